From an optimization exercise on the open Yosys and OpenROAD flow, aimed at small area; shortcuts taken in it are not production practice. RTL that was checked went through simulation tests only; none was proved equivalent to the original. Order is by start time. A run may have started before the one above it ended, and the first run may already hold edits. The series may have gaps, and a smaller design here may also do less where the tests do not look. Function not checked in runs 8 to 10, 20 to 22, 27 and 30: the RTL went through the layout flow alone.

## design.v

```verilog
module hart #(
    parameter RESET_ADDR = 32'h00000000
) (
    input  wire        i_clk,
    input  wire        i_rst,
    output wire [31:0] o_imem_raddr,
    input  wire [31:0] i_imem_rdata,
    output wire [31:0] o_dmem_addr,
    output wire        o_dmem_ren,
    output wire        o_dmem_wen,
    output wire [31:0] o_dmem_wdata,
    output wire [ 3:0] o_dmem_mask,
    input  wire [31:0] i_dmem_rdata,
    output wire        o_retire_valid,
    output wire [31:0] o_retire_inst,
    output wire        o_retire_trap,
    output wire        o_retire_halt,
    output wire [ 4:0] o_retire_rs1_raddr,
    output wire [ 4:0] o_retire_rs2_raddr,
    output wire [31:0] o_retire_rs1_rdata,
    output wire [31:0] o_retire_rs2_rdata,
    output wire [ 4:0] o_retire_rd_waddr,
    output wire [31:0] o_retire_rd_wdata,
    output wire [31:0] o_retire_pc,
    output wire [31:0] o_retire_next_pc
);
    localparam [2:0] S_CLR  = 3'd0,    
                     S_FST  = 3'd1,    
                     S_MAIN = 3'd2,
                     S_X0   = 3'd3,
                     S_X1   = 3'd4,
                     S_X2   = 3'd5,
                     S_F    = 3'd6;
    localparam [2:0] P_RS2  = 3'd7;    
    reg  [4:0] t;
    reg  [2:0] st;
    wire       t0  = (t == 5'd0);
    wire       t31 = (t == 5'd31);
    wire [31:0] inst = i_imem_rdata;
    wire [6:0]  opc  = inst[6:0];
    wire [2:0]  f3   = inst[14:12];
    wire [6:0]  f7   = inst[31:25];
    wire [4:0]  rd   = inst[11:7];
    wire [4:0]  rs1  = inst[19:15];
    wire [4:0]  rs2  = inst[24:20];
    wire op_lui   = (opc == 7'b0110111);
    wire op_auipc = (opc == 7'b0010111);
    wire op_jal   = (opc == 7'b1101111);
    wire op_jalr  = (opc == 7'b1100111);
    wire op_br    = (opc == 7'b1100011);
    wire op_load  = (opc == 7'b0000011);
    wire op_store = (opc == 7'b0100011);
    wire op_imm   = (opc == 7'b0010011);
    wire op_reg   = (opc == 7'b0110011);
    wire f7_zero  = (f7 == 7'b0000000);
    wire f7_alt   = (f7 == 7'b0100000);
    wire is_lui   = op_lui;
    wire is_auipc = op_auipc;
    wire is_jal   = op_jal;
    wire is_jalr  = op_jalr & (f3 == 3'b000);
    wire is_br    = op_br & (f3[2:1] != 2'b01);
    wire is_load  = op_load & (f3[1:0] != 2'b11) & ~(f3[2] & f3[1]);
    wire is_store = op_store & ~f3[2] & (f3[1:0] != 2'b11);
    wire is_opi   = op_imm & ((f3[1:0] != 2'b01) | (f3 == 3'b001 & f7_zero) |
                              (f3 == 3'b101 & (f7_zero | f7_alt)));
    wire is_opr   = op_reg & (f7_zero | (f7_alt & (f3 == 3'b000 | f3 == 3'b101)));
    wire is_ebrk  = (inst == 32'h00100073);
    wire is_alu   = is_opi | is_opr;
    wire legal    = is_lui | is_auipc | is_jal | is_jalr | is_br | is_load |
                    is_store | is_alu | is_ebrk;
    wire is_shift = is_alu & (f3[1:0] == 2'b01);
    wire is_slt   = is_alu & (f3[2:1] == 2'b01);
    wire sh_right = f3[2];
    wire sh_arith = inst[30];
    wire is_sub   = is_opr & (f3 == 3'b000) & inst[30];
    wire use_rs1  = ~(is_lui | is_auipc | is_jal);
    wire use_rs2  = is_opr | is_store | is_br;
    wire wr_rd    = is_alu | is_load | is_lui | is_auipc | is_jal | is_jalr;
    wire [2:0] ep = (st == S_FST) ? (use_rs2 ? P_RS2 : S_MAIN) : st;
    wire p_clr  = (st == S_CLR);
    wire p_rs2  = (ep == P_RS2);
    wire p_main = (ep == S_MAIN);
    wire p_x0   = (ep == S_X0);
    wire p_x1   = (ep == S_X1);
    wire p_x2   = (ep == S_X2);
    wire p_f    = (ep == S_F);
    wire p_sh   = p_x0 | p_x1 | p_x2;
    wire fin = (p_main & ~(is_slt | is_shift | is_load | is_store | is_br)) |
               (p_x0 & (is_slt | is_load | is_br)) |
               (p_x2 & sh_right) |
               p_f;
    reg  [31:0] op1, op2, res, npc;
    reg  [29:0] pc;
    wire        op1_in, op2_in, res_in, npc_in;
    wire [31:0] rf_lsb;
    wire        rf_bit = rf_lsb[p_rs2 ? rs2 : rs1];
    wire        we_rd;
    wire        wbit = ~p_clr & res_in;
    assign rf_lsb[0] = 1'b0;
    genvar r;
    generate
        for (r = 1; r < 32; r = r + 1) begin : g_rf
            reg  [31:0] q;
            wire we = p_clr | (we_rd & (rd == r));
            always @(posedge i_clk)
                q <= {we ? wbit : q[0], q[31:1]};
            assign rf_lsb[r] = q[0];
        end
    endgenerate
    reg imm_t;
    always @(*) begin
        imm_t = inst[31];
        if (op_lui | op_auipc) begin                  
            imm_t = (t < 5'd12) ? 1'b0 : inst[t];
        end else if (op_jal) begin                    
            if (t == 5'd0)       imm_t = 1'b0;
            else if (t <= 5'd10) imm_t = inst[20 + t];
            else if (t == 5'd11) imm_t = inst[20];
            else if (t <= 5'd19) imm_t = inst[t];
            else                 imm_t = inst[31];
        end else if (op_br) begin                     
            if (t == 5'd0)       imm_t = 1'b0;
            else if (t <= 5'd4)  imm_t = inst[7 + t];
            else if (t <= 5'd10) imm_t = inst[20 + t];
            else if (t == 5'd11) imm_t = inst[7];
            else                 imm_t = inst[31];
        end else if (op_store) begin                  
            if (t <= 5'd4)       imm_t = inst[7 + t];
            else if (t <= 5'd10) imm_t = inst[20 + t];
            else                 imm_t = inst[31];
        end else begin                                
            if (t <= 5'd10)      imm_t = inst[20 + t];
            else                 imm_t = inst[31];
        end
    end
    wire four_t = (t == 5'd2);
    reg  c;           
    reg  tk;          
    reg  aux;         
    reg  off0, off1;  
    reg  [1:0] dg;    
    reg  nc;          
    wire a_alu = is_lui ? 1'b0 : (is_auipc | is_jal | is_jalr) ? npc[0] : rf_bit;
    wire b_alu = (is_jal | is_jalr) ? four_t :
                 is_shift           ? 1'b0 :
                 (is_opr | is_br)   ? op2[0] : imm_t;
    wire binv  = is_sub | is_slt | is_br;
    wire bb    = b_alu ^ binv;
    wire cin   = t0 ? binv : c;
    wire sum   = a_alu ^ bb ^ cin;
    wire cout  = (a_alu & bb) | (a_alu & cin) | (bb & cin);
    reg  alu_out;
    always @(*) begin
        alu_out = sum;
        if (is_alu)
            case (f3)
                3'b100:  alu_out = a_alu ^ b_alu;
                3'b110:  alu_out = a_alu | b_alu;
                3'b111:  alu_out = a_alu & b_alu;
                default: alu_out = sum;
            endcase
    end
    wire cmp_signed = is_br ? ~f3[1] : ~f3[0];
    wire lt     = ~cout ^ (cmp_signed & (a_alu ^ b_alu));
    wire eq_all = tk & ~(a_alu ^ b_alu);
    wire taken  = f3[2] ? (lt ^ f3[0]) : (eq_all ^ f3[0]);
    wire [4:0] shamt = is_opr ? op2[5:1] : rs2;
    wire [1:0] dg_next = p_main ? shamt[1:0] : p_x0 ? shamt[3:2] : {1'b0, shamt[4]};
    reg sh_bit;
    always @(*) begin
        sh_bit = res[0];
        if (sh_right) begin
            if (p_x0)
                case (dg)
                    2'd1: sh_bit = (t <= 5'd30) ? res[1] : (sh_arith & aux);
                    2'd2: sh_bit = (t <= 5'd29) ? res[2] : (sh_arith & aux);
                    2'd3: sh_bit = (t <= 5'd28) ? res[3] : (sh_arith & aux);
                    default: sh_bit = res[0];
                endcase
            else if (p_x1)
                case (dg)
                    2'd1: sh_bit = (t <= 5'd27) ? res[4]  : (sh_arith & aux);
                    2'd2: sh_bit = (t <= 5'd23) ? res[8]  : (sh_arith & aux);
                    2'd3: sh_bit = (t <= 5'd19) ? res[12] : (sh_arith & aux);
                    default: sh_bit = res[0];
                endcase
            else
                sh_bit = dg[0] ? ((t <= 5'd15) ? res[16] : (sh_arith & aux)) : res[0];
        end else begin
            if (p_x0)
                case (dg)
                    2'd1: sh_bit = (t >= 5'd1) & op1[31];
                    2'd2: sh_bit = (t >= 5'd2) & op1[30];
                    2'd3: sh_bit = (t >= 5'd3) & op1[29];
                    default: sh_bit = res[0];
                endcase
            else if (p_x1)
                case (dg)
                    2'd1: sh_bit = (t >= 5'd4)  & op1[28];
                    2'd2: sh_bit = (t >= 5'd8)  & op1[24];
                    2'd3: sh_bit = (t >= 5'd12) & op1[20];
                    default: sh_bit = res[0];
                endcase
            else
                sh_bit = dg[0] ? ((t >= 5'd16) & op1[16]) : res[0];
        end
    end
    wire mis = (f3[1:0] == 2'b01 & off0) | (f3[1:0] == 2'b10 & (off0 | off1));
    wire mem_trap = (is_load | is_store) & mis;
    reg  ld_tap, st_tap;
    always @(*) begin
        case ({off1, off0})
            2'd0: begin ld_tap = res[0];  st_tap = op2[0];  end
            2'd1: begin ld_tap = res[8];  st_tap = op2[24]; end
            2'd2: begin ld_tap = res[16]; st_tap = op2[16]; end
            default: begin ld_tap = res[24]; st_tap = op2[8]; end
        endcase
    end
    wire ld_in  = f3[1] | (f3[0] ? ~t[4] : (t[4:3] == 2'b00));
    wire ld_bit = ld_in ? ld_tap : (~f3[2] & aux);
    wire st_bit = (t[4:3] == 2'b00) ? op2[0] : st_tap;
    assign res_in = p_main ? alu_out :
                    p_x0 ? (is_slt ? (t0 & c) : is_load ? ld_bit : sh_bit) :
                    (p_x1 | p_x2) ? sh_bit :
                    res[0];
    assign op1_in = p_main ? (is_store ? st_bit : (use_rs1 & rf_bit)) :
                    p_f ? rf_bit :
                    (p_sh & is_shift & ~sh_right) ? res[0] :
                    op1[0];
    assign op2_in = p_rs2 ? rf_bit : (use_rs2 & op2[0]);
    wire redir = is_jal | is_jalr | (is_br & tk);
    wire a_n   = is_jalr ? rf_bit : npc[0];
    wire b_n   = redir ? imm_t : four_t;
    wire cin_n = ~t0 & nc;
    wire sum_n = a_n ^ b_n ^ cin_n;
    wire cout_n = (a_n & b_n) | (a_n & cin_n) | (b_n & cin_n);
    wire [31:0] reset_addr = RESET_ADDR;
    assign npc_in = p_clr ? reset_addr[t] :
                    fin ? (sum_n & ~(t0 & is_jalr)) :
                    npc[0];
    assign we_rd = fin & wr_rd & ~mem_trap;
    wire ld_cap = t31 & p_main & is_load;
    always @(posedge i_clk) begin
        op1 <= {op1_in, op1[31:1]};
        op2 <= {op2_in, op2[31:1]};
        npc <= {npc_in, npc[31:1]};
        res <= ld_cap ? i_dmem_rdata : {res_in, res[31:1]};
        c   <= (t31 & p_main) ? lt : cout;
        nc  <= cout_n;
        if (p_main)
            tk <= t31 ? taken : ((t0 | tk) & ~(a_alu ^ b_alu));
        if (p_main)
            aux <= rf_bit;
        else if (p_x0 & is_load & ld_in)
            aux <= ld_tap;
        if (p_main & t0)
            off0 <= alu_out;
        if (p_main & (t == 5'd1))
            off1 <= alu_out;
        if (t31 & (p_main | p_x0 | p_x1))
            dg <= dg_next;
        if (t31 & (fin | p_clr))
            pc <= {npc_in, npc[31:3]};
    end
    always @(posedge i_clk) begin
        if (i_rst) begin
            t  <= 5'd0;
            st <= S_CLR;
        end else begin
            t <= t + 5'd1;
            if (t31) begin
                if (p_clr | fin)
                    st <= S_FST;
                else if (p_rs2)
                    st <= S_MAIN;
                else if (p_main)
                    st <= is_store ? S_F : S_X0;
                else if (p_x0)
                    st <= S_X1;
                else if (p_x1)
                    st <= S_X2;
                else
                    st <= S_F;
            end
        end
    end
    assign o_imem_raddr       = {pc, 2'b00};
    assign o_retire_pc        = {pc, 2'b00};
    assign o_retire_inst      = inst;
    assign o_retire_valid     = t31 & fin & ~p_clr;
    assign o_retire_trap      = ~legal | mem_trap | (redir & npc[2]);
    assign o_retire_halt      = is_ebrk;
    assign o_retire_rs1_raddr = use_rs1 ? rs1 : 5'd0;
    assign o_retire_rs2_raddr = use_rs2 ? rs2 : 5'd0;
    assign o_retire_rd_waddr  = wr_rd ? rd : 5'd0;
    assign o_retire_rs1_rdata = {op1_in, op1[31:1]};
    assign o_retire_rs2_rdata = {op2_in, op2[31:1]};
    assign o_retire_rd_wdata  = {res_in, res[31:1]};
    assign o_retire_next_pc   = {npc_in, npc[31:1]};
    assign o_dmem_addr  = {res_in, res[31:3], 2'b00};
    assign o_dmem_wdata = {op1_in, op1[31:1]};
    assign o_dmem_ren   = t31 & p_main & is_load & ~mis;
    assign o_dmem_wen   = t31 & p_main & is_store & ~mis;
    assign o_dmem_mask  = (f3[1:0] == 2'b00) ? (4'b0001 << {off1, off0}) :
                          (f3[1:0] == 2'b01) ? (off1 ? 4'b1100 : 4'b0011) :
                                               4'b1111;
endmodule
`default_nettype wire
```

## constraint.sdc

```tcl
create_clock -name core_clock -period 13.0 [get_ports {i_clk}]
set_input_delay 2.6000 -clock core_clock [delete_from_list [all_inputs] [get_ports {i_clk}]]
set_output_delay 2.6000 -clock core_clock [all_outputs]
set_load 0.01 [all_outputs]
```

## config.mk

```make
export PLATFORM = sky130hd
export DESIGN_NAME = hart
export DESIGN_NICKNAME = hart
export VERILOG_FILES = /design/flow/design.v
export SDC_FILE = /design/flow/constraint.sdc
export NUM_CORES = 8
export LEC_CHECK = 0
export ABC_AREA = 1
export CAP_MARGIN = 20
export CORE_MARGIN = 2
export CORE_UTILIZATION = 40
export SETUP_SLACK_MARGIN = 0.5
export SLEW_MARGIN = 20
```

## run.sh

```bash
#!/bin/bash
# synth_recipe.tcl (not shown) runs the flow's synth.tcl, then flattens the netlist and writes it again
# the make line also repeats each setting of config.mk as NAME=value (left out here)
make -C /OpenROAD-flow-scripts/flow DESIGN_CONFIG=/design/flow/config.mk WORK_HOME=/design/flow/orfs CLKGATE_MAP_FILE= SYNTH_SCRIPT=/design/flow/synth_recipe.tcl finish
```

==> results of run 1 <==
==> critical path: stages <==
cell and delay, ns:
clkdlybuf4s50_1 0.54, nor2_1 0.29, nand2_1 0.08, nor2_1 0.30, nand3_2 0.19, nand4_4 0.16
nand4_2 0.25, o21ai_4 0.39, inv_2 0.16, nand3_1 0.12, nand3_1 0.07, nand2_1 0.10
nand2_1 0.08, nand3_2 0.10, nand3_2 0.08, nand2_2 0.12, inv_2 0.04, ha_1 0.31
inv_1 0.06, o22ai_1 0.16, a21oi_1 0.07, mux2i_1 0.23, nand2_1 0.13, nand2_1 0.09
buf_4 0.35, clkdlybuf4s50_1 0.62
==> placed cells by master (no fill, tap or decap), drive strengths merged, types with 7 or more instances in the layout <==
cell type,Yosys,routed
ha,8,8
clkbuf,14,139
buf,281,7
nand3b,10,10
mux2,24,24
nand3,90,90
clkdlybuf4s50,0,371
dfxtp,1130,1130
o21ai,72,72
a21oi,37,37
nand4,42,42
nor3,28,28
inv,127,139
edfxtp,36,36
bufinv,0,11
nor2,132,132
clkinv,3,31
o211ai,18,18
nand2,224,224
==> sequential cells by signal (all words and copies together) (netlist names) <==
register / cells
aux: 1
st: 3
dg: 2
nc: 1
g_rf.q: 992
pc: 30
c: 1
t: 5
off1: 1
tk: 1
op1: 32
op2: 32
npc: 32
off0: 1
res: 32
==> path summary, 6_finish.rpt <==
check	end	cells after the start	slack (ns)	start
max	o_dmem_addr[31]	26	2.67	i_imem_rdata[31]
min	g_rf[20].q[24]	0	0.28	g_rf[20].q[25]
max reg2reg	g_rf[29].q[31]	25	8.27	t[0]
min reg2reg	g_rf[20].q[24]	0	0.28	g_rf[20].q[25]
==> routing by layer <==
layer / vias up / track usage / wire, um
met5: - / 0 / 27
met4: 4 / 0.0710 / 2520
met2: 546 / 0.264 / 29300
met1: 7407 / 0.214 / 28800
met3: 124 / 0.0433 / 4330
li1: 7533 / - / -
==> through the flow <==
stage	area, um^2	hold slack [ns]	worst slack [ns]	utilization	cells
3_3_place_gp	33000	0.310	2.68	0.443	3371
4_1_cts	36600	0.288	2.61	0.491	3563
3_5_place_dp	33000	0.312	2.63	0.443	3371
5_1_grt	36600	0.308	2.12	0.491	3563
2_1_floorplan	30200	0.310	4.80	-	2319
6_report	36600	0.279	2.67	0.491	3564
==> cell usage after synthesis, types with 2 or more instances <==
| cell | n | area (um^2) |
|---|---|---|
| edfxtp_1 | 36 | 1080 |
| nor2_1 | 128 | 480 |
| buf_6 | 3 | 33.8 |
| nor4_1 | 2 | 12.5 |
| a21oi_1 | 37 | 185 |
| a22oi_1 | 4 | 30.0 |
| nand2_4 | 5 | 56.3 |
| clkbuf_1 | 14 | 52.6 |
| buf_4 | 263 | 1970 |
| o21ai_1 | 5 | 25.0 |
| nand2_2 | 10 | 62.6 |
| nor3_1 | 27 | 135 |
| dfxtp_1 | 1130 | 22600 |
| inv_2 | 7 | 26.3 |
| fa_1 | 2 | 40.0 |
| inv_1 | 119 | 447 |
| ha_1 | 8 | 100 |
| o21a_1 | 5 | 37.5 |
| nand3_1 | 81 | 405 |
| o21ai_0 | 66 | 330 |
| o211ai_1 | 18 | 135 |
| o2111ai_1 | 2 | 17.5 |
| o22ai_1 | 4 | 25.0 |
| mux2_2 | 24 | 270 |
| nand3b_1 | 10 | 75.1 |
| nand3_2 | 8 | 80.1 |
| nand4_1 | 40 | 250 |
| o31ai_1 | 2 | 15.0 |
| clkinv_1 | 3 | 11.3 |
| buf_2 | 15 | 75.1 |
| nand2_1 | 209 | 785 |
| nor2_2 | 3 | 18.8 |
| a31oi_1 | 6 | 37.5 |
==> cells by family (layout without fill, tap and decap cells) <==
kind of cell,after synthesis,in the layout
AND/OR/NAND/NOR,530,530
adder cells (fa/ha/maj),10,10
multiplexers,25,25
XOR/XNOR,1,1
buffers and inverters,425,700
flip-flops,1166,1166
other,1,7
AO/OA/AOI/OAI,156,156
==> cell type report <==
class / count / area (um^2) / area share
Multi-Input combinational cell: 728 / 3830 / 0.105
Tap cell: 969 / 1210 / 0.0331
Inverter: 130 / 493 / 0.0135
Clock buffer: 139 / 2990 / 0.0815
Clock inverter: 53 / 646 / 0.0176
Sequential cell: 1166 / 23700 / 0.647
Antenna cell: 1 / 2.50 / 0.0000683
Timing Repair Buffer: 378 / 3770 / 0.103
==> flow_summary.yaml, run 1 <==
sta:
  hold_viol: 0
  fin_crit_sh: 0.795
  fin_skew_ns: 0.0486
  setup_viol: 0
  max_slew_margin: 0.260
  tns_ns: 0
  slew_violations: 0
  layout_min_cycle_time_ns: 10.33
  max_freq_mhz: 96.8
  worstMarginPinSlew_ns: 1.11
  grt_setup_unrepaired: "no"
cts:
  cts_tree: "built"
  ctsResizeCount: 0
  htree_levels: 3
  clk_latency_ns: 0.68
  cts.sinks: 1166
  cts_buffer_depth: 3
  cts_buffers: 104
  cts_setup_buffers: 0
  clkTransAtPathRegs_ns: 0.06
  root_buffer: "clkbuf_16"
  holdBufCountCts: 0
synthesis:
  synthesis.area_mm2: 0.0301
  synth_seq_cells: 1166
  synth_top_family_by_area: "buffers and inverters"
  synth.mux.area_fraction: 0.00930
  synth_area_per_cell_um2: 13.0
  synth_top_flop_cell: "dfxtp_1"
  synth_edf_count: 36
  synth_compound_area_frac: 0.0301
  synthAdderAreaFrac: 0.00465
  synthArstFlopShare: 0
  yosys_warnings: 1
  synth_xor_area_frac: 0.000291
  ys_seq_area_frac: 0.786
  synth-simple-area-share: 0.0820
  postSynthCellCount: 2314
  synth_cell_types: 51
placement:
  port_buffers: 371
  hpwl_mm: 46.1
  gp_congestion: 0.860
die:
  start_util: 0.404
  dieHeight_um: 279
  rows: 100
  ioPinCount: 378
  die_area_mm2: 0.0776
  die_w_um: 279
  core_mm2: 0.0746
worst_setup_path:
  crit_required_ns: 10.40
  worstPathMaxFanout: 33
  start_kind: "input port"
  crit_type: "in2out"
  crit_arrival_ns: 7.73
  crit_path_end_kind: "output port"
routing:
  vias: 15600
  dr.pass1.iters: 5
  drt-vias-per-instance: 4.38
  postRouteAntennaNets: 0
  routed_wl_mm: 64.9
  drt_iter0_markers: 1043
  drcViolationCount: 0
  wl_per_cell_um: 18.2
global_route:
  grt_max_degree: 50
  grt_pass1_wl_mm: 96.5
  grt_pass1_vias: 15500
  antenna_found_initial: 3
  track_usage: 0.166
  grt_overflow: 0
job:
  cap_violations: 0
final_layout:
  drive_above_1_share: 0.0979
  nFillCells: 6420
  nets: 2584
  area_growth_pct: 21.6
outcome:
  status: "complete, no violations"
min_path:
  hp-class: "reg2reg"
Power of run 1 is not shown: the default activity estimate is doubtful for this run.
==> run 2: changes to the inputs <==
==> flow/run.sh (new file) <==
#!/bin/bash
# Standard ORFS layout, with the port buffers made of the smallest buffer.
export BUFFER_PORTS_ARGS="-buffer_cell sky130_fd_sc_hd__buf_1"

bash standard.sh > standard.log 2>&1
==> standard.sh (new file) <==
#!/bin/bash
# synth_recipe.tcl (not shown) runs the flow's synth.tcl, then flattens the netlist and writes it again
# the make line also repeats each setting of config.mk as NAME=value (left out here)
make -C /OpenROAD-flow-scripts/flow DESIGN_CONFIG=/design/flow/config.mk WORK_HOME=/design/flow/orfs CLKGATE_MAP_FILE= SYNTH_SCRIPT=/design/flow/synth_recipe.tcl "${@:-finish}"
--- a/config.mk
+++ b/config.mk
@@ -9,5 +9,6 @@
 export CAP_MARGIN = 20
 export CORE_MARGIN = 2
 export CORE_UTILIZATION = 40
+export CTS_BUF_LIST = sky130_fd_sc_hd__clkbuf_2
 export SETUP_SLACK_MARGIN = 0.5
 export SLEW_MARGIN = 20
removed: run.sh
==> run 2 against run 1 <==
  * Still clean on timing, DRC and antenna
  * Setup slack improved by 0.80 ns
  * Count of clock-buffer cells in the layout rose by 275
  * Register-to-register slack got worse by 0.46 ns
  * Non-clock buffer count fell by 2
  * Utilization fell by 4.9 points
  * Hold slack got worse by 0.059 ns
  * Largest cell class unchanged
==> flow_summary.yaml, run 2 <==
worst_setup_path:
  cp-endpoint: "o_dmem_addr[31]"
  reg2reg_slack_ns: 7.81
  start_kind: "input port"
  r2r-start: "t[0]"
  reg2regPathDepth: 25
  crit_path_end_kind: "output port"
  crit-reg2reg-capture: "g_rf[31].q[31]"
  crit_required_ns: 10.40
  crit_type: "in2out"
  crit_start: "i_imem_rdata[11]"
  worstPathMaxFanout: 33
  crit_arrival_ns: 6.93
cts:
  ctsResizeCount: 0
  htree_levels: 5
  cts_buffer_depth: 4
  cts.sinks: 1166
  root_buffer: "clkbuf_2"
  cts_tree: "built"
  clkTransAtPathRegs_ns: 0.10
  cts_setup_buffers: 0
  cts_buffers: 283
  holdBufCountCts: 0
  clk_latency_ns: 1.39
global_route:
  grt_pass1_wl_mm: 98.5
  grt_pass1_vias: 17000
  antenna_found_initial: 6
  grt_max_degree: 42
  track_usage: 0.169
  grt_overflow: 0
sta:
  max_slew_margin: 0.323
  hold_viol: 0
  tns_ns: 0
  layout_min_cycle_time_ns: 9.53
  setup_viol: 0
  max_freq_mhz: 105
  hold_ws_ns: 0.220
  worstMarginPinSlew_ns: 1.01
  setup_slack_ns: 3.47
  fin_skew_ns: 0.142
  grt_setup_unrepaired: "no"
  fin_crit_sh: 0.733
  slew_violations: 0
routing:
  drt-vias-per-instance: 4.34
  routed_wl_mm: 65.5
  wl_per_cell_um: 17.0
  drcViolationCount: 0
  drt_iter0_markers: 900
  dr.pass1.iters: 5
  postRouteAntennaNets: 0
  vias: 16700
synthesis:
  synthesis.area_mm2: 0.0301
  synth_top_flop_cell: "dfxtp_1"
  synth_area_per_cell_um2: 13.0
  yosysTopAreaCellShare: 0.751
  postSynthCellCount: 2314
  synthArstFlopShare: 0
  synth_edf_count: 36
  synthTopCellsByCount: "dfxtp_1 (1130), buf_4 (263), nand2_1 (209)"
  yosys.area.top_type: "dfxtp_1"
  yosys_warnings: 1
  synth_seq_cells: 1166
  ys_seq_area_frac: 0.786
  synth_top_cells_by_area: "dfxtp_1 (75%), buf_4 (6.6%), edfxtp_1 (3.6%), nand2_1 (2.6%), nor2_1 (1.6%)"
  synth.most_common_cell: "dfxtp_1"
  synth_cell_types: 51
job:
  cap_violations: 0
die:
  rows: 100
  core_mm2: 0.0746
  die_area_mm2: 0.0776
  start_util: 0.404
  ioPinCount: 378
  dieHeight_um: 279
  die_w_um: 279
final_layout:
  layout_common_cells: "dfxtp_1 (1130), clkbuf_2 (414), buf_1 (371)"
  area_growth_pct: 9.54
  regMostFlops: "g_rf.q"
  nets: 2761
  largest_reg_flops: 992
  drive_above_1_share: 0.175
  final_common_cell: "dfxtp_1"
  final_cells: 3842
min_path:
  holdPathStages: 0
  hp-class: "reg2reg"
placement:
  port_buffers: 371
  hpwl_mm: 45.1
  gp_congestion: 0.877
  place_inst: 3369
  pre_cts_ws_ns: 3.51
outcome:
  status: "complete, no violations"
-- run 2: cell count changes in the layout (fill, tap and decap cells not counted), sizes merged --
cell / previous run / this run
clkinvlp: 2 / 1
inv: 139 / 134
clkinv: 31 / 45
clkdlybuf4s50: 371 / 0
buf: 7 / 376
clkbuf: 139 / 414
bufinv: 11 / 2
diode: 1 / 7
-- run 2: area by class of cell --
| class | count | area, um^2 |
|---|---|---|
| fillers | 6950 | 41600 |
| flip-flops and latches | 1166 | 23700 |
| multi-input cells | 728 | 3830 |
| clock buffers | 414 | 2070 |
| repair buffers | 376 | 1430 |
| well taps | 969 | 1210 |
| inverters | 130 | 493 |
| clock inverters | 52 | 256 |
| diodes | 7 | 17.5 |
-- run 2: worst min-delay path by stage --
stage	endpoint	from	slack [ns]
2_1_floorplan	g_rf[10].q[0]	g_rf[10].q[1]	0.31
3_3_place_gp	g_rf[19].q[17]	g_rf[19].q[18]	0.31
3_5_place_dp	g_rf[26].q[29]	g_rf[26].q[30]	0.31
4_1_cts	g_rf[24].q[13]	g_rf[24].q[14]	0.19
5_1_grt	g_rf[24].q[22]	g_rf[24].q[23]	0.21
6_report	g_rf[24].q[13]	g_rf[24].q[14]	0.22
-- run 2: layer usage --
metal,up-vias,global-route usage,part of all wire
li1,8068,-,-
met1,7891,0.208,0.44
met2,592,0.275,0.47
met3,128,0.0477,0.058
met4,4,0.0764,0.030
met5,-,0,0.00041
-- run 2: logic make-up (layout without fill, tap and decap cells) --
logic type      Yosys count  after routing  synth area share
fa+ha+maj                10             10           0.00465
simple gates            530            530            0.0820
other cells               1             13          0.000124
mux                      25             25           0.00930
compound gates          156            156            0.0301
flops                  1166           1166             0.786
xor+xnor                  1              1          0.000291
buf+inv                 425            972            0.0872
-- run 2: critical path: stages --
cell and delay (ns):
buf_1 0.07, buf_4 0.30, clkinv_1 0.74, o211ai_1 0.44
nand4_1 0.13, a21oi_1 0.19, nand4_1 0.10, nand3b_1 0.11
nand3_1 0.08, nand2_1 0.07, inv_1 0.04, nand2_1 0.06
nand2_1 0.11, nand2_1 0.09, nand2_1 0.08, nand2_1 0.12
nand2_1 0.06, nand2_1 0.08, fa_1 0.42, mux2i_1 0.22
nand2_1 0.11, nand2_1 0.08, buf_4 0.37, buf_1 0.20
-- run 2: stage by stage --
step,utilization,area (um^2)
floorplan,-,30200
global placement,0.411,30700
detailed placement,0.411,30700
CTS,0.443,33000
global route,0.443,33000
finish,0.443,33000
Power of run 2 is not shown: the default activity estimate is doubtful for this run.
==> run 3: changes to the inputs <==
--- a/config.mk
+++ b/config.mk
@@ -9,6 +9,6 @@
 export CAP_MARGIN = 20
 export CORE_MARGIN = 2
 export CORE_UTILIZATION = 40
-export CTS_BUF_LIST = sky130_fd_sc_hd__clkbuf_2
+export CTS_BUF_LIST = sky130_fd_sc_hd__clkbuf_4
 export SETUP_SLACK_MARGIN = 0.5
 export SLEW_MARGIN = 20
==> run 3 against run 2 <==
  * Still clean on timing, DRC and antenna
  * Die area did not move
  * Fmax fell by 0.23%
  * Largest cell class unchanged
  * Global-route usage barely moved
  * Sequential cell count did not move
  * Highest routed layer unchanged
  * Count of clock-buffer cells in the layout rose by 1
  * Critical endpoint unchanged
  * Register-to-register slack barely moved
  * Cell area rose by 3.3%
  * Synthesized cell count did not move
==> flow_summary.yaml, run 3 <==
worst_setup_path:
  start_kind: "input port"
  worstPathMaxFanout: 33
  reg2regPathDepth: 25
  crit_type: "in2out"
  crit_required_ns: 10.40
  crit_path_end_kind: "output port"
  crit_arrival_ns: 6.95
synthesis:
  synth_area_per_cell_um2: 13.0
  yosys_warnings: 1
  synth_edf_count: 36
  synth_cell_types: 51
  synth_top_cells_by_area: "dfxtp_1 (75%), buf_4 (6.6%), edfxtp_1 (3.6%), nand2_1 (2.6%), nor2_1 (1.6%)"
  yosys.area.top_type: "dfxtp_1"
  synth_seq_cells: 1166
  synth_top_flop_cell: "dfxtp_1"
  synthArstFlopShare: 0
  yosysTopAreaCellShare: 0.751
  synthTopCellsByCount: "dfxtp_1 (1130), buf_4 (263), nand2_1 (209)"
  ys_seq_area_frac: 0.786
  postSynthCellCount: 2314
  synth.most_common_cell: "dfxtp_1"
  synthesis.area_mm2: 0.0301
cts:
  cts_tree: "built"
  cts_buffer_depth: 4
  clk_latency_ns: 1.06
  htree_levels: 5
  cts.sinks: 1166
  cts_setup_buffers: 0
  holdBufCountCts: 0
  cts_buffers: 288
  clkTransAtPathRegs_ns: 0.07
  ctsResizeCount: 0
  root_buffer: "clkbuf_4"
global_route:
  grt_max_degree: 42
  grt_pass1_wl_mm: 98.6
  grt_overflow: 0
  grt_pass1_vias: 17100
  track_usage: 0.169
  antenna_found_initial: 5
min_path:
  hp-class: "reg2reg"
  holdPathStages: 0
final_layout:
  largest_reg_flops: 992
  stdcell_area_mm2: 0.0341
  layout_common_cells: "dfxtp_1 (1130), clkbuf_4 (415), buf_1 (371)"
  nets: 2766
  final_common_cell: "dfxtp_1"
  drive_above_1_share: 0.176
  regMostFlops: "g_rf.q"
  final_cells: 3840
  area_growth_pct: 13.1
  nFillCells: 6783
placement:
  port_buffers: 371
  hpwl_mm: 45.1
  gp_congestion: 0.877
  placed_area_mm2: 0.0307
  place_inst: 3369
die:
  rows: 100
  dieHeight_um: 279
  ioPinCount: 378
  start_util: 0.404
  core_mm2: 0.0746
  die_w_um: 279
  die_area_mm2: 0.0776
sta:
  max_freq_mhz: 105
  grt_setup_unrepaired: "no"
  layout_min_cycle_time_ns: 9.55
  hold_viol: 0
  tns_ns: 0
  slew_violations: 0
  max_slew_margin: 0.269
  fin_crit_sh: 0.735
  worstMarginPinSlew_ns: 1.09
  fin_skew_ns: 0.118
  setup_viol: 0
routing:
  postRouteAntennaNets: 0
  wl_per_cell_um: 17.0
  routed_wl_mm: 65.1
  drt-vias-per-instance: 4.35
  drcViolationCount: 0
  vias: 16700
  dr.pass1.iters: 5
  drt_iter0_markers: 900
outcome:
  status: "complete, no violations"
job:
  cap_violations: 0
==> run 3: cell type report <==
cell class / instances / area, um^2 / share of cell area
repair buffers: 376 / 1430 / 0.0419
inverters: 130 / 493 / 0.0145
diodes: 6 / 15.0 / 0.000440
flip-flops and latches: 1166 / 23700 / 0.695
clock inverters: 50 / 302 / 0.00884
multi-input cells: 728 / 3830 / 0.112
clock buffers: 415 / 3120 / 0.0914
well taps: 969 / 1210 / 0.0356
==> run 3: path summary, 6_finish.rpt <==
path	from	endpoint	slack, ns
worst max-delay path	i_imem_rdata[11]	o_dmem_addr[31]	3.45
worst min-delay path	g_rf[24].q[14]	g_rf[24].q[13]	0.27
worst max register to register	t[0]	g_rf[31].q[31]	7.82
worst min register to register	g_rf[24].q[14]	g_rf[24].q[13]	0.27
==> run 3: kinds of logic after synthesis <==
family                   share of synthesized area
other                                     0.000124
multiplexers                               0.00930
flip-flops                                   0.786
XOR/XNOR                                  0.000291
AND/OR/NAND/NOR                             0.0820
AO/OA/AOI/OAI                               0.0301
adder cells (fa/ha/maj)                    0.00465
buffers and inverters                       0.0872
==> run 3: per-stage QoR <==
step	setup slack [ns]	hold WS, ns	utilization
global route	2.98	0.267	0.457
floorplan	4.80	0.310	-
detailed placement	3.51	0.312	0.411
global placement	3.48	0.310	0.411
finish	3.45	0.270	0.457
CTS	3.50	0.259	0.457
==> run 3: critical path: stages <==
cell and delay [ns]:
buf_1 0.07, buf_4 0.31, clkinv_1 0.75, o211ai_1 0.45, nand4_1 0.13, a21oi_1 0.19
nand4_1 0.10, nand3b_1 0.12, nand3_1 0.09, nand2_1 0.07, inv_1 0.04, nand2_1 0.06
nand2_1 0.10, nand2_1 0.08, nand2_1 0.08, nand2_1 0.11, nand2_1 0.06, nand2_1 0.08
fa_1 0.42, mux2i_1 0.22, nand2_1 0.11, nand2_1 0.08, buf_4 0.36, buf_1 0.20
==> run 3: layer usage <==
metal,share of wire,vias up,global-route usage,wire length [um]
met2,0.47,597,0.271,30600
met1,0.44,7925,0.208,28500
li1,-,8068,-,-
met5,0.00015,-,0,10
met4,0.032,2,0.0812,2090
met3,0.060,121,0.0499,3930
Power of run 3 is not shown: the default activity estimate is doubtful for this run.
==> run 4: changes to the inputs <==
==> flow/run.sh (replaced) <==
#!/bin/bash
# Standard ORFS layout, with the port buffers made of the smallest buffer
# and a clock tree without dummy loads.
export BUFFER_PORTS_ARGS="-buffer_cell sky130_fd_sc_hd__buf_1"
export CTS_ARGS="-sink_clustering_enable -repair_clock_nets -buf_list {sky130_fd_sc_hd__clkbuf_4 sky130_fd_sc_hd__clkbuf_8} -dont_use_dummy_load"
bash standard.sh > standard.log 2>&1
--- a/config.mk
+++ b/config.mk
@@ -9,6 +9,5 @@
 export CAP_MARGIN = 20
 export CORE_MARGIN = 2
 export CORE_UTILIZATION = 40
-export CTS_BUF_LIST = sky130_fd_sc_hd__clkbuf_4
 export SETUP_SLACK_MARGIN = 0.5
 export SLEW_MARGIN = 20
==> run 4 against run 3 <==
  * Synthesized cell count did not move
  * Register-to-register slack improved by 0.03 ns
  * Setup slack improved by 0.022 ns
  * Sequential share of layout area rose by 2.4 points
  * Synthesized area did not move
  * Still clean on timing, DRC and antenna
  * First-iteration DRC count fell by 6.7%
==> flow_summary.yaml, run 4 <==
outcome:
  status: "complete, no violations"
min_path:
  min_to: "g_rf[20].q[23]"
  hp-class: "reg2reg"
  holdPathStages: 0
  hold_start: "g_rf[20].q[24]"
sta:
  max_freq_mhz: 105
  grt_setup_unrepaired: "no"
  fin_crit_sh: 0.733
  slew_violations: 0
  hold_viol: 0
  max_slew_margin: 0.295
  fin_skew_ns: 0.0790
  tns_ns: 0
  setup_viol: 0
  hold_ws_ns: 0.270
  layout_min_cycle_time_ns: 9.53
  worstMarginPinSlew_ns: 1.05
synthesis:
  synth_top_family_by_area: "buffers and inverters"
  yosys.area.top_type: "dfxtp_1"
  synth_top_cells_by_area: "dfxtp_1 (75%), buf_4 (6.6%), edfxtp_1 (3.6%), nand2_1 (2.6%), nor2_1 (1.6%)"
  synthArstFlopShare: 0
  yosysTopAreaCellShare: 0.751
  synth.mux.area_fraction: 0.00930
  synth_top_flop_cell: "dfxtp_1"
  yosys_warnings: 1
  postSynthCellCount: 2314
  synthAdderAreaFrac: 0.00465
  ys_seq_area_frac: 0.786
  synthTopCellsByCount: "dfxtp_1 (1130), buf_4 (263), nand2_1 (209)"
  synthesis.area_mm2: 0.0301
  synth_edf_count: 36
  synth_area_per_cell_um2: 13.0
  synth-simple-area-share: 0.0820
  synth_seq_cells: 1166
  synth.most_common_cell: "dfxtp_1"
  synth_compound_area_frac: 0.0301
  synth_xor_area_frac: 0.000291
  synth_cell_types: 51
worst_setup_path:
  start_kind: "input port"
  crit_required_ns: 10.40
  crit_arrival_ns: 6.93
  crit_start: "i_imem_rdata[14]"
  worstPathMaxFanout: 33
  r2r-start: "t[0]"
  crit_path_end_kind: "output port"
  reg2regPathDepth: 25
  crit_type: "in2out"
  crit-reg2reg-capture: "g_rf[31].q[31]"
  reg2reg_slack_ns: 7.85
final_layout:
  largest_reg_flops: 992
  area_growth_pct: 9.35
  drive_above_1_share: 0.0931
  regMostFlops: "g_rf.q"
  nets: 2644
  multi_input_area_mm2: 0.00383
  seq_area_mm2: 0.0237
  final_common_cell: "dfxtp_1"
  nFillCells: 6755
  layout_common_cells: "dfxtp_1 (1130), buf_1 (371), nand2_1 (208)"
die:
  die_area_mm2: 0.0776
  core_mm2: 0.0746
  die_w_um: 279
  start_util: 0.404
  rows: 100
  ioPinCount: 378
  dieHeight_um: 279
global_route:
  grt_pass1_wl_mm: 95.0
  grt_pass1_vias: 15800
  grt_max_degree: 42
  antenna_found_initial: 4
  track_usage: 0.163
  grt_overflow: 0
routing:
  vias: 15700
  drt-vias-per-instance: 4.45
  postRouteAntennaNets: 0
  wl_per_cell_um: 18.0
  drcViolationCount: 0
  drt_iter0_markers: 840
  routed_wl_mm: 63.6
  dr.pass1.iters: 5
cts:
  ctsResizeCount: 0
  cts_tree: "built"
  cts_setup_buffers: 0
  cts.sinks: 1166
  clk_latency_ns: 0.77
  htree_levels: 4
  cts_buffers: 166
  root_buffer: "clkbuf_8"
  clkTransAtPathRegs_ns: 0.06
  holdBufCountCts: 0
  cts_buffer_depth: 3
job:
  cap_violations: 0
placement:
  port_buffers: 371
  gp_congestion: 0.877
  hpwl_mm: 45.1
==> run 4: cell counts after synthesis <==
Identical to the previous run, type by type.
==> run 4: metal layers <==
metal / track usage / up-vias / wire length (um)
li1: - / 7554 / -
met2: 0.265 / 574 / 29400
met4: 0.0709 / 0 / 2170
met3: 0.0426 / 132 / 3780
met5: 0 / - / 0
met1: 0.206 / 7473 / 28300
==> run 4: area by class of cell <==
cell class | instances | area share
Timing Repair Buffer | 376 | 0.0434
Clock buffer | 166 | 0.0693
Tap cell | 969 | 0.0368
Sequential cell | 1166 | 0.719
Multi-Input combinational cell | 728 | 0.116
Antenna cell | 2 | 0.000152
Inverter | 130 | 0.0150
==> run 4: how the worst max path moves through the flow <==
| stage | cells past startpoint | slack, ns | to |
|---|---|---|---|
| 3_5_place_dp | 24 | 3.51 | o_dmem_addr[31] |
| 5_1_grt | 25 | 2.99 | o_dmem_addr[31] |
| 6_report | 25 | 3.47 | o_dmem_addr[31] |
| 2_1_floorplan | 27 | 4.80 | o_dmem_addr[31] |
| 4_1_cts | 24 | 3.50 | o_dmem_addr[31] |
| 3_3_place_gp | 24 | 3.48 | o_dmem_addr[31] |
==> run 4: cell families after synthesis <==
family	Yosys count
buffers and inverters	425
multiplexers	25
AO/OA/AOI/OAI	156
AND/OR/NAND/NOR	530
other	1
adder cells (fa/ha/maj)	10
flip-flops	1166
XOR/XNOR	1
==> run 4: stage by stage <==
step | area (um^2) | instances | setup slack (ns) | util
5_1_grt | 33000 | 3535 | 2.99 | 0.442
3_5_place_dp | 30700 | 3369 | 3.51 | 0.411
3_3_place_gp | 30700 | 3369 | 3.48 | 0.411
2_1_floorplan | 30200 | 2319 | 4.80 | -
6_report | 33000 | 3537 | 3.47 | 0.442
4_1_cts | 33000 | 3535 | 3.50 | 0.442
==> run 4: worst max-delay path: stages <==
cell	delay [ns]
buf_1	0.54
inv_2	0.21
nand2_1	0.16
nand2_2	0.14
nand4_4	0.18
nand4_2	0.26
o21ai_4	0.39
inv_2	0.15
nand3_1	0.12
nand3_1	0.08
nand2_1	0.08
nand2_1	0.07
nand3_2	0.08
nand3_2	0.10
nand2_2	0.13
inv_2	0.04
ha_1	0.31
inv_1	0.06
o22ai_1	0.16
a21oi_1	0.06
mux2i_1	0.22
nand2_1	0.11
nand2_1	0.08
buf_4	0.36
buf_1	0.20
Power of run 4 is not shown: the default activity estimate is doubtful for this run.
==> run 5: changes to the inputs <==
==> flow/run.sh (replaced) <==
#!/bin/bash
# Standard ORFS layout, with the port buffers made of the smallest buffer
# and a clock tree without dummy loads.
export BUFFER_PORTS_ARGS="-buffer_cell sky130_fd_sc_hd__buf_1"
export CTS_ARGS="-sink_clustering_enable -repair_clock_nets -buf_list sky130_fd_sc_hd__clkbuf_8 -dont_use_dummy_load -sink_clustering_size 20 -sink_clustering_max_diameter 45"
bash standard.sh > standard.log 2>&1
==> run 5 against run 4 <==
  * Still clean on timing, DRC and antenna
  * Synthesized area stayed put
  * Cell count is 2.2% lower
  * Routed wire length is 1.7% lower
  * Register-to-register slack better by 0.07 ns
  * Setup slack worse by 0.0077 ns
  * Fmax hardly changed
  * Utilization is 1.4 points lower
  * Hold slack better by 0.0039 ns
  * Clock skew is 0.033 ns higher
  * Global-route usage is 0.41 points lower
  * Die area stayed put
  * Critical endpoint unchanged
  * Highest routed layer is now met5
==> flow_summary.yaml, run 5 <==
worst_setup_path:
  critPathMaxStageDelay_ns: 0.73
  crit_family: "buffers and inverters"
  r2r-start: "t[0]"
  crit_required_ns: 10.40
  crit_start: "i_imem_rdata[11]"
  crit_arrival_ns: 6.94
  path_cells: "buf_1 -> buf_4 -> clkinv_1 -> o211ai_1 -> nand4_1 -> a21oi_1 -> nand4_1 -> nand3b_1 -> nand3_1 -> nand2_1 -> inv_1 -> nand2_1 -> nand2_1 -> nand2_1 -> nand2_1 -> nand2_1 -> nand2_1 -> nand2_1 -> fa_1 -> mux2i_1 -> nand2_1 -> nand2_1 -> buf_4 -> buf_1"
  start_kind: "input port"
  reg2reg_slack_ns: 7.92
  cpMostUsedCell: "nand2_1"
  crit_path_end_kind: "output port"
  crit_buf_inv: 6
  worstPathMaxFanout: 33
  crit_type: "in2out"
  cpMaxStageDelayCell: "clkinv_1"
die:
  ioPinCount: 378
  start_util: 0.404
  dieHeight_um: 279
  die_area_mm2: 0.0776
  core_mm2: 0.0746
  rows: 100
  die_w_um: 279
cts:
  root_buffer: "clkbuf_8"
  holdBufCountCts: 0
  ctsResizeCount: 0
  clk_latency_ns: 0.72
  clkTransAtPathRegs_ns: 0.10
  cts_setup_buffers: 0
  cts_buffers: 89
  cts.sinks: 1166
  cts_buffer_depth: 3
  htree_levels: 3
  cts_tree: "built"
synthesis:
  yosys_warnings: 1
  ys_seq_area_frac: 0.786
  synth_seq_cells: 1166
  synthesis.area_mm2: 0.0301
  synth_top_cells_by_area: "dfxtp_1 (75%), buf_4 (6.6%), edfxtp_1 (3.6%), nand2_1 (2.6%), nor2_1 (1.6%)"
  synth.most_common_cell: "dfxtp_1"
  yosys.area.top_type: "dfxtp_1"
  synthArstFlopShare: 0
  synth_cell_types: 51
  synth_top_flop_cell: "dfxtp_1"
  yosysTopAreaCellShare: 0.751
  postSynthCellCount: 2314
  synth_edf_count: 36
  synth_area_per_cell_um2: 13.0
  synthTopCellsByCount: "dfxtp_1 (1130), buf_4 (263), nand2_1 (209)"
placement:
  port_buffers: 371
  gp_congestion: 0.877
  hpwl_mm: 45.1
global_route:
  grt_pass1_wl_mm: 93.4
  grt_pass1_vias: 15200
  grt_max_degree: 42
  antenna_found_initial: 5
  grt_overflow: 0
  track_usage: 0.159
min_path:
  hp-class: "reg2reg"
  hold_start: "g_rf[27].q[26]"
routing:
  drt_iter0_markers: 887
  drcViolationCount: 0
  vias: 15300
  drt-vias-per-instance: 4.44
  routed_wl_mm: 62.6
  dr.pass1.iters: 5
  wl_per_cell_um: 18.1
  postRouteAntennaNets: 0
final_layout:
  final_common_cell: "dfxtp_1"
  regMostFlops: "g_rf.q"
  nets: 2567
  nFillCells: 6856
  layout_common_cells: "dfxtp_1 (1130), buf_1 (371), nand2_1 (208)"
  drive_above_1_share: 0.0651
  area_growth_pct: 5.82
  largest_reg_flops: 992
sta:
  max_slew_margin: 0.282
  setup_viol: 0
  layout_min_cycle_time_ns: 9.54
  fin_crit_sh: 0.734
  slew_violations: 0
  tns_ns: 0
  fin_skew_ns: 0.112
  worstMarginPinSlew_ns: 1.07
  hold_viol: 0
  grt_setup_unrepaired: "no"
  max_freq_mhz: 105
job:
  cap_violations: 0
outcome:
  status: "complete, no violations"
-- run 5: changes by cell type in the layout (fill, tap and decap cells not counted), sizes merged --
cell / before / now
clkbuf: 166 / 89
diode: 2 / 1
-- run 5: layout make-up --
| class | instances | area (um^2) | area share |
|---|---|---|---|
| flip-flops and latches | 1166 | 23700 | 0.743 |
| multi-input cells | 728 | 3830 | 0.120 |
| repair buffers | 376 | 1430 | 0.0448 |
| clock buffers | 89 | 1220 | 0.0384 |
| well taps | 969 | 1210 | 0.0380 |
| inverters | 130 | 493 | 0.0155 |
| diodes | 1 | 2.50 | 0.0000785 |
-- run 5: logic make-up (layout without fill, tap and decap cells) --
group	Yosys count	count (layout)	synth area share
fa+ha+maj	10	10	0.00465
xor+xnor	1	1	0.000291
mux	25	25	0.00930
buf+inv	425	595	0.0872
compound gates	156	156	0.0301
other cells	1	7	0.000124
simple gates	530	530	0.0820
flops	1166	1166	0.786
-- run 5: routing by layer --
metal	wire, um	vias to the layer above	GRT usage
met3	3390	120	0.0328
met1	28400	7324	0.208
met5	13	-	0
li1	-	7395	-
met4	2090	2	0.0607
met2	28700	508	0.260
-- run 5: final timing paths --
path | endpoint | cells after the start
worst max-delay path | o_dmem_addr[31] | 24
worst min-delay path | g_rf[27].q[25] | 0
worst max register to register | g_rf[31].q[31] | 25
worst min register to register | g_rf[27].q[25] | 0
-- run 5: through the flow --
stage / cell area, um^2 / hold slack (ns) / setup slack (ns) / utilization / instances
global placement: 30700 / 0.310 / 3.48 / 0.411 / 3369
CTS: 31900 / 0.275 / 3.50 / 0.428 / 3458
floorplan: 30200 / 0.310 / 4.80 / - / 2319
finish: 31900 / 0.274 / 3.46 / 0.428 / 3459
detailed placement: 30700 / 0.312 / 3.51 / 0.411 / 3369
global route: 31900 / 0.250 / 2.99 / 0.428 / 3459
Power of run 5 is not shown: the default activity estimate is doubtful for this run.
==> run 6: changes to the inputs <==
==> flow/run.sh (replaced) <==
#!/bin/bash
# Standard ORFS layout, with the port buffers made of the smallest buffer
# and a clock tree without dummy loads.
export BUFFER_PORTS_ARGS="-buffer_cell sky130_fd_sc_hd__buf_1"
export CTS_ARGS="-sink_clustering_enable -repair_clock_nets -buf_list sky130_fd_sc_hd__clkbuf_16 -dont_use_dummy_load -sink_clustering_size 32 -sink_clustering_max_diameter 60"
bash standard.sh > standard.log 2>&1
==> run 6 against run 5 <==
  * Global-route usage is 0.27 points lower
  * Clock skew is 0.0035 ns higher
  * Non-clock buffer count stayed put
  * Critical path type unchanged
  * Largest cell class unchanged
==> flow_summary.yaml, run 6 <==
outcome:
  status: "complete, no violations"
min_path:
  hp-class: "reg2reg"
placement:
  placed_area_mm2: 0.0307
  hpwl_mm: 45.1
  port_buffers: 371
  gp_congestion: 0.877
  pre_cts_ws_ns: 3.51
cts:
  clkTransAtPathRegs_ns: 0.10
  cts_buffers: 58
  holdBufCountCts: 0
  htree_levels: 2
  cts_tree: "built"
  clk_latency_ns: 0.66
  cts_buffer_depth: 3
  root_buffer: "clkbuf_16"
  cts_setup_buffers: 0
  ctsResizeCount: 0
  cts.sinks: 1166
routing:
  postRouteAntennaNets: 0
  drt-vias-per-instance: 4.44
  routed_wl_mm: 61.8
  wl_per_cell_um: 18.0
  dr.pass1.iters: 7
  drt_iter0_markers: 952
  drcViolationCount: 0
  vias: 15200
global_route:
  track_usage: 0.157
  grt_overflow: 0
  grt_pass1_wl_mm: 92.0
  grt_max_degree: 42
  antenna_found_initial: 4
  grt_pass1_vias: 14900
synthesis:
  synth_edf_count: 36
  synthTopCellsByCount: "dfxtp_1 (1130), buf_4 (263), nand2_1 (209)"
  yosysTopAreaCellShare: 0.751
  yosys.area.top_type: "dfxtp_1"
  ys_seq_area_frac: 0.786
  synth.most_common_cell: "dfxtp_1"
  synthesis.area_mm2: 0.0301
  yosys_warnings: 1
  synth_top_flop_cell: "dfxtp_1"
  synth_top_cells_by_area: "dfxtp_1 (75%), buf_4 (6.6%), edfxtp_1 (3.6%), nand2_1 (2.6%), nor2_1 (1.6%)"
  postSynthCellCount: 2314
  synth_seq_cells: 1166
  synthArstFlopShare: 0
  synth_cell_types: 51
  synth_area_per_cell_um2: 13.0
worst_setup_path:
  worstPathMaxFanout: 33
  cpMostUsedCell: "nand2_1"
  crit_family: "buffers and inverters"
  crit_buf_inv: 6
  crit_type: "in2out"
  reg2reg_slack_ns: 7.86
  path_cells: "buf_1 -> buf_4 -> clkinv_1 -> o211ai_1 -> nand4_1 -> a21oi_1 -> nand4_1 -> nand3b_1 -> nand3_1 -> nand2_1 -> inv_1 -> nand2_1 -> nand2_1 -> nand2_1 -> nand2_1 -> nand2_1 -> nand2_1 -> nand2_1 -> fa_1 -> mux2i_1 -> nand2_1 -> nand2_1 -> buf_4 -> buf_1"
  crit_arrival_ns: 6.95
  critPathMaxStageDelay_ns: 0.74
  start_kind: "input port"
  crit_required_ns: 10.40
  cpMaxStageDelayCell: "clkinv_1"
  crit_path_end_kind: "output port"
die:
  die_w_um: 279
  ioPinCount: 378
  die_area_mm2: 0.0776
  core_mm2: 0.0746
  rows: 100
  dieHeight_um: 279
  start_util: 0.404
sta:
  slew_violations: 0
  fin_skew_ns: 0.115
  hold_viol: 0
  worstMarginPinSlew_ns: 1.06
  tns_ns: 0
  fin_crit_sh: 0.735
  layout_min_cycle_time_ns: 9.55
  grt_setup_unrepaired: "no"
  max_slew_margin: 0.293
  max_freq_mhz: 105
  setup_slack_ns: 3.45
  setup_viol: 0
final_layout:
  largest_reg_flops: 992
  nets: 2536
  area_growth_pct: 6.59
  regMostFlops: "g_rf.q"
  layout_common_cells: "dfxtp_1 (1130), buf_1 (371), nand2_1 (208)"
  drive_above_1_share: 0.0533
  stdcell_area_mm2: 0.0321
  final_common_cell: "dfxtp_1"
job:
  cap_violations: 0
-- run 6: cell counts after synthesis --
No cell type changed its count.
-- run 6: final cells by class --
cell class / instances / area, um^2
fill: 6804 / 42400
sequential: 1166 / 23700
multi-input combinational: 728 / 3830
clock buffer: 58 / 1450
timing repair buffer: 376 / 1430
tap: 969 / 1210
inverter: 130 / 493
antenna: 3 / 7.51
-- run 6: path summary, 6_finish.rpt --
path / cells past startpoint / from / end
min: 0 / g_rf[14].q[20] / g_rf[14].q[19]
min reg2reg: 0 / g_rf[14].q[20] / g_rf[14].q[19]
max: 24 / i_imem_rdata[11] / o_dmem_addr[31]
max reg2reg: 25 / t[0] / g_rf[31].q[31]
-- run 6: cells by family (layout without fill, tap and decap cells) --
group                      Yosys count  count (layout)  synth area share
adders and majority gates           10              10           0.00465
DFF                               1166            1166             0.786
and+or+nand+nor                    530             530            0.0820
muxes                               25              25           0.00930
other                                1               9          0.000124
AOI/OAI and AO/OA                  156             156            0.0301
buffers and inverters              425             564            0.0872
xor gates and xnor gates             1               1          0.000291
-- run 6: per-stage QoR --
stage	hold WS (ns)	instances	utilization
3_5_place_dp	0.312	3369	0.411
2_1_floorplan	0.310	2319	-
3_3_place_gp	0.310	3369	0.411
5_1_grt	0.262	3428	0.431
6_report	0.257	3430	0.431
4_1_cts	0.257	3427	0.431
-- run 6: per-layer routing --
layer | track usage | routed length [um]
met5 | 0 | 13
met4 | 0.0623 | 2190
met3 | 0.0238 | 3090
met2 | 0.258 | 28500
met1 | 0.207 | 28000
-- run 6: worst register-to-register path: cells and delay by family (launching register included) --
family,cells,cell delay (ns)
DFF,1,0.74
buffers and inverters,5,1.41
and+or+nand+nor,17,1.93
muxes,1,0.22
adders and majority gates,2,0.73
Power of run 6 is not shown: the default activity estimate is doubtful for this run.
==> run 7: changes to the inputs <==
==> flow/run.sh (replaced) <==
#!/bin/bash
# Standard ORFS layout, with the port buffers made of the smallest buffer
# and a clock tree without dummy loads.
export BUFFER_PORTS_ARGS="-buffer_cell sky130_fd_sc_hd__buf_1"
export CTS_ARGS="-sink_clustering_enable -repair_clock_nets -buf_list sky130_fd_sc_hd__clkbuf_8 -dont_use_dummy_load -sink_clustering_size 18 -sink_clustering_max_diameter 60"
bash standard.sh > standard.log 2>&1
==> run 7 against run 6 <==
  * Via count increased by 0.24%
  * Setup slack improved by 0.0042 ns
  * First-iteration DRC count decreased by 0.84%
  * Critical path depth unchanged
  * Die area unchanged
  * Sequential cell count unchanged
  * Global-route usage increased by 0.25 points
  * Sequential share of layout area increased by 0.79 points
  * Register-to-register slack improved by 0.05 ns
  * Cell area decreased by 1.1%
  * Hold slack improved by 0.022 ns
  * Utilization decreased by 0.45 points
==> flow_summary.yaml, run 7 <==
synthesis:
  yosys.area.top_type: "dfxtp_1"
  yosysTopAreaCellShare: 0.751
  synthTopCellsByCount: "dfxtp_1 (1130), buf_4 (263), nand2_1 (209)"
  yosys_warnings: 1
  ys_seq_area_frac: 0.786
  synth_cell_types: 51
  synth_area_per_cell_um2: 13.0
  postSynthCellCount: 2314
  synth_seq_cells: 1166
  synth.most_common_cell: "dfxtp_1"
  synth_top_flop_cell: "dfxtp_1"
  synth_edf_count: 36
  synth_top_cells_by_area: "dfxtp_1 (75%), buf_4 (6.6%), edfxtp_1 (3.6%), nand2_1 (2.6%), nor2_1 (1.6%)"
  synthesis.area_mm2: 0.0301
  synthArstFlopShare: 0
routing:
  drt_iter0_markers: 944
  routed_wl_mm: 62.5
  wl_per_cell_um: 18.1
  dr_wl_met2_mm: 28.9
  met1_length_mm: 28.0
  vias: 15300
  drcViolationCount: 0
  drt-vias-per-instance: 4.42
  dr.pass1.iters: 5
  met3WireLength_mm: 3.41
  topRoutingLayerUsed: "met5"
  postRouteAntennaNets: 0
global_route:
  track_usage: 0.159
  grt_pass1_wl_mm: 93.1
  grt_pass1_vias: 15000
  grt_max_degree: 42
  grt_overflow: 0
  antenna_found_initial: 4
die:
  rows: 100
  dieHeight_um: 279
  die_w_um: 279
  die_area_mm2: 0.0776
  ioPinCount: 378
  core_mm2: 0.0746
  start_util: 0.404
cts:
  clk_latency_ns: 0.71
  cts.sinks: 1166
  clkTransAtPathRegs_ns: 0.10
  root_buffer: "clkbuf_8"
  ctsResizeCount: 0
  holdBufCountCts: 0
  cts_buffers: 81
  cts_setup_buffers: 0
  htree_levels: 3
  cts_tree: "built"
  cts_buffer_depth: 3
final_layout:
  regMostFlops: "g_rf.q"
  layout_common_cells: "dfxtp_1 (1130), buf_1 (371), nand2_1 (208)"
  area_growth_pct: 5.47
  final_common_cell: "dfxtp_1"
  stdcell_area_mm2: 0.0318
  largest_reg_flops: 992
  drive_above_1_share: 0.0621
  nets: 2559
  nFillCells: 6868
sta:
  hold_viol: 0
  max_freq_mhz: 105
  grt_setup_unrepaired: "no"
  tns_ns: 0
  layout_min_cycle_time_ns: 9.55
  fin_skew_ns: 0.116
  setup_viol: 0
  worstMarginPinSlew_ns: 1.01
  max_slew_margin: 0.326
  fin_crit_sh: 0.734
  slew_violations: 0
worst_setup_path:
  crit_required_ns: 10.40
  cpMostUsedCell: "nand2_1"
  worstPathMaxFanout: 33
  crit-reg2reg-capture: "g_rf[31].q[31]"
  crit_path_end_kind: "output port"
  critPathMaxStageDelay_ns: 0.75
  crit_arrival_ns: 6.95
  cp-endpoint: "o_dmem_addr[31]"
  r2r-start: "t[0]"
  crit_start: "i_imem_rdata[11]"
  crit_type: "in2out"
  crit_family: "buffers and inverters"
  reg2reg_slack_ns: 7.91
  reg2regPathDepth: 25
  crit_cells: 24
  path_cells: "buf_1 -> buf_4 -> clkinv_1 -> o211ai_1 -> nand4_1 -> a21oi_1 -> nand4_1 -> nand3b_1 -> nand3_1 -> nand2_1 -> inv_1 -> nand2_1 -> nand2_1 -> nand2_1 -> nand2_1 -> nand2_1 -> nand2_1 -> nand2_1 -> fa_1 -> mux2i_1 -> nand2_1 -> nand2_1 -> buf_4 -> buf_1"
  start_kind: "input port"
  cpMaxStageDelayCell: "clkinv_1"
  crit_buf_inv: 6
min_path:
  hp-class: "reg2reg"
  hold_start: "g_rf[27].q[22]"
placement:
  placed_area_mm2: 0.0307
  port_buffers: 371
  gp_congestion: 0.877
  hpwl_mm: 45.1
job:
  cap_violations: 0
outcome:
  status: "complete, no violations"
[run 7: changes by cell type in the layout (fill, tap and decap cells not counted)]
cell	change
clkbuf_16	-58
clkbuf_8	+81
diode_2	-1
[run 7: logic make-up after synthesis]
group | share of synthesized area
AOI/OAI and AO/OA | 0.0301
and+or+nand+nor | 0.0820
other | 0.000124
muxes | 0.00930
xor gates and xnor gates | 0.000291
DFF | 0.786
buffers and inverters | 0.0872
adders and majority gates | 0.00465
[run 7: layer usage]
metal,GRT usage,up-vias
met5,0,-
met4,0.0564,2
met3,0.0306,127
met2,0.263,486
met1,0.209,7275
li1,-,7383
[run 7: cell type report]
type	count	area, um^2	share of cell area
Antenna cell	2	5.00	0.000157
Multi-Input combinational cell	728	3830	0.121
Tap cell	969	1210	0.0381
Sequential cell	1166	23700	0.746
Inverter	130	493	0.0155
Clock buffer	81	1110	0.0351
Timing Repair Buffer	376	1430	0.0450
[run 7: worst min-delay path by stage]
stage | end | slack [ns] | cells past startpoint
after floorplan | g_rf[10].q[0] | 0.31 | 0
after global placement | g_rf[19].q[17] | 0.31 | 0
after detailed placement | g_rf[26].q[29] | 0.31 | 0
after CTS | g_rf[6].q[19] | 0.27 | 0
after global routing | g_rf[3].q[21] | 0.28 | 0
final | g_rf[27].q[21] | 0.28 | 0
[run 7: stage by stage]
step | worst slack [ns] | hold slack [ns] | utilization | std cells
6_report | 3.45 | 0.279 | 0.426 | 3452
5_1_grt | 2.99 | 0.280 | 0.426 | 3451
3_3_place_gp | 3.48 | 0.310 | 0.411 | 3369
2_1_floorplan | 4.80 | 0.310 | - | 2319
4_1_cts | 3.50 | 0.271 | 0.426 | 3450
3_5_place_dp | 3.51 | 0.312 | 0.411 | 3369
[run 7: worst register-to-register path, cell delays in order, from the launching register on]
cell and delay (ns):
dfxtp_1 0.74, buf_4 0.44, inv_1 0.32, ha_1 0.31
nand2_1 0.27, inv_1 0.25, nor2_1 0.15, nand4_1 0.10
nand3_1 0.09, nand3_1 0.09, nand2_1 0.07, inv_1 0.04
nand2_1 0.06, nand2_1 0.10, nand2_1 0.08, nand2_1 0.07
nand2_1 0.11, nand2_1 0.06, nand2_1 0.08, fa_1 0.42
mux2i_1 0.22, nand2_1 0.11, nand2_1 0.08, buf_4 0.38
nor2_1 0.12, nor2_1 0.28
Power of run 7 is not shown: the default activity estimate is doubtful for this run.
==> run 8: changes to the inputs <==
--- a/design.v
+++ b/design.v
@@ -107,32 +107,18 @@
             assign rf_lsb[r] = q[0];
         end
     endgenerate
-    reg imm_t;
-    always @(*) begin
-        imm_t = inst[31];
-        if (op_lui | op_auipc) begin                  
-            imm_t = (t < 5'd12) ? 1'b0 : inst[t];
-        end else if (op_jal) begin                    
-            if (t == 5'd0)       imm_t = 1'b0;
-            else if (t <= 5'd10) imm_t = inst[20 + t];
-            else if (t == 5'd11) imm_t = inst[20];
-            else if (t <= 5'd19) imm_t = inst[t];
-            else                 imm_t = inst[31];
-        end else if (op_br) begin                     
-            if (t == 5'd0)       imm_t = 1'b0;
-            else if (t <= 5'd4)  imm_t = inst[7 + t];
-            else if (t <= 5'd10) imm_t = inst[20 + t];
-            else if (t == 5'd11) imm_t = inst[7];
-            else                 imm_t = inst[31];
-        end else if (op_store) begin                  
-            if (t <= 5'd4)       imm_t = inst[7 + t];
-            else if (t <= 5'd10) imm_t = inst[20 + t];
-            else                 imm_t = inst[31];
-        end else begin                                
-            if (t <= 5'd10)      imm_t = inst[20 + t];
-            else                 imm_t = inst[31];
-        end
-    end
+    wire [31:0] mv = {inst[31:12], inst[31:20]};
+    wire m = mv[t];
+    wire [7:0] lv = {3'b000, inst[11:7]};
+    wire l = lv[t[2:0]];
+    wire ge12 = (t >= 5'd12);
+    wire le4  = (t <= 5'd4);
+    wire t11  = (t == 5'd11);
+    wire tz   = (t == 5'd0);
+    wire imm_t = f_u ? (ge12 & m) :
+                   f_j ? (tz ? 1'b0 : t11 ? inst[20] : t[4] & (t[3] | t[2]) ? inst[31] : m) :
+                   (f_s | f_b) ? ((f_b & tz) ? 1'b0 : le4 ? l : (f_b & t11) ? inst[7] : ge12 ? inst[31] : m) :
+                   (ge12 ? inst[31] : m);
     wire four_t = (t == 5'd2);
     reg  c;           
     reg  tk;          
==> run 8 against run 7 <==
  * Hold slack worse by 0.0077 ns
  * Sequential cell count stayed put
  * Critical path type unchanged
  * Still clean
  * Synthesized cell count is 2.4% lower
  * Global-route usage is 1.0 points lower
  * Register-to-register slack better by 0.57 ns
  * Highest routed layer is now met4
  * Die area is 0.72% lower
  * Sequential share of layout area is 0.57 points higher
  * Via count is 4.8% lower
==> flow_summary.yaml, run 8 <==
global_route:
  grt_overflow: 0
  grt_pass1_vias: 14500
  antenna_found_initial: 1
  grt_max_degree: 36
  track_usage: 0.149
  grt_pass1_wl_mm: 87.7
sta:
  worstMarginPinSlew_ns: 1.02
  tns_ns: 0
  fin_crit_sh: 0.755
  max_freq_mhz: 102
  setup_viol: 0
  fin_skew_ns: 0.0762
  grt_setup_unrepaired: "no"
  slew_violations: 0
  hold_viol: 0
  max_slew_margin: 0.316
  layout_min_cycle_time_ns: 9.81
synthesis:
  yosys.area.top_type: "dfxtp_1"
  synthTopCellsByCount: "dfxtp_1 (1130), buf_4 (259), nand2_1 (172)"
  synth_top_cells_by_area: "dfxtp_1 (76%), buf_4 (6.5%), edfxtp_1 (3.6%), nand2_1 (2.2%), inv_1 (2.0%)"
  synthesis.area_mm2: 0.0299
  synthArstFlopShare: 0
  postSynthCellCount: 2259
  synth_edf_count: 36
  synth_top_flop_cell: "dfxtp_1"
  synth_cell_types: 51
  yosysTopAreaCellShare: 0.756
  yosys_warnings: 9
  synth_seq_cells: 1166
  synth.most_common_cell: "dfxtp_1"
  synth_area_per_cell_um2: 13.2
  ys_seq_area_frac: 0.792
worst_setup_path:
  worstPathMaxFanout: 31
  r2r-start: "st[0]"
  cpMostUsedCell: "nand3_1"
  crit_required_ns: 10.40
  start_kind: "input port"
  crit_arrival_ns: 7.21
  cpMaxStageDelayCell: "o21ai_2"
  crit_start: "i_imem_rdata[14]"
  crit_path_end_kind: "output port"
  critPathMaxStageDelay_ns: 0.50
  crit_type: "in2out"
die:
  dieHeight_um: 278
  die_w_um: 278
  start_util: 0.403
  ioPinCount: 378
  die_area_mm2: 0.0770
  rows: 100
  core_mm2: 0.0742
routing:
  drt_iter0_markers: 902
  vias: 14500
  drcViolationCount: 0
  wl_per_cell_um: 17.0
  dr.pass1.iters: 5
  postRouteAntennaNets: 0
  drt-vias-per-instance: 4.27
  routed_wl_mm: 57.9
cts:
  cts_buffers: 79
  cts_tree: "built"
  ctsResizeCount: 0
  holdBufCountCts: 0
  clk_latency_ns: 0.68
  cts_buffer_depth: 3
  cts.sinks: 1166
  root_buffer: "clkbuf_8"
  cts_setup_buffers: 0
  htree_levels: 3
  clkTransAtPathRegs_ns: 0.10
final_layout:
  largest_reg_flops: 992
  layout_common_cells: "dfxtp_1 (1130), buf_1 (371), nand2_1 (172)"
  drive_above_1_share: 0.0670
  nets: 2511
  regMostFlops: "g_rf.q"
  stdcell_area_mm2: 0.0315
  area_growth_pct: 5.43
  nFillCells: 6875
  final_common_cell: "dfxtp_1"
placement:
  gp_congestion: 0.870
  port_buffers: 371
  hpwl_mm: 41.9
  placed_area_mm2: 0.0305
outcome:
  status: "complete, no violations"
min_path:
  hold_start: "g_rf[27].q[20]"
  hp-class: "reg2reg"
job:
  cap_violations: 0
[run 8: routing by layer]
layer	vias to the layer above	GRT usage	wire length [um]
met4	0	0.0582	1970
met3	107	0.0305	2680
met1	6898	0.202	27500
li1	7104	-	-
met2	435	0.233	25700
met5	-	0	0
[run 8: worst paths after layout]
kind,end,slack (ns),cells after the start
hold reg to reg,g_rf[27].q[19],0.27,0
setup reg to reg,g_rf[16].q[31],8.48,22
hold / removal,g_rf[27].q[19],0.27,0
setup / recovery,o_dmem_addr[31],3.19,25
[run 8: stage by stage]
| step | cells | utilization | hold slack, ns | worst slack, ns |
|---|---|---|---|---|
| final | 3404 | 0.425 | 0.271 | 3.19 |
| after global routing | 3404 | 0.425 | 0.268 | 2.66 |
| after CTS | 3402 | 0.425 | 0.250 | 3.12 |
| after detailed placement | 3323 | 0.410 | 0.312 | 3.13 |
| after global placement | 3323 | 0.410 | 0.310 | 3.29 |
| after floorplan | 2264 | - | 0.310 | 4.91 |
[run 8: critical path: cells and delay by family]
| family | cells | cell delay [ns] |
|---|---|---|
| AND/OR/NAND/NOR | 13 | 1.96 |
| adder cells (fa/ha/maj) | 1 | 0.32 |
| buffers and inverters | 7 | 1.35 |
| AO/OA/AOI/OAI | 4 | 0.95 |
[run 8: logic make-up (layout without fill, tap and decap cells)]
kind of cell	count (synthesis)	count (layout)	synth area share
multiplexers	31	31	0.0117
adder cells (fa/ha/maj)	10	10	0.00468
flip-flops	1166	1166	0.792
AND/OR/NAND/NOR	470	470	0.0746
AO/OA/AOI/OAI	121	121	0.0233
XOR/XNOR	2	2	0.000586
buffers and inverters	458	627	0.0928
other	1	8	0.000125
[run 8: area by class of cell]
class / instances / area, um^2 / area share
clock buffers: 79 / 1090 / 0.0345
flip-flops and latches: 1166 / 23700 / 0.751
repair buffers: 376 / 1430 / 0.0453
well taps: 969 / 1210 / 0.0384
multi-input cells: 640 / 3460 / 0.110
diodes: 2 / 5.00 / 0.000159
inverters: 172 / 646 / 0.0205
Power of run 8 is not shown: the default activity estimate is doubtful for this run.
==> run 9: changes to the inputs <==
--- a/design.v
+++ b/design.v
@@ -97,28 +97,51 @@
     wire        we_rd;
     wire        wbit = ~p_clr & res_in;
     assign rf_lsb[0] = 1'b0;
+    wire [3:0] dhi;
+    wire [7:0] dlo;
     genvar r;
     generate
+        for (r = 0; r < 4; r = r + 1) begin : g_dhi
+            assign dhi[r] = p_clr | (rd[4:3] == r);
+        end
+        for (r = 0; r < 8; r = r + 1) begin : g_dlo
+            assign dlo[r] = p_clr | (we_rd & (rd[2:0] == r));
+        end
         for (r = 1; r < 32; r = r + 1) begin : g_rf
-            reg  [31:0] q;
-            wire we = p_clr | (we_rd & (rd == r));
-            always @(posedge i_clk)
-                q <= {we ? wbit : q[0], q[31:1]};
-            assign rf_lsb[r] = q[0];
+            rf_ring u_ring (
+                .clk  (i_clk),
+                .sel_n(~(dhi[r >> 3] & dlo[r & 7])),
+                .w    (wbit),
+                .q0   (rf_lsb[r])
+            );
         end
     endgenerate
-    wire [31:0] mv = {inst[31:12], inst[31:20]};
-    wire m = mv[t];
-    wire [7:0] lv = {3'b000, inst[11:7]};
-    wire l = lv[t[2:0]];
-    wire ge12 = (t >= 5'd12);
-    wire le4  = (t <= 5'd4);
-    wire t11  = (t == 5'd11);
-    wire tz   = (t == 5'd0);
-    wire imm_t = f_u ? (ge12 & m) :
-                   f_j ? (tz ? 1'b0 : t11 ? inst[20] : t[4] & (t[3] | t[2]) ? inst[31] : m) :
-                   (f_s | f_b) ? ((f_b & tz) ? 1'b0 : le4 ? l : (f_b & t11) ? inst[7] : ge12 ? inst[31] : m) :
-                   (ge12 ? inst[31] : m);
+    reg imm_t;
+    always @(*) begin
+        imm_t = inst[31];
+        if (op_lui | op_auipc) begin                  
+            imm_t = (t < 5'd12) ? 1'b0 : inst[t];
+        end else if (op_jal) begin                    
+            if (t == 5'd0)       imm_t = 1'b0;
+            else if (t <= 5'd10) imm_t = inst[20 + t];
+            else if (t == 5'd11) imm_t = inst[20];
+            else if (t <= 5'd19) imm_t = inst[t];
+            else                 imm_t = inst[31];
+        end else if (op_br) begin                     
+            if (t == 5'd0)       imm_t = 1'b0;
+            else if (t <= 5'd4)  imm_t = inst[7 + t];
+            else if (t <= 5'd10) imm_t = inst[20 + t];
+            else if (t == 5'd11) imm_t = inst[7];
+            else                 imm_t = inst[31];
+        end else if (op_store) begin                  
+            if (t <= 5'd4)       imm_t = inst[7 + t];
+            else if (t <= 5'd10) imm_t = inst[20 + t];
+            else                 imm_t = inst[31];
+        end else begin                                
+            if (t <= 5'd10)      imm_t = inst[20 + t];
+            else                 imm_t = inst[31];
+        end
+    end
     wire four_t = (t == 5'd2);
     reg  c;           
     reg  tk;          
@@ -292,3 +315,14 @@
                                                4'b1111;
 endmodule
 `default_nettype wire
+module rf_ring (
+    input  wire clk,
+    input  wire sel_n,
+    input  wire w,
+    output wire q0
+);
+    reg [31:0] q;
+    always @(posedge clk)
+        q <= {sel_n ? q[0] : w, q[31:1]};
+    assign q0 = q[0];
+endmodule
--- a/config.mk
+++ b/config.mk
@@ -11,3 +11,5 @@
 export CORE_UTILIZATION = 40
 export SETUP_SLACK_MARGIN = 0.5
 export SLEW_MARGIN = 20
+export SYNTH_HIERARCHICAL = 1
+export SYNTH_MINIMUM_KEEP_SIZE = 0
==> run 9 against run 8 <==
  * Sequential share of layout area fell by 0.38 points
  * Critical path depth grew 1
  * Utilization grew 0.15 points
  * Register-to-register slack worse by 0.27 ns
  * Count of clock-buffer cells in the layout grew 2
  * Cell area up 0.51%
  * Largest cell class unchanged
  * Synthesized cell count increased by 1.6%
==> flow_summary.yaml, run 9 <==
cts:
  cts_buffers: 81
  ctsResizeCount: 0
  cts_tree: "built"
  htree_levels: 3
  cts.sinks: 1166
  cts_buffer_depth: 3
  holdBufCountCts: 0
  root_buffer: "clkbuf_8"
  clk_latency_ns: 0.68
  clkTransAtPathRegs_ns: 0.10
  cts_setup_buffers: 0
worst_setup_path:
  worstPathMaxFanout: 14
  cpMaxStageDelayCell: "buf_1"
  cpMostUsedCell: "nand2_1"
  crit_required_ns: 10.40
  crit_family: "simple AND/OR/NAND/NOR gates"
  crit_buf_inv: 6
  crit_path_end_kind: "output port"
  crit_type: "in2out"
  start_kind: "input port"
  crit_arrival_ns: 7.05
  critPathMaxStageDelay_ns: 0.61
die:
  die_area_mm2: 0.0771
  ioPinCount: 378
  rows: 100
  start_util: 0.403
  die_w_um: 278
  core_mm2: 0.0743
  dieHeight_um: 278
placement:
  hpwl_mm: 48.0
  gp_congestion: 0.927
  place_inst: 3364
  port_buffers: 371
synthesis:
  synth_cell_types: 49
  synth.mux.area_fraction: 0.0104
  synth_top_cells_by_area: "dfxtp_1 (75%), buf_4 (6.5%), edfxtp_1 (3.6%), nand2_1 (3.5%), inv_1 (1.6%)"
  synth_edf_count: 36
  synth_xor_area_frac: 0.000292
  postSynthCellCount: 2296
  yosys_warnings: 8
  synthAdderAreaFrac: 0.00468
  synth_compound_area_frac: 0.0327
  synth_area_per_cell_um2: 13.1
  synth_top_family_by_area: "buffers and inverters"
  synth.most_common_cell: "dfxtp_1"
  synth_seq_cells: 1166
  synth_top_flop_cell: "dfxtp_1"
  synthesis.area_mm2: 0.0300
  synthArstFlopShare: 0
  synthTopCellsByCount: "dfxtp_1 (1130), nand2_1 (281), buf_4 (259)"
  yosys.area.top_type: "dfxtp_1"
  synth-simple-area-share: 0.0740
  yosysTopAreaCellShare: 0.755
  ys_seq_area_frac: 0.791
global_route:
  track_usage: 0.165
  grt_pass1_wl_mm: 94.5
  grt_util_met3: 0.0332
  grt_max_degree: 48
  antenna_found_initial: 3
  grt_pass1_vias: 14600
  use_met1: 0.205
  gr-max-usage-layer: "met2"
  grt_util_met2: 0.270
  grt_overflow: 0
sta:
  fin_crit_sh: 0.742
  setup_viol: 0
  slew_violations: 0
  fin_skew_ns: 0.0856
  grt_setup_unrepaired: "no"
  max_slew_margin: 0.358
  layout_min_cycle_time_ns: 9.65
  tns_ns: 0
  hold_ws_ns: 0.270
  max_freq_mhz: 104
  hold_viol: 0
  worstMarginPinSlew_ns: 0.952
routing:
  vias: 15100
  drt-vias-per-instance: 4.37
  postRouteAntennaNets: 0
  drt_iter0_markers: 960
  drcViolationCount: 0
  wl_per_cell_um: 18.8
  routed_wl_mm: 64.9
  dr.pass1.iters: 5
final_layout:
  final_cells: 3448
  final_common_cell: "dfxtp_1"
  layout_common_cells: "dfxtp_1 (1130), buf_1 (371), nand2_1 (281)"
  drive_above_1_share: 0.0687
  nets: 2554
  largest_reg_flops: 992
  nFillCells: 6891
  regMostFlops: "g_rf.u_ring.q"
  area_growth_pct: 5.79
job:
  cap_violations: 0
outcome:
  status: "complete, no violations"
min_path:
  hp-class: "reg2reg"
==> run 9: per-module statistics from Yosys (local to each module, per instance) <==
| module | flip-flops and latches | cell area (um^2) | copies in the design |
|---|---|---|---|
| hart | 174 | 9650 | 1 |
| rf_ring | 32 | 656 | 31 |
==> run 9: cells by family (layout without fill, tap and decap cells) <==
group / count (synthesis) / in the layout
flip-flops: 1166 / 1166
AO/OA/AOI/OAI: 155 / 155
buffers and inverters: 428 / 603
AND/OR/NAND/NOR: 507 / 507
adder cells (fa/ha/maj): 10 / 10
XOR/XNOR: 1 / 1
multiplexers: 28 / 28
other: 1 / 9
==> run 9: layout make-up <==
cell class,count,area (um^2),area share
inverter,144,541,0.0170
multi-input combinational,707,3680,0.116
antenna,3,7.51,0.000237
tap,969,1210,0.0382
clock buffer,81,1110,0.0352
sequential,1166,23700,0.748
timing repair buffer,378,1450,0.0456
==> run 9: per-layer routing <==
| metal | share of wire | vias up |
|---|---|---|
| met5 | 0.00018 | - |
| met4 | 0.055 | 2 |
| met3 | 0.052 | 146 |
| met2 | 0.46 | 507 |
| met1 | 0.43 | 7160 |
| li1 | - | 7265 |
==> run 9: final timing paths <==
kind	slack (ns)	end	cells past startpoint	from
setup / recovery	3.35	o_dmem_addr[31]	26	i_imem_rdata[14]
hold / removal	0.27	g_rf[30].u_ring.q[30]	0	g_rf[30].u_ring.q[31]
setup reg to reg	8.21	g_rf[22].u_ring.q[31]	23	t[4]
hold reg to reg	0.27	g_rf[30].u_ring.q[30]	0	g_rf[30].u_ring.q[31]
==> run 9: worst register-to-register path, stage by stage, from the launching register on <==
cell and delay [ns]:
dfxtp_1 0.42, nor2_1 0.56, inv_1 0.30, a21oi_1 0.41, nand3_1 0.22, nand2_1 0.12, nand3_1 0.08, nand2_1 0.06
clkinv_1 0.05, a21oi_1 0.11, nand2_1 0.07, nand2_1 0.10, nand2_1 0.06, nand2_1 0.09, nand2_1 0.11, nand2_1 0.07
nand2_1 0.07, fa_1 0.47, mux2i_1 0.29, nand2_1 0.18, a21oi_2 0.24, buf_4 0.35, nand2_1 0.10, nand2_1 0.20
==> run 9: metrics by stage <==
step           instance area [um^2]  setup WS, ns  utilization
6_report                      31700          3.35        0.427
3_5_place_dp                  30600          3.35        0.412
5_1_grt                       31700          2.85        0.427
2_1_floorplan                 30000          5.02            -
3_3_place_gp                  30600          3.45        0.412
4_1_cts                       31700          3.34        0.427
Power of run 9 is not shown: the default activity estimate is doubtful for this run.
==> run 10: changes to the inputs <==
--- a/design.v
+++ b/design.v
@@ -93,7 +93,8 @@
     reg  [29:0] pc;
     wire        op1_in, op2_in, res_in, npc_in;
     wire [31:0] rf_lsb;
-    wire        rf_bit = rf_lsb[p_rs2 ? rs2 : rs1];
+    wire        rf_bit;
+    hart_rdmux u_rd (.lsb(rf_lsb), .sel(p_rs2 ? rs2 : rs1), .bit_o(rf_bit));
     wire        we_rd;
     wire        wbit = ~p_clr & res_in;
     assign rf_lsb[0] = 1'b0;
@@ -116,32 +117,8 @@
             );
         end
     endgenerate
-    reg imm_t;
-    always @(*) begin
-        imm_t = inst[31];
-        if (op_lui | op_auipc) begin                  
-            imm_t = (t < 5'd12) ? 1'b0 : inst[t];
-        end else if (op_jal) begin                    
-            if (t == 5'd0)       imm_t = 1'b0;
-            else if (t <= 5'd10) imm_t = inst[20 + t];
-            else if (t == 5'd11) imm_t = inst[20];
-            else if (t <= 5'd19) imm_t = inst[t];
-            else                 imm_t = inst[31];
-        end else if (op_br) begin                     
-            if (t == 5'd0)       imm_t = 1'b0;
-            else if (t <= 5'd4)  imm_t = inst[7 + t];
-            else if (t <= 5'd10) imm_t = inst[20 + t];
-            else if (t == 5'd11) imm_t = inst[7];
-            else                 imm_t = inst[31];
-        end else if (op_store) begin                  
-            if (t <= 5'd4)       imm_t = inst[7 + t];
-            else if (t <= 5'd10) imm_t = inst[20 + t];
-            else                 imm_t = inst[31];
-        end else begin                                
-            if (t <= 5'd10)      imm_t = inst[20 + t];
-            else                 imm_t = inst[31];
-        end
-    end
+    wire imm_t;
+    hart_imm u_imm (.inst(inst), .t(t), .imm_t(imm_t));
     wire four_t = (t == 5'd2);
     reg  c;           
     reg  tk;          
@@ -175,45 +152,8 @@
     wire taken  = f3[2] ? (lt ^ f3[0]) : (eq_all ^ f3[0]);
     wire [4:0] shamt = is_opr ? op2[5:1] : rs2;
     wire [1:0] dg_next = p_main ? shamt[1:0] : p_x0 ? shamt[3:2] : {1'b0, shamt[4]};
-    reg sh_bit;
-    always @(*) begin
-        sh_bit = res[0];
-        if (sh_right) begin
-            if (p_x0)
-                case (dg)
-                    2'd1: sh_bit = (t <= 5'd30) ? res[1] : (sh_arith & aux);
-                    2'd2: sh_bit = (t <= 5'd29) ? res[2] : (sh_arith & aux);
-                    2'd3: sh_bit = (t <= 5'd28) ? res[3] : (sh_arith & aux);
-                    default: sh_bit = res[0];
-                endcase
-            else if (p_x1)
-                case (dg)
-                    2'd1: sh_bit = (t <= 5'd27) ? res[4]  : (sh_arith & aux);
-                    2'd2: sh_bit = (t <= 5'd23) ? res[8]  : (sh_arith & aux);
-                    2'd3: sh_bit = (t <= 5'd19) ? res[12] : (sh_arith & aux);
-                    default: sh_bit = res[0];
-                endcase
-            else
-                sh_bit = dg[0] ? ((t <= 5'd15) ? res[16] : (sh_arith & aux)) : res[0];
-        end else begin
-            if (p_x0)
-                case (dg)
-                    2'd1: sh_bit = (t >= 5'd1) & op1[31];
-                    2'd2: sh_bit = (t >= 5'd2) & op1[30];
-                    2'd3: sh_bit = (t >= 5'd3) & op1[29];
-                    default: sh_bit = res[0];
-                endcase
-            else if (p_x1)
-                case (dg)
-                    2'd1: sh_bit = (t >= 5'd4)  & op1[28];
-                    2'd2: sh_bit = (t >= 5'd8)  & op1[24];
-                    2'd3: sh_bit = (t >= 5'd12) & op1[20];
-                    default: sh_bit = res[0];
-                endcase
-            else
-                sh_bit = dg[0] ? ((t >= 5'd16) & op1[16]) : res[0];
-        end
-    end
+    wire sh_bit;
+    hart_shift u_sh (.t(t), .res(res), .op1(op1), .dg(dg), .p_x0(p_x0), .p_x1(p_x1), .sh_right(sh_right), .sh_arith(sh_arith), .aux(aux), .sh_bit(sh_bit));
     wire mis = (f3[1:0] == 2'b01 & off0) | (f3[1:0] == 2'b10 & (off0 | off1));
     wire mem_trap = (is_load | is_store) & mis;
     reg  ld_tap, st_tap;
@@ -326,3 +266,68 @@
         q <= {sel_n ? q[0] : w, q[31:1]};
     assign q0 = q[0];
 endmodule
+module hart_imm (input wire [31:0] inst, input wire [4:0] t, output wire imm_t);
+    wire [6:0] opc = inst[6:0];
+    wire f_u = (opc[6:0] == 7'b0110111) | (opc[6:0] == 7'b0010111);
+    wire f_j = (opc == 7'b1101111);
+    wire f_b = (opc == 7'b1100011);
+    wire f_s = (opc == 7'b0100011);
+    wire [31:0] mv = {inst[31:12], inst[31:20]};
+    wire m = mv[t];
+    wire [7:0] lv = {3'b000, inst[11:7]};
+    wire l = lv[t[2:0]];
+    wire ge12 = (t >= 5'd12);
+    wire le4  = (t <= 5'd4);
+    wire t11  = (t == 5'd11);
+    wire tz   = (t == 5'd0);
+    assign imm_t = f_u ? (ge12 & m) :
+                   f_j ? (tz ? 1'b0 : t11 ? inst[20] : t[4] & (t[3] | t[2]) ? inst[31] : m) :
+                   (f_s | f_b) ? ((f_b & tz) ? 1'b0 : le4 ? l : (f_b & t11) ? inst[7] : ge12 ? inst[31] : m) :
+                   (ge12 ? inst[31] : m);
+endmodule
+module hart_shift (input wire [4:0] t, input wire [31:0] res, input wire [31:0] op1,
+                   input wire [1:0] dg, input wire p_x0, input wire p_x1,
+                   input wire sh_right, input wire sh_arith, input wire aux,
+                   output reg sh_bit);
+    always @(*) begin
+        sh_bit = res[0];
+        if (sh_right) begin
+            if (p_x0)
+                case (dg)
+                    2'd1: sh_bit = (t <= 5'd30) ? res[1] : (sh_arith & aux);
+                    2'd2: sh_bit = (t <= 5'd29) ? res[2] : (sh_arith & aux);
+                    2'd3: sh_bit = (t <= 5'd28) ? res[3] : (sh_arith & aux);
+                    default: sh_bit = res[0];
+                endcase
+            else if (p_x1)
+                case (dg)
+                    2'd1: sh_bit = (t <= 5'd27) ? res[4]  : (sh_arith & aux);
+                    2'd2: sh_bit = (t <= 5'd23) ? res[8]  : (sh_arith & aux);
+                    2'd3: sh_bit = (t <= 5'd19) ? res[12] : (sh_arith & aux);
+                    default: sh_bit = res[0];
+                endcase
+            else
+                sh_bit = dg[0] ? ((t <= 5'd15) ? res[16] : (sh_arith & aux)) : res[0];
+        end else begin
+            if (p_x0)
+                case (dg)
+                    2'd1: sh_bit = (t >= 5'd1) & op1[31];
+                    2'd2: sh_bit = (t >= 5'd2) & op1[30];
+                    2'd3: sh_bit = (t >= 5'd3) & op1[29];
+                    default: sh_bit = res[0];
+                endcase
+            else if (p_x1)
+                case (dg)
+                    2'd1: sh_bit = (t >= 5'd4)  & op1[28];
+                    2'd2: sh_bit = (t >= 5'd8)  & op1[24];
+                    2'd3: sh_bit = (t >= 5'd12) & op1[20];
+                    default: sh_bit = res[0];
+                endcase
+            else
+                sh_bit = dg[0] ? ((t >= 5'd16) & op1[16]) : res[0];
+        end
+    end
+endmodule
+module hart_rdmux (input wire [31:0] lsb, input wire [4:0] sel, output wire bit_o);
+    assign bit_o = lsb[sel];
+endmodule
==> run 10 against run 9 <==
  * Sequential cell count did not move
  * Cell count rose by 2.4%
  * Via count fell by 0.29%
  * Non-clock buffer count rose by 6
  * Count of clock-buffer cells in the layout fell by 2
  * Sequential share of layout area fell by 0.068 points
  * Cell area barely moved
  * Synthesized cell count rose by 3.3%
  * Hold slack got worse by 0.019 ns
  * Global-route usage fell by 1.2 points
==> flow_summary.yaml, run 10 <==
outcome:
  status: "complete, no violations"
cts:
  htree_levels: 3
  cts.sinks: 1166
  cts_buffers: 79
  clkTransAtPathRegs_ns: 0.09
  cts_setup_buffers: 0
  cts_buffer_depth: 3
  cts_tree: "built"
  holdBufCountCts: 0
  ctsResizeCount: 0
  clk_latency_ns: 0.70
  root_buffer: "clkbuf_8"
die:
  die_area_mm2: 0.0773
  dieHeight_um: 278
  start_util: 0.404
  die_w_um: 278
  core_mm2: 0.0743
  ioPinCount: 378
  rows: 100
global_route:
  grt_overflow: 0
  grt_pass1_wl_mm: 88.5
  grt_max_degree: 36
  track_usage: 0.153
  grt_pass1_vias: 14300
  antenna_found_initial: 3
synthesis:
  synth_xor_area_frac: 0.000584
  yosys_warnings: 9
  synth_top_family_by_area: "simple AND/OR/NAND/NOR gates"
  synth_compound_area_frac: 0.0148
  synthesis.area_mm2: 0.0300
  synthAdderAreaFrac: 0.00425
  synth.most_common_cell: "dfxtp_1"
  synth-simple-area-share: 0.102
  synth_seq_cells: 1166
  synth_top_cells_by_area: "dfxtp_1 (75%), buf_4 (6.6%), nand2_1 (5.3%), edfxtp_1 (3.6%), inv_1 (1.7%)"
  synthArstFlopShare: 0
  ys_seq_area_frac: 0.790
  yosys.area.top_type: "dfxtp_1"
  synth_edf_count: 36
  synth_top_flop_cell: "dfxtp_1"
  synthTopCellsByCount: "dfxtp_1 (1130), nand2_1 (427), buf_4 (264)"
  synth_area_per_cell_um2: 12.7
  synth.mux.area_fraction: 0.000333
  postSynthCellCount: 2372
  synth_cell_types: 46
  yosysTopAreaCellShare: 0.754
placement:
  placed_area_mm2: 0.0306
  hpwl_mm: 42.9
  gp_congestion: 0.881
  port_buffers: 371
  pre_cts_ws_ns: 2.48
sta:
  tns_ns: 0
  max_freq_mhz: 98.6
  setup_viol: 0
  slew_violations: 0
  max_slew_margin: 0.291
  fin_skew_ns: 0.0796
  fin_crit_sh: 0.780
  worstMarginPinSlew_ns: 1.05
  setup_slack_ns: 2.86
  grt_setup_unrepaired: "no"
  hold_viol: 0
  layout_min_cycle_time_ns: 10.14
final_layout:
  largest_reg_flops: 992
  stdcell_area_mm2: 0.0317
  final_common_cell: "dfxtp_1"
  area_growth_pct: 5.72
  regMostFlops: "g_rf.u_ring.q"
  layout_common_cells: "dfxtp_1 (1130), nand2_1 (427), buf_1 (371)"
  drive_above_1_share: 0.0636
  nets: 2639
  nFillCells: 6892
worst_setup_path:
  crit_path_end_kind: "output port"
  worstPathMaxFanout: 17
  crit_buf_inv: 8
  crit_required_ns: 10.40
  crit_type: "in2out"
  cpMaxStageDelayCell: "o21ai_2"
  cpMostUsedCell: "nand2_1"
  reg2reg_slack_ns: 7.99
  start_kind: "input port"
  crit_family: "simple AND/OR/NAND/NOR gates"
  critPathMaxStageDelay_ns: 0.61
  crit_arrival_ns: 7.54
routing:
  drcViolationCount: 0
  drt-vias-per-instance: 4.26
  dr_wl_met2_mm: 27.5
  topRoutingLayerUsed: "met4"
  met3WireLength_mm: 2.80
  wl_per_cell_um: 16.9
  vias: 15000
  dr.pass1.iters: 5
  postRouteAntennaNets: 0
  routed_wl_mm: 59.8
  drt_iter0_markers: 1066
  met1_length_mm: 27.9
job:
  cap_violations: 0
min_path:
  hp-class: "reg2reg"
[run 10: cell types whose count changed after synthesis, sizes merged, moves of 4 or more]
cell / before / now
o21ai: 73 / 43
o22ai: 5 / 1
o311ai: 4 / 0
o211ai: 14 / 4
nand3: 84 / 98
clkbuf: 10 / 4
nand4: 12 / 6
mux2: 26 / 0
nor2: 94 / 101
nand2: 296 / 455
nor3: 16 / 21
a21oi: 40 / 22
a31oi: 9 / 2
[run 10: path summary, 6_finish.rpt]
path / start / endpoint / cells past startpoint
worst max-delay path: i_imem_rdata[13] / o_retire_rd_wdata[31] / 32
worst max register to register: st[0] / g_rf[11].u_ring.q[31] / 31
worst min register to register: g_rf[16].u_ring.q[17] / g_rf[16].u_ring.q[16] / 0
worst min-delay path: g_rf[16].u_ring.q[17] / g_rf[16].u_ring.q[16] / 0
[run 10: cell families after synthesis]
| logic type | count (synthesis) |
|---|---|
| compound gates | 79 |
| mux | 1 |
| other cells | 1 |
| simple gates | 689 |
| xor+xnor | 2 |
| fa+ha+maj | 9 |
| flops | 1166 |
| buf+inv | 425 |
[run 10: modules after synthesis, one instance, submodules excluded]
module      cells inside  copies in the design
hart_shift           102                     1
hart_rdmux            78                     1
hart_imm             115                     1
rf_ring               36                    31
hart                 961                     1
[run 10: layout make-up]
type / count / area (um^2) / share of cell area
inverters: 146 / 553 / 0.0174
multi-input cells: 787 / 3690 / 0.116
diodes: 1 / 2.50 / 0.0000788
repair buffers: 384 / 1490 / 0.0470
well taps: 969 / 1210 / 0.0382
clock buffers: 79 / 1090 / 0.0343
flip-flops and latches: 1166 / 23700 / 0.747
[run 10: metal layers]
layer	up-vias	track usage
met5	-	0
met3	90	0.0286
met1	7085	0.203
met4	0	0.0511
li1	7401	-
met2	461	0.251
[run 10: metrics by stage]
| stage | cells | hold WS (ns) | util |
|---|---|---|---|
| 6_report | 3532 | 0.251 | 0.427 |
| 5_1_grt | 3532 | 0.238 | 0.427 |
| 4_1_cts | 3531 | 0.242 | 0.427 |
| 3_5_place_dp | 3452 | 0.312 | 0.412 |
| 3_3_place_gp | 3452 | 0.310 | 0.412 |
| 2_1_floorplan | 2378 | 0.310 | - |
Power of run 10 is not shown: the default activity estimate is doubtful for this run.
==> run 11: changes to the inputs <==
--- a/design.v
+++ b/design.v
@@ -93,32 +93,36 @@
     reg  [29:0] pc;
     wire        op1_in, op2_in, res_in, npc_in;
     wire [31:0] rf_lsb;
-    wire        rf_bit;
-    hart_rdmux u_rd (.lsb(rf_lsb), .sel(p_rs2 ? rs2 : rs1), .bit_o(rf_bit));
+    wire        rf_bit = rf_lsb[p_rs2 ? rs2 : rs1];
     wire        we_rd;
     wire        wbit = ~p_clr & res_in;
     assign rf_lsb[0] = 1'b0;
-    wire [3:0] dhi;
-    wire [7:0] dlo;
     genvar r;
     generate
-        for (r = 0; r < 4; r = r + 1) begin : g_dhi
-            assign dhi[r] = p_clr | (rd[4:3] == r);
-        end
-        for (r = 0; r < 8; r = r + 1) begin : g_dlo
-            assign dlo[r] = p_clr | (we_rd & (rd[2:0] == r));
-        end
         for (r = 1; r < 32; r = r + 1) begin : g_rf
-            rf_ring u_ring (
-                .clk  (i_clk),
-                .sel_n(~(dhi[r >> 3] & dlo[r & 7])),
-                .w    (wbit),
-                .q0   (rf_lsb[r])
-            );
+            reg  [31:0] q;
+            wire we = p_clr | (we_rd & (rd == r));
+            always @(posedge i_clk)
+                q <= {we ? wbit : q[0], q[31:1]};
+            assign rf_lsb[r] = q[0];
         end
     endgenerate
-    wire imm_t;
-    hart_imm u_imm (.inst(inst), .t(t), .imm_t(imm_t));
+    wire f_u = op_lui | op_auipc;
+    wire f_j = op_jal;
+    wire f_b = op_br;
+    wire f_s = op_store;
+    wire [31:0] mv = {inst[31:12], inst[31:20]};
+    wire m = mv[t];
+    wire [7:0] lv = {3'b000, inst[11:7]};
+    wire l = lv[t[2:0]];
+    wire ge12 = (t >= 5'd12);
+    wire le4  = (t <= 5'd4);
+    wire t11  = (t == 5'd11);
+    wire tz   = (t == 5'd0);
+    wire imm_t = f_u ? (ge12 & m) :
+                   f_j ? (tz ? 1'b0 : t11 ? inst[20] : t[4] & (t[3] | t[2]) ? inst[31] : m) :
+                   (f_s | f_b) ? ((f_b & tz) ? 1'b0 : le4 ? l : (f_b & t11) ? inst[7] : ge12 ? inst[31] : m) :
+                   (ge12 ? inst[31] : m);
     wire four_t = (t == 5'd2);
     reg  c;           
     reg  tk;          
@@ -152,8 +156,45 @@
     wire taken  = f3[2] ? (lt ^ f3[0]) : (eq_all ^ f3[0]);
     wire [4:0] shamt = is_opr ? op2[5:1] : rs2;
     wire [1:0] dg_next = p_main ? shamt[1:0] : p_x0 ? shamt[3:2] : {1'b0, shamt[4]};
-    wire sh_bit;
-    hart_shift u_sh (.t(t), .res(res), .op1(op1), .dg(dg), .p_x0(p_x0), .p_x1(p_x1), .sh_right(sh_right), .sh_arith(sh_arith), .aux(aux), .sh_bit(sh_bit));
+    reg sh_bit;
+    always @(*) begin
+        sh_bit = res[0];
+        if (sh_right) begin
+            if (p_x0)
+                case (dg)
+                    2'd1: sh_bit = (t <= 5'd30) ? res[1] : (sh_arith & aux);
+                    2'd2: sh_bit = (t <= 5'd29) ? res[2] : (sh_arith & aux);
+                    2'd3: sh_bit = (t <= 5'd28) ? res[3] : (sh_arith & aux);
+                    default: sh_bit = res[0];
+                endcase
+            else if (p_x1)
+                case (dg)
+                    2'd1: sh_bit = (t <= 5'd27) ? res[4]  : (sh_arith & aux);
+                    2'd2: sh_bit = (t <= 5'd23) ? res[8]  : (sh_arith & aux);
+                    2'd3: sh_bit = (t <= 5'd19) ? res[12] : (sh_arith & aux);
+                    default: sh_bit = res[0];
+                endcase
+            else
+                sh_bit = dg[0] ? ((t <= 5'd15) ? res[16] : (sh_arith & aux)) : res[0];
+        end else begin
+            if (p_x0)
+                case (dg)
+                    2'd1: sh_bit = (t >= 5'd1) & op1[31];
+                    2'd2: sh_bit = (t >= 5'd2) & op1[30];
+                    2'd3: sh_bit = (t >= 5'd3) & op1[29];
+                    default: sh_bit = res[0];
+                endcase
+            else if (p_x1)
+                case (dg)
+                    2'd1: sh_bit = (t >= 5'd4)  & op1[28];
+                    2'd2: sh_bit = (t >= 5'd8)  & op1[24];
+                    2'd3: sh_bit = (t >= 5'd12) & op1[20];
+                    default: sh_bit = res[0];
+                endcase
+            else
+                sh_bit = dg[0] ? ((t >= 5'd16) & op1[16]) : res[0];
+        end
+    end
     wire mis = (f3[1:0] == 2'b01 & off0) | (f3[1:0] == 2'b10 & (off0 | off1));
     wire mem_trap = (is_load | is_store) & mis;
     reg  ld_tap, st_tap;
@@ -255,79 +296,3 @@
                                                4'b1111;
 endmodule
 `default_nettype wire
-module rf_ring (
-    input  wire clk,
-    input  wire sel_n,
-    input  wire w,
-    output wire q0
-);
-    reg [31:0] q;
-    always @(posedge clk)
-        q <= {sel_n ? q[0] : w, q[31:1]};
-    assign q0 = q[0];
-endmodule
-module hart_imm (input wire [31:0] inst, input wire [4:0] t, output wire imm_t);
-    wire [6:0] opc = inst[6:0];
-    wire f_u = (opc[6:0] == 7'b0110111) | (opc[6:0] == 7'b0010111);
-    wire f_j = (opc == 7'b1101111);
-    wire f_b = (opc == 7'b1100011);
-    wire f_s = (opc == 7'b0100011);
-    wire [31:0] mv = {inst[31:12], inst[31:20]};
-    wire m = mv[t];
-    wire [7:0] lv = {3'b000, inst[11:7]};
-    wire l = lv[t[2:0]];
-    wire ge12 = (t >= 5'd12);
-    wire le4  = (t <= 5'd4);
-    wire t11  = (t == 5'd11);
-    wire tz   = (t == 5'd0);
-    assign imm_t = f_u ? (ge12 & m) :
-                   f_j ? (tz ? 1'b0 : t11 ? inst[20] : t[4] & (t[3] | t[2]) ? inst[31] : m) :
-                   (f_s | f_b) ? ((f_b & tz) ? 1'b0 : le4 ? l : (f_b & t11) ? inst[7] : ge12 ? inst[31] : m) :
-                   (ge12 ? inst[31] : m);
-endmodule
-module hart_shift (input wire [4:0] t, input wire [31:0] res, input wire [31:0] op1,
-                   input wire [1:0] dg, input wire p_x0, input wire p_x1,
-                   input wire sh_right, input wire sh_arith, input wire aux,
-                   output reg sh_bit);
-    always @(*) begin
-        sh_bit = res[0];
-        if (sh_right) begin
-            if (p_x0)
-                case (dg)
-                    2'd1: sh_bit = (t <= 5'd30) ? res[1] : (sh_arith & aux);
-                    2'd2: sh_bit = (t <= 5'd29) ? res[2] : (sh_arith & aux);
-                    2'd3: sh_bit = (t <= 5'd28) ? res[3] : (sh_arith & aux);
-                    default: sh_bit = res[0];
-                endcase
-            else if (p_x1)
-                case (dg)
-                    2'd1: sh_bit = (t <= 5'd27) ? res[4]  : (sh_arith & aux);
-                    2'd2: sh_bit = (t <= 5'd23) ? res[8]  : (sh_arith & aux);
-                    2'd3: sh_bit = (t <= 5'd19) ? res[12] : (sh_arith & aux);
-                    default: sh_bit = res[0];
-                endcase
-            else
-                sh_bit = dg[0] ? ((t <= 5'd15) ? res[16] : (sh_arith & aux)) : res[0];
-        end else begin
-            if (p_x0)
-                case (dg)
-                    2'd1: sh_bit = (t >= 5'd1) & op1[31];
-                    2'd2: sh_bit = (t >= 5'd2) & op1[30];
-                    2'd3: sh_bit = (t >= 5'd3) & op1[29];
-                    default: sh_bit = res[0];
-                endcase
-            else if (p_x1)
-                case (dg)
-                    2'd1: sh_bit = (t >= 5'd4)  & op1[28];
-                    2'd2: sh_bit = (t >= 5'd8)  & op1[24];
-                    2'd3: sh_bit = (t >= 5'd12) & op1[20];
-                    default: sh_bit = res[0];
-                endcase
-            else
-                sh_bit = dg[0] ? ((t >= 5'd16) & op1[16]) : res[0];
-        end
-    end
-endmodule
-module hart_rdmux (input wire [31:0] lsb, input wire [4:0] sel, output wire bit_o);
-    assign bit_o = lsb[sel];
-endmodule
--- a/config.mk
+++ b/config.mk
@@ -11,5 +11,3 @@
 export CORE_UTILIZATION = 40
 export SETUP_SLACK_MARGIN = 0.5
 export SLEW_MARGIN = 20
-export SYNTH_HIERARCHICAL = 1
-export SYNTH_MINIMUM_KEEP_SIZE = 0
==> run 11 against run 10 <==
  * Critical path depth decreased by 11
  * Non-clock buffer count decreased by 2
  * Count of clock-buffer cells in the layout is 3 higher
  * Still clean on timing, DRC and antenna
  * Clock skew decreased by 0.0026 ns
  * First-iteration DRC count down 32%
  * Die area decreased by 0.51%
  * Sequential share of layout area increased by 0.29 points
  * Cell count down 1.5%
  * Synthesized cell count decreased by 2.1%
  * Critical path type unchanged
  * Fmax up 6.1%
==> flow_summary.yaml, run 11 <==
final_layout:
  nets: 2585
  final_common_cell: "dfxtp_1"
  drive_above_1_share: 0.0558
  layout_common_cells: "dfxtp_1 (1130), buf_1 (371), nand2_1 (290)"
  area_growth_pct: 5.87
  nFillCells: 6917
  regMostFlops: "g_rf.q"
  post-route-util: 0.426
  largest_reg_flops: 992
worst_setup_path:
  start_kind: "input port"
  path_cells: "buf_1 -> nor2_1 -> nand2_2 -> nand3_1 -> nand3_2 -> nand4_4 -> nand4_1 -> nand2_1 -> nand2_1 -> nand2_1 -> nand3_1 -> nand3_1 -> nand3_1 -> nand3_1 -> nand3_1 -> nand2_1 -> fa_1 -> mux2i_1 -> nand2_1 -> nand2_1 -> buf_1"
  cpMaxStageDelayCell: "buf_1"
  crit_family: "simple AND/OR/NAND/NOR gates"
  crit_buf_inv: 2
  crit_arrival_ns: 6.96
  critPathMaxStageDelay_ns: 0.63
  worstPathMaxFanout: 14
  reg2reg_slack_ns: 8.39
  crit-reg2reg-capture: "g_rf[2].q[31]"
  crit_path_end_kind: "output port"
  r2r-start: "st[2]"
  crit_type: "in2out"
  crit_required_ns: 10.40
  reg2regPathDepth: 23
die:
  rows: 100
  die_area_mm2: 0.0769
  start_util: 0.402
  ioPinCount: 378
  die_w_um: 277
  core_mm2: 0.0742
  dieHeight_um: 277
routing:
  drcViolationCount: 0
  routed_wl_mm: 63.2
  postRouteAntennaNets: 0
  vias: 15100
  dr.pass1.iters: 7
  wl_per_cell_um: 18.2
  drt-vias-per-instance: 4.34
  drt_iter0_markers: 725
cts:
  holdBufCountCts: 0
  cts_buffer_depth: 3
  cts_tree: "built"
  htree_levels: 3
  cts_buffers: 82
  ctsResizeCount: 0
  clk_latency_ns: 0.70
  cts_setup_buffers: 0
  clkTransAtPathRegs_ns: 0.09
  root_buffer: "clkbuf_8"
  cts.sinks: 1166
synthesis:
  synth_area_per_cell_um2: 12.9
  synth_top_flop_cell: "dfxtp_1"
  yosysTopAreaCellShare: 0.758
  synth_seq_cells: 1166
  synth_cell_types: 50
  synth.most_common_cell: "dfxtp_1"
  ys_seq_area_frac: 0.794
  synthArstFlopShare: 0
  yosys.area.top_type: "dfxtp_1"
  yosys_warnings: 1
  synthTopCellsByCount: "dfxtp_1 (1130), nand2_1 (290), buf_4 (259)"
  postSynthCellCount: 2323
  synth_edf_count: 36
  synthesis.area_mm2: 0.0299
  synth_top_cells_by_area: "dfxtp_1 (76%), buf_4 (6.5%), nand2_1 (3.6%), edfxtp_1 (3.6%), inv_1 (1.9%)"
sta:
  setup_viol: 0
  hold_viol: 0
  max_slew_margin: 0.297
  max_freq_mhz: 105
  fin_crit_sh: 0.736
  tns_ns: 0
  slew_violations: 0
  fin_skew_ns: 0.0771
  grt_setup_unrepaired: "no"
  layout_min_cycle_time_ns: 9.56
  worstMarginPinSlew_ns: 1.05
global_route:
  grt_max_degree: 37
  grt_pass1_wl_mm: 94.0
  grt_overflow: 0
  antenna_found_initial: 1
  grt_util_met3: 0.0362
  grt_pass1_vias: 15000
  track_usage: 0.163
  gr-max-usage-layer: "met2"
  use_met1: 0.207
  grt_util_met2: 0.260
min_path:
  min_to: "g_rf[31].q[19]"
  hold_start: "g_rf[31].q[20]"
  holdPathStages: 0
  hp-class: "reg2reg"
placement:
  gp_congestion: 1.02
  port_buffers: 371
  hpwl_mm: 46.1
job:
  cap_violations: 0
outcome:
  status: "complete, no violations"
## run 11: cell type report
type	count	area, um^2	area share
antenna	2	5.00	0.000158
clock buffer	82	1130	0.0357
inverter	162	608	0.0192
multi-input combinational	715	3480	0.110
sequential	1166	23700	0.750
tap	969	1210	0.0383
timing repair buffer	382	1480	0.0467
## run 11: routing by layer
layer,part of all wire,routed length (um)
met4,0.053,3330
met1,0.45,28200
met2,0.45,28400
met5,0,0
met3,0.052,3310
## run 11: stage by stage
step | hold WS (ns) | area [um^2] | instances | setup slack [ns]
floorplan | 0.310 | 29900 | 2328 | 4.84
global placement | 0.310 | 30500 | 3394 | 3.47
detailed placement | 0.312 | 30500 | 3394 | 3.50
CTS | 0.231 | 31600 | 3476 | 3.49
global route | 0.237 | 31600 | 3476 | 2.98
finish | 0.236 | 31600 | 3478 | 3.44
## run 11: worst max path at each step
stage | endpoint | slack, ns | cells after the start | from
2_1_floorplan | o_dmem_addr[31] | 4.84 | 24 | i_imem_rdata[13]
5_1_grt | o_retire_rd_wdata[31] | 2.98 | 24 | i_imem_rdata[12]
3_3_place_gp | o_retire_rd_wdata[31] | 3.47 | 24 | i_imem_rdata[12]
6_report | o_retire_rd_wdata[31] | 3.44 | 21 | i_imem_rdata[12]
3_5_place_dp | o_retire_rd_wdata[31] | 3.50 | 24 | i_imem_rdata[1]
4_1_cts | o_retire_rd_wdata[31] | 3.49 | 24 | i_imem_rdata[1]
## run 11: worst register-to-register path, stage by stage (launching register included)
cell      delay, ns
dfxtp_1        0.43
inv_1          0.12
nor2_1         0.45
inv_1          0.13
nand4_1        0.28
nand2_1        0.14
nand2_1        0.39
nor2_1         0.10
nor2_1         0.10
nand2_1        0.05
nand2_1        0.06
nand2_1        0.05
nand3_1        0.11
nand3_1        0.16
nand2_1        0.18
inv_1          0.06
ha_1           0.35
a221oi_1       0.30
mux2i_1        0.15
nand2_1        0.10
buf_4          0.35
nand3_1        0.16
nand2_1        0.18
inv_1          0.07
## run 11: cells by family after synthesis
| kind of cell | share of synthesized area |
|---|---|
| XOR/XNOR | 0.000293 |
| AND/OR/NAND/NOR | 0.0811 |
| buffers and inverters | 0.0902 |
| flip-flops | 0.794 |
| other | 0.000126 |
| AO/OA/AOI/OAI | 0.0295 |
| adder cells (fa/ha/maj) | 0.00469 |
| multiplexers | 0.000335 |
Power of run 11 is not shown: the default activity estimate is doubtful for this run.
==> run 12: changes to the inputs <==
==> flow/run.sh (replaced) <==
#!/bin/bash
# Layout flow: the standard flow, with three changes:
#  1. after the standard synthesis, the combinational logic is mapped again
#     by ABC for area (amap); the flip-flops are kept as they are, with
#     their names and cell types;
#  2. the port buffers are the smallest buffer (buf_1);
#  3. a clock tree of clkbuf_8 without dummy loads.
set -euo pipefail
here=$(pwd)
R=$here/orfs/results/sky130hd/hart/base
LIB=$FLOW_HOME/platforms/sky130hd/lib/sky130_fd_sc_hd__tt_025C_1v80.lib

# 1. standard synthesis, up to the Yosys netlist
bash standard.sh $R/1_2_yosys.v > synth.log 2>&1
cp $R/1_2_yosys.v $here/standard_synth.v

# 2. remap the combinational logic
DU=$(sed 's/^/-dont_use /' flow/dont_use.txt | tr '\n' ' ')
SEQ=$(grep -o '^ *sky130_fd_sc_hd__[a-z0-9_]*' standard_synth.v | sort -u | grep -E '__(df|edf|sdf|dl|conb)' | tr '\n' ' ')
cat > remap.ys <<EOY
read_liberty -ignore_miss_func $LIB
read_verilog $here/standard_synth.v
hierarchy -top hart
blackbox $SEQ
flatten
opt_clean -purge
abc -liberty $LIB $DU -script +strash;dch,-f;amap,-F,20,-A,20,-E,1;topo
opt_clean -purge
splitnets
opt_clean -purge
hilomap -singleton -hicell sky130_fd_sc_hd__conb_1 HI -locell sky130_fd_sc_hd__conb_1 LO
insbuf -buf sky130_fd_sc_hd__buf_4 A X
opt_clean -purge
stat -liberty $LIB
write_verilog -noattr -nohex -nodec $here/remap_all.v
EOY
yosys -s remap.ys > remap.log 2>&1
python3 flow/remap.py remap_all.v $R/1_2_yosys.v

# 3. the rest of the standard flow
export BUFFER_PORTS_ARGS="-buffer_cell sky130_fd_sc_hd__buf_1"
export CTS_ARGS="-sink_clustering_enable -repair_clock_nets -buf_list sky130_fd_sc_hd__clkbuf_8 -dont_use_dummy_load -sink_clustering_size 18 -sink_clustering_max_diameter 60"
bash standard.sh > layout.log 2>&1
==> flow/dont_use.txt (new file) <==
sky130_fd_sc_hd__lpflow_bleeder_1
sky130_fd_sc_hd__lpflow_clkbufkapwr_1
sky130_fd_sc_hd__lpflow_clkbufkapwr_16
sky130_fd_sc_hd__lpflow_clkbufkapwr_2
sky130_fd_sc_hd__lpflow_clkbufkapwr_4
sky130_fd_sc_hd__lpflow_clkbufkapwr_8
sky130_fd_sc_hd__lpflow_clkinvkapwr_1
sky130_fd_sc_hd__lpflow_clkinvkapwr_16
sky130_fd_sc_hd__lpflow_clkinvkapwr_2
sky130_fd_sc_hd__lpflow_clkinvkapwr_4
sky130_fd_sc_hd__lpflow_clkinvkapwr_8
sky130_fd_sc_hd__lpflow_decapkapwr_12
sky130_fd_sc_hd__lpflow_decapkapwr_3
sky130_fd_sc_hd__lpflow_decapkapwr_4
sky130_fd_sc_hd__lpflow_decapkapwr_6
sky130_fd_sc_hd__lpflow_decapkapwr_8
sky130_fd_sc_hd__lpflow_inputiso0n_1
sky130_fd_sc_hd__lpflow_inputiso0p_1
sky130_fd_sc_hd__lpflow_inputiso1n_1
sky130_fd_sc_hd__lpflow_inputiso1p_1
sky130_fd_sc_hd__lpflow_inputisolatch_1
sky130_fd_sc_hd__lpflow_isobufsrc_1
sky130_fd_sc_hd__lpflow_isobufsrc_16
sky130_fd_sc_hd__lpflow_isobufsrc_2
sky130_fd_sc_hd__lpflow_isobufsrc_4
sky130_fd_sc_hd__lpflow_isobufsrc_8
sky130_fd_sc_hd__lpflow_isobufsrckapwr_16
sky130_fd_sc_hd__lpflow_lsbuf_lh_hl_isowell_tap_1
sky130_fd_sc_hd__lpflow_lsbuf_lh_hl_isowell_tap_2
sky130_fd_sc_hd__lpflow_lsbuf_lh_hl_isowell_tap_4
sky130_fd_sc_hd__lpflow_lsbuf_lh_isowell_4
sky130_fd_sc_hd__lpflow_lsbuf_lh_isowell_tap_1
sky130_fd_sc_hd__lpflow_lsbuf_lh_isowell_tap_2
sky130_fd_sc_hd__lpflow_lsbuf_lh_isowell_tap_4
sky130_fd_sc_hd__probe_p_8
sky130_fd_sc_hd__probec_p_8
==> flow/remap.py (new file) <==
#!/usr/bin/env python3
# Keep only module hart from a Yosys netlist that also holds the cell models.
import re, sys
src = open(sys.argv[1]).read()
m = re.search(r'^module hart\s*\(.*?^endmodule\s*$', src, re.M | re.S)
open(sys.argv[2], 'w').write(m.group(0) + '\n')
==> run 12 against run 11 <==
  * Still clean
  * Register-to-register slack got worse by 1.6 ns
  * First-iteration DRC count rose by 8.7%
  * Hold slack improved by 0.039 ns
  * Fmax shrank 19%
  * Sequential cell count is the same
  * Global-route usage fell by 1.2 points
  * Non-clock buffer count grew 8
  * Routed wire length is 10% lower
  * Sequential share of layout area increased by 2.6 points
  * Clock skew fell by 0.015 ns
  * Cell area shrank 3.3%
  * Largest cell class unchanged
==> flow_summary.yaml, run 12 <==
global_route:
  track_usage: 0.151
  grt_max_degree: 34
  grt_overflow: 0
  antenna_found_initial: 3
  grt_pass1_wl_mm: 83.5
  grt_pass1_vias: 13400
synthesis:
  synthesis.area_mm2: 0.0288
  postSynthCellCount: 1961
  yosys_warnings: 1
  synth_area_per_cell_um2: 14.7
sta:
  fin_crit_sh: 0.913
  layout_min_cycle_time_ns: 11.87
  setup_viol: 0
  tns_ns: 0
  fin_skew_ns: 0.0616
  slew_violations: 0
  worstMarginPinSlew_ns: 1.01
  hold_viol: 0
  max_slew_margin: 0.321
  grt_setup_unrepaired: "no"
  max_freq_mhz: 84.3
  setup_slack_ns: 1.13
job:
  cap_violations: 0
placement:
  gp_congestion: 0.936
  hpwl_mm: 41.2
  port_buffers: 371
  pre_cts_ws_ns: 0.655
die:
  die_w_um: 272
  core_mm2: 0.0714
  die_area_mm2: 0.0742
  start_util: 0.404
  dieHeight_um: 272
  ioPinCount: 378
  rows: 98
cts:
  root_buffer: "clkbuf_8"
  cts_setup_buffers: 0
  clkTransAtPathRegs_ns: 0.09
  ctsResizeCount: 0
  cts.sinks: 1166
  holdBufCountCts: 0
  clk_latency_ns: 0.63
  cts_buffer_depth: 3
  htree_levels: 3
  cts_buffers: 79
  cts_tree: "built"
worst_setup_path:
  crit_arrival_ns: 9.27
  worstPathMaxFanout: 28
  reg2regPathDepth: 23
  start_kind: "input port"
  crit-reg2reg-capture: "g_rf[3].q[31]"
  crit_path_end_kind: "output port"
  crit_type: "in2out"
  r2r-start: "t[0]"
  reg2reg_slack_ns: 6.75
  cp-endpoint: "o_dmem_addr[31]"
  crit_start: "i_imem_rdata[3]"
  crit_required_ns: 10.40
routing:
  vias: 13800
  dr.pass1.iters: 7
  drt-vias-per-instance: 4.43
  drcViolationCount: 0
  postRouteAntennaNets: 0
  routed_wl_mm: 56.9
  wl_per_cell_um: 18.3
  drt_iter0_markers: 788
final_layout:
  final_common_cell: "dfxtp_1"
  layout_common_cells: "dfxtp_1 (1130), buf_1 (371), clkinv_1 (86)"
  area_growth_pct: 6.03
  post-route-util: 0.428
  largest_reg_flops: 992
  drive_above_1_share: 0.0488
  nets: 2219
  regMostFlops: "g_rf.q"
outcome:
  status: "complete, no violations"
min_path:
  hp-class: "reg2reg"
  holdPathStages: 0
run 12: cell type report:
type	instances	area, um^2
multi-input combinational	429	2720
tap	950	1190
sequential	1166	23700
inverter	87	330
fill	6530	40800
clock buffer	79	1090
timing repair buffer	390	1540
antenna	3	7.51
run 12: worst min path at each step:
stage	start	endpoint	slack (ns)
after floorplan	g_rf[10].q[1]	g_rf[10].q[0]	0.31
after global placement	g_rf[7].q[14]	g_rf[7].q[13]	0.31
after detailed placement	g_rf[10].q[11]	g_rf[10].q[10]	0.31
after CTS	g_rf[19].q[15]	g_rf[19].q[14]	0.27
after global routing	g_rf[15].q[17]	g_rf[15].q[16]	0.28
final	g_rf[19].q[15]	g_rf[19].q[14]	0.27
run 12: through the flow:
stage                     cells  hold WS [ns]  instance area, um^2
final                      3104         0.275                30600
after CTS                  3101         0.274                30500
after global placement     3022         0.310                29500
after global routing       3102         0.277                30600
after floorplan            1966         0.310                28800
after detailed placement   3022         0.312                29500
run 12: worst max-delay path, cell delays in order:
cell and delay [ns]:
buf_1 0.11, nor2_1 0.11, nand3_1 0.38, nor3_1 0.48, clkinv_1 0.23, nor2_1 0.19, o21ai_0 0.16, clkinv_1 0.14
nor3_1 0.08, buf_4 0.16, o31ai_1 0.28, nand3_1 0.28, o22ai_1 0.62, clkinv_1 0.41, nor3_1 0.26, o21ai_0 0.12
o22ai_1 0.15, buf_4 0.16, nor2_1 0.04, a211oi_1 0.46, nand2_1 0.13, o21ai_0 0.14, o221a_1 0.23, nor2_1 0.09
o21bai_4 0.54, clkinvlp_4 0.44, buf_1 0.24
run 12: per-layer routing:
metal,track usage,vias up,wire length (um)
met2,0.244,465,26100
met1,0.183,6556,24100
li1,-,6608,-
met5,0,-,13
met3,0.0345,133,3240
met4,0.0917,2,3390
Power of run 12 is not shown: the default activity estimate is doubtful for this run.
==> run 13: changes to the inputs <==
--- a/config.mk
+++ b/config.mk
@@ -6,8 +6,8 @@
 export NUM_CORES = 8
 export LEC_CHECK = 0
 export ABC_AREA = 1
-export CAP_MARGIN = 20
+export CAP_MARGIN = 0
 export CORE_MARGIN = 2
 export CORE_UTILIZATION = 40
 export SETUP_SLACK_MARGIN = 0.5
-export SLEW_MARGIN = 20
+export SLEW_MARGIN = 0
==> run 13 against run 12 <==
  * Global-route usage unchanged
  * Utilization unchanged
  * Non-clock buffer count unchanged
  * Synthesized cell count unchanged
  * Die area unchanged
  * Largest cell class unchanged
  * Clock skew unchanged
  * Highest routed layer unchanged
  * Critical path type unchanged
  * Synthesized area unchanged
  * Via count unchanged
==> flow_summary.yaml, run 13 <==
synthesis:
  yosys_warnings: 1
  postSynthCellCount: 1961
  synthesis.area_mm2: 0.0288
  synth_area_per_cell_um2: 14.7
routing:
  vias: 13800
  drt-vias-per-instance: 4.43
  wl_per_cell_um: 18.3
  drt_iter0_markers: 788
  postRouteAntennaNets: 0
  dr.pass1.iters: 7
  routed_wl_mm: 56.9
  drcViolationCount: 0
final_layout:
  nFillCells: 6530
  area_growth_pct: 6.03
  nets: 2219
  drive_above_1_share: 0.0488
  largest_reg_flops: 992
  final_cells: 3104
  regMostFlops: "g_rf.q"
  layout_common_cells: "dfxtp_1 (1130), buf_1 (371), clkinv_1 (86)"
  final_common_cell: "dfxtp_1"
cts:
  clk_latency_ns: 0.63
  cts_tree: "built"
  clkTransAtPathRegs_ns: 0.09
  cts_buffers: 79
  cts_buffer_depth: 3
  cts.sinks: 1166
  root_buffer: "clkbuf_8"
  htree_levels: 3
  cts_setup_buffers: 0
outcome:
  status: "complete, no violations"
placement:
  place_inst: 3022
  pre_cts_ws_ns: 0.655
  port_buffers: 371
  hpwl_mm: 41.2
  gp_congestion: 0.936
sta:
  fin_skew_ns: 0.0616
  hold_viol: 0
  grt_setup_unrepaired: "no"
  layout_min_cycle_time_ns: 11.87
  setup_slack_ns: 1.13
  worstMarginPinSlew_ns: 1.01
  max_slew_margin: 0.321
  tns_ns: 0
  setup_viol: 0
  fin_crit_sh: 0.913
  max_freq_mhz: 84.3
  slew_violations: 0
global_route:
  track_usage: 0.151
  grt_overflow: 0
  antenna_found_initial: 3
  grt_pass1_vias: 13400
  grt_max_degree: 34
  grt_pass1_wl_mm: 83.5
worst_setup_path:
  worstPathMaxFanout: 28
  crit_required_ns: 10.40
  crit_arrival_ns: 9.27
  crit_path_end_kind: "output port"
  start_kind: "input port"
  crit_type: "in2out"
die:
  dieHeight_um: 272
  core_mm2: 0.0714
  ioPinCount: 378
  die_w_um: 272
  die_area_mm2: 0.0742
  rows: 98
  start_util: 0.404
min_path:
  hp-class: "reg2reg"
job:
  cap_violations: 0
==> run 13: final timing paths <==
| check | end | startpoint | slack [ns] | cells past startpoint |
|---|---|---|---|---|
| min reg2reg | g_rf[19].q[14] | g_rf[19].q[15] | 0.27 | 0 |
| max | o_dmem_addr[31] | i_imem_rdata[3] | 1.13 | 27 |
| min | g_rf[19].q[14] | g_rf[19].q[15] | 0.27 | 0 |
| max reg2reg | g_rf[3].q[31] | t[0] | 6.75 | 23 |
==> run 13: stage by stage <==
stage / util / cell area [um^2] / hold WS, ns
floorplan: - / 28800 / 0.310
global placement: 0.413 / 29500 / 0.310
detailed placement: 0.413 / 29500 / 0.312
CTS: 0.428 / 30500 / 0.274
global route: 0.428 / 30600 / 0.277
finish: 0.428 / 30600 / 0.275
==> run 13: what timing repair did <==
item	in CTS	in global routing
hold buffers	0	0
setup endpoints to repair	0	2
resized for setup	0	3
==> run 13: per-layer routing <==
metal | routed length (um) | GRT usage | vias to the layer above
li1 | - | - | 6608
met1 | 24100 | 0.183 | 6556
met2 | 26100 | 0.244 | 465
met3 | 3240 | 0.0345 | 133
met4 | 3390 | 0.0917 | 2
met5 | 13 | 0 | -
==> run 13: area by class of cell <==
class | instances | area, um^2 | area share
antenna | 3 | 7.51 | 0.000246
clock buffer | 79 | 1090 | 0.0356
inverter | 87 | 330 | 0.0108
multi-input combinational | 429 | 2720 | 0.0888
sequential | 1166 | 23700 | 0.775
tap | 950 | 1190 | 0.0389
timing repair buffer | 390 | 1540 | 0.0502
==> run 13: critical path, cell delays in order <==
cell and delay, ns:
buf_1 0.11, nor2_1 0.11, nand3_1 0.38, nor3_1 0.48, clkinv_1 0.23, nor2_1 0.19, o21ai_0 0.16, clkinv_1 0.14
nor3_1 0.08, buf_4 0.16, o31ai_1 0.28, nand3_1 0.28, o22ai_1 0.62, clkinv_1 0.41, nor3_1 0.26, o21ai_0 0.12
o22ai_1 0.15, buf_4 0.16, nor2_1 0.04, a211oi_1 0.46, nand2_1 0.13, o21ai_0 0.14, o221a_1 0.23, nor2_1 0.09
o21bai_4 0.54, clkinvlp_4 0.44, buf_1 0.24
Power of run 13 is not shown: the default activity estimate is doubtful for this run.
==> run 14: changes to the inputs <==
--- a/flow/run.sh
+++ b/flow/run.sh
@@ -39,5 +39,5 @@
 
 # 3. the rest of the standard flow
 export BUFFER_PORTS_ARGS="-buffer_cell sky130_fd_sc_hd__buf_1"
-export CTS_ARGS="-sink_clustering_enable -repair_clock_nets -buf_list sky130_fd_sc_hd__clkbuf_8 -dont_use_dummy_load -sink_clustering_size 18 -sink_clustering_max_diameter 60"
+export CTS_ARGS="-sink_clustering_enable -repair_clock_nets -buf_list sky130_fd_sc_hd__clkbuf_8 -dont_use_dummy_load -sink_clustering_size 22 -sink_clustering_max_diameter 70"
 bash standard.sh > layout.log 2>&1
--- a/config.mk
+++ b/config.mk
@@ -6,8 +6,8 @@
 export NUM_CORES = 8
 export LEC_CHECK = 0
 export ABC_AREA = 1
-export CAP_MARGIN = 0
+export CAP_MARGIN = 20
 export CORE_MARGIN = 2
 export CORE_UTILIZATION = 40
 export SETUP_SLACK_MARGIN = 0.5
-export SLEW_MARGIN = 0
+export SLEW_MARGIN = 20
==> run 14 against run 13 <==
  * Cell count down 0.55%
  * Utilization down 0.34 points
  * Register-to-register slack better by 0.06 ns
  * Synthesized area unchanged
  * Clock skew up 0.032 ns
  * Critical path type unchanged
  * Largest cell class unchanged
==> flow_summary.yaml, run 14 <==
worst_setup_path:
  cp-endpoint: "o_dmem_addr[31]"
  crit_arrival_ns: 9.19
  crit_start: "i_imem_rdata[3]"
  worstPathMaxFanout: 28
  crit_required_ns: 10.40
  reg2regPathDepth: 23
  crit-reg2reg-capture: "g_rf[15].q[31]"
  reg2reg_slack_ns: 6.81
  crit_path_end_kind: "output port"
  crit_type: "in2out"
  r2r-start: "t[0]"
  start_kind: "input port"
job:
  cap_violations: 0
global_route:
  antenna_found_initial: 2
  grt_pass1_vias: 13200
  grt_overflow: 0
  grt_max_degree: 34
  track_usage: 0.148
  grt_pass1_wl_mm: 82.7
die:
  die_area_mm2: 0.0742
  dieHeight_um: 272
  ioPinCount: 378
  core_mm2: 0.0714
  die_w_um: 272
  rows: 98
  start_util: 0.404
routing:
  postRouteAntennaNets: 0
  drcViolationCount: 0
  wl_per_cell_um: 18.3
  vias: 13700
  drt_iter0_markers: 808
  routed_wl_mm: 56.6
  drt-vias-per-instance: 4.44
  dr.pass1.iters: 5
sta:
  layout_min_cycle_time_ns: 11.79
  slew_violations: 0
  grt_setup_unrepaired: "no"
  hold_viol: 0
  fin_skew_ns: 0.0938
  worstMarginPinSlew_ns: 0.994
  setup_slack_ns: 1.21
  fin_crit_sh: 0.907
  max_slew_margin: 0.333
  setup_viol: 0
  max_freq_mhz: 84.8
  tns_ns: 0
cts:
  cts.sinks: 1166
  cts_tree: "built"
  clk_latency_ns: 0.72
  cts_buffers: 61
  clkTransAtPathRegs_ns: 0.11
  root_buffer: "clkbuf_8"
  htree_levels: 2
  cts_setup_buffers: 0
  cts_buffer_depth: 3
  holdBufCountCts: 0
  ctsResizeCount: 0
final_layout:
  area_growth_pct: 5.18
  multi_input_area_mm2: 0.00272
  layout_common_cells: "dfxtp_1 (1130), buf_1 (371), clkinv_1 (86)"
  seq_area_mm2: 0.0237
  nets: 2201
  largest_reg_flops: 992
  nFillCells: 6540
  final_common_cell: "dfxtp_1"
  drive_above_1_share: 0.0408
  regMostFlops: "g_rf.q"
placement:
  gp_congestion: 0.936
  port_buffers: 371
  pre_cts_ws_ns: 0.655
  hpwl_mm: 41.2
outcome:
  status: "complete, no violations"
synthesis:
  postSynthCellCount: 1961
  synth_area_per_cell_um2: 14.7
  yosys_warnings: 1
  synthesis.area_mm2: 0.0288
min_path:
  hp-class: "reg2reg"
run 14: critical path: stages:
cell        delay, ns
buf_1            0.11
nor2_1           0.11
nand3_1          0.36
nor3_1           0.47
clkinv_1         0.23
nor2_1           0.19
o21ai_0          0.15
clkinv_1         0.15
nor3_1           0.08
buf_4            0.17
o31ai_1          0.28
nand3_1          0.29
o22ai_1          0.61
clkinv_1         0.41
nor3_1           0.25
o21ai_0          0.12
o22ai_1          0.15
buf_4            0.16
nor2_1           0.04
a211oi_1         0.44
nand2_1          0.13
o21ai_0          0.15
o221a_1          0.23
nor2_1           0.08
o21bai_4         0.53
clkinvlp_4       0.43
buf_1            0.24
run 14: layout make-up:
cell class / instances / share of cell area
timing repair buffer: 390 / 0.0506
sequential: 1166 / 0.782
antenna: 4 / 0.000330
tap: 950 / 0.0392
clock buffer: 61 / 0.0277
inverter: 87 / 0.0109
multi-input combinational: 429 / 0.0895
run 14: stage by stage:
| step | std cells | util | hold WS (ns) | area, um^2 |
|---|---|---|---|---|
| after global placement | 3022 | 0.413 | 0.310 | 29500 |
| after global routing | 3083 | 0.425 | 0.227 | 30300 |
| after detailed placement | 3022 | 0.413 | 0.312 | 29500 |
| after CTS | 3083 | 0.425 | 0.228 | 30300 |
| after floorplan | 1966 | - | 0.310 | 28800 |
| final | 3087 | 0.425 | 0.252 | 30300 |
run 14: routing by layer:
metal | GRT usage | vias to the layer above | wire length (um)
li1 | - | 6573 | -
met3 | 0.0290 | 121 | 3260
met4 | 0.0827 | 2 | 3090
met5 | 0 | - | 13
met1 | 0.183 | 6587 | 23800
met2 | 0.244 | 436 | 26400
run 14: worst min-delay path by stage:
| stage | from | to | slack (ns) | depth (start not counted) |
|---|---|---|---|---|
| 6_report | g_rf[15].q[15] | g_rf[15].q[14] | 0.25 | 0 |
| 5_1_grt | g_rf[15].q[17] | g_rf[15].q[16] | 0.23 | 0 |
| 4_1_cts | g_rf[8].q[5] | g_rf[8].q[4] | 0.23 | 0 |
| 3_5_place_dp | g_rf[10].q[11] | g_rf[10].q[10] | 0.31 | 0 |
| 3_3_place_gp | g_rf[7].q[14] | g_rf[7].q[13] | 0.31 | 0 |
| 2_1_floorplan | g_rf[10].q[1] | g_rf[10].q[0] | 0.31 | 0 |
Power of run 14 is not shown: the default activity estimate is doubtful for this run.
==> run 15: changes to the inputs <==
--- a/flow/run.sh
+++ b/flow/run.sh
@@ -39,5 +39,5 @@
 
 # 3. the rest of the standard flow
 export BUFFER_PORTS_ARGS="-buffer_cell sky130_fd_sc_hd__buf_1"
-export CTS_ARGS="-sink_clustering_enable -repair_clock_nets -buf_list sky130_fd_sc_hd__clkbuf_8 -dont_use_dummy_load -sink_clustering_size 22 -sink_clustering_max_diameter 70"
+export CTS_ARGS="-sink_clustering_enable -repair_clock_nets -buf_list sky130_fd_sc_hd__clkbuf_4 -dont_use_dummy_load -sink_clustering_size 12 -sink_clustering_max_diameter 40"
 bash standard.sh > layout.log 2>&1
==> run 15 against run 14 <==
  * Still clean
  * First-iteration DRC count decreased by 0.37%
  * Non-clock buffer count unchanged
  * Routed wire length increased by 1.3%
==> flow_summary.yaml, run 15 <==
worst_setup_path:
  crit_family: "compound AO/OA/AOI/OAI gates"
  crit_required_ns: 10.40
  crit_arrival_ns: 9.23
  critPathMaxStageDelay_ns: 0.61
  r2r-start: "t[0]"
  crit_buf_inv: 8
  crit-reg2reg-capture: "g_rf[3].q[31]"
  crit_type: "in2out"
  crit_path_end_kind: "output port"
  start_kind: "input port"
  worstPathMaxFanout: 28
  cpMaxStageDelayCell: "o22ai_1"
  cpMostUsedCell: "nor2_1"
  reg2reg_slack_ns: 6.86
  reg2regPathDepth: 23
routing:
  postRouteAntennaNets: 0
  wl_per_cell_um: 18.2
  drt_iter0_markers: 805
  drcViolationCount: 0
  vias: 14000
  dr.pass1.iters: 7
  routed_wl_mm: 57.3
  drt-vias-per-instance: 4.47
sta:
  hold_viol: 0
  max_freq_mhz: 84.6
  fin_skew_ns: 0.166
  layout_min_cycle_time_ns: 11.83
  setup_viol: 0
  worstMarginPinSlew_ns: 1.02
  slew_violations: 0
  tns_ns: 0
  fin_crit_sh: 0.910
  grt_setup_unrepaired: "no"
  max_slew_margin: 0.316
synthesis:
  yosys_warnings: 1
  postSynthCellCount: 1961
  synthesis.area_mm2: 0.0288
  synth_area_per_cell_um2: 14.7
cts:
  clk_latency_ns: 0.88
  cts.sinks: 1166
  htree_levels: 3
  cts_tree: "built"
  cts_buffer_depth: 3
  cts_buffers: 121
  ctsResizeCount: 0
  holdBufCountCts: 0
  clkTransAtPathRegs_ns: 0.08
  cts_setup_buffers: 0
  root_buffer: "clkbuf_4"
global_route:
  track_usage: 0.152
  grt_overflow: 0
  grt_pass1_wl_mm: 84.2
  antenna_found_initial: 3
  grt_max_degree: 34
  grt_pass1_vias: 13800
final_layout:
  final_common_cell: "dfxtp_1"
  largest_reg_flops: 992
  layout_common_cells: "dfxtp_1 (1130), buf_1 (371), clkbuf_4 (121)"
  area_growth_pct: 5.41
  drive_above_1_share: 0.0670
  nets: 2261
  nFillCells: 6596
  regMostFlops: "g_rf.q"
min_path:
  holdPathStages: 0
  min_to: "g_rf[19].q[14]"
  hp-class: "reg2reg"
  hold_start: "g_rf[19].q[15]"
placement:
  gp_congestion: 0.936
  hpwl_mm: 41.2
  port_buffers: 371
outcome:
  status: "complete, no violations"
die:
  dieHeight_um: 272
  die_w_um: 272
  rows: 98
  start_util: 0.404
  die_area_mm2: 0.0742
  ioPinCount: 378
  core_mm2: 0.0714
job:
  cap_violations: 0
-- run 15: cell type report --
| class | instances | area [um^2] | area share |
|---|---|---|---|
| flip-flops and latches | 1166 | 23700 | 0.780 |
| multi-input cells | 429 | 2720 | 0.0893 |
| repair buffers | 390 | 1540 | 0.0505 |
| well taps | 950 | 1190 | 0.0391 |
| clock buffers | 121 | 908 | 0.0299 |
| inverters | 87 | 330 | 0.0109 |
| diodes | 3 | 7.51 | 0.000247 |
-- run 15: routing by layer --
| metal | track usage | share of wire | vias up | wire length (um) |
|---|---|---|---|---|
| met5 | 0 | 0.00023 | - | 13 |
| met4 | 0.0970 | 0.057 | 2 | 3290 |
| met3 | 0.0354 | 0.063 | 131 | 3640 |
| li1 | - | - | 6748 | - |
| met1 | 0.182 | 0.42 | 6646 | 23900 |
| met2 | 0.245 | 0.46 | 520 | 26500 |
-- run 15: worst max-delay path by stage --
stage,start,to,cells past startpoint
4_1_cts,i_imem_rdata[3],o_dmem_addr[31],28
3_3_place_gp,i_imem_rdata[3],o_dmem_addr[31],32
3_5_place_dp,i_imem_rdata[3],o_dmem_addr[31],28
5_1_grt,i_imem_rdata[3],o_dmem_addr[31],32
6_report,i_imem_rdata[3],o_dmem_addr[31],27
2_1_floorplan,i_imem_rdata[26],o_retire_rd_wdata[31],21
-- run 15: through the flow --
step	setup WS (ns)	instance area, um^2	cells	hold WS [ns]	util
after CTS	0.625	30400	3143	0.118	0.425
after detailed placement	0.655	29500	3022	0.312	0.413
after floorplan	1.09	28800	1966	0.310	-
after global routing	0.520	30400	3144	0.136	0.426
final	1.17	30400	3146	0.152	0.426
after global placement	0.932	29500	3022	0.310	0.413
Power of run 15 is not shown: the default activity estimate is doubtful for this run.
==> run 16: changes to the inputs <==
==> flow/run.sh (replaced) <==
#!/bin/bash
# Layout flow: the standard flow, with three changes:
#  1. after the standard synthesis, the combinational logic is mapped again
#     by ABC for area (amap; the smallest of a few scripts); the flip-flops are kept as they are, with
#     their names and cell types;
#  2. the port buffers are the smallest buffer (buf_1);
#  3. a clock tree of clkbuf_8 without dummy loads.
set -euo pipefail
here=$(pwd)
R=$here/orfs/results/sky130hd/hart/base
LIB=$FLOW_HOME/platforms/sky130hd/lib/sky130_fd_sc_hd__tt_025C_1v80.lib

# 1. standard synthesis, up to the Yosys netlist
bash standard.sh $R/1_2_yosys.v > synth.log 2>&1
cp $R/1_2_yosys.v $here/standard_synth.v

# 2. remap the combinational logic: a few ABC area scripts, keep the smallest
DU=$(sed 's/^/-dont_use /' flow/dont_use.txt | tr '\n' ' ')
SEQ=$(grep -o '^ *sky130_fd_sc_hd__[a-z0-9_]*' standard_synth.v | sort -u | grep -E '__(df|edf|sdf|dl|conb)' | tr '\n' ' ')
scripts=(
  "strash;dch,-f;amap,-F,20,-A,20;topo"
  "strash;dch,-f;amap,-F,20,-A,20,-E,1;topo"
  "strash;&get,-n;&deepsyn,-T,60;&put;dch,-f;amap,-F,20,-A,20;topo"
  "strash;&get,-n;&deepsyn,-T,60;&put;dch,-f;amap,-F,20,-A,20,-E,1;topo"
)
for i in "${!scripts[@]}"; do
  cat > remap_$i.ys <<EOY
read_liberty -ignore_miss_func $LIB
read_verilog $here/standard_synth.v
hierarchy -top hart
blackbox $SEQ
flatten
opt_clean -purge
abc -liberty $LIB $DU -script +${scripts[$i]}
opt_clean -purge
splitnets
opt_clean -purge
hilomap -singleton -hicell sky130_fd_sc_hd__conb_1 HI -locell sky130_fd_sc_hd__conb_1 LO
insbuf -buf sky130_fd_sc_hd__buf_4 A X
opt_clean -purge
tee -o $here/remap_$i.stat stat -liberty $LIB
write_verilog -noattr -nohex -nodec $here/remap_$i.v
EOY
  yosys -s remap_$i.ys > remap_$i.log 2>&1 &
done
wait
best=$(for i in "${!scripts[@]}"; do
  echo "$(grep 'Chip area for module' remap_$i.stat | tail -1 | awk '{print $NF}') $i"
done | sort -g | head -1 | awk '{print $2}')
echo "remap: candidate $best chosen" > remap_choice.txt
for i in "${!scripts[@]}"; do grep 'Chip area for module' remap_$i.stat | tail -1 >> remap_choice.txt; done
python3 flow/remap.py remap_$best.v $R/1_2_yosys.v

# 3. the rest of the standard flow
export BUFFER_PORTS_ARGS="-buffer_cell sky130_fd_sc_hd__buf_1"
export CTS_ARGS="-sink_clustering_enable -repair_clock_nets -buf_list sky130_fd_sc_hd__clkbuf_8 -dont_use_dummy_load -sink_clustering_size 18 -sink_clustering_max_diameter 60"
bash standard.sh > layout.log 2>&1
==> run 16 against run 15 <==
  * Sequential share of layout area about the same
  * Count of clock-buffer cells in the layout decreased by 39
  * Synthesized area decreased by 0.72%
  * Utilization increased by 0.14 points
  * Die area decreased by 0.71%
  * Critical path depth increased by 2
  * Cell count decreased by 1.4%
  * Synthesized cell count unchanged
  * Register-to-register slack got worse by 0.42 ns
==> flow_summary.yaml, run 16 <==
outcome:
  status: "complete, no violations"
cts:
  cts.sinks: 1166
  clk_latency_ns: 0.69
  cts_tree: "built"
  root_buffer: "clkbuf_8"
  cts_buffers: 82
  holdBufCountCts: 0
  htree_levels: 3
  cts_buffer_depth: 3
  cts_setup_buffers: 0
  clkTransAtPathRegs_ns: 0.09
routing:
  wl_per_cell_um: 19.9
  drt-vias-per-instance: 4.42
  routed_wl_mm: 61.8
  postRouteAntennaNets: 0
  dr.pass1.iters: 5
  drt_iter0_markers: 904
  vias: 13700
  drcViolationCount: 0
die:
  dieHeight_um: 271
  die_area_mm2: 0.0737
  ioPinCount: 378
  rows: 98
  start_util: 0.402
  die_w_um: 271
  core_mm2: 0.0711
worst_setup_path:
  crit_cells: 29
  worstPathMaxFanout: 9
  crit_buf_inv: 8
  cpMaxStageDelayCell: "nor3_2"
  crit_arrival_ns: 9.19
  critPathMaxStageDelay_ns: 0.57
  crit_required_ns: 10.40
  reg2regPathDepth: 24
  crit_path_end_kind: "output port"
  crit_family: "compound AO/OA/AOI/OAI gates"
  start_kind: "input port"
  crit_type: "in2out"
synthesis:
  yosys_warnings: 1
  postSynthCellCount: 1961
  synthesis.area_mm2: 0.0286
  synth_area_per_cell_um2: 14.6
global_route:
  grt_util_met3: 0.0384
  grt_max_degree: 35
  antenna_found_initial: 5
  grt_overflow: 0
  use_met1: 0.211
  track_usage: 0.165
  grt_pass1_vias: 13500
  grt_pass1_wl_mm: 89.6
  grt_util_met2: 0.271
  gr-max-usage-layer: "met2"
sta:
  layout_min_cycle_time_ns: 11.79
  setup_viol: 0
  tns_ns: 0
  max_slew_margin: 0.377
  hold_viol: 0
  max_freq_mhz: 84.8
  fin_skew_ns: 0.111
  setup_slack_ns: 1.21
  fin_crit_sh: 0.907
  worstMarginPinSlew_ns: 0.929
  grt_setup_unrepaired: "no"
  slew_violations: 0
min_path:
  hp-class: "reg2reg"
  holdPathStages: 0
final_layout:
  final_common_cell: "dfxtp_1"
  drive_above_1_share: 0.0497
  regMostFlops: "g_rf.q"
  post-route-util: 0.427
  nets: 2219
  area_growth_pct: 6.17
  largest_reg_flops: 992
  stdcell_area_mm2: 0.0304
  nFillCells: 6560
  layout_common_cells: "dfxtp_1 (1130), buf_1 (371), o21ai_0 (89)"
placement:
  pre_cts_ws_ns: 0.870
  gp_congestion: 0.922
  hpwl_mm: 45.4
  placed_area_mm2: 0.0292
  port_buffers: 371
job:
  cap_violations: 0
run 16: metrics by stage:
stage	instances	hold slack, ns
global placement	3019	0.310
detailed placement	3019	0.312
global route	3101	0.257
CTS	3101	0.262
floorplan	1966	0.310
finish	3102	0.263
run 16: final timing paths:
| kind | from | end | slack (ns) |
|---|---|---|---|
| hold / removal | g_rf[15].q[20] | g_rf[15].q[19] | 0.26 |
| hold reg to reg | g_rf[15].q[20] | g_rf[15].q[19] | 0.26 |
| setup reg to reg | st[1] | g_rf[25].q[31] | 6.44 |
| setup / recovery | i_imem_rdata[12] | o_retire_rd_wdata[31] | 1.21 |
run 16: per-layer routing:
metal | part of all wire | wire, um | vias to the layer above
li1 | - | - | 6484
met1 | 0.44 | 26900 | 6623
met2 | 0.46 | 28700 | 480
met3 | 0.063 | 3880 | 121
met4 | 0.038 | 2330 | 2
met5 | 0.00019 | 12 | -
run 16: layout make-up:
type,count,area [um^2],area share
Antenna cell,1,2.50,0.0000824
Clock buffer,82,1130,0.0371
Inverter,81,304,0.0100
Multi-Input combinational cell,435,2540,0.0838
Sequential cell,1166,23700,0.780
Tap cell,950,1190,0.0391
Timing Repair Buffer,387,1510,0.0498
run 16: repair_timing:
item                                    in CTS  in global routing
endpoints found under the setup margin       0                  2
gates resized for setup                      0                  5
endpoints found under the hold margin        0                  0
Power of run 16 is not shown: the default activity estimate is doubtful for this run.
==> run 17: changes to the inputs <==
--- a/flow/run.sh
+++ b/flow/run.sh
@@ -53,5 +53,5 @@
 
 # 3. the rest of the standard flow
 export BUFFER_PORTS_ARGS="-buffer_cell sky130_fd_sc_hd__buf_1"
-export CTS_ARGS="-sink_clustering_enable -repair_clock_nets -buf_list sky130_fd_sc_hd__clkbuf_8 -dont_use_dummy_load -sink_clustering_size 18 -sink_clustering_max_diameter 60"
+export CTS_ARGS="-sink_clustering_enable -repair_clock_nets -buf_list sky130_fd_sc_hd__clkbuf_4 -dont_use_dummy_load -sink_clustering_size 11 -sink_clustering_max_diameter 40"
 bash standard.sh > layout.log 2>&1
==> run 17 against run 16 <==
  * Fmax rose by 0.36%
  * Sequential cell count is the same
  * First-iteration DRC count is 8.6% lower
  * Cell area down 0.34%
  * Cell count up 1.9%
  * Via count is 2.5% higher
  * Die area is the same
  * Hold slack got worse by 0.037 ns
  * Setup slack improved by 0.043 ns
  * Largest cell class unchanged
==> flow_summary.yaml, run 17 <==
min_path:
  holdPathStages: 0
  hp-class: "reg2reg"
  min_to: "g_rf[4].q[14]"
  hold_start: "g_rf[4].q[15]"
placement:
  hpwl_mm: 45.4
  port_buffers: 371
  gp_congestion: 0.922
worst_setup_path:
  crit_path_end_kind: "output port"
  r2r-start: "st[1]"
  worstPathMaxFanout: 9
  critPathMaxStageDelay_ns: 0.56
  reg2reg_slack_ns: 6.39
  crit-reg2reg-capture: "g_rf[25].q[31]"
  crit_arrival_ns: 9.15
  crit_required_ns: 10.40
  start_kind: "input port"
  reg2regPathDepth: 24
  cpMaxStageDelayCell: "nor3_2"
  crit_type: "in2out"
global_route:
  grt_pass1_vias: 13900
  antenna_found_initial: 6
  grt_overflow: 0
  track_usage: 0.169
  grt_pass1_wl_mm: 91.2
  grt_max_degree: 35
sta:
  tns_ns: 0
  hold_viol: 0
  slew_violations: 0
  max_slew_margin: 0.388
  layout_min_cycle_time_ns: 11.75
  setup_viol: 0
  fin_skew_ns: 0.0973
  max_freq_mhz: 85.1
  fin_crit_sh: 0.903
  grt_setup_unrepaired: "no"
  worstMarginPinSlew_ns: 0.915
synthesis:
  yosys_warnings: 1
  synthesis.area_mm2: 0.0286
  postSynthCellCount: 1961
  synth_area_per_cell_um2: 14.6
final_layout:
  multi_input_area_mm2: 0.00254
  layout_common_cells: "dfxtp_1 (1130), buf_1 (371), clkbuf_4 (134)"
  seq_area_mm2: 0.0237
  nets: 2271
  nFillCells: 6606
  regMostFlops: "g_rf.q"
  drive_above_1_share: 0.0722
  largest_reg_flops: 992
  area_growth_pct: 5.81
  final_common_cell: "dfxtp_1"
die:
  die_area_mm2: 0.0737
  core_mm2: 0.0711
  ioPinCount: 378
  dieHeight_um: 271
  start_util: 0.402
  die_w_um: 271
  rows: 98
routing:
  drt-vias-per-instance: 4.44
  drt_iter0_markers: 826
  postRouteAntennaNets: 0
  dr.pass1.iters: 6
  vias: 14100
  routed_wl_mm: 62.5
  wl_per_cell_um: 19.8
  drcViolationCount: 0
cts:
  clkTransAtPathRegs_ns: 0.10
  cts_buffers: 134
  holdBufCountCts: 0
  cts.sinks: 1166
  htree_levels: 4
  cts_buffer_depth: 3
  cts_tree: "built"
  root_buffer: "clkbuf_4"
  ctsResizeCount: 0
  cts_setup_buffers: 0
  clk_latency_ns: 0.94
outcome:
  status: "complete, no violations"
job:
  cap_violations: 0
-- run 17: area by class of cell --
cell class,count,share of cell area
Antenna cell,9,0.000744
Inverter,81,0.0100
Sequential cell,1166,0.783
Tap cell,950,0.0393
Clock buffer,134,0.0332
Timing Repair Buffer,387,0.0500
Multi-Input combinational cell,435,0.0840
-- run 17: worst max-delay path, delay by kind of cell --
| family | cells | cell delay [ns] |
|---|---|---|
| AND/OR/NAND/NOR | 9 | 1.71 |
| AO/OA/AOI/OAI | 12 | 2.84 |
| buffers and inverters | 8 | 1.97 |
-- run 17: metrics by stage --
step           cell area (um^2)   util  instances  hold WS [ns]  worst slack, ns
5_1_grt                   30300  0.426       3159         0.245            0.536
3_5_place_dp              29200  0.411       3019         0.312            0.870
3_3_place_gp              29200  0.411       3019         0.310             1.01
4_1_cts                   30200  0.425       3153         0.232            0.841
6_report                  30300  0.426       3162         0.227             1.25
2_1_floorplan             28600      -       1966         0.310             2.83
-- run 17: how the worst max path moves through the flow --
stage,startpoint,to,slack (ns)
finish,i_imem_rdata[12],o_retire_rd_wdata[31],1.25
global route,i_imem_rdata[12],o_retire_rd_wdata[31],0.54
CTS,i_imem_rdata[12],o_retire_rd_wdata[31],0.84
detailed placement,i_imem_rdata[12],o_retire_rd_wdata[31],0.87
global placement,i_imem_rdata[12],o_dmem_addr[31],1.01
floorplan,i_imem_rdata[14],o_retire_rd_wdata[31],2.83
-- run 17: routing by layer --
layer / part of all wire / vias to the layer above / wire length [um] / track usage
li1: - / 6661 / - / -
met1: 0.43 / 6715 / 27100 / 0.211
met2: 0.46 / 531 / 28900 / 0.274
met3: 0.065 / 142 / 4080 / 0.0494
met4: 0.037 / 2 / 2340 / 0.0726
met5: 0.00019 / - / 12 / 0
Power of run 17 is not shown: the default activity estimate is doubtful for this run.
==> run 18: changes to the inputs <==
--- a/flow/run.sh
+++ b/flow/run.sh
@@ -53,5 +53,5 @@
 
 # 3. the rest of the standard flow
 export BUFFER_PORTS_ARGS="-buffer_cell sky130_fd_sc_hd__buf_1"
-export CTS_ARGS="-sink_clustering_enable -repair_clock_nets -buf_list sky130_fd_sc_hd__clkbuf_4 -dont_use_dummy_load -sink_clustering_size 11 -sink_clustering_max_diameter 40"
+export CTS_ARGS="-sink_clustering_enable -repair_clock_nets -buf_list sky130_fd_sc_hd__clkbuf_4 -dont_use_dummy_load -sink_clustering_size 12 -sink_clustering_max_diameter 30"
 bash standard.sh > layout.log 2>&1
==> run 18 against run 17 <==
  * Setup slack improved by 0.063 ns
  * Register-to-register slack better by 0.09 ns
  * Die area unchanged
  * Synthesized area stayed put
  * Critical path type unchanged
  * Critical endpoint unchanged
  * Cell area up 0.43%
  * First-iteration DRC count grew 3.4%
  * Non-clock buffer count stayed put
  * Utilization increased by 0.18 points
  * Sequential cell count did not move
  * Routed wire length is 0.45% lower
  * Still clean on timing, DRC and antenna
  * Sequential share of layout area is 0.34 points lower
  * Fmax grew 0.54%
==> flow_summary.yaml, run 18 <==
die:
  rows: 98
  core_mm2: 0.0711
  ioPinCount: 378
  die_area_mm2: 0.0737
  dieHeight_um: 271
  die_w_um: 271
  start_util: 0.402
routing:
  wl_per_cell_um: 19.6
  postRouteAntennaNets: 0
  drt_iter0_markers: 854
  drt-vias-per-instance: 4.45
  vias: 14100
  drcViolationCount: 0
  dr.pass1.iters: 5
  routed_wl_mm: 62.2
sta:
  worstMarginPinSlew_ns: 0.909
  tns_ns: 0
  hold_ws_ns: 0.242
  slew_violations: 0
  fin_crit_sh: 0.899
  max_freq_mhz: 85.6
  fin_skew_ns: 0.133
  max_slew_margin: 0.390
  setup_viol: 0
  grt_setup_unrepaired: "no"
  hold_viol: 0
  layout_min_cycle_time_ns: 11.68
worst_setup_path:
  r2r-start: "st[1]"
  crit_start: "i_imem_rdata[12]"
  cpMaxStageDelayCell: "nor3_2"
  crit_path_end_kind: "output port"
  critPathMaxStageDelay_ns: 0.54
  crit_family: "compound AO/OA/AOI/OAI gates"
  crit_arrival_ns: 9.08
  start_kind: "input port"
  crit_type: "in2out"
  crit_buf_inv: 8
  crit_required_ns: 10.40
  worstPathMaxFanout: 9
cts:
  cts_buffer_depth: 3
  cts.sinks: 1166
  cts_tree: "built"
  cts_setup_buffers: 0
  clk_latency_ns: 1.01
  clkTransAtPathRegs_ns: 0.09
  holdBufCountCts: 0
  ctsResizeCount: 0
  root_buffer: "clkbuf_4"
  htree_levels: 4
  cts_buffers: 153
job:
  cap_violations: 0
final_layout:
  nets: 2290
  stdcell_area_mm2: 0.0304
  final_common_cell: "dfxtp_1"
  post-route-util: 0.428
  regMostFlops: "g_rf.q"
  layout_common_cells: "dfxtp_1 (1130), buf_1 (371), clkbuf_4 (153)"
  drive_above_1_share: 0.0801
  largest_reg_flops: 992
  area_growth_pct: 6.27
global_route:
  grt_overflow: 0
  track_usage: 0.168
  grt_pass1_vias: 14000
  grt_max_degree: 35
  antenna_found_initial: 6
  grt_pass1_wl_mm: 90.6
placement:
  hpwl_mm: 45.4
  port_buffers: 371
  placed_area_mm2: 0.0292
  gp_congestion: 0.922
synthesis:
  yosys_warnings: 1
  postSynthCellCount: 1961
  synth_area_per_cell_um2: 14.6
  synthesis.area_mm2: 0.0286
outcome:
  status: "complete, no violations"
min_path:
  hp-class: "reg2reg"
  hold_start: "g_rf[21].q[13]"
run 18: worst reg2reg max path: stages, from the launching register on:
cell	delay, ns
dfxtp_1	0.49
clkinv_1	0.22
nor2_1	0.62
a21oi_1	0.22
nand2_1	0.34
clkinv_1	0.24
o22ai_1	0.50
clkinv_1	0.25
a221o_1	0.31
a221oi_1	0.22
nor2_1	0.08
nor2_1	0.10
o22ai_1	0.14
o22ai_1	0.22
nor2_1	0.10
a21oi_1	0.21
clkinv_1	0.14
a21oi_1	0.23
nor2_1	0.10
a211oi_1	0.18
a31oi_1	0.12
o32ai_1	0.33
clkinv_1	0.39
nand3_1	0.37
o21ai_0	0.28
run 18: metrics by stage:
stage	cells	setup WS (ns)
5_1_grt	3174	0.520
6_report	3176	1.32
3_3_place_gp	3019	1.01
3_5_place_dp	3019	0.870
4_1_cts	3172	0.841
2_1_floorplan	1966	2.83
run 18: worst paths after layout:
| kind | end | slack, ns | cells after the start |
|---|---|---|---|
| worst max register to register | g_rf[25].q[31] | 6.48 | 24 |
| worst min register to register | g_rf[21].q[12] | 0.24 | 0 |
| worst max-delay path | o_retire_rd_wdata[31] | 1.32 | 29 |
| worst min-delay path | g_rf[21].q[12] | 0.24 | 0 |
run 18: metal layers:
metal,vias up,wire (um),track usage
met5,-,33,0
met2,567,29000,0.272
met1,6726,26800,0.210
li1,6698,-,-
met4,4,2100,0.0726
met3,136,4300,0.0502
run 18: layout make-up:
cell class                 instances  area, um^2
tap                              950        1190
fill                            6614       40700
antenna                            4        10.0
inverter                          81         304
clock buffer                     153        1150
multi-input combinational        435        2540
timing repair buffer             387        1510
sequential                      1166       23700
Power of run 18 is not shown: the default activity estimate is doubtful for this run.
==> run 19: changes to the inputs <==
--- a/flow/run.sh
+++ b/flow/run.sh
@@ -1,10 +1,11 @@
 #!/bin/bash
 # Layout flow: the standard flow, with three changes:
 #  1. after the standard synthesis, the combinational logic is mapped again
-#     by ABC for area (amap; the smallest of a few scripts); the flip-flops are kept as they are, with
+#     by ABC for area (amap; the smallest of a few scripts); the
+#     flip-flops are kept as they are, with
 #     their names and cell types;
 #  2. the port buffers are the smallest buffer (buf_1);
-#  3. a clock tree of clkbuf_8 without dummy loads.
+#  3. a clock tree of clkbuf_4 without dummy loads.
 set -euo pipefail
 here=$(pwd)
 R=$here/orfs/results/sky130hd/hart/base
@@ -53,5 +54,5 @@
 
 # 3. the rest of the standard flow
 export BUFFER_PORTS_ARGS="-buffer_cell sky130_fd_sc_hd__buf_1"
-export CTS_ARGS="-sink_clustering_enable -repair_clock_nets -buf_list sky130_fd_sc_hd__clkbuf_4 -dont_use_dummy_load -sink_clustering_size 12 -sink_clustering_max_diameter 30"
+export CTS_ARGS="-sink_clustering_enable -repair_clock_nets -buf_list sky130_fd_sc_hd__clkbuf_4 -dont_use_dummy_load -sink_clustering_size 11 -sink_clustering_max_diameter 40"
 bash standard.sh > layout.log 2>&1
==> run 19 against run 18 <==
  * Still clean
  * Fmax shrank 0.53%
  * Sequential cell count unchanged
  * Die area stayed put
  * Cell count decreased by 0.44%
  * Register-to-register slack worse by 0.09 ns
  * Routed wire length up 0.45%
  * Hold slack got worse by 0.015 ns
  * Synthesized cell count is the same
  * Cell area is 0.43% lower
  * Critical path depth is the same
==> flow_summary.yaml, run 19 <==
outcome:
  status: "complete, no violations"
global_route:
  grt_max_degree: 35
  antenna_found_initial: 6
  track_usage: 0.169
  grt_overflow: 0
  grt_pass1_vias: 13900
  grt_pass1_wl_mm: 91.2
worst_setup_path:
  start_kind: "input port"
  crit_arrival_ns: 9.15
  critPathMaxStageDelay_ns: 0.56
  crit_type: "in2out"
  reg2reg_slack_ns: 6.39
  worstPathMaxFanout: 9
  reg2regPathDepth: 24
  r2r-start: "st[1]"
  crit-reg2reg-capture: "g_rf[25].q[31]"
  cpMaxStageDelayCell: "nor3_2"
  crit_path_end_kind: "output port"
  crit_required_ns: 10.40
sta:
  worstMarginPinSlew_ns: 0.915
  setup_viol: 0
  fin_skew_ns: 0.0973
  hold_viol: 0
  layout_min_cycle_time_ns: 11.75
  max_slew_margin: 0.388
  slew_violations: 0
  grt_setup_unrepaired: "no"
  setup_slack_ns: 1.25
  tns_ns: 0
  max_freq_mhz: 85.1
  fin_crit_sh: 0.903
final_layout:
  largest_reg_flops: 992
  stdcell_area_mm2: 0.0303
  drive_above_1_share: 0.0722
  nets: 2271
  layout_common_cells: "dfxtp_1 (1130), buf_1 (371), clkbuf_4 (134)"
  final_common_cell: "dfxtp_1"
  regMostFlops: "g_rf.q"
  area_growth_pct: 5.81
routing:
  routed_wl_mm: 62.5
  vias: 14100
  drcViolationCount: 0
  wl_per_cell_um: 19.8
  postRouteAntennaNets: 0
  drt_iter0_markers: 826
  drt-vias-per-instance: 4.44
  dr.pass1.iters: 6
placement:
  hpwl_mm: 45.4
  gp_congestion: 0.922
  placed_area_mm2: 0.0292
  pre_cts_ws_ns: 0.870
  port_buffers: 371
die:
  start_util: 0.402
  core_mm2: 0.0711
  ioPinCount: 378
  die_area_mm2: 0.0737
  die_w_um: 271
  dieHeight_um: 271
  rows: 98
min_path:
  hp-class: "reg2reg"
  min_to: "g_rf[4].q[14]"
  holdPathStages: 0
  hold_start: "g_rf[4].q[15]"
cts:
  htree_levels: 4
  clkTransAtPathRegs_ns: 0.10
  cts_setup_buffers: 0
  cts_buffer_depth: 3
  ctsResizeCount: 0
  cts_buffers: 134
  root_buffer: "clkbuf_4"
  clk_latency_ns: 0.94
  cts_tree: "built"
  holdBufCountCts: 0
  cts.sinks: 1166
synthesis:
  synthesis.area_mm2: 0.0286
  yosys_warnings: 1
  synth_area_per_cell_um2: 14.6
  postSynthCellCount: 1961
job:
  cap_violations: 0
==> run 19: worst max path at each step <==
stage                      from               endpoint  slack, ns  depth (start not counted)
6_report       i_imem_rdata[12]  o_retire_rd_wdata[31]       1.25                         29
5_1_grt        i_imem_rdata[12]  o_retire_rd_wdata[31]       0.54                         30
4_1_cts        i_imem_rdata[12]  o_retire_rd_wdata[31]       0.84                         30
3_5_place_dp   i_imem_rdata[12]  o_retire_rd_wdata[31]       0.87                         30
3_3_place_gp   i_imem_rdata[12]        o_dmem_addr[31]       1.01                         30
2_1_floorplan  i_imem_rdata[14]  o_retire_rd_wdata[31]       2.83                         29
==> run 19: critical path, delay by kind of cell <==
kind / cells / cell delay [ns]
simple gates: 9 / 1.71
compound gates: 12 / 2.84
buf+inv: 8 / 1.97
==> run 19: layout make-up <==
cell class	count	area [um^2]
Fill cell	6606	40800
Sequential cell	1166	23700
Multi-Input combinational cell	435	2540
Timing Repair Buffer	387	1510
Tap cell	950	1190
Clock buffer	134	1010
Inverter	81	304
Antenna cell	9	22.5
==> run 19: routing by layer <==
layer  vias up  global-route usage  wire, um
li1       6661                   -         -
met1      6715               0.211     27100
met2       531               0.274     28900
met3       142              0.0494      4080
met4         2              0.0726      2340
met5         -                   0        12
==> run 19: through the flow <==
stage / std cells / utilization / hold WS [ns]
finish: 3162 / 0.426 / 0.227
global route: 3159 / 0.426 / 0.245
CTS: 3153 / 0.425 / 0.232
detailed placement: 3019 / 0.411 / 0.312
global placement: 3019 / 0.411 / 0.310
floorplan: 1966 / - / 0.310
Power of run 19 is not shown: the default activity estimate is doubtful for this run.
==> run 20: changes to the inputs <==
--- a/design.v
+++ b/design.v
@@ -125,10 +125,9 @@
                    (ge12 ? inst[31] : m);
     wire four_t = (t == 5'd2);
     reg  c;           
-    reg  tk;          
     reg  aux;         
     reg  off0, off1;  
-    reg  [1:0] dg;    
+    wire [1:0] dg = {off1, off0};
     reg  nc;          
     wire a_alu = is_lui ? 1'b0 : (is_auipc | is_jal | is_jalr) ? npc[0] : rf_bit;
     wire b_alu = (is_jal | is_jalr) ? four_t :
@@ -152,7 +151,7 @@
     end
     wire cmp_signed = is_br ? ~f3[1] : ~f3[0];
     wire lt     = ~cout ^ (cmp_signed & (a_alu ^ b_alu));
-    wire eq_all = tk & ~(a_alu ^ b_alu);
+    wire eq_all = aux & ~(a_alu ^ b_alu);
     wire taken  = f3[2] ? (lt ^ f3[0]) : (eq_all ^ f3[0]);
     wire [4:0] shamt = is_opr ? op2[5:1] : rs2;
     wire [1:0] dg_next = p_main ? shamt[1:0] : p_x0 ? shamt[3:2] : {1'b0, shamt[4]};
@@ -218,7 +217,7 @@
                     (p_sh & is_shift & ~sh_right) ? res[0] :
                     op1[0];
     assign op2_in = p_rs2 ? rf_bit : (use_rs2 & op2[0]);
-    wire redir = is_jal | is_jalr | (is_br & tk);
+    wire redir = is_jal | is_jalr | (is_br & aux);
     wire a_n   = is_jalr ? rf_bit : npc[0];
     wire b_n   = redir ? imm_t : four_t;
     wire cin_n = ~t0 & nc;
@@ -238,17 +237,17 @@
         c   <= (t31 & p_main) ? lt : cout;
         nc  <= cout_n;
         if (p_main)
-            tk <= t31 ? taken : ((t0 | tk) & ~(a_alu ^ b_alu));
-        if (p_main)
-            aux <= rf_bit;
+            aux <= is_br ? (t31 ? taken : ((t0 | aux) & ~(a_alu ^ b_alu))) : rf_bit;
         else if (p_x0 & is_load & ld_in)
             aux <= ld_tap;
-        if (p_main & t0)
-            off0 <= alu_out;
-        if (p_main & (t == 5'd1))
-            off1 <= alu_out;
-        if (t31 & (p_main | p_x0 | p_x1))
-            dg <= dg_next;
+        if (t31 & (p_main | p_x0 | p_x1) & is_shift)
+            {off1, off0} <= dg_next;
+        else begin
+            if (p_main & t0)
+                off0 <= alu_out;
+            if (p_main & (t == 5'd1))
+                off1 <= alu_out;
+        end
         if (t31 & (fin | p_clr))
             pc <= {npc_in, npc[31:3]};
     end
@@ -286,7 +285,7 @@
     assign o_retire_rs1_rdata = {op1_in, op1[31:1]};
     assign o_retire_rs2_rdata = {op2_in, op2[31:1]};
     assign o_retire_rd_wdata  = {res_in, res[31:1]};
-    assign o_retire_next_pc   = {npc_in, npc[31:1]};
+    assign o_retire_next_pc   = {npc_in, npc[31:3], 2'b00};
     assign o_dmem_addr  = {res_in, res[31:3], 2'b00};
     assign o_dmem_wdata = {op1_in, op1[31:1]};
     assign o_dmem_ren   = t31 & p_main & is_load & ~mis;
==> run 20 against run 19 <==
  * Die area is 0.21% lower
  * Clock skew is 0.026 ns higher
  * Hold slack hardly changed
  * Setup slack better by 0.086 ns
  * Utilization is 0.34 points higher
  * Sequential cell count is 3 lower
  * Critical path depth is 2 lower
  * Synthesized cell count is 1.1% higher
  * Count of clock-buffer cells in the layout is 4 higher
  * Sequential share of layout area is 0.12 points lower
  * Register-to-register slack better by 0.15 ns
  * First-iteration DRC count is 3.5% lower
==> flow_summary.yaml, run 20 <==
die:
  core_mm2: 0.0704
  die_area_mm2: 0.0735
  ioPinCount: 378
  start_util: 0.406
  die_w_um: 271
  rows: 97
  dieHeight_um: 271
global_route:
  track_usage: 0.166
  grt_pass1_vias: 14100
  grt_max_degree: 35
  grt_overflow: 0
  grt_pass1_wl_mm: 89.4
  antenna_found_initial: 6
cts:
  cts_buffer_depth: 3
  cts_setup_buffers: 0
  holdBufCountCts: 0
  clk_latency_ns: 0.96
  cts_tree: "built"
  htree_levels: 4
  ctsResizeCount: 0
  clkTransAtPathRegs_ns: 0.10
  cts.sinks: 1163
  root_buffer: "clkbuf_4"
  cts_buffers: 138
routing:
  drt_iter0_markers: 797
  postRouteAntennaNets: 0
  vias: 14200
  wl_per_cell_um: 19.4
  routed_wl_mm: 61.4
  drt-vias-per-instance: 4.46
  dr.pass1.iters: 8
  drcViolationCount: 0
final_layout:
  layout_common_cells: "dfxtp_1 (1130), buf_1 (369), clkbuf_4 (138)"
  largest_reg_flops: 992
  drive_above_1_share: 0.0696
  area_growth_pct: 5.80
  nets: 2294
  regMostFlops: "g_rf.q"
  final_common_cell: "dfxtp_1"
  multi_input_area_mm2: 0.00249
  nFillCells: 6460
  seq_area_mm2: 0.0236
sta:
  grt_setup_unrepaired: "no"
  fin_skew_ns: 0.124
  slew_violations: 0
  max_slew_margin: 0.390
  hold_ws_ns: 0.226
  worstMarginPinSlew_ns: 0.905
  hold_viol: 0
  tns_ns: 0
  fin_crit_sh: 0.897
  setup_viol: 0
  max_freq_mhz: 85.8
  layout_min_cycle_time_ns: 11.66
worst_setup_path:
  crit_arrival_ns: 9.06
  crit_start: "i_imem_rdata[12]"
  crit_path_end_kind: "output port"
  crit_buf_inv: 7
  crit_family: "compound AO/OA/AOI/OAI gates"
  crit_required_ns: 10.40
  worstPathMaxFanout: 9
  reg2regPathDepth: 23
  crit_cells: 27
  cpMaxStageDelayCell: "o21ai_0"
  reg2reg_slack_ns: 6.54
  cp-endpoint: "o_dmem_addr[31]"
  crit-reg2reg-capture: "g_rf[15].q[31]"
  crit_type: "in2out"
  start_kind: "input port"
  critPathMaxStageDelay_ns: 0.74
  r2r-start: "st[1]"
job:
  cap_violations: 0
outcome:
  status: "complete, no violations"
synthesis:
  synth_area_per_cell_um2: 14.4
  postSynthCellCount: 1982
  synthesis.area_mm2: 0.0286
  yosys_warnings: 1
placement:
  hpwl_mm: 44.9
  port_buffers: 369
  gp_congestion: 0.896
min_path:
  hp-class: "reg2reg"
[run 20: metrics by stage]
stage                     instances  setup slack [ns]  instance area, um^2  utilization
final                          3175              1.34                30200        0.429
after global routing           3173             0.590                30200        0.429
after CTS                      3166              1.05                30200        0.429
after detailed placement       3028              1.06                29100        0.414
after global placement         3026              1.45                29100        0.414
after floorplan                1989              3.26                28600            -
[run 20: layer usage]
layer | global-route usage | part of all wire
met1 | 0.212 | 0.45
met2 | 0.259 | 0.45
met3 | 0.0415 | 0.055
met4 | 0.0947 | 0.049
met5 | 0 | 0.00021
[run 20: worst min-delay path by stage]
stage / startpoint / to / cells past startpoint
global placement: g_rf[15].q[4] / g_rf[15].q[3] / 0
global route: g_rf[30].q[15] / g_rf[30].q[14] / 0
detailed placement: g_rf[13].q[27] / g_rf[13].q[26] / 0
floorplan: g_rf[10].q[1] / g_rf[10].q[0] / 0
CTS: g_rf[30].q[15] / g_rf[30].q[14] / 0
finish: g_rf[30].q[15] / g_rf[30].q[14] / 0
[run 20: area by class of cell]
type	count	area share
diodes	9	0.000745
clock buffers	138	0.0343
inverters	96	0.0119
multi-input cells	446	0.0826
flip-flops and latches	1163	0.782
well taps	940	0.0389
repair buffers	383	0.0500
Power of run 20 is not shown: the default activity estimate is doubtful for this run.
==> run 21: changes to the inputs <==
--- a/flow/run.sh
+++ b/flow/run.sh
@@ -54,5 +54,5 @@
 
 # 3. the rest of the standard flow
 export BUFFER_PORTS_ARGS="-buffer_cell sky130_fd_sc_hd__buf_1"
-export CTS_ARGS="-sink_clustering_enable -repair_clock_nets -buf_list sky130_fd_sc_hd__clkbuf_4 -dont_use_dummy_load -sink_clustering_size 11 -sink_clustering_max_diameter 40"
+export CTS_ARGS="-sink_clustering_enable -repair_clock_nets -buf_list sky130_fd_sc_hd__clkbuf_4 -dont_use_dummy_load -sink_clustering_size 12 -sink_clustering_max_diameter 40"
 bash standard.sh > layout.log 2>&1
==> run 21 against run 20 <==
  * Still clean
  * Cell count is 0.22% lower
  * Cell area down 0.17%
  * Clock skew down 0.017 ns
  * First-iteration DRC count fell by 4.5%
  * Utilization shrank 0.075 points
==> flow_summary.yaml, run 21 <==
outcome:
  status: "complete, no violations"
final_layout:
  final_common_cell: "dfxtp_1"
  stdcell_area_mm2: 0.0302
  regMostFlops: "g_rf.q"
  drive_above_1_share: 0.0667
  nets: 2287
  largest_reg_flops: 992
  area_growth_pct: 5.61
  nFillCells: 6447
  final_cells: 3168
  layout_common_cells: "dfxtp_1 (1130), buf_1 (369), clkbuf_4 (131)"
die:
  rows: 97
  die_area_mm2: 0.0735
  start_util: 0.406
  ioPinCount: 378
  die_w_um: 271
  dieHeight_um: 271
  core_mm2: 0.0704
placement:
  gp_congestion: 0.896
  port_buffers: 369
  hpwl_mm: 44.9
  place_inst: 3028
  placed_area_mm2: 0.0291
  pre_cts_ws_ns: 1.06
min_path:
  hold_start: "g_rf[30].q[15]"
  hp-class: "reg2reg"
worst_setup_path:
  crit_start: "i_imem_rdata[14]"
  crit_family: "compound AO/OA/AOI/OAI gates"
  crit_path_end_kind: "output port"
  critPathMaxStageDelay_ns: 0.76
  start_kind: "input port"
  r2r-start: "st[1]"
  worstPathMaxFanout: 9
  crit_required_ns: 10.40
  crit_buf_inv: 7
  crit_arrival_ns: 9.02
  cpMaxStageDelayCell: "o21ai_0"
  crit_type: "in2out"
job:
  cap_violations: 0
sta:
  max_slew_margin: 0.371
  fin_skew_ns: 0.107
  worstMarginPinSlew_ns: 0.933
  layout_min_cycle_time_ns: 11.62
  setup_slack_ns: 1.38
  tns_ns: 0
  slew_violations: 0
  max_freq_mhz: 86.1
  setup_viol: 0
  hold_viol: 0
  grt_setup_unrepaired: "no"
  fin_crit_sh: 0.893
routing:
  drt_iter0_markers: 761
  routed_wl_mm: 61.2
  drt-vias-per-instance: 4.47
  drcViolationCount: 0
  vias: 14100
  wl_per_cell_um: 19.3
  dr.pass1.iters: 6
  postRouteAntennaNets: 0
synthesis:
  synthesis.area_mm2: 0.0286
  postSynthCellCount: 1982
  synth_area_per_cell_um2: 14.4
  yosys_warnings: 1
cts:
  root_buffer: "clkbuf_4"
  cts_buffer_depth: 3
  holdBufCountCts: 0
  cts_buffers: 131
  clkTransAtPathRegs_ns: 0.11
  clk_latency_ns: 0.94
  cts.sinks: 1163
  cts_tree: "built"
  htree_levels: 4
global_route:
  grt_max_degree: 35
  grt_pass1_wl_mm: 89.4
  grt_pass1_vias: 14000
  track_usage: 0.166
  antenna_found_initial: 3
  grt_overflow: 0
[run 21: worst reg2reg max path, stage by stage, from the launching register on]
cell,delay (ns)
dfxtp_1,0.49
clkinv_1,0.35
nor2_1,0.38
a21oi_1,0.15
clkinv_1,0.13
nor2_1,0.06
nand2_1,0.22
clkinv_1,0.21
o22ai_1,0.33
clkinv_1,0.14
nor2_1,0.28
a222oi_1,0.17
a32oi_1,0.23
a22oi_1,0.12
o21ai_0,0.76
o22ai_1,0.26
o21ai_0,0.35
clkinv_1,0.19
nor2_1,0.13
a21oi_1,0.07
o22ai_1,0.24
clkinv_1,0.32
nand3_1,0.41
o21ai_0,0.26
[run 21: what timing repair did]
action | CTS | global route
buffers inserted | 0 | 0
endpoints found under the setup margin | 0 | 2
gates resized for setup | 0 | 2
hold endpoints to repair | 0 | 0
[run 21: final timing paths]
path                      to  slack (ns)  depth (start not counted)
max          o_dmem_addr[31]        1.38                         27
min           g_rf[30].q[14]        0.24                          0
max reg2reg   g_rf[24].q[31]        6.63                         23
min reg2reg   g_rf[30].q[14]        0.24                          0
[run 21: metal layers]
layer / vias up / global-route usage / part of all wire
li1: 6686 / - / -
met1: 6761 / 0.213 / 0.45
met2: 538 / 0.265 / 0.46
met3: 161 / 0.0402 / 0.054
met4: 0 / 0.0800 / 0.040
met5: - / 0 / 0
[run 21: through the flow]
stage / utilization / hold WS [ns]
3_3_place_gp: 0.414 / 0.310
5_1_grt: 0.428 / 0.225
3_5_place_dp: 0.414 / 0.312
4_1_cts: 0.428 / 0.245
6_report: 0.428 / 0.242
2_1_floorplan: - / 0.310
[run 21: area by class of cell]
cell class / count / area, um^2 / area share
timing repair buffer: 383 / 1510 / 0.0501
tap: 940 / 1180 / 0.0390
sequential: 1163 / 23600 / 0.783
multi-input combinational: 446 / 2490 / 0.0827
clock buffer: 131 / 983 / 0.0326
inverter: 96 / 360 / 0.0119
antenna: 9 / 22.5 / 0.000747
Power of run 21 is not shown: the default activity estimate is doubtful for this run.
==> run 22: changes to the inputs <==
--- a/flow/run.sh
+++ b/flow/run.sh
@@ -54,5 +54,5 @@
 
 # 3. the rest of the standard flow
 export BUFFER_PORTS_ARGS="-buffer_cell sky130_fd_sc_hd__buf_1"
-export CTS_ARGS="-sink_clustering_enable -repair_clock_nets -buf_list sky130_fd_sc_hd__clkbuf_4 -dont_use_dummy_load -sink_clustering_size 12 -sink_clustering_max_diameter 40"
+export CTS_ARGS="-sink_clustering_enable -repair_clock_nets -buf_list sky130_fd_sc_hd__clkbuf_16 -dont_use_dummy_load -sink_clustering_size 38 -sink_clustering_max_diameter 60"
 bash standard.sh > layout.log 2>&1
==> run 22 against run 21 <==
  * Highest routed layer is now met5
  * Cell area increased by 1.0%
  * Register-to-register slack about the same
  * Routed wire length decreased by 0.90%
  * Clock skew decreased by 0.0039 ns
  * First-iteration DRC count increased by 23%
  * Hold slack improved by 0.0013 ns
  * Setup slack improved by 0.014 ns
  * Critical path type unchanged
  * Via count decreased by 4.1%
  * Synthesized area unchanged
  * Utilization increased by 0.44 points
  * Die area unchanged
  * Sequential share of layout area decreased by 0.79 points
==> flow_summary.yaml, run 22 <==
synthesis:
  synth_area_per_cell_um2: 14.4
  synthesis.area_mm2: 0.0286
  postSynthCellCount: 1982
  yosys_warnings: 1
routing:
  postRouteAntennaNets: 0
  drcViolationCount: 0
  drt_iter0_markers: 935
  vias: 13600
  wl_per_cell_um: 19.7
  dr.pass1.iters: 5
  drt-vias-per-instance: 4.40
  routed_wl_mm: 60.7
worst_setup_path:
  reg2reg_slack_ns: 6.62
  start_kind: "input port"
  crit_required_ns: 10.40
  crit_path_end_kind: "output port"
  crit_arrival_ns: 9.00
  crit_type: "in2out"
  worstPathMaxFanout: 9
final_layout:
  layout_common_cells: "dfxtp_1 (1130), buf_1 (369), nor2_1 (100)"
  final_common_cell: "dfxtp_1"
  drive_above_1_share: 0.0322
  regMostFlops: "g_rf.q"
  area_growth_pct: 6.69
  largest_reg_flops: 992
  nets: 2208
min_path:
  hp-class: "reg2reg"
cts:
  root_buffer: "clkbuf_16"
  clkTransAtPathRegs_ns: 0.12
  cts.sinks: 1163
  cts_buffers: 52
  htree_levels: 2
  cts_tree: "built"
  clk_latency_ns: 0.66
  holdBufCountCts: 0
  cts_buffer_depth: 3
job:
  cap_violations: 0
placement:
  hpwl_mm: 44.9
  port_buffers: 369
  gp_congestion: 0.896
die:
  ioPinCount: 378
  rows: 97
  start_util: 0.406
  core_mm2: 0.0704
  die_area_mm2: 0.0735
  die_w_um: 271
  dieHeight_um: 271
sta:
  fin_skew_ns: 0.103
  max_freq_mhz: 86.2
  worstMarginPinSlew_ns: 0.876
  hold_viol: 0
  grt_setup_unrepaired: "no"
  tns_ns: 0
  fin_crit_sh: 0.892
  max_slew_margin: 0.410
  layout_min_cycle_time_ns: 11.60
  setup_viol: 0
  slew_violations: 0
outcome:
  status: "complete, no violations"
global_route:
  grt_overflow: 0
  grt_pass1_wl_mm: 87.5
  antenna_found_initial: 1
  grt_pass1_vias: 13200
  grt_max_degree: 39
  track_usage: 0.161
## run 22: through the flow
step           hold slack (ns)  instances  cell area [um^2]  worst slack, ns   util
2_1_floorplan            0.310       1989             28600             3.26      -
3_3_place_gp             0.310       3026             29100             1.45  0.414
3_5_place_dp             0.312       3028             29100             1.06  0.414
4_1_cts                  0.246       3080             30400             1.05  0.433
5_1_grt                  0.238       3080             30500            0.589  0.433
6_report                 0.243       3085             30500             1.40  0.433
## run 22: path summary, 6_finish.rpt
check                     to  depth (start not counted)             start
max          o_dmem_addr[31]                         27  i_imem_rdata[13]
min           g_rf[30].q[14]                          0    g_rf[30].q[15]
max reg2reg   g_rf[27].q[31]                         23             st[1]
min reg2reg   g_rf[30].q[14]                          0    g_rf[30].q[15]
## run 22: area by class of cell
class / count / area, um^2
Timing Repair Buffer: 383 / 1510
Fill cell: 6374 / 39900
Multi-Input combinational cell: 446 / 2490
Sequential cell: 1163 / 23600
Inverter: 96 / 360
Antenna cell: 5 / 12.5
Tap cell: 940 / 1180
Clock buffer: 52 / 1300
## run 22: layer usage
layer  vias up  GRT usage  part of all wire
li1       6485          -                 -
met1      6533      0.213              0.45
met2       444      0.265              0.46
met3       101     0.0332             0.058
met4         2     0.0493             0.030
met5         -          0           0.00018
## run 22: repair_timing
| item | 4_1_cts | 5_1_grt |
|---|---|---|
| resized for setup | 0 | 2 |
| setup endpoints to repair | 0 | 2 |
| setup buffers | 0 | 0 |
## run 22: worst max-delay path, stage by stage
cell and delay (ns):
buf_1 0.34, nor2_1 0.18, a221oi_1 0.33, nor2_1 0.10, o2111ai_1 0.35, nor2_1 0.17
clkinv_1 0.13, nand2_1 0.14, nor2_4 0.34, nand2_1 0.09, nand2_1 0.23, clkinv_1 0.21
o22ai_1 0.33, clkinv_1 0.14, nor2_1 0.28, a222oi_1 0.17, a32oi_1 0.22, a22oi_1 0.12
o21ai_0 0.72, o22ai_1 0.26, o21ai_0 0.35, clkinv_1 0.18, nor2_1 0.13, a21oi_1 0.07
o22ai_1 0.25, clkinv_1 0.33, buf_1 0.22
Power of run 22 is not shown: the default activity estimate is doubtful for this run.
==> run 23: changes to the inputs <==
--- a/design.v
+++ b/design.v
@@ -248,7 +248,7 @@
             if (p_main & (t == 5'd1))
                 off1 <= alu_out;
         end
-        if (t31 & (fin | p_clr))
+        if (t31)
             pc <= {npc_in, npc[31:3]};
     end
     always @(posedge i_clk) begin
--- a/flow/run.sh
+++ b/flow/run.sh
@@ -54,5 +54,5 @@
 
 # 3. the rest of the standard flow
 export BUFFER_PORTS_ARGS="-buffer_cell sky130_fd_sc_hd__buf_1"
-export CTS_ARGS="-sink_clustering_enable -repair_clock_nets -buf_list sky130_fd_sc_hd__clkbuf_16 -dont_use_dummy_load -sink_clustering_size 38 -sink_clustering_max_diameter 60"
+export CTS_ARGS="-sink_clustering_enable -repair_clock_nets -buf_list sky130_fd_sc_hd__clkbuf_4 -dont_use_dummy_load -sink_clustering_size 12 -sink_clustering_max_diameter 40"
 bash standard.sh > layout.log 2>&1
--- a/config.mk
+++ b/config.mk
@@ -9,5 +9,6 @@
 export CAP_MARGIN = 20
 export CORE_MARGIN = 2
 export CORE_UTILIZATION = 40
+export GPL_TIMING_DRIVEN = 0
 export SETUP_SLACK_MARGIN = 0.5
 export SLEW_MARGIN = 20
==> run 23 against run 22 <==
  * Sequential share of layout area is 4.1 points lower
  * Sequential cell count is the same
  * Via count up 10%
  * Clock skew increased by 0.0029 ns
  * Utilization is 2.5 points higher
  * Critical path depth up 5
  * Highest routed layer unchanged
  * Cell count increased by 11%
  * Synthesized cell count decreased by 1.4%
  * Global-route usage up 0.12 points
==> flow_summary.yaml, run 23 <==
outcome:
  status: "complete, no violations"
worst_setup_path:
  cpMostUsedCell: "clkinv_1"
  crit_path_end_kind: "output port"
  cpMaxStageDelayCell: "o22ai_2"
  worstPathMaxFanout: 6
  crit_type: "in2out"
  start_kind: "input port"
  crit_required_ns: 10.40
  crit_arrival_ns: 9.39
  critPathMaxStageDelay_ns: 0.33
final_layout:
  nets: 2530
  drive_above_1_share: 0.175
  area_growth_pct: 12.9
  multi_input_area_mm2: 0.00253
  layout_common_cells: "dfxtp_1 (1130), buf_1 (367), buf_4 (285)"
  stdcell_area_mm2: 0.0322
  nFillCells: 6363
  seq_area_mm2: 0.0236
  regMostFlops: "g_rf.q"
  largest_reg_flops: 992
  final_common_cell: "dfxtp_1"
cts:
  htree_levels: 4
  root_buffer: "clkbuf_4"
  clk_latency_ns: 0.93
  cts_buffers: 130
  cts.sinks: 1163
  cts_buffer_depth: 3
  clkTransAtPathRegs_ns: 0.11
  cts_tree: "built"
die:
  ioPinCount: 378
  start_util: 0.405
  die_area_mm2: 0.0733
  rows: 97
  core_mm2: 0.0703
  dieHeight_um: 271
  die_w_um: 271
routing:
  vias: 15000
  postRouteAntennaNets: 0
  dr.pass1.iters: 5
  routed_wl_mm: 60.2
  drt_iter0_markers: 935
  drcViolationCount: 0
  drt-vias-per-instance: 4.39
  wl_per_cell_um: 17.7
global_route:
  grt_max_degree: 34
  grt_pass1_wl_mm: 88.6
  grt_pass1_vias: 14600
  track_usage: 0.162
  antenna_found_initial: 4
  grt_overflow: 0
placement:
  port_buffers: 369
  gp_congestion: 0.935
  placed_area_mm2: 0.0311
  hpwl_mm: 44.2
sta:
  worstMarginPinSlew_ns: 1.15
  setup_viol: 0
  tns_ns: 0
  max_slew_margin: 0.229
  grt_setup_unrepaired: "no"
  hold_viol: 0
  max_freq_mhz: 83.4
  layout_min_cycle_time_ns: 11.99
  fin_crit_sh: 0.922
  fin_skew_ns: 0.106
  slew_violations: 0
min_path:
  hp-class: "reg2reg"
synthesis:
  postSynthCellCount: 1954
  synthesis.area_mm2: 0.0285
  yosys_warnings: 1
  synth_area_per_cell_um2: 14.6
job:
  cap_violations: 0
run 23: path summary, 6_finish.rpt:
kind / startpoint / to / cells after the start / slack (ns)
worst max-delay path: i_imem_rdata[2] / o_retire_rd_wdata[31] / 32 / 1.01
worst max register to register: st[2] / g_rf[31].q[31] / 20 / 6.53
worst min-delay path: g_rf[6].q[28] / g_rf[6].q[27] / 0 / 0.25
worst min register to register: g_rf[6].q[28] / g_rf[6].q[27] / 0 / 0.25
run 23: cell type report:
| type | instances | area share |
|---|---|---|
| diodes | 7 | 0.000545 |
| plain buffers | 284 | 0.0663 |
| clock buffers | 130 | 0.0303 |
| inverters | 75 | 0.00887 |
| multi-input cells | 439 | 0.0787 |
| flip-flops and latches | 1163 | 0.734 |
| well taps | 940 | 0.0366 |
| repair buffers | 371 | 0.0444 |
run 23: stage by stage:
step / utilization / worst slack, ns / hold slack (ns) / cells
4_1_cts: 0.457 / 0.712 / 0.253 / 3402
2_1_floorplan: - / 3.15 / 0.310 / 1961
5_1_grt: 0.457 / 0.532 / 0.251 / 3405
3_5_place_dp: 0.443 / -0.800 / 0.312 / 3271
6_report: 0.458 / 1.01 / 0.252 / 3409
3_3_place_gp: 0.442 / -0.824 / 0.310 / 3270
run 23: what timing repair did:
| item | in CTS | in global routing |
|---|---|---|
| gates cloned | 0 | 0 |
| buffers inserted | 1 | 0 |
| hold buffers | 0 | 0 |
| pin swaps | 1 | 0 |
| gates resized for setup | 8 | 8 |
| endpoints found under the setup margin | 2 | 2 |
| endpoints found under the hold margin | 0 | 0 |
run 23: layer usage:
| layer | GRT usage | share of wire | wire, um |
|---|---|---|---|
| met1 | 0.197 | 0.42 | 25400 |
| met2 | 0.273 | 0.48 | 29000 |
| met3 | 0.0401 | 0.064 | 3820 |
| met4 | 0.0695 | 0.033 | 1990 |
| met5 | 0 | 0.00013 | 8 |
run 23: critical path: cells and delay by family:
| family | cells | cell delay (ns) |
|---|---|---|
| buffers and inverters | 9 | 1.98 |
| AOI/OAI and AO/OA | 12 | 2.42 |
| and+or+nand+nor | 11 | 2.38 |
Power of run 23 is not shown: the default activity estimate is doubtful for this run.
==> run 24: changes to the inputs <==
--- a/config.mk
+++ b/config.mk
@@ -9,6 +9,5 @@
 export CAP_MARGIN = 20
 export CORE_MARGIN = 2
 export CORE_UTILIZATION = 40
-export GPL_TIMING_DRIVEN = 0
 export SETUP_SLACK_MARGIN = 0.5
 export SLEW_MARGIN = 20
==> run 24 against run 23 <==
  * First-iteration DRC count shrank 22%
  * Via count shrank 7.4%
  * Sequential share of layout area grew 5.4 points
  * Hold slack gained 0.021 ns
  * Largest cell class unchanged
  * Global-route usage shrank 0.52 points
  * Cell count shrank 8.4%
  * Utilization shrank 3.1 points
  * Setup slack gained 0.22 ns
  * Cell area shrank 6.8%
  * Non-clock buffer count shrank 271
  * Count of clock-buffer cells in the layout shrank 13
  * Die area is the same
==> flow_summary.yaml, run 24 <==
outcome:
  status: "complete, no violations"
cts:
  clkTransAtPathRegs_ns: 0.11
  clk_latency_ns: 0.86
  cts_buffers: 117
  cts_tree: "built"
  cts.sinks: 1163
  root_buffer: "clkbuf_4"
  htree_levels: 3
  cts_buffer_depth: 3
final_layout:
  area_growth_pct: 5.19
  regMostFlops: "g_rf.q"
  largest_reg_flops: 992
  drive_above_1_share: 0.0634
  nets: 2246
  final_common_cell: "dfxtp_1"
  post-route-util: 0.426
  layout_common_cells: "dfxtp_1 (1130), buf_1 (369), clkbuf_4 (117)"
sta:
  grt_setup_unrepaired: "no"
  fin_skew_ns: 0.0924
  slew_violations: 0
  hold_viol: 0
  tns_ns: 0
  hold_ws_ns: 0.273
  max_slew_margin: 0.281
  fin_crit_sh: 0.906
  setup_viol: 0
  max_freq_mhz: 84.9
  layout_min_cycle_time_ns: 11.77
  worstMarginPinSlew_ns: 1.07
die:
  dieHeight_um: 271
  rows: 97
  die_area_mm2: 0.0733
  core_mm2: 0.0703
  start_util: 0.405
  die_w_um: 271
  ioPinCount: 378
worst_setup_path:
  crit_path_end_kind: "output port"
  start_kind: "input port"
  crit_type: "in2out"
  cpMostUsedCell: "clkinv_1"
  crit_arrival_ns: 9.17
  worstPathMaxFanout: 14
  crit_required_ns: 10.40
  r2r-start: "st[2]"
  crit_family: "compound AO/OA/AOI/OAI gates"
  crit_buf_inv: 10
  crit_start: "i_imem_rdata[14]"
  critPathMaxStageDelay_ns: 0.41
  reg2reg_slack_ns: 6.83
  cpMaxStageDelayCell: "clkinv_1"
min_path:
  hp-class: "reg2reg"
  hold_start: "g_rf[19].q[14]"
global_route:
  grt_overflow: 0
  grt_pass1_wl_mm: 85.9
  grt_pass1_vias: 13500
  grt_max_degree: 35
  antenna_found_initial: 3
  grt_util_met2: 0.262
  track_usage: 0.157
  gr-max-usage-layer: "met2"
  grt_util_met3: 0.0368
  use_met1: 0.196
job:
  cap_violations: 0
synthesis:
  postSynthCellCount: 1954
  yosys_warnings: 1
  synth_area_per_cell_um2: 14.6
  synthesis.area_mm2: 0.0285
routing:
  routed_wl_mm: 58.4
  drcViolationCount: 0
  drt_iter0_markers: 730
  drt-vias-per-instance: 4.44
  wl_per_cell_um: 18.7
  postRouteAntennaNets: 0
  vias: 13900
  dr.pass1.iters: 6
placement:
  gp_congestion: 0.933
  hpwl_mm: 42.7
  port_buffers: 369
-- run 24: worst reg2reg max path, delay by kind of cell, from the launching register on --
kind / cells / cell delay [ns]
AO/OA/AOI/OAI: 14 / 3.73
AND/OR/NAND/NOR: 4 / 0.90
flip-flops: 1 / 0.52
buffers and inverters: 4 / 0.83
-- run 24: what timing repair did --
action	4_1_cts	5_1_grt
buffers inserted	0	0
endpoints found under the setup margin	0	2
resized for setup	0	6
hold buffers	0	0
-- run 24: path summary, 6_finish.rpt --
path | to | cells after the start
min reg2reg | g_rf[19].q[13] | 0
max | o_dmem_addr[31] | 31
max reg2reg | aux | 22
min | g_rf[19].q[13] | 0
-- run 24: per-stage QoR --
step,setup slack [ns],instance area (um^2),std cells
after detailed placement,0.976,29100,3001
after floorplan,3.15,28500,1961
after CTS,0.952,29900,3118
after global routing,0.568,30000,3123
final,1.23,30000,3123
after global placement,1.16,29100,3001
-- run 24: metal layers --
| metal | up-vias | part of all wire |
|---|---|---|
| met4 | 0 | 0.030 |
| met5 | - | 0 |
| met2 | 473 | 0.48 |
| met1 | 6674 | 0.44 |
| li1 | 6592 | - |
| met3 | 113 | 0.056 |
-- run 24: area by class of cell --
cell class,count,area (um^2)
Fill cell,6516,40300
Clock buffer,117,878
Sequential cell,1163,23600
Tap cell,940,1180
Inverter,75,282
Multi-Input combinational cell,439,2500
Timing Repair Buffer,384,1500
Antenna cell,5,12.5
Power of run 24 is not shown: the default activity estimate is doubtful for this run.
==> run 25: changes to the inputs <==
--- a/flow/run.sh
+++ b/flow/run.sh
@@ -54,5 +54,5 @@
 
 # 3. the rest of the standard flow
 export BUFFER_PORTS_ARGS="-buffer_cell sky130_fd_sc_hd__buf_1"
-export CTS_ARGS="-sink_clustering_enable -repair_clock_nets -buf_list sky130_fd_sc_hd__clkbuf_4 -dont_use_dummy_load -sink_clustering_size 12 -sink_clustering_max_diameter 40"
+export CTS_ARGS="-sink_clustering_enable -repair_clock_nets -buf_list sky130_fd_sc_hd__clkbuf_4 -dont_use_dummy_load -sink_clustering_size 13 -sink_clustering_max_diameter 40"
 bash standard.sh > layout.log 2>&1
==> run 25 against run 24 <==
  * Count of clock-buffer cells in the layout is 7 lower
  * Sequential share of layout area rose by 0.14 points
  * Routed wire length about the same
  * Critical endpoint unchanged
  * Highest routed layer unchanged
==> flow_summary.yaml, run 25 <==
routing:
  drt-vias-per-instance: 4.45
  postRouteAntennaNets: 0
  wl_per_cell_um: 18.7
  routed_wl_mm: 58.4
  drcViolationCount: 0
  drt_iter0_markers: 692
  vias: 13900
  dr.pass1.iters: 5
synthesis:
  yosys_warnings: 1
  synth_area_per_cell_um2: 14.6
  postSynthCellCount: 1954
  synthesis.area_mm2: 0.0285
final_layout:
  regMostFlops: "g_rf.q"
  final_cells: 3115
  largest_reg_flops: 992
  area_growth_pct: 5.00
  final_common_cell: "dfxtp_1"
  drive_above_1_share: 0.0603
  nets: 2239
  layout_common_cells: "dfxtp_1 (1130), buf_1 (369), clkbuf_4 (110)"
  nFillCells: 6508
sta:
  slew_violations: 0
  max_slew_margin: 0.266
  worstMarginPinSlew_ns: 1.09
  setup_viol: 0
  max_freq_mhz: 85.5
  tns_ns: 0
  layout_min_cycle_time_ns: 11.70
  setup_slack_ns: 1.30
  fin_crit_sh: 0.900
  hold_viol: 0
  fin_skew_ns: 0.0936
  grt_setup_unrepaired: "no"
die:
  start_util: 0.405
  die_w_um: 271
  rows: 97
  ioPinCount: 378
  core_mm2: 0.0703
  dieHeight_um: 271
  die_area_mm2: 0.0733
worst_setup_path:
  reg2reg_slack_ns: 6.83
  crit_path_end_kind: "output port"
  crit_type: "in2out"
  crit-reg2reg-capture: "aux"
  crit_arrival_ns: 9.10
  worstPathMaxFanout: 14
  cpMaxStageDelayCell: "o21ai_1"
  critPathMaxStageDelay_ns: 0.40
  start_kind: "input port"
  r2r-start: "st[2]"
  cpMostUsedCell: "clkinv_1"
  crit_required_ns: 10.40
  reg2regPathDepth: 22
placement:
  hpwl_mm: 42.7
  port_buffers: 369
  pre_cts_ws_ns: 0.976
  place_inst: 3001
  gp_congestion: 0.933
min_path:
  hp-class: "reg2reg"
  hold_start: "g_rf[17].q[22]"
  min_to: "g_rf[17].q[21]"
  holdPathStages: 0
job:
  cap_violations: 0
cts:
  clkTransAtPathRegs_ns: 0.11
  clk_latency_ns: 0.88
  cts_setup_buffers: 0
  cts.sinks: 1163
  htree_levels: 3
  cts_tree: "built"
  cts_buffer_depth: 3
  cts_buffers: 110
  root_buffer: "clkbuf_4"
global_route:
  grt_max_degree: 35
  grt_overflow: 0
  grt_pass1_vias: 13400
  antenna_found_initial: 3
  grt_pass1_wl_mm: 85.7
  track_usage: 0.156
outcome:
  status: "complete, no violations"
[run 25: layer usage]
metal,up-vias,global-route usage,part of all wire
li1,6582,-,-
met1,6660,0.196,0.44
met2,502,0.261,0.48
met3,109,0.0365,0.055
met4,0,0.0606,0.031
met5,-,0,0
[run 25: repair_timing]
| item | CTS | global route |
|---|---|---|
| setup endpoints to repair | 0 | 2 |
| hold buffers | 0 | 0 |
| resized for setup | 0 | 6 |
[run 25: how the worst max path moves through the flow]
stage                           startpoint                    end  slack [ns]
final                     i_imem_rdata[14]        o_dmem_addr[31]        1.30
after global routing      i_imem_rdata[12]        o_dmem_addr[31]        0.57
after CTS                 i_imem_rdata[14]        o_dmem_addr[31]        0.95
after detailed placement  i_imem_rdata[14]        o_dmem_addr[31]        0.98
after global placement    i_imem_rdata[14]        o_dmem_addr[31]        1.16
after floorplan            i_imem_rdata[3]  o_retire_rd_wdata[31]        3.15
[run 25: per-stage QoR]
stage / util / instance area (um^2) / hold WS, ns
final: 0.426 / 29900 / 0.238
after global routing: 0.426 / 29900 / 0.207
after CTS: 0.425 / 29900 / 0.216
after detailed placement: 0.413 / 29100 / 0.312
after global placement: 0.413 / 29100 / 0.310
after floorplan: - / 28500 / 0.310
[run 25: layout make-up]
cell class	count	area, um^2	share of cell area
antenna	4	10.0	0.000335
clock buffer	110	826	0.0276
inverter	75	282	0.00941
multi-input combinational	439	2500	0.0836
sequential	1163	23600	0.790
tap	940	1180	0.0393
timing repair buffer	384	1500	0.0501
[run 25: worst max-delay path, delay by kind of cell]
family / cells / cell delay [ns]
compound gates: 13 / 2.78
buf+inv: 10 / 2.05
simple gates: 8 / 1.63
Power of run 25 is not shown: the default activity estimate is doubtful for this run.
==> run 26: changes to the inputs <==
--- a/flow/run.sh
+++ b/flow/run.sh
@@ -54,5 +54,5 @@
 
 # 3. the rest of the standard flow
 export BUFFER_PORTS_ARGS="-buffer_cell sky130_fd_sc_hd__buf_1"
-export CTS_ARGS="-sink_clustering_enable -repair_clock_nets -buf_list sky130_fd_sc_hd__clkbuf_4 -dont_use_dummy_load -sink_clustering_size 13 -sink_clustering_max_diameter 40"
+export CTS_ARGS="-sink_clustering_enable -repair_clock_nets -buf_list sky130_fd_sc_hd__clkbuf_4 -dont_use_dummy_load -sink_clustering_size 12 -sink_clustering_max_diameter 46"
 bash standard.sh > layout.log 2>&1
==> run 26 against run 25 <==
  * Highest routed layer unchanged
  * Setup slack worse by 0.033 ns
  * Global-route usage barely moved
  * Critical path depth is the same
  * Fmax is 0.28% lower
  * Largest cell class unchanged
  * Die area unchanged
  * Count of clock-buffer cells in the layout is 1 higher
  * Non-clock buffer count is the same
  * Synthesized cell count unchanged
  * Synthesized area unchanged
==> flow_summary.yaml, run 26 <==
outcome:
  status: "complete, no violations"
sta:
  fin_skew_ns: 0.0762
  slew_violations: 0
  setup_viol: 0
  layout_min_cycle_time_ns: 11.73
  max_freq_mhz: 85.2
  worstMarginPinSlew_ns: 1.03
  fin_crit_sh: 0.902
  max_slew_margin: 0.306
  hold_viol: 0
  grt_setup_unrepaired: "no"
  tns_ns: 0
global_route:
  grt_overflow: 0
  grt_pass1_vias: 13400
  antenna_found_initial: 4
  grt_max_degree: 35
  track_usage: 0.157
  grt_pass1_wl_mm: 86.0
cts:
  htree_levels: 3
  cts_buffers: 111
  cts_setup_buffers: 0
  clk_latency_ns: 0.86
  root_buffer: "clkbuf_4"
  cts.sinks: 1163
  cts_tree: "built"
  clkTransAtPathRegs_ns: 0.10
  cts_buffer_depth: 3
worst_setup_path:
  crit_required_ns: 10.40
  cpMostUsedCell: "clkinv_1"
  start_kind: "input port"
  crit_type: "in2out"
  crit_arrival_ns: 9.13
  cpMaxStageDelayCell: "clkinv_1"
  worstPathMaxFanout: 14
  critPathMaxStageDelay_ns: 0.42
  crit_path_end_kind: "output port"
synthesis:
  synthesis.area_mm2: 0.0285
  synth_area_per_cell_um2: 14.6
  postSynthCellCount: 1954
  yosys_warnings: 1
final_layout:
  regMostFlops: "g_rf.q"
  drive_above_1_share: 0.0608
  layout_common_cells: "dfxtp_1 (1130), buf_1 (369), clkbuf_4 (111)"
  final_common_cell: "dfxtp_1"
  seq_area_mm2: 0.0236
  area_growth_pct: 5.03
  nets: 2240
  largest_reg_flops: 992
  post-route-util: 0.426
  multi_input_area_mm2: 0.00250
  nFillCells: 6512
die:
  die_w_um: 271
  rows: 97
  start_util: 0.405
  die_area_mm2: 0.0733
  ioPinCount: 378
  core_mm2: 0.0703
  dieHeight_um: 271
placement:
  port_buffers: 369
  gp_congestion: 0.933
  hpwl_mm: 42.7
routing:
  routed_wl_mm: 58.4
  dr.pass1.iters: 5
  drcViolationCount: 0
  postRouteAntennaNets: 0
  drt-vias-per-instance: 4.43
  vias: 13800
  drt_iter0_markers: 727
  wl_per_cell_um: 18.7
min_path:
  hp-class: "reg2reg"
job:
  cap_violations: 0
-- run 26: cell types whose count changed in the layout (fill, tap and decap cells not counted) --
| cell | change |
|---|---|
| diode_2 | +1 |
| clkbuf_4 | +1 |
-- run 26: worst max-delay path: cells and delay by family --
| kind | cells | cell delay (ns) |
|---|---|---|
| AO/OA/AOI/OAI | 13 | 2.74 |
| buffers and inverters | 10 | 2.09 |
| AND/OR/NAND/NOR | 8 | 1.67 |
-- run 26: metal layers --
layer  wire length, um  vias to the layer above  GRT usage
met5                 0                        -          0
met4              1850                        0     0.0609
met3              3040                      110     0.0375
met2             27900                      478      0.261
met1             25600                     6654      0.197
li1                  -                     6573          -
-- run 26: through the flow --
step	setup WS [ns]	std cells	hold WS, ns	cell area (um^2)
after floorplan	3.15	1961	0.310	28500
after global placement	1.16	3001	0.310	29100
after detailed placement	0.976	3001	0.312	29100
after CTS	0.952	3112	0.267	29900
after global routing	0.568	3117	0.292	29900
final	1.27	3117	0.296	29900
-- run 26: cell type report --
type,count,area share
inverters,75,0.00941
diodes,5,0.000418
well taps,940,0.0393
repair buffers,384,0.0501
flip-flops and latches,1163,0.789
multi-input cells,439,0.0836
clock buffers,111,0.0279
-- run 26: repair_timing --
action                                  in CTS  in global routing
endpoints found under the setup margin       0                  2
gates resized for setup                      0                  6
hold buffers                                 0                  0
-- run 26: final timing paths --
check	from	end	slack [ns]	cells after the start
worst max register to register	st[2]	aux	6.82	22
worst min register to register	g_rf[19].q[14]	g_rf[19].q[13]	0.30	0
worst max-delay path	i_imem_rdata[14]	o_dmem_addr[31]	1.27	31
worst min-delay path	g_rf[19].q[14]	g_rf[19].q[13]	0.30	0
Power of run 26 is not shown: the default activity estimate is doubtful for this run.
==> run 27: changes to the inputs <==
--- a/design.v
+++ b/design.v
@@ -73,9 +73,9 @@
     wire sh_right = f3[2];
     wire sh_arith = inst[30];
     wire is_sub   = is_opr & (f3 == 3'b000) & inst[30];
-    wire use_rs1  = ~(is_lui | is_auipc | is_jal);
-    wire use_rs2  = is_opr | is_store | is_br;
-    wire wr_rd    = is_alu | is_load | is_lui | is_auipc | is_jal | is_jalr;
+    wire use_rs1  = ~inst[2] | (inst[6] & ~inst[3]);               
+    wire use_rs2  = inst[5] & ~inst[3] & ~inst[2] & ~(inst[4] & inst[6]);  
+    wire wr_rd    = ~(inst[5] & ~inst[2] & (~inst[4] | inst[6]));   
     wire [2:0] ep = (st == S_FST) ? (use_rs2 ? P_RS2 : S_MAIN) : st;
     wire p_clr  = (st == S_CLR);
     wire p_rs2  = (ep == P_RS2);
@@ -86,7 +86,7 @@
     wire p_f    = (ep == S_F);
     wire p_sh   = p_x0 | p_x1 | p_x2;
     wire fin = (p_main & ~(is_slt | is_shift | is_load | is_store | is_br)) |
-               (p_x0 & (is_slt | is_load | is_br)) |
+               (p_x0 & (~inst[4] | f3[1])) |        
                (p_x2 & sh_right) |
                p_f;
     reg  [31:0] op1, op2, res, npc;
@@ -208,14 +208,13 @@
     wire ld_in  = f3[1] | (f3[0] ? ~t[4] : (t[4:3] == 2'b00));
     wire ld_bit = ld_in ? ld_tap : (~f3[2] & aux);
     wire st_bit = (t[4:3] == 2'b00) ? op2[0] : st_tap;
-    assign res_in = p_main ? alu_out :
-                    p_x0 ? (is_slt ? (t0 & c) : is_load ? ld_bit : sh_bit) :
+    assign res_in = (st == S_FST | st == S_MAIN) ? alu_out :
+                    p_x0 ? (inst[4] ? (f3[1] ? (t0 & c) : sh_bit) : ld_bit) :
                     (p_x1 | p_x2) ? sh_bit :
                     res[0];
-    assign op1_in = p_main ? (is_store ? st_bit : (use_rs1 & rf_bit)) :
-                    p_f ? rf_bit :
-                    (p_sh & is_shift & ~sh_right) ? res[0] :
-                    op1[0];
+    assign op1_in = p_sh ? ((inst[4] & ~f3[1] & ~f3[2]) ? res[0] : op1[0]) :    
+                    ((st == S_FST | st == S_MAIN) & is_store) ? st_bit :
+                    (use_rs1 & rf_bit);
     assign op2_in = p_rs2 ? rf_bit : (use_rs2 & op2[0]);
     wire redir = is_jal | is_jalr | (is_br & aux);
     wire a_n   = is_jalr ? rf_bit : npc[0];
@@ -227,7 +226,7 @@
     assign npc_in = p_clr ? reset_addr[t] :
                     fin ? (sum_n & ~(t0 & is_jalr)) :
                     npc[0];
-    assign we_rd = fin & wr_rd & ~mem_trap;
+    assign we_rd = fin & wr_rd & legal & ~mem_trap;
     wire ld_cap = t31 & p_main & is_load;
     always @(posedge i_clk) begin
         op1 <= {op1_in, op1[31:1]};
@@ -238,7 +237,7 @@
         nc  <= cout_n;
         if (p_main)
             aux <= is_br ? (t31 ? taken : ((t0 | aux) & ~(a_alu ^ b_alu))) : rf_bit;
-        else if (p_x0 & is_load & ld_in)
+        else if (p_x0 & ~inst[4] & ~inst[6] & ld_in)           
             aux <= ld_tap;
         if (t31 & (p_main | p_x0 | p_x1) & is_shift)
             {off1, off0} <= dg_next;
@@ -263,7 +262,7 @@
                 else if (p_rs2)
                     st <= S_MAIN;
                 else if (p_main)
-                    st <= is_store ? S_F : S_X0;
+                    st <= (~inst[4] & inst[5] & ~inst[6]) ? S_F : S_X0;    
                 else if (p_x0)
                     st <= S_X1;
                 else if (p_x1)
--- a/flow/run.sh
+++ b/flow/run.sh
@@ -54,5 +54,5 @@
 
 # 3. the rest of the standard flow
 export BUFFER_PORTS_ARGS="-buffer_cell sky130_fd_sc_hd__buf_1"
-export CTS_ARGS="-sink_clustering_enable -repair_clock_nets -buf_list sky130_fd_sc_hd__clkbuf_4 -dont_use_dummy_load -sink_clustering_size 12 -sink_clustering_max_diameter 46"
+export CTS_ARGS="-sink_clustering_enable -repair_clock_nets -buf_list sky130_fd_sc_hd__clkbuf_4 -dont_use_dummy_load -sink_clustering_size 12 -sink_clustering_max_diameter 40"
 bash standard.sh > layout.log 2>&1
==> run 27 against run 26 <==
  * Still clean on timing, DRC and antenna
  * Via count increased by 3.4%
  * Hold slack worse by 0.055 ns
  * Register-to-register slack worse by 0.89 ns
  * Utilization decreased by 0.15 points
  * Cell count up 2.2%
  * First-iteration DRC count rose by 9.4%
  * Setup slack improved by 0.44 ns
  * Fmax up 3.9%
  * Routed wire length rose by 3.8%
  * Synthesized cell count increased by 2.2%
  * Sequential cell count unchanged
  * Count of clock-buffer cells in the layout is 20 higher
  * Critical endpoint is now o_retire_rd_wdata[31]
==> flow_summary.yaml, run 27 <==
sta:
  fin_crit_sh: 0.869
  worstMarginPinSlew_ns: 1.10
  hold_ws_ns: 0.241
  hold_viol: 0
  fin_skew_ns: 0.116
  tns_ns: 0
  max_slew_margin: 0.256
  slew_violations: 0
  grt_setup_unrepaired: "no"
  layout_min_cycle_time_ns: 11.29
  max_freq_mhz: 88.6
  setup_viol: 0
worst_setup_path:
  worstPathMaxFanout: 9
  reg2reg_slack_ns: 5.93
  crit-reg2reg-capture: "g_rf[14].q[31]"
  path_cells: "buf_1 -> clkinv_1 -> o2111ai_1 -> o21ai_0 -> clkinv_1 -> nor3_1 -> buf_4 -> o22ai_1 -> clkinv_1 -> nor2_1 -> a222oi_1 -> a32o_1 -> a21oi_1 -> o21ai_0 -> buf_4 -> o22ai_1 -> clkinv_1 -> o22ai_1 -> a21oi_1 -> a31oi_1 -> a31oi_1 -> o22ai_1 -> buf_1"
  reg2regPathDepth: 27
  crit_path_end_kind: "output port"
  r2r-start: "st[0]"
  critPathMaxStageDelay_ns: 0.76
  crit_type: "in2out"
  crit_arrival_ns: 8.69
  crit_required_ns: 10.40
  cpMaxStageDelayCell: "o2111ai_1"
  start_kind: "input port"
min_path:
  hold_start: "g_rf[1].q[24]"
  holdPathStages: 0
  min_to: "g_rf[1].q[23]"
  hp-class: "reg2reg"
routing:
  wl_per_cell_um: 19.0
  dr.pass1.iters: 5
  drt-vias-per-instance: 4.48
  drt_iter0_markers: 795
  drcViolationCount: 0
  vias: 14300
  postRouteAntennaNets: 0
  routed_wl_mm: 60.6
final_layout:
  area_growth_pct: 5.43
  largest_reg_flops: 992
  post-route-util: 0.424
  final_cells: 3185
  regMostFlops: "g_rf.q"
  layout_common_cells: "dfxtp_1 (1130), buf_1 (369), clkbuf_4 (131)"
  drive_above_1_share: 0.0645
  nets: 2300
  nFillCells: 6632
  final_common_cell: "dfxtp_1"
job:
  cap_violations: 0
cts:
  htree_levels: 4
  clkTransAtPathRegs_ns: 0.11
  clk_latency_ns: 0.93
  cts_buffers: 131
  cts_setup_buffers: 0
  holdBufCountCts: 0
  root_buffer: "clkbuf_4"
  ctsResizeCount: 0
  cts.sinks: 1163
  cts_buffer_depth: 3
  cts_tree: "built"
die:
  dieHeight_um: 272
  die_w_um: 272
  core_mm2: 0.0712
  rows: 98
  ioPinCount: 378
  start_util: 0.402
  die_area_mm2: 0.0738
global_route:
  antenna_found_initial: 8
  grt_overflow: 0
  track_usage: 0.164
  grt_pass1_wl_mm: 89.3
  grt_pass1_vias: 14200
  grt_max_degree: 36
synthesis:
  synth_area_per_cell_um2: 14.4
  yosys_warnings: 1
  synthesis.area_mm2: 0.0287
  postSynthCellCount: 1997
placement:
  gp_congestion: 0.914
  port_buffers: 369
  hpwl_mm: 44.3
  place_inst: 3051
outcome:
  status: "complete, no violations"
run 27: critical path: cells and delay by family:
| kind | cells | cell delay (ns) |
|---|---|---|
| compound gates | 13 | 3.81 |
| buf+inv | 8 | 1.91 |
| simple gates | 2 | 0.35 |
run 27: final cells by class:
| cell class | instances | area [um^2] | share of cell area |
|---|---|---|---|
| inverters | 97 | 364 | 0.0120 |
| well taps | 950 | 1190 | 0.0393 |
| repair buffers | 381 | 1480 | 0.0488 |
| flip-flops and latches | 1163 | 23600 | 0.781 |
| multi-input cells | 460 | 2590 | 0.0857 |
| clock buffers | 131 | 983 | 0.0325 |
| diodes | 3 | 7.51 | 0.000248 |
run 27: routing by layer:
metal | GRT usage | part of all wire | up-vias
li1 | - | - | 6729
met1 | 0.204 | 0.44 | 6924
met2 | 0.277 | 0.48 | 517
met3 | 0.0408 | 0.055 | 107
met4 | 0.0602 | 0.025 | 2
met5 | 0 | 0.00013 | -
run 27: worst max path at each step:
stage | start | to | slack, ns | cells past startpoint
after floorplan | i_imem_rdata[4] | o_retire_rd_wdata[31] | 2.66 | 21
final | i_imem_rdata[4] | o_retire_rd_wdata[31] | 1.71 | 23
after detailed placement | i_imem_rdata[4] | o_retire_rd_wdata[31] | 1.82 | 23
after global placement | i_imem_rdata[4] | o_retire_rd_wdata[31] | 1.77 | 23
after global routing | i_imem_rdata[4] | o_retire_rd_wdata[31] | 1.09 | 24
after CTS | i_imem_rdata[4] | o_retire_rd_wdata[31] | 1.75 | 23
run 27: metrics by stage:
step	setup WS, ns	cell area, um^2
2_1_floorplan	2.66	28700
6_report	1.71	30200
3_3_place_gp	1.77	29200
3_5_place_dp	1.82	29200
5_1_grt	1.09	30200
4_1_cts	1.75	30200
Power of run 27 is not shown: the default activity estimate is doubtful for this run.
==> run 28: changes to the inputs <==
==> design.v: back to that of run 23 <==
--- a/flow/run.sh
+++ b/flow/run.sh
@@ -54,5 +54,5 @@
 
 # 3. the rest of the standard flow
 export BUFFER_PORTS_ARGS="-buffer_cell sky130_fd_sc_hd__buf_1"
-export CTS_ARGS="-sink_clustering_enable -repair_clock_nets -buf_list sky130_fd_sc_hd__clkbuf_4 -dont_use_dummy_load -sink_clustering_size 12 -sink_clustering_max_diameter 40"
+export CTS_ARGS="-sink_clustering_enable -repair_clock_nets -buf_list sky130_fd_sc_hd__clkbuf_4 -dont_use_dummy_load -sink_clustering_size 13 -sink_clustering_max_diameter 35"
 bash standard.sh > layout.log 2>&1
--- a/config.mk
+++ b/config.mk
@@ -9,5 +9,6 @@
 export CAP_MARGIN = 20
 export CORE_MARGIN = 2
 export CORE_UTILIZATION = 40
+export PLACE_DENSITY = 0.85
 export SETUP_SLACK_MARGIN = 0.5
 export SLEW_MARGIN = 20
==> run 28 against run 27 <==
  * Cell count shrank 2.1%
  * Via count shrank 2.0%
  * Sequential share of layout area grew 0.81 points
  * Register-to-register slack gained 0.53 ns
  * Synthesized area shrank 0.65%
  * Still clean
  * Sequential cell count is the same
  * Hold slack lost 0.011 ns
  * Synthesized cell count shrank 2.2%
  * Global-route usage shrank 1.5 points
  * Fmax shrank 4.0%
  * Die area shrank 0.64%
==> flow_summary.yaml, run 28 <==
routing:
  postRouteAntennaNets: 0
  met1_length_mm: 22.9
  drt_iter0_markers: 1022
  drcViolationCount: 0
  wl_per_cell_um: 18.1
  drt-vias-per-instance: 4.49
  dr.pass1.iters: 7
  routed_wl_mm: 56.3
  met3WireLength_mm: 4.15
  dr_wl_met2_mm: 26.3
  topRoutingLayerUsed: "met4"
  vias: 14000
worst_setup_path:
  crit_path_end_kind: "output port"
  crit_start: "i_imem_rdata[12]"
  worstPathMaxFanout: 9
  cpMostUsedCell: "clkinv_1"
  crit_arrival_ns: 9.17
  reg2regPathDepth: 23
  crit_buf_inv: 9
  crit_type: "in2out"
  critPathMaxStageDelay_ns: 0.42
  reg2reg_slack_ns: 6.46
  cpMaxStageDelayCell: "buf_1"
  crit_required_ns: 10.40
  start_kind: "input port"
  crit_family: "compound AO/OA/AOI/OAI gates"
  crit-reg2reg-capture: "g_rf[6].q[31]"
  r2r-start: "st[2]"
final_layout:
  regMostFlops: "g_rf.q"
  nets: 2241
  layout_common_cells: "dfxtp_1 (1130), buf_1 (369), clkbuf_4 (117)"
  nFillCells: 6214
  largest_reg_flops: 992
  post-route-util: 0.426
  area_growth_pct: 5.03
  multi_input_area_mm2: 0.00249
  final_common_cell: "dfxtp_1"
  seq_area_mm2: 0.0236
  drive_above_1_share: 0.0598
outcome:
  status: "complete, no violations"
sta:
  setup_viol: 0
  fin_skew_ns: 0.172
  layout_min_cycle_time_ns: 11.77
  grt_setup_unrepaired: "no"
  hold_viol: 0
  worstMarginPinSlew_ns: 0.916
  max_slew_margin: 0.384
  fin_crit_sh: 0.905
  max_freq_mhz: 85.0
  slew_violations: 0
  tns_ns: 0
min_path:
  holdPathStages: 0
  min_to: "g_rf[6].q[30]"
  hp-class: "reg2reg"
  hold_start: "g_rf[6].q[31]"
global_route:
  grt_overflow: 0
  grt_pass1_vias: 13500
  grt_pass1_wl_mm: 82.6
  grt_max_degree: 35
  track_usage: 0.150
  antenna_found_initial: 5
cts:
  clkTransAtPathRegs_ns: 0.12
  clk_latency_ns: 0.89
  htree_levels: 3
  root_buffer: "clkbuf_4"
  cts_tree: "built"
  holdBufCountCts: 0
  cts.sinks: 1163
  cts_buffer_depth: 3
  cts_buffers: 117
synthesis:
  synth_area_per_cell_um2: 14.6
  yosys_warnings: 1
  postSynthCellCount: 1954
  synthesis.area_mm2: 0.0285
die:
  core_mm2: 0.0703
  dieHeight_um: 271
  ioPinCount: 378
  rows: 97
  die_area_mm2: 0.0733
  start_util: 0.405
  die_w_um: 271
placement:
  hpwl_mm: 41.2
  gp_congestion: 0.953
  port_buffers: 369
job:
  cap_violations: 0
run 28: how the worst max path moves through the flow:
| stage | cells past startpoint | slack [ns] | to |
|---|---|---|---|
| floorplan | 30 | 3.15 | o_retire_rd_wdata[31] |
| global placement | 32 | 1.43 | o_retire_rd_wdata[31] |
| detailed placement | 32 | 1.20 | o_retire_rd_wdata[31] |
| CTS | 32 | 1.14 | o_retire_rd_wdata[31] |
| global route | 32 | 0.55 | o_retire_rd_wdata[31] |
| finish | 32 | 1.23 | o_dmem_addr[31] |
run 28: cell type report:
cell class / instances / share of cell area
Timing Repair Buffer: 379 / 0.0488
Clock buffer: 117 / 0.0294
Antenna cell: 4 / 0.000335
Inverter: 75 / 0.00941
Tap cell: 940 / 0.0393
Sequential cell: 1163 / 0.789
Multi-Input combinational cell: 439 / 0.0833
run 28: layer usage:
metal,vias to the layer above,global-route usage
met4,0,0.0814
li1,6574,-
met3,153,0.0417
met5,-,0
met1,6620,0.179
met2,646,0.244
run 28: metrics by stage:
step	hold slack [ns]	std cells	area, um^2	setup WS [ns]
2_1_floorplan	0.310	1961	28500	3.15
3_3_place_gp	0.310	2996	29000	1.43
3_5_place_dp	0.312	2996	29000	1.20
4_1_cts	0.231	3113	29900	1.14
5_1_grt	0.239	3116	29900	0.551
6_report	0.230	3117	29900	1.23
run 28: repair_timing:
action,CTS,global route
endpoints found under the setup margin,0,2
setup buffers,0,0
resized for setup,0,1
Power of run 28 is not shown: the default activity estimate is doubtful for this run.
==> run 29: changes to the inputs <==
--- a/flow/run.sh
+++ b/flow/run.sh
@@ -23,6 +23,10 @@
   "strash;dch,-f;amap,-F,20,-A,20,-E,1;topo"
   "strash;&get,-n;&deepsyn,-T,60;&put;dch,-f;amap,-F,20,-A,20;topo"
   "strash;&get,-n;&deepsyn,-T,60;&put;dch,-f;amap,-F,20,-A,20,-E,1;topo"
+  "strash;&get,-n;&deepsyn,-T,60,-S,2;&put;dch,-f;amap,-F,20,-A,20;topo"
+  "strash;&get,-n;&deepsyn,-T,60,-S,3;&put;dch,-f;amap,-F,20,-A,20;topo"
+  "strash;&get,-n;&synch2;&deepsyn,-T,60;&put;dch,-f;amap,-F,20,-A,20;topo"
+  "strash;dc2;&get,-n;&deepsyn,-T,60;&put;dch,-f;amap,-F,20,-A,20;topo"
 )
 for i in "${!scripts[@]}"; do
   cat > remap_$i.ys <<EOY
@@ -54,5 +58,5 @@
 
 # 3. the rest of the standard flow
 export BUFFER_PORTS_ARGS="-buffer_cell sky130_fd_sc_hd__buf_1"
-export CTS_ARGS="-sink_clustering_enable -repair_clock_nets -buf_list sky130_fd_sc_hd__clkbuf_4 -dont_use_dummy_load -sink_clustering_size 13 -sink_clustering_max_diameter 35"
+export CTS_ARGS="-sink_clustering_enable -repair_clock_nets -buf_list sky130_fd_sc_hd__clkbuf_4 -dont_use_dummy_load -sink_clustering_size 12 -sink_clustering_max_diameter 40"
 bash standard.sh > layout.log 2>&1
--- a/config.mk
+++ b/config.mk
@@ -9,6 +9,5 @@
 export CAP_MARGIN = 20
 export CORE_MARGIN = 2
 export CORE_UTILIZATION = 40
-export PLACE_DENSITY = 0.85
 export SETUP_SLACK_MARGIN = 0.5
 export SLEW_MARGIN = 20
==> run 29 against run 28 <==
  * Synthesized cell count did not move
  * Still clean
  * Clock skew fell by 0.079 ns
  * Critical endpoint unchanged
  * Die area did not move
  * Hold slack improved by 0.042 ns
  * Routed wire length rose by 3.6%
  * Via count fell by 1.0%
  * Utilization rose by 0.068 points
  * Cell count rose by 0.19%
  * Largest cell class unchanged
  * First-iteration DRC count fell by 29%
  * Register-to-register slack improved by 0.37 ns
==> flow_summary.yaml, run 29 <==
sta:
  tns_ns: 0
  slew_violations: 0
  max_slew_margin: 0.281
  fin_skew_ns: 0.0924
  layout_min_cycle_time_ns: 11.77
  setup_viol: 0
  grt_setup_unrepaired: "no"
  worstMarginPinSlew_ns: 1.07
  hold_viol: 0
  setup_slack_ns: 1.23
  fin_crit_sh: 0.906
  max_freq_mhz: 84.9
global_route:
  grt_overflow: 0
  grt_max_degree: 35
  grt_pass1_wl_mm: 85.9
  grt_pass1_vias: 13500
  track_usage: 0.157
  antenna_found_initial: 3
min_path:
  hp-class: "reg2reg"
  min_to: "g_rf[19].q[13]"
  hold_start: "g_rf[19].q[14]"
  holdPathStages: 0
worst_setup_path:
  cpMostUsedCell: "clkinv_1"
  start_kind: "input port"
  crit_type: "in2out"
  reg2regPathDepth: 22
  critPathMaxStageDelay_ns: 0.41
  crit_buf_inv: 10
  crit_path_end_kind: "output port"
  worstPathMaxFanout: 14
  crit-reg2reg-capture: "aux"
  reg2reg_slack_ns: 6.83
  cpMaxStageDelayCell: "clkinv_1"
  r2r-start: "st[2]"
  crit_family: "compound AO/OA/AOI/OAI gates"
  crit_arrival_ns: 9.17
  crit_required_ns: 10.40
final_layout:
  stdcell_area_mm2: 0.0300
  regMostFlops: "g_rf.q"
  largest_reg_flops: 992
  drive_above_1_share: 0.0634
  layout_common_cells: "dfxtp_1 (1130), buf_1 (369), clkbuf_4 (117)"
  area_growth_pct: 5.19
  final_common_cell: "dfxtp_1"
  nets: 2246
routing:
  dr.pass1.iters: 6
  vias: 13900
  drt-vias-per-instance: 4.44
  routed_wl_mm: 58.4
  drcViolationCount: 0
  postRouteAntennaNets: 0
  drt_iter0_markers: 730
  wl_per_cell_um: 18.7
cts:
  cts_setup_buffers: 0
  cts.sinks: 1163
  cts_buffer_depth: 3
  cts_buffers: 117
  clk_latency_ns: 0.86
  cts_tree: "built"
  root_buffer: "clkbuf_4"
  clkTransAtPathRegs_ns: 0.11
  htree_levels: 3
placement:
  placed_area_mm2: 0.0291
  pre_cts_ws_ns: 0.976
  hpwl_mm: 42.7
  port_buffers: 369
  gp_congestion: 0.933
outcome:
  status: "complete, no violations"
die:
  core_mm2: 0.0703
  die_area_mm2: 0.0733
  start_util: 0.405
  rows: 97
  dieHeight_um: 271
  ioPinCount: 378
  die_w_um: 271
synthesis:
  synth_area_per_cell_um2: 14.6
  yosys_warnings: 1
  synthesis.area_mm2: 0.0285
  postSynthCellCount: 1954
job:
  cap_violations: 0
-- run 29: changes by cell type in the layout (fill, tap and decap cells not counted), sizes merged --
cell and delta:
clkinv -1, buf +5, diode +1, inv +1
-- run 29: worst max-delay path by stage --
stage	startpoint	endpoint	slack [ns]	cells after the start
finish	i_imem_rdata[14]	o_dmem_addr[31]	1.23	31
global route	i_imem_rdata[12]	o_dmem_addr[31]	0.57	33
global placement	i_imem_rdata[14]	o_dmem_addr[31]	1.16	31
floorplan	i_imem_rdata[3]	o_retire_rd_wdata[31]	3.15	30
detailed placement	i_imem_rdata[14]	o_dmem_addr[31]	0.98	31
CTS	i_imem_rdata[14]	o_dmem_addr[31]	0.95	31
-- run 29: worst reg2reg max path, delay by kind of cell, from the launching register on --
kind / cells / cell delay, ns
buffers and inverters: 4 / 0.83
AOI/OAI and AO/OA: 14 / 3.73
DFF: 1 / 0.52
and+or+nand+nor: 4 / 0.90
-- run 29: area by class of cell --
cell class / count / area, um^2
diodes: 5 / 12.5
clock buffers: 117 / 878
fillers: 6516 / 40300
inverters: 75 / 282
multi-input cells: 439 / 2500
flip-flops and latches: 1163 / 23600
well taps: 940 / 1180
repair buffers: 384 / 1500
-- run 29: metrics by stage --
step / hold slack [ns] / instances / util
after global routing: 0.243 / 3123 / 0.426
final: 0.273 / 3123 / 0.426
after CTS: 0.258 / 3118 / 0.426
after global placement: 0.310 / 3001 / 0.413
after detailed placement: 0.312 / 3001 / 0.413
after floorplan: 0.310 / 1961 / -
-- run 29: metal layers --
layer | GRT usage | wire length (um) | vias to the layer above | share of wire
met2 | 0.262 | 27900 | 473 | 0.48
met1 | 0.196 | 25500 | 6674 | 0.44
li1 | - | - | 6592 | -
met3 | 0.0368 | 3250 | 113 | 0.056
met5 | 0 | 0 | - | 0
met4 | 0.0592 | 1760 | 0 | 0.030
-- run 29: what timing repair did --
item                                    in CTS  in global routing
endpoints found under the setup margin       0                  2
resized for setup                            0                  6
hold buffers                                 0                  0
Power of run 29 is not shown: the default activity estimate is doubtful for this run.
==> run 30: changes to the inputs <==
--- a/design.v
+++ b/design.v
@@ -238,7 +238,7 @@
         nc  <= cout_n;
         if (p_main)
             aux <= is_br ? (t31 ? taken : ((t0 | aux) & ~(a_alu ^ b_alu))) : rf_bit;
-        else if (p_x0 & is_load & ld_in)
+        else if (p_x0 & ~inst[4] & ~inst[6] & ld_in)
             aux <= ld_tap;
         if (t31 & (p_main | p_x0 | p_x1) & is_shift)
             {off1, off0} <= dg_next;
@@ -263,7 +263,7 @@
                 else if (p_rs2)
                     st <= S_MAIN;
                 else if (p_main)
-                    st <= is_store ? S_F : S_X0;
+                    st <= (~inst[4] & inst[5] & ~inst[6]) ? S_F : S_X0;
                 else if (p_x0)
                     st <= S_X1;
                 else if (p_x1)
==> run 30 against run 29 <==
  * Sequential share of layout area down 0.26 points
  * Routed wire length up 3.8%
  * Largest cell class unchanged
  * Die area up 0.32%
  * Setup slack better by 0.013 ns
  * First-iteration DRC count up 7.8%
  * Cell count up 0.86%
  * Sequential cell count unchanged
  * Utilization up 0.065 points
  * Cell area up 0.33%
  * Synthesized cell count up 1.3%
  * Clock skew up 0.079 ns
  * Hold slack worse by 0.060 ns
==> flow_summary.yaml, run 30 <==
routing:
  routed_wl_mm: 60.6
  postRouteAntennaNets: 0
  drcViolationCount: 0
  drt-vias-per-instance: 4.45
  vias: 14000
  wl_per_cell_um: 19.2
  dr.pass1.iters: 6
  drt_iter0_markers: 787
placement:
  gp_congestion: 0.915
  hpwl_mm: 44.6
  place_inst: 3024
  port_buffers: 369
global_route:
  antenna_found_initial: 4
  track_usage: 0.163
  grt_overflow: 0
  grt_max_degree: 37
  grt_pass1_vias: 13900
  grt_pass1_wl_mm: 88.9
die:
  core_mm2: 0.0704
  ioPinCount: 378
  die_area_mm2: 0.0736
  die_w_um: 271
  rows: 97
  start_util: 0.406
  dieHeight_um: 271
cts:
  root_buffer: "clkbuf_4"
  cts_buffers: 121
  htree_levels: 3
  cts_buffer_depth: 3
  cts.sinks: 1163
  cts_tree: "built"
  clkTransAtPathRegs_ns: 0.11
  clk_latency_ns: 0.91
  holdBufCountCts: 0
sta:
  tns_ns: 0
  layout_min_cycle_time_ns: 11.76
  slew_violations: 0
  grt_setup_unrepaired: "no"
  hold_viol: 0
  fin_skew_ns: 0.171
  setup_viol: 0
  max_freq_mhz: 85.0
  worstMarginPinSlew_ns: 1.13
  fin_crit_sh: 0.905
  max_slew_margin: 0.240
synthesis:
  yosys_warnings: 1
  postSynthCellCount: 1979
  synthesis.area_mm2: 0.0286
  synth_area_per_cell_um2: 14.4
worst_setup_path:
  crit_required_ns: 10.40
  crit-reg2reg-capture: "aux"
  r2r-start: "st[1]"
  crit_path_end_kind: "output port"
  crit_arrival_ns: 9.16
  reg2regPathDepth: 24
  reg2reg_slack_ns: 6.29
  worstPathMaxFanout: 10
  start_kind: "input port"
  crit_type: "in2out"
final_layout:
  layout_common_cells: "dfxtp_1 (1130), buf_1 (369), clkbuf_4 (121)"
  nets: 2273
  regMostFlops: "g_rf.q"
  largest_reg_flops: 992
  final_common_cell: "dfxtp_1"
  drive_above_1_share: 0.0621
  area_growth_pct: 5.19
  final_cells: 3150
job:
  cap_violations: 0
outcome:
  status: "complete, no violations"
min_path:
  min_to: "g_rf[15].q[7]"
  holdPathStages: 0
  hp-class: "reg2reg"
  hold_start: "g_rf[15].q[8]"
[run 30: worst max-delay path, stage by stage]
cell	delay [ns]
buf_1	0.13
or4_1	0.51
nor3_2	0.31
nand2_1	0.25
a2111oi_0	0.45
buf_4	0.23
nor2_1	0.07
clkinv_1	0.08
nor2_1	0.12
and3_1	0.29
nor3_1	0.13
buf_4	0.20
nor3_1	0.06
a31oi_1	0.37
clkinv_1	0.29
nor2_1	0.39
clkinv_1	0.21
o221a_1	0.28
o221ai_1	0.07
a31o_1	0.17
o22ai_1	0.16
o22ai_1	0.40
clkinv_1	0.16
o22ai_1	0.37
o21a_1	0.18
nor2_1	0.06
nor2_2	0.39
buf_1	0.21
[run 30: per-layer routing]
layer | global-route usage | share of wire | vias up | wire length (um)
met1 | 0.201 | 0.43 | 6664 | 26100
met2 | 0.267 | 0.46 | 561 | 28100
met5 | 0 | 0.00021 | - | 13
li1 | - | - | 6655 | -
met4 | 0.0639 | 0.034 | 2 | 2050
met3 | 0.0476 | 0.071 | 136 | 4290
[run 30: timing repair]
action / in CTS / in global routing
setup buffers: 0 / 0
setup endpoints to repair: 0 / 2
gates resized for setup: 0 / 2
[run 30: layout make-up]
cell class | instances | area (um^2)
multi-input combinational | 450 | 2530
antenna | 5 | 12.5
inverter | 89 | 334
tap | 940 | 1180
sequential | 1163 | 23600
clock buffer | 121 | 908
fill | 6464 | 40300
timing repair buffer | 382 | 1480
[run 30: stage by stage]
step | hold WS (ns) | worst slack, ns | utilization | cell area, um^2
after global routing | 0.209 | 0.621 | 0.427 | 30000
final | 0.213 | 1.24 | 0.427 | 30100
after global placement | 0.310 | 1.33 | 0.414 | 29100
after CTS | 0.188 | 0.884 | 0.427 | 30000
after detailed placement | 0.312 | 0.923 | 0.414 | 29100
after floorplan | 0.310 | 2.37 | - | 28600
[run 30: worst max path at each step]
stage	from	end	slack [ns]	cells past startpoint
finish	i_imem_rdata[31]	o_dmem_addr[31]	1.24	28
global placement	i_imem_rdata[26]	o_retire_rd_wdata[31]	1.33	28
global route	i_imem_rdata[31]	o_retire_rd_wdata[31]	0.62	28
detailed placement	i_imem_rdata[26]	o_retire_rd_wdata[31]	0.92	28
floorplan	i_imem_rdata[26]	o_retire_rd_wdata[31]	2.37	25
CTS	i_imem_rdata[26]	o_retire_rd_wdata[31]	0.88	28
Power of run 30 is not shown: the default activity estimate is doubtful for this run.
==> run 31: changes to the inputs <==
--- a/design.v
+++ b/design.v
@@ -238,7 +238,7 @@
         nc  <= cout_n;
         if (p_main)
             aux <= is_br ? (t31 ? taken : ((t0 | aux) & ~(a_alu ^ b_alu))) : rf_bit;
-        else if (p_x0 & ~inst[4] & ~inst[6] & ld_in)
+        else if (p_x0 & is_load & ld_in)
             aux <= ld_tap;
         if (t31 & (p_main | p_x0 | p_x1) & is_shift)
             {off1, off0} <= dg_next;
@@ -263,7 +263,7 @@
                 else if (p_rs2)
                     st <= S_MAIN;
                 else if (p_main)
-                    st <= (~inst[4] & inst[5] & ~inst[6]) ? S_F : S_X0;
+                    st <= is_store ? S_F : S_X0;
                 else if (p_x0)
                     st <= S_X1;
                 else if (p_x1)
--- a/flow/run.sh
+++ b/flow/run.sh
@@ -41,7 +41,6 @@
 splitnets
 opt_clean -purge
 hilomap -singleton -hicell sky130_fd_sc_hd__conb_1 HI -locell sky130_fd_sc_hd__conb_1 LO
-insbuf -buf sky130_fd_sc_hd__buf_4 A X
 opt_clean -purge
 tee -o $here/remap_$i.stat stat -liberty $LIB
 write_verilog -noattr -nohex -nodec $here/remap_$i.v
--- a/config.mk
+++ b/config.mk
@@ -9,5 +9,6 @@
 export CAP_MARGIN = 20
 export CORE_MARGIN = 2
 export CORE_UTILIZATION = 40
+export GPL_TIMING_DRIVEN = 0
 export SETUP_SLACK_MARGIN = 0.5
 export SLEW_MARGIN = 20
==> run 31 against run 30 <==
  * Setup slack improved by 0.028 ns
  * Synthesized area decreased by 7.8%
  * Via count fell by 1.0%
  * Die area is 7.7% lower
  * Register-to-register slack better by 0.13 ns
  * Hold slack improved by 0.051 ns
  * Fmax rose by 0.24%
  * Sequential share of layout area increased by 0.62 points
  * Clock skew is 0.034 ns lower
  * Global-route usage is 0.23 points higher
  * Still clean on timing, DRC and antenna
==> flow_summary.yaml, run 31 <==
outcome:
  status: "complete, no violations"
worst_setup_path:
  crit_arrival_ns: 9.13
  crit_path_end_kind: "output port"
  cpMaxStageDelayCell: "o221ai_2"
  worstPathMaxFanout: 8
  cp-endpoint: "o_retire_rd_wdata[31]"
  start_kind: "input port"
  reg2reg_slack_ns: 6.42
  crit-reg2reg-capture: "g_rf[17].q[31]"
  crit_start: "i_imem_rdata[12]"
  reg2regPathDepth: 22
  critPathMaxStageDelay_ns: 0.36
  crit_buf_inv: 8
  crit_type: "in2out"
  crit_required_ns: 10.40
  r2r-start: "st[2]"
  crit_family: "compound AO/OA/AOI/OAI gates"
  crit_cells: 31
final_layout:
  seq_area_mm2: 0.0236
  nets: 2237
  regMostFlops: "g_rf.q"
  drive_above_1_share: 0.0636
  multi_input_area_mm2: 0.00252
  layout_common_cells: "dfxtp_1 (1130), buf_1 (366), clkbuf_4 (118)"
  largest_reg_flops: 992
  final_common_cell: "dfxtp_1"
  area_growth_pct: 13.2
  nFillCells: 5893
sta:
  hold_viol: 0
  max_slew_margin: 0.301
  slew_violations: 0
  layout_min_cycle_time_ns: 11.73
  tns_ns: 0
  worstMarginPinSlew_ns: 1.04
  grt_setup_unrepaired: "no"
  max_freq_mhz: 85.2
  setup_viol: 0
  fin_skew_ns: 0.138
  fin_crit_sh: 0.902
die:
  core_mm2: 0.0655
  die_w_um: 261
  dieHeight_um: 261
  ioPinCount: 378
  die_area_mm2: 0.0679
  start_util: 0.402
  rows: 94
routing:
  drt_iter0_markers: 933
  routed_wl_mm: 56.7
  vias: 13900
  wl_per_cell_um: 18.7
  dr.pass1.iters: 6
  drcViolationCount: 0
  drt-vias-per-instance: 4.57
  postRouteAntennaNets: 0
global_route:
  grt_max_degree: 35
  grt_pass1_wl_mm: 82.4
  track_usage: 0.165
  grt_overflow: 0
  antenna_found_initial: 2
  grt_pass1_vias: 13100
cts:
  clkTransAtPathRegs_ns: 0.11
  cts_tree: "built"
  htree_levels: 3
  cts_buffer_depth: 3
  cts_buffers: 118
  holdBufCountCts: 0
  cts.sinks: 1163
  clk_latency_ns: 0.89
  root_buffer: "clkbuf_4"
synthesis:
  synth_area_per_cell_um2: 15.8
  synthesis.area_mm2: 0.0263
  postSynthCellCount: 1670
  yosys_warnings: 1
placement:
  hpwl_mm: 40.9
  port_buffers: 369
  gp_congestion: 0.944
job:
  cap_violations: 0
min_path:
  hp-class: "reg2reg"
  hold_start: "g_rf[14].q[23]"
## run 31: changes by cell type in the layout (fill, tap and decap cells not counted), moves of 4 or more
cell / delta
clkinv_1: -19
nor2b_1: +6
o32a_1: +4
buf_4: -8
a21oi_1: -9
a31oi_1: +4
o221a_1: -4
nor3_1: -17
## run 31: layout make-up
cell class              count  area share
clock buffers             118      0.0297
multi-input cells         439      0.0844
repair buffers            374      0.0478
well taps                 864      0.0363
diodes                      4    0.000336
inverters                  75     0.00969
flip-flops and latches   1163       0.792
## run 31: worst min path at each step
stage                endpoint  slack, ns  cells past startpoint
3_3_place_gp    g_rf[18].q[1]       0.31                      0
5_1_grt        g_rf[17].q[30]       0.27                      0
2_1_floorplan   g_rf[10].q[0]       0.31                      0
3_5_place_dp   g_rf[27].q[22]       0.31                      0
4_1_cts        g_rf[26].q[13]       0.23                      0
6_report       g_rf[14].q[22]       0.26                      0
## run 31: through the flow
step | setup slack, ns | hold slack, ns | area [um^2] | std cells | utilization
after detailed placement | -0.579 | 0.312 | 28900 | 2911 | 0.441
after floorplan | 3.21 | 0.310 | 26400 | 1677 | -
final | 1.27 | 0.264 | 29800 | 3037 | 0.455
after CTS | 0.555 | 0.233 | 29800 | 3031 | 0.455
after global routing | 0.605 | 0.271 | 29800 | 3034 | 0.455
after global placement | -0.994 | 0.310 | 28800 | 2910 | 0.440
## run 31: metal layers
layer,global-route usage,vias up,share of wire
met2,0.275,561,0.47
met5,0,-,0
met1,0.207,6603,0.44
met3,0.0373,149,0.060
li1,-,6563,-
met4,0.0686,0,0.036
## run 31: worst register-to-register path: cells and delay by family, from the launching register on
kind,cells,cell delay (ns)
AOI/OAI and AO/OA,14,3.89
buffers and inverters,4,0.93
DFF,1,0.52
and+or+nand+nor,4,1.00
## run 31: what timing repair did
item,in CTS,in global routing
resized for setup,6,8
buffers inserted,2,2
hold endpoints to repair,0,0
endpoints found under the setup margin,2,2
pin swaps,1,1
Power of run 31 is not shown: the default activity estimate is doubtful for this run.

re-timing with driven ports:
The flow's constraints put no driver on any port. The routed layouts listed below were extracted and timed again, unchanged, in two steps.
Step 1 sets driving cells, clkbuf_16 on the clock port and buf_2 on the other inputs (assumed; they add their load-dependent delay and slew).
Step 2, shift: input delay + t, output delay - t, t = (earliest + latest rising clock arrival at the registers) / 2. This alone moves slack from input paths to output paths.
a / b / c = ideal ports / drivers / drivers and shift; a / b = the first two.
run	t, ns	setup WS [ns]	worst setup path at the end	slew at the worst register clock pin (ns)	worst data-port slew with drivers (ns)
run 1	0.713	2.666 / 2.617 / 2.617	input to output	0.07 / 0.07	0.09
run 2	1.345	3.467 / 3.438 / 3.438	input to output	0.12 / 0.12	0.09
run 3	1.056	3.445 / 3.416 / 3.416	input to output	0.07 / 0.07	0.08
run 4	0.784	3.467 / 3.439 / 3.439	input to output	0.07 / 0.07	0.09
run 5	0.720	3.459 / 3.430 / 3.430	input to output	0.11 / 0.11	0.08
run 6	0.658	3.448 / 3.418 / 3.418	input to output	0.11 / 0.11	0.08
run 7	0.706	3.452 / 3.423 / 3.423	input to output	0.10 / 0.10	0.08
run 8	0.701	3.191 / 3.168 / 3.168	input to output	0.11 / 0.11	0.08
run 9	0.697	3.348 / 3.318 / 3.318	input to output	0.11 / 0.11	0.10
run 10	0.717	2.859 / 2.782 / 2.782	input to output	0.11 / 0.11	0.11
run 11	0.722	3.438 / 3.323 / 3.323	input to output	0.11 / 0.11	0.11
run 12	0.682	1.134 / 1.114 / 1.114	input to output	0.10 / 0.10	0.13
run 13	0.682	1.134 / 1.114 / 1.114	input to output	0.10 / 0.10	0.13
run 14	0.725	1.206 / 1.186 / 1.186	input to output	0.12 / 0.12	0.10
run 15	0.863	1.173 / 1.152 / 1.152	input to output	0.12 / 0.12	0.10
run 16	0.684	1.212 / 1.185 / 1.185	input to output	0.11 / 0.11	0.10
run 17	0.949	1.255 / 1.228 / 1.228	input to output	0.11 / 0.11	0.11
run 18	0.964	1.317 / 1.291 / 1.291	input to output	0.11 / 0.11	0.11
run 19	0.949	1.255 / 1.228 / 1.228	input to output	0.11 / 0.11	0.11
run 20	0.956	1.340 / 1.314 / 1.314	input to output	0.11 / 0.11	0.14
run 21	0.941	1.385 / 1.339 / 1.339	input to output	0.12 / 0.12	0.13
run 22	0.664	1.399 / 1.372 / 1.372	input to output	0.12 / 0.12	0.14
run 23	0.936	1.012 / 0.928 / 0.928	input to output	0.12 / 0.12	0.11
run 24	0.867	1.228 / 1.199 / 1.199	input to output	0.12 / 0.12	0.12
run 25	0.880	1.301 / 1.269 / 1.269	input to output	0.12 / 0.12	0.12
run 26	0.871	1.268 / 1.240 / 1.240	input to output	0.12 / 0.12	0.12
run 27	0.920	1.708 / 1.681 / 1.681	input to output	0.12 / 0.12	0.11
run 28	0.861	1.234 / 1.201 / 1.201	input to output	0.13 / 0.13	0.10
run 29	0.867	1.228 / 1.199 / 1.199	input to output	0.12 / 0.12	0.12
run 30	0.882	1.241 / 1.220 / 1.220	input to output	0.12 / 0.12	0.12
run 31	0.871	1.269 / 1.244 / 1.244	input to output	0.12 / 0.12	0.12
After both steps setup and hold are still met in every run listed. For run 11, which loses most, drivers alone change the setup slack by -0.115 ns; drivers and shift together by -0.115 ns.
